Context: an optimization exercise on an open-source flow, tuned for a short achievable clock period and few clock cycles per item. The choices shown serve that exercise and are no tape-out recipe.
Where RTL was checked, it was by simulation tests only, not by an equivalence proof against the original.
The runs stand in the order in which they began. Some may have run side by side, so a run need not build on the results above it, and the first need not be the original design.
The series may have gaps, and a smaller design here may also do less where the tests do not look.
The RTL of runs 3 to 10 and 12 to 15 was laid out without a check of its function.

## flow/config.mk

```make
export PLATFORM = sky130hd
export DESIGN_NAME = mm_gcd
export DESIGN_NICKNAME = mm_gcd
export VERILOG_FILES = /design/flow/design.v
export SDC_FILE = /design/flow/constraint.sdc
export NUM_CORES = 4
export LEC_CHECK = 0
export CAP_MARGIN = 20
export CORE_MARGIN = 2
export CORE_UTILIZATION = 40
export SLEW_MARGIN = 20
```

## flow/constraint.sdc

```tcl
create_clock -name core_clock -period 5.0 [get_ports {clock}]
set_input_delay 1.0000 -clock core_clock [delete_from_list [all_inputs] [get_ports {clock}]]
set_output_delay 1.0000 -clock core_clock [all_outputs]
set_load 0.01 [all_outputs]
```

## flow/design.v

```verilog
`timescale 1ns/10ps
module mm_gcd (
    clock,
    reset,
    a,
    b,
    c,
    start,
    finished
);
input clock;
input reset;
input [31:0] a;
input [31:0] b;
output [31:0] c;
reg [31:0] c;
input start;
output finished;
reg finished;
reg [31:0] y;
reg [31:0] x;
always @(posedge clock) begin: MM_GCD_RTL
    if (reset == 0) begin
        y <= 0;
        x <= 0;
        finished <= 1;
        c <= 0;
    end
    else begin
        if (start) begin
            finished <= 1'b0;
            x <= a;
            y <= b;
        end
        else begin
            if ((y == 0)) begin
                finished <= 1'b1;
                c <= x;
            end
            else if ((x > y)) begin
                x <= (x - y);
            end
            else begin
                y <= (y - x);
            end
        end
    end
end
endmodule
```

## flow/run.sh

```bash
#!/bin/bash
# synth_recipe.tcl (not shown) runs the flow's synth.tcl, then flattens the netlist and writes it again
# the make line also repeats each setting of config.mk as NAME=value (left out here)
make -C /OpenROAD-flow-scripts/flow DESIGN_CONFIG=/design/flow/config.mk WORK_HOME=/design/flow/orfs CLKGATE_MAP_FILE= SYNTH_SCRIPT=/design/flow/synth_recipe.tcl finish
```

==> results of run 1 <==
## layer usage
metal | vias up | routed length, µm
met1 | 3524 | 11450
met5 | - | 0
met2 | 226 | 12310
li1 | 3648 | -
met4 | 0 | 1184
met3 | 61 | 1114
## synthesized netlist by cell type, types with 5 or more instances
cell type and n:
a21boi_0 7, a21o_1 26, a21oi_1 127, a221o_1 8, a22oi_2 10, a311oi_1 12, a31oi_1 5, and2_1 5
and3_1 12, buf_2 28, clkbuf_1 26, dfxtp_1 97, ha_1 63, inv_1 81, nand2_1 136, nand3_1 17
nand4_1 19, nor2_1 45, nor2b_1 7, nor3_1 14, nor4_1 10, o211ai_1 12, o21a_1 7, o21ai_0 55
o21ai_1 5, o21ai_2 10, o21bai_1 13, xnor2_1 35, xor2_1 19
## metrics by stage
stage | area, µm² | util
after global placement | 8660 | 0.4629
after global routing | 8972 | 0.4797
after detailed placement | 8661 | 0.4630
after floorplan | 7627 | -
final | 8972 | 0.4797
after CTS | 8956 | 0.4788
## cell usage in the layout (no fill, tap or decap), drive strengths merged, types with 7 or more instances in the layout
master         Yosys  routed
clkdlybuf4s50      0      99
o211ai            13      13
nand4             19      19
a21oi            128     128
o21ai             71      71
dfxtp             97      97
nor2b              7       7
a21o              26      26
nand2            137     137
inv               82      85
a22oi             14      14
ha                63      63
nor3              16      16
nand3             18      18
xnor2             35      35
a21boi             9       9
a221o              8       8
a311oi            12      12
nor4              10      10
o21a               8       8
buf               36       8
o21bai            13      13
nor2              46      46
and3              13      13
xor2              19      19
clkbuf            26      10
## flip-flops by register name (all words and copies together), names as in the netlist
signal / cells
c: 32
x: 32
y: 32
finished: 1
## cell families after synthesis
logic type,count (synthesis),share of synthesized area
xor gates and xnor gates,54,0.06201
and+or+nand+nor,283,0.1719
buffers and inverters,145,0.08136
AOI/OAI and AO/OA,349,0.3163
DFF,97,0.2546
adders and majority gates,65,0.1086
muxes,4,0.005250
## critical path, delay by kind of cell, from the launching register on
kind / cells / cell delay, ns
AND/OR/NAND/NOR: 5 / 1.46
AO/OA/AOI/OAI: 4 / 1.18
adder cells (fa/ha/maj): 1 / 0.45
flip-flops: 1 / 0.40
buffers and inverters: 1 / 0.06
## worst paths after layout
| kind | endpoint | slack [ns] | cells after the start |
|---|---|---|---|
| max | y[29] | 1.31 | 11 |
| min | c[22] | 0.46 | 2 |
| max reg2reg | y[29] | 1.31 | 11 |
| min reg2reg | c[22] | 0.46 | 2 |
## cell type report
type | instances | area, µm²
sequential | 97 | 1942
clock inverter | 6 | 56.30
multi-input combinational | 755 | 5076
fill | 1907 | 9733
tap | 234 | 292.8
inverter | 83 | 311.5
clock buffer | 10 | 239.0
timing repair buffer | 107 | 1055
==> impl_metrics.toml, run 1 <==
[die]
ios = 100
rows = 50
core_um2 = 18710
chipHeight_um = 142.1
floorplan.initialDensity = 0.4078
die_area_um2 = 20190
die_w_um = 142.1

[placed_design]
hpwl_um = 20010
gp_congestion = 0.9593
pre_cts_ws_ns = 1.320
dp_cells = 1275
port_buffers = 99

[logic_synthesis]
synth.net_count = 1129
ys_types = 80
yosysSeqAreaShare = 0.2546
ys_ff_latch = 97
syn-instance-count = 997
synth_ff_type = "dfxtp_1"
yosysWarnings = 1
synth_top_cells_by_area = "dfxtp_1 25%, ha_1 10%, a21oi_1 8.3%"
netlist.area_leader.share = 0.2546
synth_edf_count = 0
async_reset_ff_frac = 0
syn_area_um2 = 7627
syn_area_per_cell_um2 = 7.650
synth_largest_area_cell = "dfxtp_1"

[clock_network]
cts_buffers = 9
cts_tree = "done"
root_buffer = "clkbuf_16"
clk_path_buf_depth = 2
cts_sinks = 97
post_cts_buffers = 0
cts.repair.resized = 0
insertion_delay_ns = 0.36
postCtsHoldBufs = 0
path_clk_slew_ns = 0.07
cts_max_level = 3

[global_routing]
met2_usage = 0.4297
grt-ovfl-total = 0
grtUsageMet1 = 0.3324
antenna_found_initial = 0
grt_first_pass_wirelength_um = 40280
use_met3 = 0.02961
grt_max_degree = 49
grt_usage = 0.2579
busiest_layer = "met2"
grt_pass1_vias = 7247

[worst_hold_path]
hold_path_startpoint = "c[22]"
hold_class = "reg -> reg"

[critical_path]
crit_chain = "inv_1 > ha_1 > and2_1 > nand4_1 > nor3_1 > nand3_1 > o31ai_1 > a21oi_1 > nor3_2 > a21boi_1 > a2111oi_2"
worst_ep_arrival_time_ns = 3.92
cp_max_fo = 8
crit_path_start_kind = "register"
r2r-start = "y[3]"
cp_slowest_cell = "nor3_2"
crit_path_start = "y[3]"
slowest_delay_ns = 0.68
path_class = "reg -> reg"
worstPathRequired_ns = 5.23
cp-end-kind = "register"

[route]
drcViolationCount = 0
drt_wl_total_um = 26060
wire_per_inst_um = 20.17
vias = 7459
vias_per_cell = 5.773
drt-initial-drc-count = 535
drtAntennaViolNets = 0
dr.pass1.iters = 5

[timing]
setup_viol = 0
drv_slew = 0
max_freq_mhz = 270.8
min_period_over_period = 0.7385
finClkSkew_ns = 0.008335
final-hold-violation-count = 0
setup_ws_ns = 1.308
rsz0062_at_grt = "no"
fin_crit_ns = 3.692
worst_pin_slew_ns = 0.8345
relSlewSlack = 0.4407
hold_ws_ns = 0.4553
fin_setup_tns_ns = 0

[run_status]
outcome = "timing/DRC/antenna clean"

[layout]
fin_nets = 1185
antennaDiodeCount = 0
stdcell_count = 1292
drive_gt1_frac = 0.06994
area_delta_synth_final_pct = 17.63

[job]
drv_cap = 0
Testbench counts, summed over its fixed seeds: cycles 348,584, items 2,400.
Power of run 1 is not shown: the default activity estimate is doubtful for this run.
==> run 2, diff against run 1 <==
==> flow/design.v (replaced) <==
`timescale 1ns/10ps
module mm_gcd (
    clock,
    reset,
    a,
    b,
    c,
    start,
    finished
);
input clock;
input reset;
input [31:0] a;
input [31:0] b;
output [31:0] c;
input start;
output finished;
reg [31:0] u;
reg [31:0] v;
reg [4:0] k;
reg fin;
reg fix;
assign finished = fin;
assign c = u << k;
function [4:0] ctz32;
    input [31:0] x;
    integer i;
    begin
        ctz32 = 5'd0;
        for (i = 31; i >= 0; i = i - 1)
            if (x[i]) ctz32 = i;
    end
endfunction
function [3:0] qsel;
    input [2:0] l;
    input [2:0] s;
    reg [3:0] lf, sf;
    integer m;
    begin
        lf = {l, 1'b1};
        sf = {s, 1'b1};
        qsel = 4'd0;
        for (m = 7; m >= 1; m = m - 2) begin
            if (((lf - m * sf) & 4'hf) == 4'd0) qsel = {1'b1, m[2:0]};
            if (((lf + m * sf) & 4'hf) == 4'd0) qsel = {1'b0, m[2:0]};
        end
    end
endfunction
function [31:0] reduce;
    input [31:0] l;
    input [31:0] s;
    reg [3:0] q;
    reg [37:0] se, ns, p, x, y, nx, ny, nl, sum, csa_c, nsum, ncsa_c;
    reg [37:0] r, nr, ar, sh;
    reg [3:0] t;
    integer i;
    begin
        q = qsel(l[3:1], s[3:1]);
        se = {6'd0, s};
        ns = ~se ^ 38'd1;                       
        case (q[2:0])
            3'd3: p = se << 1;
            3'd5: p = se << 2;
            3'd7: p = se << 3;
            default: p = 38'd0;
        endcase
        if (q[3]) begin
            x = (q[2:0] == 3'd7) ? (ns << 3) : ((q[2:0] == 3'd5) ? (ns << 2) :
                ((q[2:0] == 3'd3) ? (ns << 1) : 38'd0));
            y = (q[2:0] == 3'd7) ? se : ns;
            nx = p;
            ny = (q[2:0] == 3'd7) ? ns : se;
        end else begin
            x = p;
            y = (q[2:0] == 3'd7) ? ns : se;
            nx = (q[2:0] == 3'd7) ? (ns << 3) : ((q[2:0] == 3'd5) ? (ns << 2) :
                 ((q[2:0] == 3'd3) ? (ns << 1) : 38'd0));
            ny = (q[2:0] == 3'd7) ? se : ns;
        end
        nl = ~{6'd0, l} ^ 38'd1;                
        sum = {6'd0, l} ^ x ^ y;
        csa_c = (({6'd0, l} & x) | ({6'd0, l} & y) | (x & y)) << 1;
        r = sum + csa_c;
        nsum = nl ^ nx ^ ny;
        ncsa_c = ((nl & nx) | (nl & ny) | (nx & ny)) << 1;
        nr = nsum + ncsa_c;
        ar = r[37] ? nr : r;
        t = 4'd7;
        for (i = 10; i >= 4; i = i - 1)
            if (r[i]) t = i - 4;
        sh = (ar >> 4) >> t;
        reduce = sh[31:0];
    end
endfunction
wire [4:0] za = ctz32(a);
wire [4:0] zb = ctz32(b);
wire [31:0] ao = a >> za;
wire [31:0] bo = b >> zb;
wire a_zero = (a == 32'd0);
wire b_zero = (b == 32'd0);
wire a_pow2 = ((a & (a - 32'd1)) == 32'd0);
wire b_pow2 = ((b & (b - 32'd1)) == 32'd0);
wire gt = (u > v);
wire eq = (u == v);
wire [31:0] wu = reduce(u, v);
wire [31:0] wv = reduce(v, u);
wire [31:0] w = gt ? wu : wv;
wire w_one = gt ? (wu == 32'd1) : (wv == 32'd1);
wire [31:0] uf = u >> ctz32(u);
always @(posedge clock) begin
    if (reset == 0) begin
        fin <= 1'b1;
        fix <= 1'b0;
    end
    else if (start) begin
        fix <= 1'b0;
        if (a_zero || b_zero) begin
            fin <= 1'b1;
            u <= a | b;
            k <= 5'd0;
        end
        else begin
            k <= (za < zb) ? za : zb;
            u <= (a_pow2 || b_pow2) ? 32'd1 : ao;
            v <= bo;
            fin <= a_pow2 || b_pow2 || (a == b);
        end
    end
    else if (!fin) begin
        if (fix) begin
            fix <= 1'b0;
            if (u == 32'd0) begin
                u <= v;
                fin <= 1'b1;
            end
            else begin
                u <= uf;
                fin <= (uf == 32'd1);
            end
        end
        else if (eq) begin
            fin <= 1'b1;
        end
        else begin
            u <= w;
            v <= gt ? v : u;
            fin <= w_one;
            fix <= ~w[0];
        end
    end
end
endmodule
==> run 2 against run 1 <==
The layout now fails its checks (negative setup slack). Clock skew grew 0.010 ns. Final area grew to 5.7 times the previous value. Sequential cell count shrank 26. Final cell count increased to 5.7 times the previous value. Register-to-register slack lost 4.4 ns. Via count increased to 6.0 times the previous value. Worst hold slack gained 0.42 ns. Non-clock buffer count rose by 1601.
==> impl_metrics.toml, run 2 <==
[placed_design]
port_buffers = 99
gp_congestion = 1.038
pre_cts_ws_ns = -3.766
placed_area_um2 = 47970
hpwl_um = 154100
dp_cells = 7318

[die]
rows = 107
core_um2 = 85280
chipHeight_um = 297.3
floorplan.initialDensity = 0.4036
ios = 100
die_area_um2 = 88410
die_w_um = 297.3

[clock_network]
insertion_delay_ns = 0.39
cts_sinks = 71
root_buffer = "clkbuf_16"
clk_path_buf_depth = 2
cts_tree = "done"
cts_max_level = 3
cts_buffers = 9
path_clk_slew_ns = 0.07

[logic_synthesis]
synth_top_cells_by_area = "ha_1 11%, mux2i_1 8.5%, fa_1 7.7%"
yosysWarnings = 1
synth_edf_count = 69
synth_largest_area_cell = "ha_1"
syn-instance-count = 4850
synthTopCellsByCount = "517 x nor2_1, 453 x nand2_1, 368 x a21oi_1, 361 x o21ai_0, 322 x inv_1"
async_reset_ff_frac = 0
syn_area_um2 = 34420
syn_area_per_cell_um2 = 7.096
synth.net_count = 5355
yosysMostFrequentCell = "nor2_1"
netlist.area_leader.share = 0.1109
ys_types = 110
ys_ff_latch = 71
synth_ff_type = "edfxtp_1"
yosysSeqAreaShare = 0.06136

[route]
vias_per_cell = 6.085
dr.pass1.iters = 6
drt-initial-drc-count = 4156
vias = 45090
drt_wl_total_um = 184200
wire_per_inst_um = 24.86
drtAntennaViolNets = 0
drcViolationCount = 0

[timing]
final-hold-violation-count = 0
rsz0062_at_grt = "yes"
fin_crit_ns = 8.104
finClkSkew_ns = 0.01878
min_period_over_period = 1.621
worst_pin_slew_ns = 1.127
relSlewSlack = 0.2480
setup_viol = 34
max_freq_mhz = 123.4
setup_ws_ns = -3.104
drv_slew = 0

[critical_path]
reg2reg_slack_ns = -3.10
worstPathRequired_ns = 5.33
cp_max_fo = 19
cp-end-kind = "register"
cp_slowest_cell = "fa_1"
r2r-start = "u[2]"
slowest_delay_ns = 0.55
crit_path_start_kind = "register"
r2r-end = "fin"
path_class = "reg -> reg"
reg2regPathDepth = 35
endpoint = "fin"
worst_ep_arrival_time_ns = 8.44
crit_path_start = "u[2]"

[global_routing]
grt_max_degree = 37
grt-ovfl-total = 0
antenna_found_initial = 4
grt_usage = 0.4008
grt_first_pass_wirelength_um = 272800
grt_pass1_vias = 43940

[layout]
area_delta_synth_final_pct = 49.65
stdcell_count = 7409
fin_nets = 6761
final_cell_area_um2 = 51510
layout_commonest_cell = "buf_4"
final_cell_mix = "1526 x buf_4, 501 x nor2_1, 447 x nand2_1"
top_regs = "u x32, v x32, k x5"
drive_gt1_frac = 0.3388

[run_status]
check.faults = "negative setup slack"
outcome = "finished with violations"

[worst_hold_path]
hold_class = "reg -> reg"

[job]
drv_cap = 0
==> run 2: cell type report <==
cell class	count	area, µm²
diodes	4	10.01
clock buffers	10	229.0
clock inverters	6	115.1
fillers	8017	33770
inverters	330	1256
multi-input cells	4136	32480
flip-flops and latches	71	2112
well taps	1144	1431
repair buffers	1708	13870
==> run 2: what timing repair did <==
item / 4_1_cts / 5_1_grt
gates cloned: 2 / 0
gates resized for setup: 268 / 253
hold buffers: 0 / 0
buffers inserted: 52 / 18
endpoints found under the setup margin: 34 / 53
pin swaps: 79 / 80
==> run 2: cells by family (layout without fill, tap and decap cells) <==
family                     Yosys count  count (layout)  share of synthesized area
AOI/OAI and AO/OA                 1593            1594                     0.3084
xor gates and xnor gates           220             220                    0.05598
adders and majority gates          442             442                     0.1894
buffers and inverters              644            2054                    0.07438
DFF                                 71              71                    0.06136
muxes                              343             343                     0.1059
other                                0               4                          0
and+or+nand+nor                   1537            1537                     0.2046
==> run 2: worst min path at each step <==
stage,startpoint,to,slack [ns],depth (start not counted)
after global placement,fin,fix,0.81,2
after detailed placement,fin,fix,0.84,2
after CTS,fin,fix,0.85,2
after global routing,fin,fix,0.87,2
after floorplan,fin,fix,0.58,2
final,fin,fix,0.87,2
==> run 2: critical path: cells and delay by family, from the launching register on <==
| family | cells | cell delay [ns] |
|---|---|---|
| compound gates | 10 | 2.29 |
| fa+ha+maj | 5 | 1.96 |
| simple gates | 9 | 1.55 |
| buf+inv | 8 | 1.20 |
| xor+xnor | 3 | 0.57 |
| flops | 1 | 0.44 |
==> run 2: metrics by stage <==
step,TNS (ns),util,hold WS (ns)
after global placement,-109.65,0.5625,0.8117
after floorplan,-100.93,-,0.5761
after detailed placement,-112.51,0.5625,0.8351
after global routing,-102.55,0.6038,0.8730
final,-94.70,0.6040,0.8727
after CTS,-91.15,0.5876,0.8475
==> run 2: layer usage <==
metal | vias to the layer above | routed length, µm | global-route usage
li1 | 20780 | - | -
met1 | 21640 | 74100 | 0.5020
met2 | 2153 | 80860 | 0.6431
met3 | 507 | 16040 | 0.07333
met4 | 8 | 13050 | 0.2351
met5 | - | 119 | 0
Testbench counts for the RTL of run 2, summed over its fixed seeds: cycles 20,152, items 2,400.
Power of run 2 is left out: the tool's default activity adds up to more than one toggle a clock period on the data nets, which glitch-free logic cannot reach.
==> run 3, diff against run 2 <==
==> flow/design.v (replaced) <==
`timescale 1ns/10ps
module mm_gcd (
    clock,
    reset,
    a,
    b,
    c,
    start,
    finished
);
input clock;
input reset;
input [31:0] a;
input [31:0] b;
output [31:0] c;
input start;
output finished;
reg [31:0] u;
reg [31:0] v;
reg [4:0] k;
reg fin;
reg fix;
reg [4:0] qu;      
reg [4:0] qv;      
assign finished = fin;
assign c = u << k;
function [4:0] ctz32;
    input [31:0] x;
    integer i;
    begin
        ctz32 = 5'd0;
        for (i = 31; i >= 0; i = i - 1)
            if (x[i]) ctz32 = i;
    end
endfunction
function [4:0] qtab;
    input [2:0] l;
    input [2:0] s;
    begin
        case ({l, s})
            6'o00: qtab = 5'b00011;
            6'o01: qtab = 5'b01000;
            6'o02: qtab = 5'b10000;
            6'o03: qtab = 5'b00110;
            6'o04: qtab = 5'b00101;
            6'o05: qtab = 5'b10011;
            6'o06: qtab = 5'b01011;
            6'o07: qtab = 5'b00000;
            6'o10: qtab = 5'b10011;
            6'o11: qtab = 5'b00011;
            6'o12: qtab = 5'b00110;
            6'o13: qtab = 5'b01011;
            6'o14: qtab = 5'b01000;
            6'o15: qtab = 5'b00101;
            6'o16: qtab = 5'b00000;
            6'o17: qtab = 5'b10000;
            6'o20: qtab = 5'b01011;
            6'o21: qtab = 5'b00110;
            6'o22: qtab = 5'b00011;
            6'o23: qtab = 5'b10011;
            6'o24: qtab = 5'b10000;
            6'o25: qtab = 5'b00000;
            6'o26: qtab = 5'b00101;
            6'o27: qtab = 5'b01000;
            6'o30: qtab = 5'b00110;
            6'o31: qtab = 5'b10000;
            6'o32: qtab = 5'b01000;
            6'o33: qtab = 5'b00011;
            6'o34: qtab = 5'b00000;
            6'o35: qtab = 5'b01011;
            6'o36: qtab = 5'b10011;
            6'o37: qtab = 5'b00101;
            6'o40: qtab = 5'b00101;
            6'o41: qtab = 5'b10011;
            6'o42: qtab = 5'b01011;
            6'o43: qtab = 5'b00000;
            6'o44: qtab = 5'b00011;
            6'o45: qtab = 5'b01000;
            6'o46: qtab = 5'b10000;
            6'o47: qtab = 5'b00110;
            6'o50: qtab = 5'b01000;
            6'o51: qtab = 5'b00101;
            6'o52: qtab = 5'b00000;
            6'o53: qtab = 5'b10000;
            6'o54: qtab = 5'b10011;
            6'o55: qtab = 5'b00011;
            6'o56: qtab = 5'b00110;
            6'o57: qtab = 5'b01011;
            6'o60: qtab = 5'b10000;
            6'o61: qtab = 5'b00000;
            6'o62: qtab = 5'b00101;
            6'o63: qtab = 5'b01000;
            6'o64: qtab = 5'b01011;
            6'o65: qtab = 5'b00110;
            6'o66: qtab = 5'b00011;
            6'o67: qtab = 5'b10011;
            6'o70: qtab = 5'b00000;
            6'o71: qtab = 5'b01011;
            6'o72: qtab = 5'b10011;
            6'o73: qtab = 5'b00101;
            6'o74: qtab = 5'b00110;
            6'o75: qtab = 5'b10000;
            6'o76: qtab = 5'b01000;
            6'o77: qtab = 5'b00011;
        endcase
    end
endfunction
function [4:0] qneg;
    input [4:0] q;
    input n;
    begin
        qneg = {q[4:2], q[1] ^ n, q[0] ^ n};
    end
endfunction
function [71:0] reduce_sums;
    input [31:0] l;
    input [31:0] s;
    input [4:0] q;
    reg [35:0] se, sp, sn, nl, le, x, y, nx, ny, r, nr;
    begin
        le = {4'd0, l};
        se = {4'd0, s};
        nl = ~le ^ 36'd1;                   
        sn = ~se ^ 36'd1;                   
        sp = q[1] ? sn : se;                
        x = ({36{q[4]}} & (sp << 1)) | ({36{q[3]}} & (sp << 2)) | ({36{q[2]}} & (sp << 3));
        sp = q[1] ? se : sn;
        nx = ({36{q[4]}} & (sp << 1)) | ({36{q[3]}} & (sp << 2)) | ({36{q[2]}} & (sp << 3));
        y = q[0] ? sn : se;
        ny = q[0] ? se : sn;
        r = (le ^ x ^ y) + (((le & x) | (le & y) | (x & y)) << 1);
        nr = (nl ^ nx ^ ny) + (((nl & nx) | (nl & ny) | (nx & ny)) << 1);
        reduce_sums = {r, nr};
    end
endfunction
wire [4:0] za = ctz32(a);
wire [4:0] zb = ctz32(b);
wire [31:0] ao = a >> za;
wire [31:0] bo = b >> zb;
wire a_zero = (a == 32'd0);
wire b_zero = (b == 32'd0);
wire a_pow2 = ((a & (a - 32'd1)) == 32'd0);
wire b_pow2 = ((b & (b - 32'd1)) == 32'd0);
wire gt = (u > v);
wire eq = (u == v);
wire [35:0] ru, nru, rv, nrv;
assign {ru, nru} = reduce_sums(u, v, qu);
assign {rv, nrv} = reduce_sums(v, u, qv);
function [2:0] tz;
    input [6:0] x;
    begin
        casez (x)
            7'b??????1: tz = 3'd0;
            7'b?????10: tz = 3'd1;
            7'b????100: tz = 3'd2;
            7'b???1000: tz = 3'd3;
            7'b??10000: tz = 3'd4;
            7'b?100000: tz = 3'd5;
            7'b1000000: tz = 3'd6;
            default:    tz = 3'd7;
        endcase
    end
endfunction
function is_one_pow2;    
    input [35:0] x;
    begin
        is_one_pow2 = (x[35:12] == 24'd0) && (x[3:0] == 4'd0) &&
                      (x[11:4] != 8'd0) && ((x[11:4] & (x[11:4] - 8'd1)) == 8'd0);
    end
endfunction
wire [2:0] tu = tz(ru[10:4]);
wire [2:0] tv = tz(rv[10:4]);
wire [35:0] au = ru[35] ? nru : ru;
wire [35:0] av = rv[35] ? nrv : rv;
wire [31:0] wu = au[35:4] >> tu;
wire [31:0] wv = av[35:4] >> tv;
wire ou = is_one_pow2(ru) || is_one_pow2(nru);
wire ov = is_one_pow2(rv) || is_one_pow2(nrv);
wire eu = (ru[11:4] == 8'd0);            
wire ev = (rv[11:4] == 8'd0);
wire [14:0] ru_sh = ru[18:4] >> tu;
wire [14:0] rv_sh = rv[18:4] >> tv;
wire [4:0] qu_gt = qneg(qtab(ru_sh[3:1], v[3:1]), ru[35]);
wire [4:0] qv_gt = qneg(qtab(v[3:1], ru_sh[3:1]), ru[35]);
wire [4:0] qu_le = qneg(qtab(rv_sh[3:1], u[3:1]), rv[35]);
wire [4:0] qv_le = qneg(qtab(u[3:1], rv_sh[3:1]), rv[35]);
wire [31:0] uf = u >> ctz32(u);
always @(posedge clock) begin
    if (reset == 0) begin
        fin <= 1'b1;
        fix <= 1'b0;
    end
    else if (start) begin
        fix <= 1'b0;
        if (a_zero || b_zero) begin
            fin <= 1'b1;
            u <= a | b;
            k <= 5'd0;
        end
        else begin
            k <= (za < zb) ? za : zb;
            u <= (a_pow2 || b_pow2) ? 32'd1 : ao;
            v <= bo;
            fin <= a_pow2 || b_pow2 || (a == b);
            qu <= qtab(ao[3:1], bo[3:1]);
            qv <= qtab(bo[3:1], ao[3:1]);
        end
    end
    else if (!fin) begin
        if (fix) begin
            fix <= 1'b0;
            if (u == 32'd0) begin
                u <= v;
                fin <= 1'b1;
            end
            else begin
                u <= uf;
                fin <= (uf == 32'd1);
                qu <= qtab(uf[3:1], v[3:1]);
                qv <= qtab(v[3:1], uf[3:1]);
            end
        end
        else if (eq) begin
            fin <= 1'b1;
        end
        else if (gt) begin
            u <= wu;
            fin <= ou;
            fix <= eu;
            qu <= qu_gt;
            qv <= qv_gt;
        end
        else begin
            u <= wv;
            v <= u;
            fin <= ov;
            fix <= ev;
            qu <= qu_le;
            qv <= qv_le;
        end
    end
end
endmodule
==> run 3 against run 2 <==
The layout still fails its checks (negative setup slack). Via count shrank 2.8%. Area after synthesis is 0.67% higher. Non-clock buffer count increased by 30. Worst setup slack better by 1.8 ns. Synthesized cell count shrank 5.4%. Critical path depth is 8 lower. Sequential cell count rose by 10. Clock-buffer cell count is 1 lower. Clock skew shrank 0.0068 ns. First-iteration DRC count grew 23%. Core utilization is 0.71 points higher. Fmax increased by 28%. Critical endpoint is now qv[0].
==> impl_metrics.toml, run 3 <==
[run_status]
outcome = "finished with violations"
check.faults = "negative setup slack"

[global_routing]
antenna_found_initial = 6
grt_first_pass_wirelength_um = 268000
grt_max_degree = 59
grt_usage = 0.3960
grt-ovfl-total = 0
grt_pass1_vias = 42100

[job]
drv_cap = 0

[critical_path]
cp_max_fo = 4
worst_ep_arrival_time_ns = 6.41
path_class = "reg -> reg"
cp-end-kind = "register"
worstPathRequired_ns = 5.09
crit_path_start_kind = "register"

[logic_synthesis]
yosysSeqAreaShare = 0.06962
ys_ff_latch = 81
yosysMostFrequentCell = "inv_1"
syn-instance-count = 4586
netlist.area_leader.share = 0.09793
syn_area_um2 = 34650
synthTopCellsByCount = "394 x inv_1, 345 x nand2_1, 339 x mux2i_1, 329 x nor2_1, 294 x a21oi_1"
synth_top_cells_by_area = "mux2i_1 9.8%, ha_1 9.0%, fa_1 7.4%"
syn_area_per_cell_um2 = 7.555
synth_ff_type = "edfxtp_1"
yosysWarnings = 1
synth_edf_count = 79
synth_largest_area_cell = "mux2i_1"
synth.net_count = 5030
ys_types = 99
async_reset_ff_frac = 0

[timing]
fin_crit_ns = 6.315
drv_slew = 0
relSlewSlack = 0.2105
final-hold-violation-count = 0
setup_viol = 43
rsz0062_at_grt = "yes"
min_period_over_period = 1.263
setup_ws_ns = -1.315
finClkSkew_ns = 0.01200
max_freq_mhz = 158.4
worst_pin_slew_ns = 1.182

[worst_hold_path]
hold_class = "reg -> reg"

[layout]
utilization = 0.6111
top_regs = "u x32, v x32"
final_cell_area_um2 = 52280
final_cell_mix = "1518 x buf_4, 387 x inv_1, 336 x nand2_1"
area_delta_synth_final_pct = 50.88
fin_nets = 6452
drive_gt1_frac = 0.3607
layout_commonest_cell = "buf_4"

[placed_design]
placed_area_um2 = 48040
port_buffers = 99
pre_cts_ws_ns = -1.531
hpwl_um = 151400
gp_congestion = 1.082

[clock_network]
path_clk_slew_ns = 0.07
root_buffer = "clkbuf_16"
cts_max_level = 3
cts_tree = "done"
insertion_delay_ns = 0.40
cts_buffers = 9
clk_path_buf_depth = 2
cts_sinks = 81
postCtsHoldBufs = 0

[route]
drt-initial-drc-count = 5110
dr.pass1.iters = 10
vias = 43820
wire_per_inst_um = 25.70
drcViolationCount = 0
drtAntennaViolNets = 0
vias_per_cell = 6.120
drt_wl_total_um = 184100

[die]
die_area_um2 = 88990
rows = 107
core_um2 = 85550
chipHeight_um = 298.3
floorplan.initialDensity = 0.4050
ios = 100
die_w_um = 298.3
[run 3: metrics by stage]
| step | TNS [ns] | hold slack (ns) | std cells |
|---|---|---|---|
| global placement | -40.62 | 0.7001 | 7021 |
| detailed placement | -41.87 | 0.6816 | 7021 |
| finish | -43.05 | 0.7389 | 7161 |
| floorplan | -10.80 | 0.5848 | 4586 |
| CTS | -33.82 | 0.7038 | 7124 |
| global route | -49.34 | 0.7689 | 7158 |
[run 3: what timing repair did]
action	4_1_cts	5_1_grt
pin swaps	146	140
setup buffers	112	45
resized for setup	407	183
cloned	9	0
setup endpoints to repair	44	44
[run 3: kinds of logic after synthesis]
logic type | after synthesis | share of synthesized area
adder cells (fa/ha/maj) | 382 | 0.1653
AO/OA/AOI/OAI | 1386 | 0.2794
XOR/XNOR | 399 | 0.1009
multiplexers | 454 | 0.1490
AND/OR/NAND/NOR | 1148 | 0.1553
buffers and inverters | 736 | 0.08049
flip-flops | 81 | 0.06962
[run 3: final cells by class]
type	instances	area [µm²]
diodes	4	10.01
clock buffers	9	225.2
clock inverters	7	45.04
fillers	7765	33270
inverters	408	1540
multi-input cells	3770	32330
flip-flops and latches	81	2412
well taps	1144	1431
repair buffers	1738	14290
[run 3: metal layers]
metal / up-vias / track usage / wire, µm
met5: - / 0 / 56
met4: 8 / 0.2131 / 11890
met3: 511 / 0.07263 / 17370
met2: 2335 / 0.6161 / 80180
met1: 21090 / 0.5195 / 74570
li1: 19880 / - / -
[run 3: worst max-delay path: stages (launching register included)]
cell	delay, ns
edfxtp_1	0.41
buf_4	0.16
buf_6	0.11
xor2_2	0.15
a222oi_1	0.30
inv_1	0.11
fa_1	0.45
ha_1	0.33
nor2b_1	0.15
o31a_1	0.30
buf_6	0.13
buf_4	0.13
o21a_1	0.21
o21a_1	0.21
mux2i_1	0.14
and2_4	0.17
nor2_1	0.12
a211oi_2	0.06
o31ai_2	0.34
clkbuf_16	0.23
clkinvlp_4	0.15
ha_4	0.21
mux2_2	0.28
mux4_2	0.51
xnor2_2	0.19
nor3_2	0.08
a31oi_4	0.24
a31oi_1	0.13
[run 3: final timing paths]
path,cells after the start,start,slack (ns),end
max,27,qv[1],-1.31,qv[0]
min,2,fin,0.74,fix
max reg2reg,27,qv[1],-1.31,qv[0]
min reg2reg,2,fin,0.74,fix
Power of run 3 is left out for the same reason.
==> run 4, diff against run 3 <==
==> flow/design.v (replaced) <==
`timescale 1ns/10ps
module mm_gcd (
    clock,
    reset,
    a,
    b,
    c,
    start,
    finished
);
input clock;
input reset;
input [31:0] a;
input [31:0] b;
output [31:0] c;
input start;
output finished;
reg [32:0] u;      
reg [32:0] v;      
reg [4:0] k;
reg fin;
reg fix;
reg [4:0] qu;      
reg [4:0] qv;      
wire [31:0] mag = u[32] ? {~u[31:1], 1'b1} : u[31:0];
assign finished = fin;
assign c = mag << k;
function [4:0] ctz32;
    input [31:0] x;
    integer i;
    begin
        ctz32 = 5'd0;
        for (i = 31; i >= 0; i = i - 1)
            if (x[i]) ctz32 = i;
    end
endfunction
function [5:0] ctz33;
    input [32:0] x;
    integer i;
    begin
        ctz33 = 6'd0;
        for (i = 32; i >= 0; i = i - 1)
            if (x[i]) ctz33 = i;
    end
endfunction
function [4:0] qtab;
    input [2:0] l;
    input [2:0] s;
    begin
        case ({l, s})
            6'o00: qtab = 5'b00011;
            6'o01: qtab = 5'b01000;
            6'o02: qtab = 5'b10000;
            6'o03: qtab = 5'b00110;
            6'o04: qtab = 5'b00101;
            6'o05: qtab = 5'b10011;
            6'o06: qtab = 5'b01011;
            6'o07: qtab = 5'b00000;
            6'o10: qtab = 5'b10011;
            6'o11: qtab = 5'b00011;
            6'o12: qtab = 5'b00110;
            6'o13: qtab = 5'b01011;
            6'o14: qtab = 5'b01000;
            6'o15: qtab = 5'b00101;
            6'o16: qtab = 5'b00000;
            6'o17: qtab = 5'b10000;
            6'o20: qtab = 5'b01011;
            6'o21: qtab = 5'b00110;
            6'o22: qtab = 5'b00011;
            6'o23: qtab = 5'b10011;
            6'o24: qtab = 5'b10000;
            6'o25: qtab = 5'b00000;
            6'o26: qtab = 5'b00101;
            6'o27: qtab = 5'b01000;
            6'o30: qtab = 5'b00110;
            6'o31: qtab = 5'b10000;
            6'o32: qtab = 5'b01000;
            6'o33: qtab = 5'b00011;
            6'o34: qtab = 5'b00000;
            6'o35: qtab = 5'b01011;
            6'o36: qtab = 5'b10011;
            6'o37: qtab = 5'b00101;
            6'o40: qtab = 5'b00101;
            6'o41: qtab = 5'b10011;
            6'o42: qtab = 5'b01011;
            6'o43: qtab = 5'b00000;
            6'o44: qtab = 5'b00011;
            6'o45: qtab = 5'b01000;
            6'o46: qtab = 5'b10000;
            6'o47: qtab = 5'b00110;
            6'o50: qtab = 5'b01000;
            6'o51: qtab = 5'b00101;
            6'o52: qtab = 5'b00000;
            6'o53: qtab = 5'b10000;
            6'o54: qtab = 5'b10011;
            6'o55: qtab = 5'b00011;
            6'o56: qtab = 5'b00110;
            6'o57: qtab = 5'b01011;
            6'o60: qtab = 5'b10000;
            6'o61: qtab = 5'b00000;
            6'o62: qtab = 5'b00101;
            6'o63: qtab = 5'b01000;
            6'o64: qtab = 5'b01011;
            6'o65: qtab = 5'b00110;
            6'o66: qtab = 5'b00011;
            6'o67: qtab = 5'b10011;
            6'o70: qtab = 5'b00000;
            6'o71: qtab = 5'b01011;
            6'o72: qtab = 5'b10011;
            6'o73: qtab = 5'b00101;
            6'o74: qtab = 5'b00110;
            6'o75: qtab = 5'b10000;
            6'o76: qtab = 5'b01000;
            6'o77: qtab = 5'b00011;
        endcase
    end
endfunction
function [72:0] step;
    input [32:0] l;
    input [32:0] s;
    input [4:0] q;
    reg [35:0] le, se, sn, sp, x, y, ps, cs, p, g, z;
    reg [2:0] t;
    reg [2:0] lo;
    reg c4, more;
    integer i;
    begin
        le = {{3{l[32]}}, l};
        se = {{3{s[32]}}, s};
        sn = ~se ^ 36'd1;                   
        sp = q[1] ? sn : se;
        x = ({36{q[4]}} & (sp << 1)) | ({36{q[3]}} & (sp << 2)) | ({36{q[2]}} & (sp << 3));
        y = q[0] ? sn : se;
        ps = le ^ x ^ y;
        cs = ((le & x) | (le & y) | (x & y)) << 1;
        p = ps ^ cs;
        g = ps & cs;
        z = p ^ ((ps | cs) << 1);
        c4 = (ps[3:0] != 4'd0) || (cs[3:0] != 4'd0);
        more = (z[11:4] == 8'd0);
        t = 3'd7;
        for (i = 10; i >= 4; i = i - 1)
            if (z[i]) t = i - 4;
        lo = 3'd0;
        for (i = 4; i <= 11; i = i + 1) begin
            if (t == i - 4)
                lo = {p[i+3] ^ (g[i+2] | (p[i+2] & g[i+1]) | (p[i+2] & p[i+1] & g[i])),
                      p[i+2] ^ (g[i+1] | (p[i+1] & g[i])),
                      p[i+1] ^ g[i]};
        end
        step = {ps[35:4], cs[35:4], c4, t, more, lo};
    end
endfunction
wire [4:0] za = ctz32(a);
wire [4:0] zb = ctz32(b);
wire [31:0] ao = a >> za;
wire [31:0] bo = b >> zb;
wire a_zero = (a == 32'd0);
wire b_zero = (b == 32'd0);
wire a_pow2 = ((a & (a - 32'd1)) == 32'd0);
wire b_pow2 = ((b & (b - 32'd1)) == 32'd0);
wire [33:0] sum_uv = {u[32], u} + {v[32], v};
wire [33:0] dif_uv = {u[32], u} - {v[32], v};
wire gt = (sum_uv[33] == dif_uv[33]);           
wire eq = (u == v) || (u[32:1] == ~v[32:1]);   
wire [31:0] psu, csu, psv, csv;
wire c4u, c4v, mu, mv;
wire [2:0] tu, tv, lu, lv;
assign {psu, csu, c4u, tu, mu, lu} = step(u, v, qu);
assign {psv, csv, c4v, tv, mv, lv} = step(v, u, qv);
wire [32:0] sumu = ({psu, 1'b1} + {csu, c4u});    
wire [32:0] sumv = ({psv, 1'b1} + {csv, c4v});
wire [31:0] ru = sumu[32:1];                      
wire [31:0] rv = sumv[32:1];
wire [32:0] wu = {{8{ru[31]}}, ru} >> tu;          
wire [32:0] wv = {{8{rv[31]}}, rv} >> tv;
function is_unit;
    input [31:0] r;
    input [2:0] t;
    reg [31:0] above;
    begin
        above = ~(32'd1 << t) & ~((32'd1 << t) - 32'd1);
        is_unit = ((r & above) == 32'd0) || ((~r & above) == 32'd0);
    end
endfunction
wire ou = is_unit(ru, tu);
wire ov = is_unit(rv, tv);
wire [5:0] zu = ctz33(u);
wire [32:0] uf = $signed(u) >>> zu;
always @(posedge clock) begin
    if (reset == 0) begin
        fin <= 1'b1;
        fix <= 1'b0;
    end
    else if (start) begin
        fix <= 1'b0;
        if (a_zero || b_zero) begin
            fin <= 1'b1;
            u <= {1'b0, a | b};
            k <= 5'd0;
        end
        else begin
            k <= (za < zb) ? za : zb;
            u <= (a_pow2 || b_pow2) ? 33'd1 : {1'b0, ao};
            v <= {1'b0, bo};
            fin <= a_pow2 || b_pow2 || (a == b);
            qu <= qtab(ao[3:1], bo[3:1]);
            qv <= qtab(bo[3:1], ao[3:1]);
        end
    end
    else if (!fin) begin
        if (fix) begin
            fix <= 1'b0;
            if (u == 33'd0) begin
                u <= v;
                fin <= 1'b1;
            end
            else begin
                u <= uf;
                fin <= (uf == 33'd1) || (uf == {33{1'b1}});
                qu <= qtab(uf[3:1], v[3:1]);
                qv <= qtab(v[3:1], uf[3:1]);
            end
        end
        else if (eq) begin
            fin <= 1'b1;
        end
        else if (gt) begin
            u <= wu;
            fin <= ou && !mu;
            fix <= mu;
            qu <= qtab(lu, v[3:1]);
            qv <= qtab(v[3:1], lu);
        end
        else begin
            u <= wv;
            v <= u;
            fin <= ov && !mv;
            fix <= mv;
            qu <= qtab(lv, u[3:1]);
            qv <= qtab(u[3:1], lv);
        end
    end
end
endmodule
==> run 4 against run 3 <==
The layout still fails its checks (negative setup slack). Core utilization decreased by 1.8 points. Critical path depth fell by 5. Die area fell by 8.7%. Non-clock buffer count decreased by 202. Largest cell class unchanged. Clock-buffer cell count grew 1. Global-route usage decreased by 1.5 points. Worst hold slack improved by 0.21 ns. Sequential share of layout area up 0.69 points. Via count shrank 8.2%.
==> impl_metrics.toml, run 4 <==
[route]
drcViolationCount = 0
vias = 40250
vias_per_cell = 6.199
dr.pass1.iters = 7
drtAntennaViolNets = 0
wire_per_inst_um = 25.04
drt-initial-drc-count = 4586
drt_wl_total_um = 162600

[logic_synthesis]
syn-instance-count = 4252
synth_edf_count = 81
synth_largest_area_cell = "ha_1"
async_reset_ff_frac = 0
synth_top_cells_by_area = "ha_1 9.3%, mux2i_1 9.1%, edfxtp_1 7.7%"
syn_area_per_cell_um2 = 7.429
synthTopCellsByCount = "346 x nor2_1, 338 x nand2_1, 321 x a21oi_1, 288 x mux2i_1, 249 x clkbuf_1"
synth_ff_type = "edfxtp_1"
yosysSeqAreaShare = 0.07827
ys_types = 115
synth.net_count = 4640
ys_ff_latch = 83
netlist.area_leader.share = 0.09308
yosysMostFrequentCell = "nor2_1"
yosysWarnings = 1
syn_area_um2 = 31590

[critical_path]
worstPathRequired_ns = 5.31
reg2regPathDepth = 22
reg2reg_slack_ns = -0.63
r2r-start = "qv[4]"
cp_max_fo = 8
crit_path_start = "qv[4]"
endpoint = "fin"
r2r-end = "fin"
cp-end-kind = "register"
crit_path_start_kind = "register"
path_class = "reg -> reg"
worst_ep_arrival_time_ns = 5.94

[timing]
fin_crit_ns = 5.629
fin_setup_tns_ns = -17.23
drv_slew = 0
rsz0062_at_grt = "yes"
final-hold-violation-count = 0
min_period_over_period = 1.126
setup_viol = 73
relSlewSlack = 0.3381
finClkSkew_ns = 0.01633
setup_ws_ns = -0.6293
max_freq_mhz = 177.6
worst_pin_slew_ns = 0.9929

[layout]
fillCellCount = 7289
fin_nets = 5824
stdcell_count = 6493
final_cell_mix = "1352 x buf_4, 342 x nor2_1, 334 x nand2_1"
area_delta_synth_final_pct = 47.65
drive_gt1_frac = 0.3670
final_cell_area_um2 = 46640
layout_commonest_cell = "buf_4"
top_regs = "u x33, v x33"

[clock_network]
postCtsHoldBufs = 0
insertion_delay_ns = 0.38
cts_buffers = 9
cts_tree = "done"
cts_sinks = 83
cts_max_level = 3
clk_path_buf_depth = 2
path_clk_slew_ns = 0.08
root_buffer = "clkbuf_16"

[placed_design]
port_buffers = 99
gp_congestion = 1.086
hpwl_um = 133700
pre_cts_ws_ns = -1.003
dp_cells = 6400
placed_area_um2 = 43610

[die]
core_um2 = 78610
die_w_um = 285.0
chipHeight_um = 285.0
die_area_um2 = 81240
floorplan.initialDensity = 0.4018
rows = 103
ios = 100

[global_routing]
grt_pass1_vias = 37760
grt_first_pass_wirelength_um = 237400
grt_max_degree = 62
grt_usage = 0.3808
antenna_found_initial = 4
grt-ovfl-total = 0

[worst_hold_path]
whs_path_depth = 2
hold_class = "reg -> reg"

[run_status]
outcome = "finished with violations"
check.faults = "negative setup slack"

[job]
drv_cap = 0
## run 4: cell types whose count changed after synthesis, moves of 38 or more
cell,delta
a222oi_1,-108
fa_1,-42
xor2_1,-91
inv_1,-169
buf_2,+41
mux2_2,-38
a21o_1,-54
mux2i_1,-51
## run 4: critical path, cell delays in order (launching register included)
cell,delay (ns)
edfxtp_1,0.46
buf_4,0.22
a222oi_1,0.35
inv_1,0.10
fa_1,0.53
nor2b_4,0.06
and4b_2,0.30
fa_2,0.36
and3b_2,0.28
nor4_4,0.06
o32a_1,0.34
buf_6,0.14
a221oi_4,0.24
buf_4,0.16
xnor2_2,0.06
or3b_4,0.38
or4_4,0.51
nor4_4,0.16
nand4b_1,0.14
o32ai_2,0.31
buf_4,0.20
o21ai_4,0.07
a21oi_2,0.11
## run 4: cell families (layout without fill, tap and decap cells)
group / Yosys count / after routing / synth area share
buf+inv: 606 / 1795 / 0.07585
fa+ha+maj: 325 / 325 / 0.1488
simple gates: 1181 / 1181 / 0.1792
xor+xnor: 285 / 285 / 0.07926
compound gates: 1419 / 1419 / 0.3110
mux: 353 / 353 / 0.1276
other cells: 0 / 2 / 0
flops: 83 / 83 / 0.07827
## run 4: worst min path at each step
| stage | to | start | slack (ns) |
|---|---|---|---|
| 2_1_floorplan | fin | fin | 0.73 |
| 3_3_place_gp | u[5] | fix | 0.90 |
| 3_5_place_dp | u[5] | fix | 0.90 |
| 4_1_cts | u[7] | fix | 0.93 |
| 5_1_grt | u[5] | fix | 0.93 |
| 6_report | u[5] | fix | 0.95 |
## run 4: repair_timing
| action | CTS | global route |
|---|---|---|
| gates cloned | 1 | 0 |
| pin swaps | 109 | 123 |
| setup endpoints to repair | 77 | 80 |
| hold endpoints to repair | 0 | 0 |
| gates resized for setup | 256 | 244 |
| buffers inserted | 49 | 40 |
## run 4: metal layers
metal	part of all wire	wire length, µm	GRT usage
met5	0.00035	57	0.005814
met4	0.073	11900	0.2281
met3	0.088	14340	0.06584
met2	0.44	71370	0.6009
met1	0.40	64930	0.4863
## run 4: final cells by class
type | instances | area (µm²) | share of cell area
Antenna cell | 2 | 5.005 | 0.0001073
Clock buffer | 10 | 229.0 | 0.004909
Clock inverter | 6 | 50.05 | 0.001073
Inverter | 243 | 933.4 | 0.02001
Multi-Input combinational cell | 3563 | 29210 | 0.6262
Sequential cell | 83 | 2472 | 0.05301
Tap cell | 1050 | 1314 | 0.02817
Timing Repair Buffer | 1536 | 12430 | 0.2665
## run 4: stage by stage
| stage | hold WS (ns) | utilization |
|---|---|---|
| CTS | 0.9332 | 0.5756 |
| global route | 0.9300 | 0.5933 |
| floorplan | 0.7260 | - |
| detailed placement | 0.9050 | 0.5547 |
| finish | 0.9491 | 0.5933 |
| global placement | 0.8985 | 0.5547 |
Power of run 4 is left out for the same reason.
==> run 5, diff against run 4 <==
--- a/flow/config.mk
+++ b/flow/config.mk
@@ -8,4 +8,6 @@
 export CAP_MARGIN = 20
 export CORE_MARGIN = 2
 export CORE_UTILIZATION = 40
+export SETUP_SLACK_MARGIN = 0.3
 export SLEW_MARGIN = 20
+export TNS_END_PERCENT = 100
==> run 5 against run 4 <==
The layout still fails its checks (negative setup slack). Fmax decreased by 2.1%. Sequential share of layout area barely moved. Core utilization about the same. Clock skew down 0.0032 ns. Synthesized cell count unchanged. First-iteration DRC count fell by 1.9%. Die area did not move. Clock-buffer cell count shrank 1. Critical path depth is 1 lower. Critical endpoint unchanged. Largest cell class unchanged. Highest routed layer is now met4.
==> impl_metrics.toml, run 5 <==
[placed_design]
port_buffers = 99
dp_cells = 6353
gp_congestion = 1.107
hpwl_um = 130800

[die]
ios = 100
floorplan.initialDensity = 0.4018
die_area_um2 = 81240
chipHeight_um = 285.0
die_w_um = 285.0
core_um2 = 78610
rows = 103

[critical_path]
worstPathRequired_ns = 5.31
worst_ep_arrival_time_ns = 6.06
cp-end-kind = "register"
crit_family = "simple AND/OR/NAND/NOR gates"
cp_max_fo = 3
path_class = "reg -> reg"
cp_slowest_cell = "fa_1"
crit_top_cell = "buf_4"
crit_chain = "xor2_2 > a222oi_1 > inv_1 > fa_1 > nor2b_4 > and4b_2 > fa_2 > and3b_2 > nor4_2 > buf_4 > o32a_1 > a221oi_4 > xnor2_1 > or3b_2 > or4_4 > nor4_4 > nand4b_1 > o32ai_2 > buf_4 > o21ai_1 > a21oi_1"
path_depth = 21
crit_buf_inv = 3
crit_path_start_kind = "register"
r2r-start = "u[1]"
reg2regPathDepth = 21
crit_path_start = "u[1]"
slowest_delay_ns = 0.55

[timing]
drv_slew = 0
max_freq_mhz = 174.0
finClkSkew_ns = 0.01312
rsz0062_at_grt = "yes"
final-hold-violation-count = 0
setup_ws_ns = -0.7485
setup_viol = 42
min_period_over_period = 1.150
relSlewSlack = 0.2555
worst_pin_slew_ns = 1.108
fin_crit_ns = 5.748

[clock_network]
insertion_delay_ns = 0.39
cts_tree = "done"
cts_sinks = 83
root_buffer = "clkbuf_16"
cts_buffers = 9
postCtsHoldBufs = 0
path_clk_slew_ns = 0.08
clk_path_buf_depth = 2
cts_max_level = 3

[global_routing]
grt_first_pass_wirelength_um = 235900
grt_pass1_vias = 37850
antenna_found_initial = 3
grt-ovfl-total = 0
grt_max_degree = 62
grt_usage = 0.3764

[job]
drv_cap = 0

[logic_synthesis]
yosysMostFrequentCell = "nor2_1"
yosysWarnings = 1
async_reset_ff_frac = 0
yosysSeqAreaShare = 0.07827
synth.net_count = 4640
ys_types = 115
syn_area_per_cell_um2 = 7.429
syn_area_um2 = 31590
ys_ff_latch = 83
synth_edf_count = 81
synth_top_cells_by_area = "ha_1 9.3%, mux2i_1 9.1%, edfxtp_1 7.7%"
synthTopCellsByCount = "346 x nor2_1, 338 x nand2_1, 321 x a21oi_1, 288 x mux2i_1, 249 x clkbuf_1"
syn-instance-count = 4252
synth_largest_area_cell = "ha_1"
netlist.area_leader.share = 0.09308
synth_ff_type = "edfxtp_1"

[layout]
stdcell_count = 6479
top_regs = "u x33, v x33"
drive_gt1_frac = 0.3676
final_cell_mix = "1334 x buf_4, 331 x nor2_1, 327 x nand2_1"
layout_commonest_cell = "buf_4"
area_delta_synth_final_pct = 47.73
fin_nets = 5810

[route]
vias_per_cell = 6.192
wire_per_inst_um = 24.76
dr.pass1.iters = 8
vias = 40120
drt-initial-drc-count = 4500
drt_wl_total_um = 160400
drtAntennaViolNets = 0
drcViolationCount = 0

[worst_hold_path]
hold_class = "reg -> reg"
hold_path_startpoint = "fix"
whs_path_depth = 3

[run_status]
outcome = "finished with violations"
check.faults = "negative setup slack"
## run 5: cells by family after synthesis
kind of cell / count (synthesis) / synth area share
buffers and inverters: 606 / 0.07585
AND/OR/NAND/NOR: 1181 / 0.1792
XOR/XNOR: 285 / 0.07926
AO/OA/AOI/OAI: 1419 / 0.3110
multiplexers: 353 / 0.1276
flip-flops: 83 / 0.07827
adder cells (fa/ha/maj): 325 / 0.1488
## run 5: worst paths after layout
path / end / slack, ns
worst max-delay path: fin / -0.75
worst min-delay path: u[5] / 0.93
worst max register to register: fin / -0.75
worst min register to register: u[5] / 0.93
## run 5: worst reg2reg max path: cells and delay by family (launching register included)
family	cells	cell delay [ns]
adders and majority gates	2	0.92
AOI/OAI and AO/OA	6	1.54
DFF	1	0.53
buffers and inverters	3	0.40
xor gates and xnor gates	2	0.39
and+or+nand+nor	8	1.92
## run 5: per-stage QoR
step | hold slack [ns] | cell area (µm²) | utilization | setup TNS, ns | setup slack, ns
final | 0.9298 | 46670 | 0.5936 | -18.26 | -0.7485
after global routing | 0.9448 | 46660 | 0.5936 | -24.67 | -0.9012
after CTS | 0.9001 | 45410 | 0.5776 | -13.20 | -0.6112
after detailed placement | 0.8923 | 43250 | 0.5501 | -25.55 | -0.8902
after global placement | 0.8999 | 43250 | 0.5501 | -24.62 | -0.8652
after floorplan | 0.7260 | 32540 | - | -6.504 | -0.5378
## run 5: final cells by class
type / instances / area [µm²]
Clock inverter: 7 / 83.83
Clock buffer: 9 / 225.2
Fill cell: 7102 / 31950
Inverter: 243 / 928.4
Antenna cell: 2 / 5.005
Multi-Input combinational cell: 3563 / 29290
Tap cell: 1050 / 1314
Sequential cell: 83 / 2472
Timing Repair Buffer: 1522 / 12350
## run 5: what timing repair did
item | CTS | global route
cloned | 2 | 2
resized for setup | 299 | 197
pin swaps | 108 | 81
buffers inserted | 60 | 44
endpoints found under the hold margin | 0 | 0
endpoints found under the setup margin | 82 | 82
## run 5: per-layer routing
layer  global-route usage  vias to the layer above  wire [µm]
met4               0.2212                        0      11740
met2               0.5956                     2251      70130
met5                    0                        -          0
met3              0.06560                      470      15090
li1                     -                    18310          -
met1               0.4809                    19090      63490
Power of run 5 is left out for the same reason.
==> run 6, diff against run 5 <==
--- a/flow/config.mk
+++ b/flow/config.mk
@@ -7,7 +7,9 @@
 export LEC_CHECK = 0
 export CAP_MARGIN = 20
 export CORE_MARGIN = 2
-export CORE_UTILIZATION = 40
+export CORE_UTILIZATION = 25
+export GPL_TIMING_DRIVEN = 1
+export PLACE_DENSITY = 0.5
 export SETUP_SLACK_MARGIN = 0.3
 export SLEW_MARGIN = 20
 export TNS_END_PERCENT = 100
==> run 6 against run 5 <==
The layout still fails its checks (negative setup slack). Global-route usage is 13 points lower. Critical endpoint unchanged. First-iteration DRC count up 4.0%. Largest cell class unchanged. Wire length increased by 3.6%. Worst hold slack better by 0.035 ns.
==> impl_metrics.toml, run 6 <==
[layout]
final_cell_mix = "1348 x buf_4, 335 x nor2_1, 329 x nand2_1"
fin_nets = 5814
layout_commonest_cell = "buf_4"
top_regs = "u x33, v x33"
area_delta_synth_final_pct = 49.07
fillCellCount = 13090
drive_gt1_frac = 0.3590

[clock_network]
clk_path_buf_depth = 2
cts_tree = "done"
cts_buffers = 9
cts_max_level = 3
insertion_delay_ns = 0.38
postCtsHoldBufs = 0
root_buffer = "clkbuf_16"
path_clk_slew_ns = 0.07
cts_sinks = 83

[route]
wire_per_inst_um = 23.47
vias_per_cell = 5.632
drt_wl_total_um = 166200
dr.pass1.iters = 10
drcViolationCount = 0
drt-initial-drc-count = 4680
drtAntennaViolNets = 0
vias = 39890

[die]
die_w_um = 359.5
rows = 130
ios = 100
die_area_um2 = 129200
chipHeight_um = 359.5
core_um2 = 125600
floorplan.initialDensity = 0.2516

[global_routing]
grt_first_pass_wirelength_um = 242300
grt_usage = 0.2434
grt_pass1_vias = 37600
grt_max_degree = 52
antenna_found_initial = 3
grt-ovfl-total = 0

[timing]
rsz0062_at_grt = "yes"
fin_crit_ns = 5.772
worst_pin_slew_ns = 1.052
setup_ws_ns = -0.7723
finClkSkew_ns = 0.01352
drv_slew = 0
relSlewSlack = 0.2989
fin_setup_tns_ns = -20.71
min_period_over_period = 1.154
final-hold-violation-count = 0
setup_viol = 43
max_freq_mhz = 173.2

[critical_path]
crit_path_start_kind = "register"
worst_ep_arrival_time_ns = 6.09
worstPathRequired_ns = 5.32
cp-end-kind = "register"
cp_max_fo = 5
reg2reg_slack_ns = -0.77
path_class = "reg -> reg"

[logic_synthesis]
synth_top_cells_by_area = "ha_1 9.3%, mux2i_1 9.1%, edfxtp_1 7.7%"
netlist.area_leader.share = 0.09308
async_reset_ff_frac = 0
synth_ff_type = "edfxtp_1"
synth_edf_count = 81
synthTopCellsByCount = "346 x nor2_1, 338 x nand2_1, 321 x a21oi_1, 288 x mux2i_1, 249 x clkbuf_1"
ys_types = 115
syn-instance-count = 4252
yosysWarnings = 1
ys_ff_latch = 83
syn_area_um2 = 31590
yosysSeqAreaShare = 0.07827
synth.net_count = 4640
yosysMostFrequentCell = "nor2_1"
syn_area_per_cell_um2 = 7.429
synth_largest_area_cell = "ha_1"

[placed_design]
hpwl_um = 137500
gp_congestion = 1.045
port_buffers = 99
pre_cts_ws_ns = -0.9986

[run_status]
outcome = "finished with violations"
check.faults = "negative setup slack"

[worst_hold_path]
hold_class = "reg -> reg"

[job]
drv_cap = 0
==> run 6: cell counts after synthesis <==
No cell type changed its count.
==> run 6: layer usage <==
layer | global-route usage | vias up | routed length (µm)
met4 | 0.09244 | 4 | 7242
li1 | - | 18310 | -
met5 | 0 | - | 23
met2 | 0.3901 | 1894 | 74000
met1 | 0.3228 | 19340 | 70240
met3 | 0.04549 | 340 | 14740
==> run 6: final cells by class <==
class | count | area [µm²] | share of cell area
multi-input cells | 3563 | 29050 | 0.6169
well taps | 1650 | 2064 | 0.04384
repair buffers | 1526 | 12300 | 0.2613
clock inverters | 5 | 40.04 | 0.0008502
flip-flops and latches | 83 | 2472 | 0.05250
clock buffers | 11 | 232.7 | 0.004942
diodes | 1 | 2.502 | 0.00005314
inverters | 243 | 923.4 | 0.01961
==> run 6: path summary, 6_finish.rpt <==
kind              startpoint    end  cells after the start
hold reg to reg        v[32]  u[32]                      3
hold / removal         v[32]  u[32]                      3
setup reg to reg       qv[1]    fin                     22
setup / recovery       qv[1]    fin                     22
==> run 6: what timing repair did <==
item,CTS,global route
gates resized for setup,196,249
cloned,2,1
buffers inserted,34,42
setup endpoints to repair,72,91
pin swaps,53,83
==> run 6: worst max-delay path, cell delays in order (launching register included) <==
cell,delay (ns)
edfxtp_1,0.50
buf_6,0.19
xor2_2,0.15
a222oi_1,0.36
inv_1,0.10
fa_2,0.54
nor2b_2,0.04
and4b_2,0.28
fa_2,0.36
and3b_2,0.26
nor4_2,0.04
buf_4,0.15
o32a_1,0.38
a221oi_4,0.35
xnor2_1,0.14
or3b_2,0.45
or4_1,0.46
nor4_4,0.18
nand4b_1,0.16
o32ai_2,0.29
buf_4,0.16
o21ai_1,0.05
a21oi_1,0.11
==> run 6: logic make-up (layout without fill, tap and decap cells) <==
group / after synthesis / in the layout / synth area share
DFF: 83 / 83 / 0.07827
AOI/OAI and AO/OA: 1419 / 1419 / 0.3110
other: 0 / 1 / 0
adders and majority gates: 325 / 325 / 0.1488
buffers and inverters: 606 / 1785 / 0.07585
muxes: 353 / 353 / 0.1276
and+or+nand+nor: 1181 / 1181 / 0.1792
xor gates and xnor gates: 285 / 285 / 0.07926
==> run 6: per-stage QoR <==
step	cell area (µm²)	std cells	utilization	hold WS [ns]
detailed placement	44250	6985	0.3524	0.9473
global route	47090	7081	0.3750	0.9938
finish	47090	7082	0.3750	0.9651
CTS	45580	7037	0.3630	0.9492
global placement	44250	6985	0.3524	0.9212
floorplan	32540	4252	-	0.7260
Power of run 6 is left out for the same reason.
==> run 7, diff against run 6 <==
==> flow/design.v (replaced) <==
`timescale 1ns/10ps
module mm_gcd (
    clock,
    reset,
    a,
    b,
    c,
    start,
    finished
);
input clock;
input reset;
input [31:0] a;
input [31:0] b;
output [31:0] c;
input start;
output finished;
reg [32:0] u;      
reg [32:0] v;      
reg [4:0] k;
reg fin;
reg fix;
reg [7:0] qu;      
reg [7:0] qv;      
wire [31:0] mag = u[32] ? {~u[31:1], 1'b1} : u[31:0];
assign finished = fin;
assign c = mag << k;
function [4:0] ctz32;
    input [31:0] x;
    integer i;
    begin
        ctz32 = 5'd0;
        for (i = 31; i >= 0; i = i - 1)
            if (x[i]) ctz32 = i;
    end
endfunction
function [5:0] ctz33;
    input [32:0] x;
    integer i;
    begin
        ctz33 = 6'd0;
        for (i = 32; i >= 0; i = i - 1)
            if (x[i]) ctz33 = i;
    end
endfunction
function [31:0] ks32;
    input [31:0] x;
    input [31:0] y;
    input ci;
    reg [31:0] p, g, pp, g2, p2;
    integer i, d;
    begin
        p = x ^ y;
        g = x & y;
        g[0] = g[0] | (p[0] & ci);
        pp = p;
        for (d = 1; d < 32; d = d * 2) begin
            g2 = g;
            p2 = pp;
            for (i = d; i < 32; i = i + 1) begin
                g2[i] = g[i] | (pp[i] & g[i-d]);
                p2[i] = pp[i] & pp[i-d];
            end
            g = g2;
            pp = p2;
        end
        ks32 = p ^ {g[30:0], ci};
    end
endfunction
function [7:0] qtab;
    input [2:0] l;
    input [2:0] s;
    begin
        case ({l, s})
            6'o00: qtab = 8'b00000001;
            6'o01: qtab = 8'b00100010;
            6'o02: qtab = 8'b10000010;
            6'o03: qtab = 8'b00000110;
            6'o04: qtab = 8'b00001001;
            6'o05: qtab = 8'b01000001;
            6'o06: qtab = 8'b00010001;
            6'o07: qtab = 8'b00000010;
            6'o10: qtab = 8'b01000001;
            6'o11: qtab = 8'b00000001;
            6'o12: qtab = 8'b00000110;
            6'o13: qtab = 8'b00010001;
            6'o14: qtab = 8'b00100010;
            6'o15: qtab = 8'b00001001;
            6'o16: qtab = 8'b00000010;
            6'o17: qtab = 8'b10000010;
            6'o20: qtab = 8'b00010001;
            6'o21: qtab = 8'b00000110;
            6'o22: qtab = 8'b00000001;
            6'o23: qtab = 8'b01000001;
            6'o24: qtab = 8'b10000010;
            6'o25: qtab = 8'b00000010;
            6'o26: qtab = 8'b00001001;
            6'o27: qtab = 8'b00100010;
            6'o30: qtab = 8'b00000110;
            6'o31: qtab = 8'b10000010;
            6'o32: qtab = 8'b00100010;
            6'o33: qtab = 8'b00000001;
            6'o34: qtab = 8'b00000010;
            6'o35: qtab = 8'b00010001;
            6'o36: qtab = 8'b01000001;
            6'o37: qtab = 8'b00001001;
            6'o40: qtab = 8'b00001001;
            6'o41: qtab = 8'b01000001;
            6'o42: qtab = 8'b00010001;
            6'o43: qtab = 8'b00000010;
            6'o44: qtab = 8'b00000001;
            6'o45: qtab = 8'b00100010;
            6'o46: qtab = 8'b10000010;
            6'o47: qtab = 8'b00000110;
            6'o50: qtab = 8'b00100010;
            6'o51: qtab = 8'b00001001;
            6'o52: qtab = 8'b00000010;
            6'o53: qtab = 8'b10000010;
            6'o54: qtab = 8'b01000001;
            6'o55: qtab = 8'b00000001;
            6'o56: qtab = 8'b00000110;
            6'o57: qtab = 8'b00010001;
            6'o60: qtab = 8'b10000010;
            6'o61: qtab = 8'b00000010;
            6'o62: qtab = 8'b00001001;
            6'o63: qtab = 8'b00100010;
            6'o64: qtab = 8'b00010001;
            6'o65: qtab = 8'b00000110;
            6'o66: qtab = 8'b00000001;
            6'o67: qtab = 8'b01000001;
            6'o70: qtab = 8'b00000010;
            6'o71: qtab = 8'b00010001;
            6'o72: qtab = 8'b01000001;
            6'o73: qtab = 8'b00001001;
            6'o74: qtab = 8'b00000110;
            6'o75: qtab = 8'b10000010;
            6'o76: qtab = 8'b00100010;
            6'o77: qtab = 8'b00000001;
        endcase
    end
endfunction
function [76:0] step;
    input [32:0] l;
    input [32:0] s;
    input [7:0] q;
    reg [35:0] le, se, sn, x, y, ps, cs, p, g, z;
    reg [7:0] sel;
    reg [2:0] lo;
    reg c4, more, none;
    integer i, j;
    begin
        le = {{3{l[32]}}, l};
        se = {{3{s[32]}}, s};
        sn = ~se ^ 36'd1;                   
        x = ({36{q[7]}} & (se << 1)) | ({36{q[6]}} & (sn << 1)) |
            ({36{q[5]}} & (se << 2)) | ({36{q[4]}} & (sn << 2)) |
            ({36{q[3]}} & (se << 3)) | ({36{q[2]}} & (sn << 3));
        y = ({36{q[1]}} & se) | ({36{q[0]}} & sn);
        ps = le ^ x ^ y;
        cs = ((le & x) | (le & y) | (x & y)) << 1;
        p = ps ^ cs;
        g = ps & cs;
        z = p ^ ((ps | cs) << 1);
        c4 = (ps[3:0] != 4'd0) || (cs[3:0] != 4'd0);
        more = (z[11:4] == 8'd0);
        none = 1'b1;
        for (j = 0; j < 7; j = j + 1) begin
            sel[j] = z[4+j] & none;
            none = none & ~z[4+j];
        end
        sel[7] = none;
        lo = 3'd0;
        for (j = 0; j < 8; j = j + 1) begin
            i = 4 + j;
            lo = lo | ({3{sel[j]}} &
                 {p[i+3] ^ (g[i+2] | (p[i+2] & g[i+1]) | (p[i+2] & p[i+1] & g[i])),
                  p[i+2] ^ (g[i+1] | (p[i+1] & g[i])),
                  p[i+1] ^ g[i]});
        end
        step = {ps[35:4], cs[35:4], c4, sel, more, lo};
    end
endfunction
function is_unit;
    input [31:0] r;
    input [7:0] sel;
    integer j;
    begin
        is_unit = 1'b0;
        for (j = 0; j < 8; j = j + 1)
            is_unit = is_unit | (sel[j] & ((r >> (j + 1)) == 32'd0 ||
                                           (~r >> (j + 1)) == 32'd0));
    end
endfunction
wire [4:0] za = ctz32(a);
wire [4:0] zb = ctz32(b);
wire [31:0] ao = a >> za;
wire [31:0] bo = b >> zb;
wire a_zero = (a == 32'd0);
wire b_zero = (b == 32'd0);
wire a_pow2 = ((a & (a - 32'd1)) == 32'd0);
wire b_pow2 = ((b & (b - 32'd1)) == 32'd0);
wire [33:0] sum_uv = {u[32], u} + {v[32], v};
wire [33:0] dif_uv = {u[32], u} - {v[32], v};
wire gt = (sum_uv[33] == dif_uv[33]);           
wire eq = (u == v) || (u[32:1] == ~v[32:1]);   
wire [31:0] psu, csu, psv, csv;
wire c4u, c4v, mu, mv;
wire [7:0] su, sv;
wire [2:0] lu, lv;
assign {psu, csu, c4u, su, mu, lu} = step(u, v, qu);
assign {psv, csv, c4v, sv, mv, lv} = step(v, u, qv);
wire [31:0] ru = ks32(psu, csu, c4u);             
wire [31:0] rv = ks32(psv, csv, c4v);
wire [39:0] rux = {{8{ru[31]}}, ru};
wire [39:0] rvx = {{8{rv[31]}}, rv};
wire [7:0] gsu = {8{gt}} & su;
wire [7:0] gsv = {8{~gt}} & sv;
reg [32:0] w;
integer wi, wj;
always @* begin
    w = 33'd0;
    for (wj = 0; wj < 8; wj = wj + 1)
        for (wi = 0; wi < 33; wi = wi + 1)
            w[wi] = w[wi] | (gsu[wj] & rux[wi+wj]) | (gsv[wj] & rvx[wi+wj]);
end
wire ou = is_unit(ru, su) && !mu;
wire ov = is_unit(rv, sv) && !mv;
wire [5:0] zu = ctz33(u);
wire [32:0] uf = $signed(u) >>> zu;
always @(posedge clock) begin
    if (reset == 0) begin
        fin <= 1'b1;
        fix <= 1'b0;
    end
    else if (start) begin
        fix <= 1'b0;
        if (a_zero || b_zero) begin
            fin <= 1'b1;
            u <= {1'b0, a | b};
            k <= 5'd0;
        end
        else begin
            k <= (za < zb) ? za : zb;
            u <= (a_pow2 || b_pow2) ? 33'd1 : {1'b0, ao};
            v <= {1'b0, bo};
            fin <= a_pow2 || b_pow2 || (a == b);
            qu <= qtab(ao[3:1], bo[3:1]);
            qv <= qtab(bo[3:1], ao[3:1]);
        end
    end
    else if (!fin) begin
        if (fix) begin
            fix <= 1'b0;
            if (u == 33'd0) begin
                u <= v;
                fin <= 1'b1;
            end
            else begin
                u <= uf;
                fin <= (uf == 33'd1) || (uf == {33{1'b1}});
                qu <= qtab(uf[3:1], v[3:1]);
                qv <= qtab(v[3:1], uf[3:1]);
            end
        end
        else if (eq) begin
            fin <= 1'b1;
        end
        else begin
            u <= w;
            if (!gt)
                v <= u;
            fin <= gt ? ou : ov;
            fix <= gt ? mu : mv;
            qu <= gt ? qtab(lu, v[3:1]) : qtab(lv, u[3:1]);
            qv <= gt ? qtab(v[3:1], lu) : qtab(u[3:1], lv);
        end
    end
end
endmodule
==> flow/config.mk (replaced) <==
export PLATFORM = sky130hd
export DESIGN_NAME = mm_gcd
export DESIGN_NICKNAME = mm_gcd
export VERILOG_FILES = /design/flow/design.v
export SDC_FILE = /design/flow/constraint.sdc
export NUM_CORES = 4
export LEC_CHECK = 0
export CAP_MARGIN = 20
export CORE_MARGIN = 2
export CORE_UTILIZATION = 40
export SLEW_MARGIN = 20
==> run 7 against run 6 <==
Still fails the layout checks on negative setup slack. Critical path depth increased by 1. Clock-buffer cell count decreased by 2. Final area increased by 0.56%. Synthesized cell count increased by 1.2%. Wire length increased by 16%. Die area decreased by 37%. Area after synthesis increased by 0.20%. Clock skew increased by 0.0025 ns. Worst hold slack got worse by 0.13 ns. Final cell count decreased by 7.7%. Highest routed layer unchanged.
==> impl_metrics.toml, run 7 <==
[run_status]
outcome = "finished with violations"
check.faults = "negative setup slack"

[clock_network]
clk_path_buf_depth = 2
cts_sinks = 89
path_clk_slew_ns = 0.08
root_buffer = "clkbuf_16"
postCtsHoldBufs = 0
cts_max_level = 3
cts_tree = "done"
insertion_delay_ns = 0.39
cts_buffers = 9

[placed_design]
port_buffers = 99
pre_cts_ws_ns = -1.763
hpwl_um = 156000
gp_congestion = 1.103

[logic_synthesis]
async_reset_ff_frac = 0
yosysSeqAreaShare = 0.08380
yosysWarnings = 1
syn_area_um2 = 31650
synth_top_cells_by_area = "mux2i_1 11%, edfxtp_1 8.3%, ha_1 7.2%"
ys_ff_latch = 89
synth_largest_area_cell = "mux2i_1"
synthTopCellsByCount = "345 x nor2_1, 335 x mux2i_1, 310 x clkbuf_1, 291 x a21oi_1, 289 x nand2_1"
ys_types = 117
synth_edf_count = 87
netlist.area_leader.share = 0.1059
yosysMostFrequentCell = "nor2_1"
synth.net_count = 4637
syn_area_per_cell_um2 = 7.359
syn-instance-count = 4301
synth_ff_type = "edfxtp_1"

[layout]
top_regs = "u x33, v x33"
area_delta_synth_final_pct = 49.60
layout_commonest_cell = "buf_4"
drive_gt1_frac = 0.3730
final_cell_mix = "1349 x buf_4, 327 x mux2i_1, 325 x nor2_1"
fin_nets = 5813

[critical_path]
r2r-end = "fin"
cp-end-kind = "register"
worstPathRequired_ns = 5.24
cp_slowest_cell = "fa_1"
reg2reg_slack_ns = -0.93
reg2regPathDepth = 23
slowest_delay_ns = 0.53
worst_ep_arrival_time_ns = 6.17
path_class = "reg -> reg"
crit_path_start_kind = "register"
cp_max_fo = 5
r2r-start = "u[1]"
crit_chain = "buf_6 > mux2_2 > fa_1 > nor4bb_4 > fa_2 > fa_2 > and3b_2 > or4_4 > a41oi_4 > o21ai_4 > a21o_1 > buf_6 > a221oi_4 > xor2_1 > buf_4 > nand4_1 > nor4_1 > buf_4 > buf_6 > o21bai_1 > a221o_1 > a222oi_1 > a31oi_1"
crit_top_cell = "buf_6"

[route]
drt_wl_total_um = 192600
wire_per_inst_um = 29.48
vias_per_cell = 6.577
drt-initial-drc-count = 6432
dr.pass1.iters = 9
drtAntennaViolNets = 0
vias = 42970
drcViolationCount = 0

[global_routing]
grt-ovfl-total = 0
grt_usage = 0.4526
grt_first_pass_wirelength_um = 275500
grt_max_degree = 43
antenna_found_initial = 4
grt_pass1_vias = 40210

[timing]
setup_ws_ns = -0.9289
drv_slew = 0
worst_pin_slew_ns = 1.282
max_freq_mhz = 168.7
min_period_over_period = 1.186
final-hold-violation-count = 0
rsz0062_at_grt = "yes"
setup_viol = 48
finClkSkew_ns = 0.01605
fin_crit_ns = 5.929
relSlewSlack = 0.1431

[die]
die_w_um = 285.3
rows = 103
core_um2 = 78610
chipHeight_um = 285.3
die_area_um2 = 81400
floorplan.initialDensity = 0.4026
ios = 100

[worst_hold_path]
hold_class = "reg -> reg"
whs_path_depth = 3
whs_endpoint = "fix"
hold_path_startpoint = "fix"

[job]
drv_cap = 0
-- run 7: changes by cell type in the layout (fill, tap and decap cells not counted), moves of 21 or more --
cell	delta
nand3_1	+109
xor2_1	-88
mux2i_1	+58
ha_1	-50
mux2_2	+48
nand2_1	-47
nor3_1	+43
buf_6	+37
inv_1	-34
o21ai_0	+27
o221a_2	-27
a21o_1	-21
-- run 7: worst max path at each step --
stage	startpoint	end	slack (ns)	depth (start not counted)
2_1_floorplan	u[3]	fin	-0.73	23
3_3_place_gp	u[1]	u[21]	-2.07	20
3_5_place_dp	u[1]	u[21]	-1.76	20
4_1_cts	u[1]	u[13]	-0.85	21
5_1_grt	u[1]	fin	-1.07	23
6_report	u[1]	fin	-0.93	23
-- run 7: cell type report --
cell class | instances | area, µm²
Inverter | 194 | 728.2
Tap cell | 1050 | 1314
Fill cell | 7306 | 31260
Clock inverter | 7 | 123.9
Clock buffer | 9 | 225.2
Multi-Input combinational cell | 3608 | 29340
Sequential cell | 89 | 2653
Timing Repair Buffer | 1575 | 12970
Antenna cell | 2 | 5.005
-- run 7: worst max-delay path: cells and delay by family, from the launching register on --
kind	cells	cell delay (ns)
DFF	1	0.51
buffers and inverters	5	0.75
adders and majority gates	3	1.05
xor gates and xnor gates	1	0.11
and+or+nand+nor	5	1.17
muxes	1	0.34
AOI/OAI and AO/OA	8	1.83
-- run 7: timing repair --
item / in CTS / in global routing
cloned: 1 / 0
resized for setup: 394 / 203
pin swaps: 159 / 143
buffers inserted: 89 / 40
endpoints found under the setup margin: 49 / 51
-- run 7: per-layer routing --
metal | wire (µm) | track usage
met1 | 79120 | 0.6249
met2 | 77250 | 0.6392
met5 | 229 | 0
met3 | 25540 | 0.1418
met4 | 10460 | 0.2035
-- run 7: logic make-up after synthesis --
group,synth area share
AOI/OAI and AO/OA,0.3050
xor gates and xnor gates,0.04886
adders and majority gates,0.1288
buffers and inverters,0.07578
DFF,0.08380
muxes,0.1515
and+or+nand+nor,0.2063
-- run 7: through the flow --
step                      hold WS, ns  setup TNS [ns]  cell area (µm²)    util  instances
after detailed placement       0.7932          -30.44            43200  0.5495       6401
after floorplan                0.6370          -4.718            31980       -       4301
final                          0.8320          -21.79            47350  0.6024       6534
after CTS                      0.8110          -17.59            46140  0.5869       6501
after global placement         0.7895          -31.92            43200  0.5495       6401
after global routing           0.8289          -28.80            47350  0.6023       6532
Power of run 7 is left out for the same reason.
==> run 8, diff against run 7 <==
--- a/flow/design.v
+++ b/flow/design.v
@@ -139,7 +139,29 @@
         endcase
     end
 endfunction
-function [76:0] step;
+function sum_is;
+    input [35:0] ps;
+    input [35:0] cs;
+    input [35:0] kc;
+    reg [35:0] need;
+    begin
+        need = ((ps & cs) | ((ps | cs) & ~kc)) << 1;
+        sum_is = ((ps ^ cs ^ kc) == need);
+    end
+endfunction
+function is_unit;
+    input [35:0] ps;
+    input [35:0] cs;
+    input [7:0] sel;
+    integer j;
+    begin
+        is_unit = 1'b0;
+        for (j = 0; j < 8; j = j + 1)
+            is_unit = is_unit | (sel[j] & (sum_is(ps, cs, 36'd1 << (j + 4)) ||
+                                           sum_is(ps, cs, -(36'd1 << (j + 4)))));
+    end
+endfunction
+function [77:0] step;
     input [32:0] l;
     input [32:0] s;
     input [7:0] q;
@@ -177,18 +199,7 @@
                   p[i+2] ^ (g[i+1] | (p[i+1] & g[i])),
                   p[i+1] ^ g[i]});
         end
-        step = {ps[35:4], cs[35:4], c4, sel, more, lo};
-    end
-endfunction
-function is_unit;
-    input [31:0] r;
-    input [7:0] sel;
-    integer j;
-    begin
-        is_unit = 1'b0;
-        for (j = 0; j < 8; j = j + 1)
-            is_unit = is_unit | (sel[j] & ((r >> (j + 1)) == 32'd0 ||
-                                           (~r >> (j + 1)) == 32'd0));
+        step = {ps[35:4], cs[35:4], c4, sel, more, lo, is_unit(ps, cs, sel)};
     end
 endfunction
 wire [4:0] za = ctz32(a);
@@ -204,11 +215,11 @@
 wire gt = (sum_uv[33] == dif_uv[33]);           
 wire eq = (u == v) || (u[32:1] == ~v[32:1]);   
 wire [31:0] psu, csu, psv, csv;
-wire c4u, c4v, mu, mv;
+wire c4u, c4v, mu, mv, unu, unv;
 wire [7:0] su, sv;
 wire [2:0] lu, lv;
-assign {psu, csu, c4u, su, mu, lu} = step(u, v, qu);
-assign {psv, csv, c4v, sv, mv, lv} = step(v, u, qv);
+assign {psu, csu, c4u, su, mu, lu, unu} = step(u, v, qu);
+assign {psv, csv, c4v, sv, mv, lv, unv} = step(v, u, qv);
 wire [31:0] ru = ks32(psu, csu, c4u);             
 wire [31:0] rv = ks32(psv, csv, c4v);
 wire [39:0] rux = {{8{ru[31]}}, ru};
@@ -223,8 +234,8 @@
         for (wi = 0; wi < 33; wi = wi + 1)
             w[wi] = w[wi] | (gsu[wj] & rux[wi+wj]) | (gsv[wj] & rvx[wi+wj]);
 end
-wire ou = is_unit(ru, su) && !mu;
-wire ov = is_unit(rv, sv) && !mv;
+wire ou = unu && !mu;
+wire ov = unv && !mv;
 wire [5:0] zu = ctz33(u);
 wire [32:0] uf = $signed(u) >>> zu;
 always @(posedge clock) begin
==> run 8 against run 7 <==
The layout still fails its checks (negative setup slack). Non-clock buffer count grew 36. Area after synthesis increased by 1.4%. Global-route usage is 1.0 points lower. Sequential cell count unchanged. First-iteration DRC count fell by 11%. Highest routed layer unchanged.
==> impl_metrics.toml, run 8 <==
[logic_synthesis]
ys_types = 113
synthTopCellsByCount = "357 x mux2i_1, 335 x nand2_1, 319 x nor2_1, 293 x inv_1, 275 x clkbuf_1"
synth_largest_area_cell = "mux2i_1"
yosysWarnings = 1
syn_area_per_cell_um2 = 7.493
yosysSeqAreaShare = 0.08267
ys_ff_latch = 89
syn-instance-count = 4282
synth.net_count = 4716
syn_area_um2 = 32080
synth_ff_type = "edfxtp_1"
synth_edf_count = 87
synth_top_cells_by_area = "mux2i_1 11%, ha_1 9.2%, fa_1 8.2%"
async_reset_ff_frac = 0
netlist.area_leader.share = 0.1114
yosysMostFrequentCell = "mux2i_1"

[global_routing]
met2_usage = 0.6353
use_met3 = 0.1244
busiest_layer = "met2"
grt_first_pass_wirelength_um = 269600
grtUsageMet1 = 0.6061
grt_usage = 0.4421
antenna_found_initial = 3
grt-ovfl-total = 0
grt_pass1_vias = 39620
grt_max_degree = 58

[route]
drt_wl_total_um = 188000
vias = 41820
vias_per_cell = 6.345
drcViolationCount = 0
drt-initial-drc-count = 5743
wire_per_inst_um = 28.53
dr.pass1.iters = 6
drtAntennaViolNets = 0

[clock_network]
cts_buffers = 9
clk_path_buf_depth = 2
path_clk_slew_ns = 0.08
cts_tree = "done"
postCtsHoldBufs = 0
cts_max_level = 3
root_buffer = "clkbuf_16"
cts_sinks = 89
insertion_delay_ns = 0.40

[critical_path]
worstPathRequired_ns = 5.15
crit_path_start_kind = "register"
r2r-start = "u[1]"
r2r-end = "u[24]"
reg2reg_slack_ns = -0.69
reg2regPathDepth = 21
cp-end-kind = "register"
path_class = "reg -> reg"
cp_max_fo = 4
crit_path_start = "u[1]"
worst_ep_arrival_time_ns = 5.84

[timing]
rsz0062_at_grt = "yes"
drv_slew = 0
fin_crit_ns = 5.689
max_freq_mhz = 175.8
min_period_over_period = 1.138
worst_pin_slew_ns = 1.171
setup_viol = 49
finClkSkew_ns = 0.01005
relSlewSlack = 0.2161
final-hold-violation-count = 0
setup_ws_ns = -0.6890

[job]
drv_cap = 0

[placed_design]
port_buffers = 99
hpwl_um = 154700
placed_area_um2 = 44600
pre_cts_ws_ns = -1.062
gp_congestion = 1.054

[die]
die_w_um = 287.2
rows = 103
chipHeight_um = 287.2
core_um2 = 79260
floorplan.initialDensity = 0.4048
ios = 100
die_area_um2 = 82490

[layout]
final_cell_mix = "1398 x buf_4, 352 x mux2i_1, 322 x nand2_1"
area_delta_synth_final_pct = 47.88
final_cell_area_um2 = 47450
layout_commonest_cell = "buf_4"
top_regs = "u x33, v x33"
utilization = 0.5986
fillCellCount = 7445
drive_gt1_frac = 0.3514
fin_nets = 5969

[worst_hold_path]
hold_path_startpoint = "fin"
whs_endpoint = "fix"
whs_path_depth = 2
hold_class = "reg -> reg"

[run_status]
check.faults = "negative setup slack"
outcome = "finished with violations"
==> run 8: cell types whose count changed in the layout (fill, tap and decap cells not counted), sizes merged, moves of 22 or more <==
cell,before,now
a21oi,296,273
a22oi,54,31
and3,25,54
buf,1475,1512
fa,88,132
ha,181,235
inv,191,301
mux2,72,47
mux2i,335,357
nand2,290,336
nand3,206,143
nor2,347,324
xor2,54,110
==> run 8: critical path: stages (launching register included) <==
cell      delay [ns]
edfxtp_1        0.51
mux2_4          0.35
fa_2            0.37
or4_4           0.56
nor4_4          0.16
buf_4           0.18
fa_2            0.22
fa_2            0.20
and3b_2         0.21
o211ai_1        0.20
a21oi_1         0.11
o211a_1         0.23
o31a_1          0.26
o21a_1          0.22
o41ai_4         0.25
buf_4           0.18
o22a_1          0.15
nand2_2         0.07
a22o_1          0.21
nor4_4          0.31
a41oi_2         0.18
a211o_1         0.31
==> run 8: logic make-up (layout without fill, tap and decap cells) <==
| family | after synthesis | in the layout | share of synthesized area |
|---|---|---|---|
| fa+ha+maj | 371 | 371 | 0.1753 |
| compound gates | 1240 | 1240 | 0.2633 |
| mux | 429 | 429 | 0.1454 |
| simple gates | 1262 | 1263 | 0.1903 |
| flops | 89 | 89 | 0.08267 |
| other cells | 0 | 1 | 0 |
| xor+xnor | 217 | 217 | 0.05982 |
| buf+inv | 674 | 1931 | 0.08318 |
==> run 8: what timing repair did <==
item                                    CTS  global route
endpoints found under the hold margin     0             0
gates resized for setup                 198           196
pin swaps                               125           108
buffers inserted                         45            49
endpoints found under the setup margin   50            50
gates cloned                              1             1
==> run 8: layout make-up <==
cell class	count	area [µm²]	share of cell area
diodes	1	2.502	0.00005274
clock buffers	10	229.0	0.004826
clock inverters	6	73.82	0.001556
inverters	304	1146	0.02416
multi-input cells	3520	28780	0.6065
flip-flops and latches	89	2653	0.05591
well taps	1050	1314	0.02769
repair buffers	1611	13250	0.2793
==> run 8: worst max path at each step <==
stage / to / depth (start not counted)
after floorplan: u[29] / 22
after global placement: u[24] / 22
after detailed placement: u[24] / 22
after CTS: u[24] / 21
after global routing: u[29] / 20
final: u[24] / 21
==> run 8: through the flow <==
step / hold WS, ns / setup TNS, ns / instances
after CTS: 0.5960 / -19.64 / 6547
after detailed placement: 0.5846 / -31.44 / 6488
after floorplan: 0.5832 / -13.54 / 4282
after global routing: 0.6607 / -28.72 / 6591
after global placement: 0.5776 / -30.34 / 6488
final: 0.6094 / -19.75 / 6591
==> run 8: metal layers <==
layer / wire length, µm / share of wire / vias to the layer above
met1: 77990 / 0.41 / 20170
met3: 23350 / 0.12 / 554
met4: 11130 / 0.059 / 2
met2: 75560 / 0.40 / 2708
met5: 13 / 0.000069 / -
li1: - / - / 18390
Power of run 8 is left out for the same reason.
==> run 9, diff against run 8 <==
==> flow/design.v (replaced) <==
`timescale 1ns/10ps
module mm_gcd (
    clock,
    reset,
    a,
    b,
    c,
    start,
    finished
);
input clock;
input reset;
input [31:0] a;
input [31:0] b;
output [31:0] c;
input start;
output finished;
reg [32:0] u;      
reg [32:0] v;      
reg [4:0] k;
reg fin;
reg fix;
reg [4:0] qu;      
reg [4:0] qv;      
wire [31:0] mag = u[32] ? {~u[31:1], 1'b1} : u[31:0];
assign finished = fin;
assign c = mag << k;
function [4:0] ctz32;
    input [31:0] x;
    integer i;
    begin
        ctz32 = 5'd0;
        for (i = 31; i >= 0; i = i - 1)
            if (x[i]) ctz32 = i;
    end
endfunction
function [5:0] ctz33;
    input [32:0] x;
    integer i;
    begin
        ctz33 = 6'd0;
        for (i = 32; i >= 0; i = i - 1)
            if (x[i]) ctz33 = i;
    end
endfunction
function [4:0] qtab;
    input [2:0] l;
    input [2:0] s;
    begin
        case ({l, s})
            6'o00: qtab = 5'b00011;
            6'o01: qtab = 5'b01000;
            6'o02: qtab = 5'b10000;
            6'o03: qtab = 5'b00110;
            6'o04: qtab = 5'b00101;
            6'o05: qtab = 5'b10011;
            6'o06: qtab = 5'b01011;
            6'o07: qtab = 5'b00000;
            6'o10: qtab = 5'b10011;
            6'o11: qtab = 5'b00011;
            6'o12: qtab = 5'b00110;
            6'o13: qtab = 5'b01011;
            6'o14: qtab = 5'b01000;
            6'o15: qtab = 5'b00101;
            6'o16: qtab = 5'b00000;
            6'o17: qtab = 5'b10000;
            6'o20: qtab = 5'b01011;
            6'o21: qtab = 5'b00110;
            6'o22: qtab = 5'b00011;
            6'o23: qtab = 5'b10011;
            6'o24: qtab = 5'b10000;
            6'o25: qtab = 5'b00000;
            6'o26: qtab = 5'b00101;
            6'o27: qtab = 5'b01000;
            6'o30: qtab = 5'b00110;
            6'o31: qtab = 5'b10000;
            6'o32: qtab = 5'b01000;
            6'o33: qtab = 5'b00011;
            6'o34: qtab = 5'b00000;
            6'o35: qtab = 5'b01011;
            6'o36: qtab = 5'b10011;
            6'o37: qtab = 5'b00101;
            6'o40: qtab = 5'b00101;
            6'o41: qtab = 5'b10011;
            6'o42: qtab = 5'b01011;
            6'o43: qtab = 5'b00000;
            6'o44: qtab = 5'b00011;
            6'o45: qtab = 5'b01000;
            6'o46: qtab = 5'b10000;
            6'o47: qtab = 5'b00110;
            6'o50: qtab = 5'b01000;
            6'o51: qtab = 5'b00101;
            6'o52: qtab = 5'b00000;
            6'o53: qtab = 5'b10000;
            6'o54: qtab = 5'b10011;
            6'o55: qtab = 5'b00011;
            6'o56: qtab = 5'b00110;
            6'o57: qtab = 5'b01011;
            6'o60: qtab = 5'b10000;
            6'o61: qtab = 5'b00000;
            6'o62: qtab = 5'b00101;
            6'o63: qtab = 5'b01000;
            6'o64: qtab = 5'b01011;
            6'o65: qtab = 5'b00110;
            6'o66: qtab = 5'b00011;
            6'o67: qtab = 5'b10011;
            6'o70: qtab = 5'b00000;
            6'o71: qtab = 5'b01011;
            6'o72: qtab = 5'b10011;
            6'o73: qtab = 5'b00101;
            6'o74: qtab = 5'b00110;
            6'o75: qtab = 5'b10000;
            6'o76: qtab = 5'b01000;
            6'o77: qtab = 5'b00011;
        endcase
    end
endfunction
function [72:0] step;
    input [32:0] l;
    input [32:0] s;
    input [4:0] q;
    reg [35:0] le, se, sn, sp, x, y, ps, cs, p, g, z;
    reg [2:0] t;
    reg [2:0] lo;
    reg c4, more;
    integer i;
    begin
        le = {{3{l[32]}}, l};
        se = {{3{s[32]}}, s};
        sn = ~se ^ 36'd1;                   
        sp = q[1] ? sn : se;
        x = ({36{q[4]}} & (sp << 1)) | ({36{q[3]}} & (sp << 2)) | ({36{q[2]}} & (sp << 3));
        y = q[0] ? sn : se;
        ps = le ^ x ^ y;
        cs = ((le & x) | (le & y) | (x & y)) << 1;
        p = ps ^ cs;
        g = ps & cs;
        z = p ^ ((ps | cs) << 1);
        c4 = (ps[3:0] != 4'd0) || (cs[3:0] != 4'd0);
        more = (z[11:4] == 8'd0);
        t = 3'd7;
        for (i = 10; i >= 4; i = i - 1)
            if (z[i]) t = i - 4;
        lo = 3'd0;
        for (i = 4; i <= 11; i = i + 1) begin
            if (t == i - 4)
                lo = {p[i+3] ^ (g[i+2] | (p[i+2] & g[i+1]) | (p[i+2] & p[i+1] & g[i])),
                      p[i+2] ^ (g[i+1] | (p[i+1] & g[i])),
                      p[i+1] ^ g[i]};
        end
        step = {ps[35:4], cs[35:4], c4, t, more, lo};
    end
endfunction
wire [4:0] za = ctz32(a);
wire [4:0] zb = ctz32(b);
wire [31:0] ao = a >> za;
wire [31:0] bo = b >> zb;
wire a_zero = (a == 32'd0);
wire b_zero = (b == 32'd0);
wire a_pow2 = ((a & (a - 32'd1)) == 32'd0);
wire b_pow2 = ((b & (b - 32'd1)) == 32'd0);
wire [33:0] sum_uv = {u[32], u} + {v[32], v};
wire [33:0] dif_uv = {u[32], u} - {v[32], v};
wire gt = (sum_uv[33] == dif_uv[33]);           
wire eq = (u == v) || (u[32:1] == ~v[32:1]);   
wire [31:0] psu, csu, psv, csv;
wire c4u, c4v, mu, mv;
wire [2:0] tu, tv, lu, lv;
assign {psu, csu, c4u, tu, mu, lu} = step(u, v, qu);
assign {psv, csv, c4v, tv, mv, lv} = step(v, u, qv);
wire [31:0] ru, rv;                               
mm_gcd_add32 add_u (.x(psu), .y(csu), .ci(c4u), .s(ru));
mm_gcd_add32 add_v (.x(psv), .y(csv), .ci(c4v), .s(rv));
wire [32:0] wu = {{8{ru[31]}}, ru} >> tu;          
wire [32:0] wv = {{8{rv[31]}}, rv} >> tv;
function is_unit;
    input [31:0] r;
    input [2:0] t;
    reg [31:0] above;
    begin
        above = ~(32'd1 << t) & ~((32'd1 << t) - 32'd1);
        is_unit = ((r & above) == 32'd0) || ((~r & above) == 32'd0);
    end
endfunction
wire ou = is_unit(ru, tu);
wire ov = is_unit(rv, tv);
wire [5:0] zu = ctz33(u);
wire [32:0] uf = $signed(u) >>> zu;
always @(posedge clock) begin
    if (reset == 0) begin
        fin <= 1'b1;
        fix <= 1'b0;
    end
    else if (start) begin
        fix <= 1'b0;
        if (a_zero || b_zero) begin
            fin <= 1'b1;
            u <= {1'b0, a | b};
            k <= 5'd0;
        end
        else begin
            k <= (za < zb) ? za : zb;
            u <= (a_pow2 || b_pow2) ? 33'd1 : {1'b0, ao};
            v <= {1'b0, bo};
            fin <= a_pow2 || b_pow2 || (a == b);
            qu <= qtab(ao[3:1], bo[3:1]);
            qv <= qtab(bo[3:1], ao[3:1]);
        end
    end
    else if (!fin) begin
        if (fix) begin
            fix <= 1'b0;
            if (u == 33'd0) begin
                u <= v;
                fin <= 1'b1;
            end
            else begin
                u <= uf;
                fin <= (uf == 33'd1) || (uf == {33{1'b1}});
                qu <= qtab(uf[3:1], v[3:1]);
                qv <= qtab(v[3:1], uf[3:1]);
            end
        end
        else if (eq) begin
            fin <= 1'b1;
        end
        else if (gt) begin
            u <= wu;
            fin <= ou && !mu;
            fix <= mu;
            qu <= qtab(lu, v[3:1]);
            qv <= qtab(v[3:1], lu);
        end
        else begin
            u <= wv;
            v <= u;
            fin <= ov && !mv;
            fix <= mv;
            qu <= qtab(lv, u[3:1]);
            qv <= qtab(u[3:1], lv);
        end
    end
end
endmodule
module mm_gcd_add32 (
    x,
    y,
    ci,
    s
);
input [31:0] x;
input [31:0] y;
input ci;
output [31:0] s;
reg [31:0] p, g, pp, g2, p2;
integer i, d;
always @* begin
    p = x ^ y;
    g = x & y;
    g[0] = g[0] | (p[0] & ci);
    pp = p;
    for (d = 1; d < 32; d = d * 2) begin
        g2 = g;
        p2 = pp;
        for (i = d; i < 32; i = i + 1) begin
            g2[i] = g[i] | (pp[i] & g[i-d]);
            p2[i] = pp[i] & pp[i-d];
        end
        g = g2;
        pp = p2;
    end
end
assign s = p ^ {g[30:0], ci};
endmodule
--- a/flow/config.mk
+++ b/flow/config.mk
@@ -9,3 +9,5 @@
 export CORE_MARGIN = 2
 export CORE_UTILIZATION = 40
 export SLEW_MARGIN = 20
+export SYNTH_HIERARCHICAL = 1
+export SYNTH_MINIMUM_KEEP_SIZE = 10
==> run 9 against run 8 <==
The layout still fails its checks (negative setup slack). Worst setup slack worse by 0.31 ns. Synthesized cell count grew 1.2%. Via count down 3.2%. Critical path depth grew 3. Final area fell by 0.59%. Clock-buffer cell count decreased by 1. Fmax fell by 5.2%. Worst hold slack better by 0.12 ns. Clock skew increased by 0.0019 ns. First-iteration DRC count fell by 15%. Global-route usage shrank 7.6 points. Critical path type unchanged. Highest routed layer unchanged.
==> impl_metrics.toml, run 9 <==
[run_status]
outcome = "finished with violations"
check.faults = "negative setup slack"

[critical_path]
crit_path_start_kind = "register"
cp-end-kind = "register"
worstPathRequired_ns = 5.32
path_class = "reg -> reg"
cp_max_fo = 3
worst_ep_arrival_time_ns = 6.32

[timing]
rsz0062_at_grt = "yes"
finClkSkew_ns = 0.01193
min_period_over_period = 1.200
worst_pin_slew_ns = 1.066
setup_viol = 42
fin_crit_ns = 6.002
drv_slew = 0
setup_ws_ns = -1.002
final-hold-violation-count = 0
max_freq_mhz = 166.6
relSlewSlack = 0.2831

[die]
die_w_um = 290.3
die_area_um2 = 84250
ios = 100
rows = 104
core_um2 = 80810
chipHeight_um = 290.3
floorplan.initialDensity = 0.4056

[clock_network]
insertion_delay_ns = 0.39
cts_sinks = 83
cts_buffers = 9
cts_max_level = 3
cts_tree = "done"
path_clk_slew_ns = 0.08
root_buffer = "clkbuf_16"
postCtsHoldBufs = 0
clk_path_buf_depth = 2

[placed_design]
port_buffers = 99
pre_cts_ws_ns = -1.166
hpwl_um = 133200
gp_congestion = 1.110

[logic_synthesis]
synth_top_cells_by_area = "mux2i_1 10%, ha_1 9.7%, edfxtp_1 7.4%"
syn_area_um2 = 32780
yosysWarnings = 8
async_reset_ff_frac = 0
synth_largest_area_cell = "mux2i_1"
syn-instance-count = 4333
synth_ff_type = "edfxtp_1"
synth_edf_count = 81
syn_area_per_cell_um2 = 7.565
netlist.area_leader.share = 0.1035
yosysMostFrequentCell = "nand2_1"
ys_types = 125
ys_ff_latch = 83
yosysSeqAreaShare = 0.07543
synthTopCellsByCount = "429 x nand2_1, 339 x mux2i_1, 314 x a21oi_1, 314 x nor2_1, 253 x ha_1"
synth.net_count = 4741

[route]
drcViolationCount = 0
drt-initial-drc-count = 4885
drt_wl_total_um = 161700
wire_per_inst_um = 24.70
dr.pass1.iters = 9
vias_per_cell = 6.184
drtAntennaViolNets = 0
vias = 40490

[layout]
final_cell_mix = "1316 x buf_4, 404 x nand2_1, 308 x nor2_1"
top_regs = "u x33, v x33"
area_delta_synth_final_pct = 43.89
layout_commonest_cell = "buf_4"
fin_nets = 5887
drive_gt1_frac = 0.3437

[global_routing]
use_met3 = 0.07808
grtUsageMet1 = 0.4671
busiest_layer = "met2"
grt_usage = 0.3663
grt-ovfl-total = 0
grt_pass1_vias = 38520
antenna_found_initial = 8
grt_max_degree = 45
met2_usage = 0.5681
grt_first_pass_wirelength_um = 238900

[job]
drv_cap = 0

[worst_hold_path]
hold_class = "reg -> reg"
-- run 9: cell count changes in the layout (fill, tap and decap cells not counted), sizes merged, moves of 30 or more --
| cell | before | now |
|---|---|---|
| a21oi | 273 | 322 |
| buf | 1512 | 1405 |
| a22o | 10 | 40 |
| a31oi | 90 | 44 |
| nand3 | 143 | 78 |
| mux4 | 25 | 55 |
| o22ai | 112 | 61 |
| a221o | 4 | 42 |
| inv | 301 | 263 |
| fa | 132 | 88 |
| xor2 | 110 | 172 |
| and3 | 54 | 9 |
| nand2 | 336 | 430 |
-- run 9: final timing paths --
kind                            startpoint   to  slack (ns)  depth (start not counted)
worst max-delay path                 qu[1]  fin       -1.00                         24
worst min-delay path                   fin  fix        0.73                          2
worst max register to register       qu[1]  fin       -1.00                         24
worst min register to register         fin  fix        0.73                          2
-- run 9: metrics by stage --
stage	util	TNS, ns	cell area, µm²	hold slack [ns]	std cells
floorplan	-	-2.838	33210	0.5808	4333
global placement	0.5477	-26.46	44260	0.6732	6468
detailed placement	0.5477	-28.22	44260	0.6616	6468
CTS	0.5677	-14.25	45870	0.6752	6514
global route	0.5836	-26.08	47160	0.7427	6545
finish	0.5837	-20.97	47160	0.7281	6548
-- run 9: per-layer routing --
metal,vias up,wire (µm)
met5,-,68
met4,6,11940
met3,549,16330
met2,2241,69620
met1,19220,63780
li1,18480,-
-- run 9: layout make-up --
| cell class | instances | area (µm²) |
|---|---|---|
| flip-flops and latches | 83 | 2472 |
| clock inverters | 7 | 76.32 |
| inverters | 265 | 1002 |
| repair buffers | 1504 | 12190 |
| fillers | 7448 | 33640 |
| clock buffers | 9 | 225.2 |
| multi-input cells | 3616 | 29860 |
| diodes | 4 | 10.01 |
| well taps | 1060 | 1326 |
-- run 9: repair_timing --
item | 4_1_cts | 5_1_grt
pin swaps | 80 | 93
setup buffers | 35 | 36
endpoints found under the setup margin | 76 | 77
gates resized for setup | 241 | 192
cloned | 2 | 0
-- run 9: kinds of logic after synthesis --
group / Yosys count / synth area share
fa+ha+maj: 344 / 0.1512
flops: 83 / 0.07543
mux: 429 / 0.1541
buf+inv: 634 / 0.07883
simple gates: 1225 / 0.1770
xor+xnor: 283 / 0.07608
compound gates: 1335 / 0.2873
-- run 9: worst max-delay path, cell delays in order (launching register included) --
cell and delay [ns]:
edfxtp_1 0.46, xor2_1 0.20, a222oi_1 0.34, inv_1 0.14, fa_1 0.46, nor2b_2 0.16, nand4_1 0.19, fa_2 0.48
fa_2 0.40, a21o_4 0.23, nand4_4 0.14, a21oi_4 0.08, a2111o_1 0.42, a21o_1 0.20, o311ai_4 0.10, nand4_1 0.13
or4_4 0.45, a2111oi_4 0.26, nand2_1 0.12, and3b_1 0.20, nor4_2 0.23, buf_4 0.19, a41o_4 0.13, o32ai_1 0.09
a31oi_1 0.15
-- run 9: modules after synthesis (local to each module, per instance) --
module,times used,cells
mm_gcd,1,3791
mm_gcd_add32,2,271
Power of run 9 is left out for the same reason.
==> run 10, diff against run 9 <==
==> flow/design.v (replaced) <==
`timescale 1ns/10ps
module mm_gcd (
    clock,
    reset,
    a,
    b,
    c,
    start,
    finished
);
input clock;
input reset;
input [31:0] a;
input [31:0] b;
output [31:0] c;
input start;
output finished;
reg [32:0] u;      
reg [32:0] v;      
reg [4:0] k;
reg fin;
reg fix;
wire [31:0] mag = u[32] ? {~u[31:1], 1'b1} : u[31:0];
assign finished = fin;
assign c = mag << k;
function [4:0] ctz32;
    input [31:0] x;
    integer i;
    begin
        ctz32 = 5'd0;
        for (i = 31; i >= 0; i = i - 1)
            if (x[i]) ctz32 = i;
    end
endfunction
function [5:0] ctz33;
    input [32:0] x;
    integer i;
    begin
        ctz33 = 6'd0;
        for (i = 32; i >= 0; i = i - 1)
            if (x[i]) ctz33 = i;
    end
endfunction
function [42:0] step;
    input [32:0] l;
    input [32:0] s;
    reg [34:0] le, y, z, r, need;
    reg [2:0] t;
    reg more, unit;
    integer i;
    begin
        le = {{2{l[32]}}, l};
        y = {{2{s[32]}}, s};
        if (l[1] == s[1])
            y = ~y ^ 35'd1;                 
        z = le ^ y ^ ((le | y) << 1);
        more = (z[9:2] == 8'd0);
        t = 3'd7;
        for (i = 8; i >= 2; i = i - 1)
            if (z[i]) t = i - 2;
        unit = 1'b0;
        for (i = 2; i < 10; i = i + 1) begin
            need = ((le & y) | ((le | y) & ~(35'd1 << i))) << 1;
            if (t == i - 2 && (le ^ y ^ (35'd1 << i)) == need) unit = 1'b1;
            need = ((le & y) | ((le | y) & ~(-(35'd1 << i)))) << 1;
            if (t == i - 2 && (le ^ y ^ (-(35'd1 << i))) == need) unit = 1'b1;
        end
        r = le + y;
        step = {r[34:2], t, more, unit};
    end
endfunction
wire [4:0] za = ctz32(a);
wire [4:0] zb = ctz32(b);
wire [31:0] ao = a >> za;
wire [31:0] bo = b >> zb;
wire a_zero = (a == 32'd0);
wire b_zero = (b == 32'd0);
wire a_pow2 = ((a & (a - 32'd1)) == 32'd0);
wire b_pow2 = ((b & (b - 32'd1)) == 32'd0);
wire [33:0] sum_uv = {u[32], u} + {v[32], v};
wire [33:0] dif_uv = {u[32], u} - {v[32], v};
wire gt = (sum_uv[33] == dif_uv[33]);           
wire eq = (u == v) || (u[32:1] == ~v[32:1]);   
wire [32:0] ru, rv;
wire [2:0] tu, tv;
wire mu, mv, nu, nv;
assign {ru, tu, mu, nu} = step(u, v);
assign {rv, tv, mv, nv} = step(v, u);
wire [32:0] wu = $signed(ru) >>> tu;
wire [32:0] wv = $signed(rv) >>> tv;
wire ou = nu && !mu;
wire ov = nv && !mv;
wire [5:0] zu = ctz33(u);
wire [32:0] uf = $signed(u) >>> zu;
always @(posedge clock) begin
    if (reset == 0) begin
        fin <= 1'b1;
        fix <= 1'b0;
    end
    else if (start) begin
        fix <= 1'b0;
        if (a_zero || b_zero) begin
            fin <= 1'b1;
            u <= {1'b0, a | b};
            k <= 5'd0;
        end
        else begin
            k <= (za < zb) ? za : zb;
            u <= (a_pow2 || b_pow2) ? 33'd1 : {1'b0, ao};
            v <= {1'b0, bo};
            fin <= a_pow2 || b_pow2 || (a == b);
        end
    end
    else if (!fin) begin
        if (fix) begin
            fix <= 1'b0;
            if (u == 33'd0) begin
                u <= v;
                fin <= 1'b1;
            end
            else begin
                u <= uf;
                fin <= (uf == 33'd1) || (uf == {33{1'b1}});
            end
        end
        else if (eq) begin
            fin <= 1'b1;
        end
        else if (gt) begin
            u <= wu;
            fin <= ou && !mu;
            fix <= mu;
        end
        else begin
            u <= wv;
            v <= u;
            fin <= ov && !mv;
            fix <= mv;
        end
    end
end
endmodule
--- a/flow/config.mk
+++ b/flow/config.mk
@@ -8,6 +8,6 @@
 export CAP_MARGIN = 20
 export CORE_MARGIN = 2
 export CORE_UTILIZATION = 40
+export SETUP_SLACK_MARGIN = 0.3
 export SLEW_MARGIN = 20
-export SYNTH_HIERARCHICAL = 1
-export SYNTH_MINIMUM_KEEP_SIZE = 10
+export TNS_END_PERCENT = 100
==> run 10 against run 9 <==
Critical path depth down 12. Final area down 34%. Core utilization down 8.9 points. Sequential cell count down 10. Non-clock buffer count down 993. Wire length down 21%. Sequential share of layout area up 1.7 points. Critical endpoint unchanged. Now clean on timing, DRC and antenna. Critical path type unchanged. Fmax up 23%. Worst setup slack better by 1.1 ns. Register-to-register slack better by 1.1 ns.
==> impl_metrics.toml, run 10 <==
[route]
dr.pass1.iters = 9
vias_per_cell = 6.499
vias = 29550
drt_wl_total_um = 128200
drtAntennaViolNets = 0
drt-initial-drc-count = 4174
drcViolationCount = 0
wire_per_inst_um = 28.19

[timing]
rsz0062_at_grt = "yes"
drv_slew = 0
setup_ws_ns = 0.1291
min_period_over_period = 0.9742
relSlewSlack = 0.2950
max_freq_mhz = 205.3
worst_pin_slew_ns = 1.057
final-hold-violation-count = 0
fin_crit_ns = 4.871
finClkSkew_ns = 0.009990
setup_viol = 0

[logic_synthesis]
synthTopCellsByCount = "297 x inv_1, 267 x nor2_1, 249 x nand2_1, 247 x mux2i_1, 239 x a21oi_1"
synth_top_cells_by_area = "ha_1 12%, mux2i_1 9.7%, edfxtp_1 8.4%"
netlist.area_leader.share = 0.1152
syn_area_per_cell_um2 = 7.439
synth.net_count = 3777
syn-instance-count = 3416
synth_edf_count = 71
yosysSeqAreaShare = 0.08548
syn_area_um2 = 25410
ys_types = 120
yosysWarnings = 1
yosysMostFrequentCell = "inv_1"
async_reset_ff_frac = 0
ys_ff_latch = 73
synth_ff_type = "edfxtp_1"
synth_largest_area_cell = "ha_1"

[clock_network]
cts_buffers = 9
cts_max_level = 3
insertion_delay_ns = 0.36
root_buffer = "clkbuf_16"
clk_path_buf_depth = 2
cts_tree = "done"
path_clk_slew_ns = 0.06
cts_sinks = 73

[layout]
drive_gt1_frac = 0.1951
layout_commonest_cell = "buf_4"
area_delta_synth_final_pct = 22.53
antennaDiodeCount = 0
fin_nets = 4057
final_cell_mix = "387 x buf_4, 294 x inv_1, 263 x nor2_1"
top_regs = "u x33, v x33, k x5"

[die]
die_w_um = 256.0
rows = 92
chipHeight_um = 256.0
ios = 100
die_area_um2 = 65560
floorplan.initialDensity = 0.4036
core_um2 = 62970

[critical_path]
path_class = "reg -> reg"
cp-end-kind = "register"
crit_path_start_kind = "register"
cp_max_fo = 8
reg2regPathDepth = 12
worstPathRequired_ns = 5.28
worst_ep_arrival_time_ns = 5.15

[global_routing]
grt_pass1_vias = 27580
grt_usage = 0.3730
grt_first_pass_wirelength_um = 184300
grt-ovfl-total = 0
antenna_found_initial = 2
grt_max_degree = 45

[placed_design]
port_buffers = 99
gp_congestion = 1.091
hpwl_um = 104100
pre_cts_ws_ns = -0.03545

[run_status]
outcome = "timing/DRC/antenna clean"

[job]
drv_cap = 0

[worst_hold_path]
hold_class = "reg -> reg"
whs_path_depth = 2
## run 10: worst max-delay path, stage by stage, from the launching register on
cell and delay, ns:
edfxtp_1 0.81, nor2b_1 0.26, o21a_1 0.19, a211o_1 0.30, nand3_1 0.37, o211ai_1 0.69, o32ai_1 0.25, a221oi_2 0.46
nand4_1 0.28, o31a_1 0.40, nor4b_2 0.28, nand4_1 0.26, a31oi_1 0.24
## run 10: logic make-up after synthesis
kind of cell / after synthesis / synth area share
buf+inv: 544 / 0.08622
flops: 73 / 0.08548
simple gates: 956 / 0.1834
xor+xnor: 227 / 0.07824
compound gates: 1015 / 0.2701
fa+ha+maj: 296 / 0.1633
mux: 305 / 0.1333
## run 10: layout make-up
cell class              instances  area [µm²]
clock buffers                   9       225.2
clock inverters                 7       92.59
fillers                      6302       31830
inverters                     302        1134
multi-input cells            2799       22060
flip-flops and latches         73        2172
well taps                     846        1059
repair buffers                511        4389
## run 10: repair_timing
action                                  in CTS  in global routing
resized for setup                           25                172
cloned                                       2                  2
hold buffers                                 0                  0
setup buffers                                4                 34
endpoints found under the setup margin      15                 36
pin swaps                                    4                 48
## run 10: final timing paths
kind	start	end	slack, ns
worst max-delay path	u[9]	fin	0.13
worst min-delay path	fin	fix	0.68
worst max register to register	u[9]	fin	0.13
worst min register to register	fin	fix	0.68
## run 10: layer usage
| metal | vias up | share of wire | global-route usage |
|---|---|---|---|
| met5 | - | 0 | 0 |
| met4 | 0 | 0.099 | 0.2934 |
| met2 | 1880 | 0.43 | 0.5810 |
| li1 | 13100 | - | - |
| met1 | 14020 | 0.38 | 0.4586 |
| met3 | 552 | 0.093 | 0.06001 |
## run 10: stage by stage
| step | TNS, ns | instance area (µm²) | utilization | hold slack, ns | std cells |
|---|---|---|---|---|---|
| floorplan | 0 | 25420 | - | 0.5969 | 3416 |
| global placement | 0 | 29410 | 0.4671 | 0.6565 | 4489 |
| detailed placement | -0.03545 | 29410 | 0.4671 | 0.6467 | 4489 |
| CTS | 0 | 29960 | 0.4758 | 0.6597 | 4511 |
| global route | 0 | 31140 | 0.4945 | 0.6980 | 4547 |
| finish | 0 | 31140 | 0.4945 | 0.6804 | 4547 |
Power of run 10 is left out for the same reason.
==> run 11, diff against run 10 <==
--- a/flow/design.v
+++ b/flow/design.v
@@ -86,12 +86,15 @@
 wire mu, mv, nu, nv;
 assign {ru, tu, mu, nu} = step(u, v);
 assign {rv, tv, mv, nv} = step(v, u);
-wire [32:0] wu = $signed(ru) >>> tu;
-wire [32:0] wv = $signed(rv) >>> tv;
+wire [39:0] wux = {{7{ru[32]}}, ru} >> tu;      
+wire [32:0] wu = wux[32:0];
+wire [39:0] wvx = {{7{rv[32]}}, rv} >> tv;
+wire [32:0] wv = wvx[32:0];
 wire ou = nu && !mu;
 wire ov = nv && !mv;
 wire [5:0] zu = ctz33(u);
-wire [32:0] uf = $signed(u) >>> zu;
+wire [65:0] ufx = {{33{u[32]}}, u} >> zu;
+wire [32:0] uf = ufx[32:0];                    
 always @(posedge clock) begin
     if (reset == 0) begin
         fin <= 1'b1;
==> run 11 against run 10 <==
Still clean. Area after synthesis grew 0.50%. Fmax rose by 1.0%. Die area increased by 0.49%. Non-clock buffer count up 158. Sequential share of layout area shrank 0.32 points. Global-route usage increased by 3.8 points. Synthesized cell count is 2.1% higher. Largest cell class unchanged.
==> impl_metrics.toml, run 11 <==
[run_status]
outcome = "timing/DRC/antenna clean"

[logic_synthesis]
synthTopCellsByCount = "304 x a21oi_1, 301 x inv_1, 270 x nand2_1, 266 x nor2_1, 234 x ha_1"
synth_ff_type = "edfxtp_1"
synth-xor-area-share = 0.07751
synth_largest_area_cell = "ha_1"
ys_ff_latch = 73
async_reset_ff_frac = 0
yosys.area_share.adder = 0.1636
syn-instance-count = 3487
yosysSeqAreaShare = 0.08506
yosysMostFrequentCell = "a21oi_1"
synth_edf_count = 71
yosysWarnings = 1
netlist.area_leader.share = 0.1146
synth_top_family_by_area = "compound AO/OA/AOI/OAI gates"
synth_mux_area_frac = 0.1193
ys_types = 115
synth.net_count = 3848
synthSimpleGateAreaFrac = 0.1943
synth_top_cells_by_area = "ha_1 11%, edfxtp_1 8.3%, mux2i_1 7.9%"
syn_area_um2 = 25540
synth-compound-area-share = 0.2741
syn_area_per_cell_um2 = 7.323

[critical_path]
cp-end-kind = "register"
crit_buf_inv = 4
worst_ep_arrival_time_ns = 5.14
worstPathRequired_ns = 5.31
crit_path_start_kind = "register"
cp_max_fo = 7
crit_chain = "ha_4 > buf_12 > buf_12 > buf_4 > xor2_1 > ha_1 > inv_1 > fa_1 > nor4_1 > nand4_1 > or4b_4 > or3_1 > or3_1 > o31ai_1 > nand2_1 > a31oi_2 > o21ba_4 > a41o_1 > o21ai_0 > a21oi_1"
cp_slowest_cell = "or4b_4"
slowest_delay_ns = 0.60
crit_family = "simple AND/OR/NAND/NOR gates"
path_class = "reg -> reg"

[global_routing]
use_met3 = 0.07216
grt_pass1_vias = 29060
antenna_found_initial = 6
busiest_layer = "met2"
grt_usage = 0.4109
grt-ovfl-total = 0
grt_max_degree = 53
grtUsageMet1 = 0.4940
grt_first_pass_wirelength_um = 200300
met2_usage = 0.6654

[route]
wire_per_inst_um = 29.42
vias = 30640
drtAntennaViolNets = 0
drt_wl_total_um = 140500
drt-initial-drc-count = 3698
drcViolationCount = 0
dr.pass1.iters = 6
vias_per_cell = 6.417

[timing]
max_freq_mhz = 207.4
relSlewSlack = 0.3011
worst_pin_slew_ns = 1.048
final-hold-violation-count = 0
setup_viol = 0
finClkSkew_ns = 0.01713
rsz0062_at_grt = "yes"
fin_crit_ns = 4.822
drv_slew = 0
min_period_over_period = 0.9645

[die]
rows = 92
die_w_um = 256.7
core_um2 = 63080
floorplan.initialDensity = 0.4048
chipHeight_um = 256.7
die_area_um2 = 65880
ios = 100

[layout]
area_delta_synth_final_pct = 27.80
final_cell_area_um2 = 32640
top_regs = "u x33, v x33, k x5"
layout_commonest_cell = "buf_4"
drive_gt1_frac = 0.2239
final_cell_mix = "528 x buf_4, 299 x inv_1, 287 x a21oi_1"
fin_nets = 4281

[placed_design]
gp_congestion = 1.109
port_buffers = 99
hpwl_um = 115100
placed_area_um2 = 31020

[clock_network]
cts_tree = "done"
root_buffer = "clkbuf_16"
clk_path_buf_depth = 2
postCtsHoldBufs = 0
cts_sinks = 73
cts_max_level = 3
insertion_delay_ns = 0.39
path_clk_slew_ns = 0.07
cts_buffers = 9

[job]
drv_cap = 0

[worst_hold_path]
hold_class = "reg -> reg"
## run 11: path summary, 6_finish.rpt
check / start / to / slack (ns) / cells past startpoint
setup / recovery: u[1] / fin / 0.18 / 20
hold / removal: fin / fix / 0.59 / 2
setup reg to reg: u[1] / fin / 0.18 / 20
hold reg to reg: fin / fix / 0.59 / 2
## run 11: final cells by class
cell class                      instances  area, µm²
Timing Repair Buffer                  669       5804
Clock inverter                          7      123.9
Inverter                              308       1156
Tap cell                              846       1059
Fill cell                            6420      30440
Antenna cell                            4      10.01
Multi-Input combinational cell       2859      22090
Sequential cell                        73       2172
Clock buffer                            9      225.2
## run 11: tightest hold or removal path, delay by kind of cell, from the launching register on
kind / cells / cell delay [ns]
AO/OA/AOI/OAI: 1 / 0.06
flip-flops: 1 / 0.39
AND/OR/NAND/NOR: 1 / 0.10
## run 11: routing by layer
layer | part of all wire | vias up
met3 | 0.091 | 501
met5 | 0.000093 | -
met4 | 0.086 | 2
met1 | 0.37 | 14700
li1 | - | 13650
met2 | 0.45 | 1794
## run 11: stage by stage
stage / instances / hold slack [ns] / worst slack, ns / setup TNS [ns] / util
final: 4775 / 0.5906 / 0.1776 / 0 / 0.5174
after global routing: 4771 / 0.6368 / -0.0008997 / -0.0008997 / 0.5172
after CTS: 4739 / 0.5819 / 0.1989 / 0 / 0.5018
after detailed placement: 4711 / 0.5721 / -0.1031 / -0.1840 / 0.4917
after global placement: 4711 / 0.5664 / -0.04848 / -0.07402 / 0.4917
after floorplan: 3487 / 0.5190 / 0.2910 / 0 / -
## run 11: what timing repair did
item	CTS	global route
endpoints found under the setup margin	26	66
resized for setup	30	148
buffers inserted	11	29
pin swaps	5	28
cloned	1	3
## run 11: logic make-up after synthesis
logic type,count (synthesis)
xor+xnor,226
compound gates,1054
buf+inv,556
flops,73
fa+ha+maj,299
mux,266
simple gates,1013
Testbench counts for the RTL of run 11, summed over its fixed seeds: cycles 28,447, items 2,400.
Power of run 11 is left out for the same reason.
==> run 12, diff against run 11 <==
--- a/flow/design.v
+++ b/flow/design.v
@@ -17,6 +17,7 @@
 output finished;
 reg [32:0] u;      
 reg [32:0] v;      
+reg [35:0] m;      
 reg [4:0] k;
 reg fin;
 reg fix;
@@ -41,32 +42,136 @@
             if (x[i]) ctz33 = i;
     end
 endfunction
-function [42:0] step;
-    input [32:0] l;
+function [4:0] qtab;
+    input [2:0] l;
+    input [2:0] s;
+    begin
+        case ({l, s})
+            6'o00: qtab = 5'b11000;
+            6'o01: qtab = 5'b00010;
+            6'o02: qtab = 5'b00100;
+            6'o03: qtab = 5'b10001;
+            6'o04: qtab = 5'b00001;
+            6'o05: qtab = 5'b10100;
+            6'o06: qtab = 5'b10010;
+            6'o07: qtab = 5'b01000;
+            6'o10: qtab = 5'b10100;
+            6'o11: qtab = 5'b11000;
+            6'o12: qtab = 5'b10001;
+            6'o13: qtab = 5'b10010;
+            6'o14: qtab = 5'b00010;
+            6'o15: qtab = 5'b00001;
+            6'o16: qtab = 5'b01000;
+            6'o17: qtab = 5'b00100;
+            6'o20: qtab = 5'b10010;
+            6'o21: qtab = 5'b10001;
+            6'o22: qtab = 5'b11000;
+            6'o23: qtab = 5'b10100;
+            6'o24: qtab = 5'b00100;
+            6'o25: qtab = 5'b01000;
+            6'o26: qtab = 5'b00001;
+            6'o27: qtab = 5'b00010;
+            6'o30: qtab = 5'b10001;
+            6'o31: qtab = 5'b00100;
+            6'o32: qtab = 5'b00010;
+            6'o33: qtab = 5'b11000;
+            6'o34: qtab = 5'b01000;
+            6'o35: qtab = 5'b10010;
+            6'o36: qtab = 5'b10100;
+            6'o37: qtab = 5'b00001;
+            6'o40: qtab = 5'b00001;
+            6'o41: qtab = 5'b10100;
+            6'o42: qtab = 5'b10010;
+            6'o43: qtab = 5'b01000;
+            6'o44: qtab = 5'b11000;
+            6'o45: qtab = 5'b00010;
+            6'o46: qtab = 5'b00100;
+            6'o47: qtab = 5'b10001;
+            6'o50: qtab = 5'b00010;
+            6'o51: qtab = 5'b00001;
+            6'o52: qtab = 5'b01000;
+            6'o53: qtab = 5'b00100;
+            6'o54: qtab = 5'b10100;
+            6'o55: qtab = 5'b11000;
+            6'o56: qtab = 5'b10001;
+            6'o57: qtab = 5'b10010;
+            6'o60: qtab = 5'b00100;
+            6'o61: qtab = 5'b01000;
+            6'o62: qtab = 5'b00001;
+            6'o63: qtab = 5'b00010;
+            6'o64: qtab = 5'b10010;
+            6'o65: qtab = 5'b10001;
+            6'o66: qtab = 5'b11000;
+            6'o67: qtab = 5'b10100;
+            6'o70: qtab = 5'b01000;
+            6'o71: qtab = 5'b10010;
+            6'o72: qtab = 5'b10100;
+            6'o73: qtab = 5'b00001;
+            6'o74: qtab = 5'b10001;
+            6'o75: qtab = 5'b00100;
+            6'o76: qtab = 5'b00010;
+            6'o77: qtab = 5'b11000;
+        endcase
+    end
+endfunction
+function [35:0] pm;
     input [32:0] s;
-    reg [34:0] le, y, z, r, need;
-    reg [2:0] t;
+    input l1;
+    reg [35:0] se;
+    begin
+        se = {{3{s[32]}}, s};
+        pm = (l1 == s[1]) ? (~se ^ 36'd1) : se;
+    end
+endfunction
+function [46:0] step;
+    input [35:0] x;
+    input [35:0] y;
+    reg [35:0] p, g, z, r, need;
+    reg [2:0] t, lo;
     reg more, unit;
     integer i;
     begin
-        le = {{2{l[32]}}, l};
-        y = {{2{s[32]}}, s};
-        if (l[1] == s[1])
-            y = ~y ^ 35'd1;                 
-        z = le ^ y ^ ((le | y) << 1);
+        p = x ^ y;
+        g = x & y;
+        z = p ^ ((x | y) << 1);
         more = (z[9:2] == 8'd0);
         t = 3'd7;
         for (i = 8; i >= 2; i = i - 1)
             if (z[i]) t = i - 2;
         unit = 1'b0;
+        lo = 3'd0;
         for (i = 2; i < 10; i = i + 1) begin
-            need = ((le & y) | ((le | y) & ~(35'd1 << i))) << 1;
-            if (t == i - 2 && (le ^ y ^ (35'd1 << i)) == need) unit = 1'b1;
-            need = ((le & y) | ((le | y) & ~(-(35'd1 << i)))) << 1;
-            if (t == i - 2 && (le ^ y ^ (-(35'd1 << i))) == need) unit = 1'b1;
-        end
-        r = le + y;
-        step = {r[34:2], t, more, unit};
+            need = ((x & y) | ((x | y) & ~(36'd1 << i))) << 1;
+            if (t == i - 2 && (p ^ (36'd1 << i)) == need) unit = 1'b1;
+            need = ((x & y) | ((x | y) & ~(-(36'd1 << i)))) << 1;
+            if (t == i - 2 && (p ^ (-(36'd1 << i))) == need) unit = 1'b1;
+            if (t == i - 2)
+                lo = {p[i+3] ^ (g[i+2] | (p[i+2] & g[i+1]) | (p[i+2] & p[i+1] & g[i])),
+                      p[i+2] ^ (g[i+1] | (p[i+1] & g[i])),
+                      p[i+1] ^ g[i]};
+        end
+        r = x + y;
+        step = {r[35:2], t, more, unit, lo};
+    end
+endfunction
+function [287:0] mults;
+    input [32:0] s;
+    reg [35:0] se, sn;
+    begin
+        se = {{3{s[32]}}, s};
+        sn = ~se ^ 36'd1;                   
+        mults = {se, se + (se << 1), se + (se << 2), (se << 3) + sn,
+                 sn, sn + (sn << 1), sn + (sn << 2), (sn << 3) + se};
+    end
+endfunction
+function [35:0] pick;
+    input [287:0] ms;
+    input [4:0] q;
+    begin
+        pick = ({36{~q[4] & q[3]}} & ms[287:252]) | ({36{~q[4] & q[2]}} & ms[251:216]) |
+               ({36{~q[4] & q[1]}} & ms[215:180]) | ({36{~q[4] & q[0]}} & ms[179:144]) |
+               ({36{q[4] & q[3]}} & ms[143:108]) | ({36{q[4] & q[2]}} & ms[107:72]) |
+               ({36{q[4] & q[1]}} & ms[71:36]) | ({36{q[4] & q[0]}} & ms[35:0]);
     end
 endfunction
 wire [4:0] za = ctz32(a);
@@ -81,17 +186,17 @@
 wire [33:0] dif_uv = {u[32], u} - {v[32], v};
 wire gt = (sum_uv[33] == dif_uv[33]);           
 wire eq = (u == v) || (u[32:1] == ~v[32:1]);   
-wire [32:0] ru, rv;
-wire [2:0] tu, tv;
+wire [33:0] ru, rv;
+wire [2:0] tu, tv, lu, lv;
 wire mu, mv, nu, nv;
-assign {ru, tu, mu, nu} = step(u, v);
-assign {rv, tv, mv, nv} = step(v, u);
-wire [39:0] wux = {{7{ru[32]}}, ru} >> tu;      
+assign {ru, tu, mu, nu, lu} = step({{3{u[32]}}, u}, m);
+assign {rv, tv, mv, nv, lv} = step({{3{v[32]}}, v}, pm(u, v[1]));
+wire [40:0] wux = {{7{ru[33]}}, ru} >> tu;      
 wire [32:0] wu = wux[32:0];
-wire [39:0] wvx = {{7{rv[32]}}, rv} >> tv;
+wire [40:0] wvx = {{7{rv[33]}}, rv} >> tv;
 wire [32:0] wv = wvx[32:0];
-wire ou = nu && !mu;
-wire ov = nv && !mv;
+wire [287:0] mults_u = mults(u);
+wire [287:0] mults_v = mults(v);
 wire [5:0] zu = ctz33(u);
 wire [65:0] ufx = {{33{u[32]}}, u} >> zu;
 wire [32:0] uf = ufx[32:0];                    
@@ -111,6 +216,7 @@
             k <= (za < zb) ? za : zb;
             u <= (a_pow2 || b_pow2) ? 33'd1 : {1'b0, ao};
             v <= {1'b0, bo};
+            m <= pm({1'b0, bo}, ao[1]);
             fin <= a_pow2 || b_pow2 || (a == b);
         end
     end
@@ -123,6 +229,7 @@
             end
             else begin
                 u <= uf;
+                m <= pm(v, uf[1]);
                 fin <= (uf == 33'd1) || (uf == {33{1'b1}});
             end
         end
@@ -131,14 +238,16 @@
         end
         else if (gt) begin
             u <= wu;
-            fin <= ou && !mu;
+            fin <= nu && !mu;
             fix <= mu;
+            m <= pick(mults_v, qtab(lu, v[3:1]));
         end
         else begin
             u <= wv;
             v <= u;
-            fin <= ov && !mv;
+            fin <= nv && !mv;
             fix <= mv;
+            m <= pick(mults_u, qtab(lv, u[3:1]));
         end
     end
 end
--- a/flow/config.mk
+++ b/flow/config.mk
@@ -8,6 +8,4 @@
 export CAP_MARGIN = 20
 export CORE_MARGIN = 2
 export CORE_UTILIZATION = 40
-export SETUP_SLACK_MARGIN = 0.3
 export SLEW_MARGIN = 20
-export TNS_END_PERCENT = 100
==> run 12 against run 11 <==
Now fails the layout checks on negative setup slack. Wire length up 110%. Area after synthesis grew 95%. Fmax decreased by 11%. Sequential cell count increased by 36. Synthesized cell count up 96%. Clock skew grew 0.011 ns. Critical path depth up 6. Die area is 93% higher. Sequential share of layout area decreased by 1.9 points. First-iteration DRC count increased by 110%. Critical endpoint is now m[17].
==> impl_metrics.toml, run 12 <==
[logic_synthesis]
async_reset_ff_frac = 0
yosysSeqAreaShare = 0.06538
synth_ff_type = "edfxtp_1"
synth_largest_area_cell = "ha_1"
yosysMostFrequentCell = "ha_1"
synth_top_cells_by_area = "ha_1 16%, mux2i_1 6.8%, xnor2_1 6.6%"
syn_area_per_cell_um2 = 7.274
ys_ff_latch = 109
syn-instance-count = 6840
synthTopCellsByCount = "625 x ha_1, 613 x a21oi_1, 548 x nand2_1, 521 x nor2_1, 431 x o21ai_0"
synth.net_count = 7606
netlist.area_leader.share = 0.1572
synth_edf_count = 107
yosysWarnings = 1
ys_types = 106
syn_area_um2 = 49750

[critical_path]
path_class = "reg -> reg"
cp_slowest_cell = "edfxtp_1"
worstPathRequired_ns = 5.17
crit_top_cell = "buf_12"
slowest_delay_ns = 0.43
crit_family = "buffers and inverters"
cp-end-kind = "register"
path_depth = 26
reg2regPathDepth = 26
cp_max_fo = 9
crit_buf_inv = 10
crit_path_start_kind = "register"
worst_ep_arrival_time_ns = 5.61

[layout]
largest_register_ffs = 36
top_register = "m"
top_regs = "m x36, u x33, v x33"
final_cell_mix = "1568 x buf_4, 604 x ha_1, 588 x a21oi_1"
fin_nets = 8939
stdcell_count = 9831
drive_gt1_frac = 0.2704
area_delta_synth_final_pct = 36.28
layout_commonest_cell = "buf_4"

[global_routing]
grt_usage = 0.4502
grt_max_degree = 55
grt-ovfl-total = 0
grt_pass1_vias = 59900
antenna_found_initial = 17
grt_first_pass_wirelength_um = 421700

[clock_network]
clk_path_buf_depth = 2
postCtsHoldBufs = 0
root_buffer = "clkbuf_16"
insertion_delay_ns = 0.44
path_clk_slew_ns = 0.10
cts_tree = "done"
cts_buffers = 9
cts_max_level = 3
cts_sinks = 109

[run_status]
check.faults = "negative setup slack"
outcome = "finished with violations"

[die]
die_area_um2 = 127200
ios = 100
core_um2 = 123600
floorplan.initialDensity = 0.4024
rows = 129
die_w_um = 356.7
chipHeight_um = 356.7

[timing]
final-hold-violation-count = 0
finClkSkew_ns = 0.02798
setup_ws_ns = -0.4341
setup_viol = 36
max_freq_mhz = 184.0
min_period_over_period = 1.087
worst_pin_slew_ns = 1.075
fin_crit_ns = 5.434
drv_slew = 0
rsz0062_at_grt = "yes"
fin_setup_tns_ns = -9.861
relSlewSlack = 0.2832

[placed_design]
gp_congestion = 1.115
hpwl_um = 245600
port_buffers = 99
dp_cells = 9685

[worst_hold_path]
whs_path_depth = 2
hold_class = "reg -> reg"

[route]
drt-initial-drc-count = 7692
drcViolationCount = 0
drt_wl_total_um = 300800
wire_per_inst_um = 30.60
drtAntennaViolNets = 0
dr.pass1.iters = 7
vias = 63470
vias_per_cell = 6.456

[job]
drv_cap = 0
[run 12: cell type report]
| cell class | instances | area (µm²) |
|---|---|---|
| Inverter | 343 | 1295 |
| Clock inverter | 7 | 93.84 |
| Antenna cell | 16 | 40.04 |
| Clock buffer | 9 | 225.2 |
| Tap cell | 1637 | 2048 |
| Multi-Input combinational cell | 5915 | 45750 |
| Fill cell | 11980 | 55830 |
| Timing Repair Buffer | 1795 | 15100 |
| Sequential cell | 109 | 3253 |
[run 12: path summary, 6_finish.rpt]
| kind | from | end | slack [ns] |
|---|---|---|---|
| worst max-delay path | v[1] | m[17] | -0.43 |
| worst min-delay path | fin | fix | 0.65 |
| worst max register to register | v[1] | m[17] | -0.43 |
| worst min register to register | fin | fix | 0.65 |
[run 12: timing repair]
| action | in CTS | in global routing |
|---|---|---|
| setup buffers | 32 | 78 |
| resized for setup | 157 | 339 |
| pin swaps | 58 | 145 |
| setup endpoints to repair | 54 | 62 |
| gates cloned | 4 | 7 |
[run 12: kinds of logic (layout without fill, tap and decap cells)]
family	after synthesis	in the layout	synth area share
compound gates	2387	2387	0.3174
xor+xnor	570	570	0.1022
fa+ha+maj	707	707	0.1886
buf+inv	816	2154	0.06566
flops	109	109	0.06538
mux	405	405	0.08769
other cells	0	16	0
simple gates	1846	1846	0.1732
[run 12: through the flow]
stage / setup slack [ns] / hold WS [ns] / util / cell area, µm²
after CTS: -0.2893 / 0.6509 / 0.5282 / 65300
after floorplan: -0.8606 / 0.5760 / - / 50020
after detailed placement: -0.7277 / 0.6329 / 0.5161 / 63810
after global routing: -0.5473 / 0.6798 / 0.5481 / 67770
final: -0.4341 / 0.6538 / 0.5484 / 67810
after global placement: -0.6833 / 0.6306 / 0.5161 / 63810
[run 12: metal layers]
metal,share of wire,vias to the layer above,routed length (µm),GRT usage
met3,0.12,858,34740,0.1212
met1,0.40,30590,120500,0.5880
met5,0.00021,-,62,0
met4,0.071,10,21330,0.2661
li1,-,28040,-,-
met2,0.41,3968,124200,0.6607
[run 12: worst min-delay path, cell delays in order (launching register included)]
cell,delay (ns)
dfxtp_1,0.39
a21oi_1,0.17
nor2_1,0.05
Power of run 12 is left out for the same reason.
==> run 13, diff against run 12 <==
--- a/flow/design.v
+++ b/flow/design.v
@@ -123,35 +123,44 @@
         pm = (l1 == s[1]) ? (~se ^ 36'd1) : se;
     end
 endfunction
-function [46:0] step;
+function [48:0] step;
     input [35:0] x;
     input [35:0] y;
+    input [2:0] o;
     reg [35:0] p, g, z, r, need;
+    reg [7:0] sel;
     reg [2:0] t, lo;
-    reg more, unit;
+    reg [4:0] q;
+    reg more, unit, none, eqp, eqn;
     integer i;
     begin
         p = x ^ y;
         g = x & y;
         z = p ^ ((x | y) << 1);
         more = (z[9:2] == 8'd0);
-        t = 3'd7;
-        for (i = 8; i >= 2; i = i - 1)
-            if (z[i]) t = i - 2;
+        none = 1'b1;
+        for (i = 0; i < 7; i = i + 1) begin
+            sel[i] = z[i+2] & none;
+            none = none & ~z[i+2];
+        end
+        sel[7] = none;
+        t = {sel[4] | sel[5] | sel[6] | sel[7], sel[2] | sel[3] | sel[6] | sel[7],
+             sel[1] | sel[3] | sel[5] | sel[7]};
         unit = 1'b0;
-        lo = 3'd0;
+        q = 5'd0;
         for (i = 2; i < 10; i = i + 1) begin
             need = ((x & y) | ((x | y) & ~(36'd1 << i))) << 1;
-            if (t == i - 2 && (p ^ (36'd1 << i)) == need) unit = 1'b1;
+            eqp = ((p ^ (36'd1 << i)) == need);
             need = ((x & y) | ((x | y) & ~(-(36'd1 << i)))) << 1;
-            if (t == i - 2 && (p ^ (-(36'd1 << i))) == need) unit = 1'b1;
-            if (t == i - 2)
-                lo = {p[i+3] ^ (g[i+2] | (p[i+2] & g[i+1]) | (p[i+2] & p[i+1] & g[i])),
-                      p[i+2] ^ (g[i+1] | (p[i+1] & g[i])),
-                      p[i+1] ^ g[i]};
+            eqn = ((p ^ (-(36'd1 << i))) == need);
+            unit = unit | (sel[i-2] & (eqp | eqn));
+            lo = {p[i+3] ^ (g[i+2] | (p[i+2] & g[i+1]) | (p[i+2] & p[i+1] & g[i])),
+                  p[i+2] ^ (g[i+1] | (p[i+1] & g[i])),
+                  p[i+1] ^ g[i]};
+            q = q | ({5{sel[i-2]}} & qtab(lo, o));
         end
         r = x + y;
-        step = {r[35:2], t, more, unit, lo};
+        step = {r[35:2], t, more, unit, q};
     end
 endfunction
 function [287:0] mults;
@@ -187,16 +196,17 @@
 wire gt = (sum_uv[33] == dif_uv[33]);           
 wire eq = (u == v) || (u[32:1] == ~v[32:1]);   
 wire [33:0] ru, rv;
-wire [2:0] tu, tv, lu, lv;
+wire [2:0] tu, tv;
+wire [4:0] qnu, qnv;
 wire mu, mv, nu, nv;
-assign {ru, tu, mu, nu, lu} = step({{3{u[32]}}, u}, m);
-assign {rv, tv, mv, nv, lv} = step({{3{v[32]}}, v}, pm(u, v[1]));
+assign {ru, tu, mu, nu, qnu} = step({{3{u[32]}}, u}, m, v[3:1]);
+assign {rv, tv, mv, nv, qnv} = step({{3{v[32]}}, v}, pm(u, v[1]), u[3:1]);
 wire [40:0] wux = {{7{ru[33]}}, ru} >> tu;      
 wire [32:0] wu = wux[32:0];
 wire [40:0] wvx = {{7{rv[33]}}, rv} >> tv;
 wire [32:0] wv = wvx[32:0];
-wire [287:0] mults_u = mults(u);
-wire [287:0] mults_v = mults(v);
+wire [35:0] m_gt = pick(mults(v), qnu);
+wire [35:0] m_le = pick(mults(u), qnv);
 wire [5:0] zu = ctz33(u);
 wire [65:0] ufx = {{33{u[32]}}, u} >> zu;
 wire [32:0] uf = ufx[32:0];                    
@@ -240,14 +250,14 @@
             u <= wu;
             fin <= nu && !mu;
             fix <= mu;
-            m <= pick(mults_v, qtab(lu, v[3:1]));
+            m <= m_gt;
         end
         else begin
             u <= wv;
             v <= u;
             fin <= nv && !mv;
             fix <= mv;
-            m <= pick(mults_u, qtab(lv, u[3:1]));
+            m <= m_le;
         end
     end
 end
--- a/flow/config.mk
+++ b/flow/config.mk
@@ -8,4 +8,6 @@
 export CAP_MARGIN = 20
 export CORE_MARGIN = 2
 export CORE_UTILIZATION = 40
+export SETUP_SLACK_MARGIN = 0.3
 export SLEW_MARGIN = 20
+export TNS_END_PERCENT = 100
==> run 13 against run 12 <==
The layout still fails its checks (negative setup slack). First-iteration DRC count is 7.9% lower. Sequential share of layout area about the same. Critical path depth shrank 2. Worst setup slack gained 0.066 ns. Die area grew 3.6%. Clock skew down 0.0030 ns. Worst hold slack improved by 0.036 ns. Area after synthesis rose by 3.6%. Sequential cell count unchanged. Non-clock buffer count decreased by 207. Via count down 0.35%.
==> impl_metrics.toml, run 13 <==
[layout]
fillCellCount = 12430
final_cell_mix = "1370 x buf_4, 667 x a21oi_1, 608 x ha_1"
top_register = "m"
largest_register_ffs = 36
final_cell_area_um2 = 67600
multi_input_area_um2 = 47120
area_delta_synth_final_pct = 31.12
layout_commonest_cell = "buf_4"
stdcell_count = 9824
fin_nets = 8916
utilization = 0.5294
drive_gt1_frac = 0.2503
top_regs = "m x36, u x33, v x33"
regArea_um2 = 3253

[timing]
final-hold-violation-count = 0
finClkSkew_ns = 0.02500
min_period_over_period = 1.074
rsz0062_at_grt = "yes"
setup_viol = 40
fin_crit_ns = 5.368
worst_pin_slew_ns = 1.176
setup_ws_ns = -0.3683
relSlewSlack = 0.2160
hold_ws_ns = 0.6898
max_freq_mhz = 186.3
drv_slew = 0

[critical_path]
crit_chain = "clkinvlp_4 > ha_4 > buf_12 > xor2_2 > ha_2 > inv_2 > fa_2 > xnor2_4 > buf_6 > mux2i_2 > xnor2_1 > mux2i_1 > o2111ai_2 > buf_4 > or2_4 > buf_12 > buf_8 > nor2_1 > a21oi_1 > xnor2_1 > a2111oi_2 > o21ai_1 > a32oi_1 > o21ai_1"
r2r-start = "v[1]"
worstPathRequired_ns = 5.16
path_class = "reg -> reg"
slowest_delay_ns = 0.41
worst_ep_arrival_time_ns = 5.53
cp_slowest_cell = "edfxtp_1"
cp-end-kind = "register"
cp_max_fo = 7
crit_path_start_kind = "register"
crit_buf_inv = 7
reg2reg_slack_ns = -0.37
reg2regPathDepth = 24
r2r-end = "m[10]"
crit_family = "compound AO/OA/AOI/OAI gates"

[route]
drcViolationCount = 0
wire_per_inst_um = 28.38
drt_wl_total_um = 278800
drt-initial-drc-count = 7081
dr.pass1.iters = 8
vias_per_cell = 6.438
vias = 63250
drtAntennaViolNets = 0

[logic_synthesis]
async_reset_ff_frac = 0
synthTopCellsByCount = "703 x a21oi_1, 625 x ha_1, 598 x nand2_1, 591 x nor2_1, 490 x o21ai_0"
ys_types = 107
syn_area_per_cell_um2 = 7.282
syn-instance-count = 7080
yosysWarnings = 1
netlist.area_leader.share = 0.1517
yosysSeqAreaShare = 0.06310
syn_area_um2 = 51550
yosysMostFrequentCell = "a21oi_1"
synth_edf_count = 107
synth_top_cells_by_area = "ha_1 15%, mux2i_1 7.0%, a21oi_1 6.8%"
synth_ff_type = "edfxtp_1"
ys_ff_latch = 109
synth_largest_area_cell = "ha_1"
synth.net_count = 7846

[die]
floorplan.initialDensity = 0.4038
ios = 100
die_area_um2 = 131800
chipHeight_um = 363.0
die_w_um = 363.0
rows = 131
core_um2 = 127700

[global_routing]
grt_max_degree = 96
grt_usage = 0.4036
grt_first_pass_wirelength_um = 399000
antenna_found_initial = 10
grt_pass1_vias = 60030
grt-ovfl-total = 0

[placed_design]
port_buffers = 99
gp_congestion = 1.104
placed_area_um2 = 64310
hpwl_um = 226100
dp_cells = 9718

[clock_network]
path_clk_slew_ns = 0.10
cts_sinks = 109
cts_max_level = 3
cts_tree = "done"
insertion_delay_ns = 0.43
root_buffer = "clkbuf_16"
clk_path_buf_depth = 2
cts_buffers = 9
postCtsHoldBufs = 0

[run_status]
check.faults = "negative setup slack"
outcome = "finished with violations"

[worst_hold_path]
whs_endpoint = "fix"
hold_class = "reg -> reg"
whs_path_depth = 2
hold_path_startpoint = "fin"

[job]
drv_cap = 0
## run 13: cell count changes in the layout (fill, tap and decap cells not counted), sizes merged, moves of 31 or more
cell    delta
o21ai     +50
mux4      +62
nor2      +68
a21oi     +86
buf      -203
nand3     -31
a211oi    -45
nand2     +50
## run 13: worst max-delay path by stage
stage / depth (start not counted) / slack, ns / start / end
after CTS: 25 / -0.27 / v[1] / m[19]
after global placement: 18 / -0.58 / a[8] / u[15]
after global routing: 23 / -0.51 / v[1] / m[10]
after floorplan: 20 / -0.50 / v[1] / m[7]
after detailed placement: 20 / -0.55 / v[1] / m[7]
final: 24 / -0.37 / v[1] / m[10]
## run 13: worst reg2reg max path: stages (launching register included)
cell and delay (ns):
edfxtp_1 0.41, clkinvlp_4 0.13, ha_4 0.33, buf_12 0.15
xor2_2 0.16, ha_2 0.20, inv_2 0.04, fa_2 0.40
xnor2_4 0.22, buf_6 0.13, mux2i_2 0.23, xnor2_1 0.17
mux2i_1 0.28, o2111ai_2 0.23, buf_4 0.20, or2_4 0.32
buf_12 0.17, buf_8 0.14, nor2_1 0.11, a21oi_1 0.06
xnor2_1 0.16, a2111oi_2 0.34, o21ai_1 0.24, a32oi_1 0.24
o21ai_1 0.09
## run 13: what timing repair did
action	in CTS	in global routing
endpoints found under the setup margin	70	83
resized for setup	221	222
gates cloned	5	3
setup buffers	46	28
pin swaps	107	109
## run 13: per-stage QoR
step | TNS (ns) | setup WS, ns
floorplan | -16.03 | -0.4969
global placement | -18.20 | -0.5817
detailed placement | -19.86 | -0.5504
CTS | -5.306 | -0.2724
global route | -13.51 | -0.5114
finish | -7.761 | -0.3683
## run 13: layout make-up
class,count,area share
Antenna cell,7,0.0002591
Clock buffer,9,0.003332
Clock inverter,7,0.001944
Inverter,353,0.01982
Multi-Input combinational cell,6089,0.6971
Sequential cell,109,0.04813
Tap cell,1662,0.03076
Timing Repair Buffer,1588,0.1986
## run 13: cells by family (layout without fill, tap and decap cells)
family | after synthesis | in the layout | share of synthesized area
other | 0 | 7 | 0
AND/OR/NAND/NOR | 1951 | 1951 | 0.1754
buffers and inverters | 882 | 1957 | 0.06708
multiplexers | 495 | 495 | 0.1173
AO/OA/AOI/OAI | 2396 | 2396 | 0.2999
adder cells (fa/ha/maj) | 701 | 701 | 0.1808
XOR/XNOR | 546 | 546 | 0.09637
flip-flops | 109 | 109 | 0.06310
## run 13: per-layer routing
layer / track usage / vias to the layer above / routed length [µm]
met5: 0 / - / 35
met4: 0.2317 / 6 / 19290
met3: 0.08306 / 744 / 27710
met2: 0.6225 / 3427 / 120000
met1: 0.5214 / 30730 / 111800
li1: - / 28340 / -
Power of run 13 is left out for the same reason.
==> run 14, diff against run 13 <==
--- a/flow/design.v
+++ b/flow/design.v
@@ -123,14 +123,14 @@
         pm = (l1 == s[1]) ? (~se ^ 36'd1) : se;
     end
 endfunction
-function [48:0] step;
+function [91:0] step;
     input [35:0] x;
     input [35:0] y;
     input [2:0] o;
     reg [35:0] p, g, z, r, need;
     reg [7:0] sel;
     reg [2:0] t, lo;
-    reg [4:0] q;
+    reg [39:0] q;
     reg more, unit, none, eqp, eqn;
     integer i;
     begin
@@ -147,7 +147,6 @@
         t = {sel[4] | sel[5] | sel[6] | sel[7], sel[2] | sel[3] | sel[6] | sel[7],
              sel[1] | sel[3] | sel[5] | sel[7]};
         unit = 1'b0;
-        q = 5'd0;
         for (i = 2; i < 10; i = i + 1) begin
             need = ((x & y) | ((x | y) & ~(36'd1 << i))) << 1;
             eqp = ((p ^ (36'd1 << i)) == need);
@@ -157,30 +156,38 @@
             lo = {p[i+3] ^ (g[i+2] | (p[i+2] & g[i+1]) | (p[i+2] & p[i+1] & g[i])),
                   p[i+2] ^ (g[i+1] | (p[i+1] & g[i])),
                   p[i+1] ^ g[i]};
-            q = q | ({5{sel[i-2]}} & qtab(lo, o));
+            q[5*(i-2) +: 5] = qtab(lo, o);
         end
         r = x + y;
-        step = {r[35:2], t, more, unit, q};
-    end
-endfunction
-function [287:0] mults;
+        step = {r[35:2], t, more, unit, sel, q};
+    end
+endfunction
+function [143:0] mults;
     input [32:0] s;
-    reg [35:0] se, sn;
+    reg [35:0] se;
     begin
         se = {{3{s[32]}}, s};
-        sn = ~se ^ 36'd1;                   
-        mults = {se, se + (se << 1), se + (se << 2), (se << 3) + sn,
-                 sn, sn + (sn << 1), sn + (sn << 2), (sn << 3) + se};
+        mults = {se, se + (se << 1), se + (se << 2), (se << 3) - se};
     end
 endfunction
 function [35:0] pick;
-    input [287:0] ms;
+    input [143:0] ms;
     input [4:0] q;
     begin
-        pick = ({36{~q[4] & q[3]}} & ms[287:252]) | ({36{~q[4] & q[2]}} & ms[251:216]) |
-               ({36{~q[4] & q[1]}} & ms[215:180]) | ({36{~q[4] & q[0]}} & ms[179:144]) |
-               ({36{q[4] & q[3]}} & ms[143:108]) | ({36{q[4] & q[2]}} & ms[107:72]) |
-               ({36{q[4] & q[1]}} & ms[71:36]) | ({36{q[4] & q[0]}} & ms[35:0]);
+        pick = (({36{q[3]}} & ms[143:108]) | ({36{q[2]}} & ms[107:72]) |
+                ({36{q[1]}} & ms[71:36]) | ({36{q[0]}} & ms[35:0])) ^
+               ({36{q[4]}} & ~36'd1);
+    end
+endfunction
+function [35:0] next_m;
+    input [143:0] ms;
+    input [7:0] sel;
+    input [39:0] q;
+    integer i;
+    begin
+        next_m = 36'd0;
+        for (i = 0; i < 8; i = i + 1)
+            next_m = next_m | ({36{sel[i]}} & pick(ms, q[5*i +: 5]));
     end
 endfunction
 wire [4:0] za = ctz32(a);
@@ -197,16 +204,17 @@
 wire eq = (u == v) || (u[32:1] == ~v[32:1]);   
 wire [33:0] ru, rv;
 wire [2:0] tu, tv;
-wire [4:0] qnu, qnv;
+wire [7:0] su, sv;
+wire [39:0] qnu, qnv;
 wire mu, mv, nu, nv;
-assign {ru, tu, mu, nu, qnu} = step({{3{u[32]}}, u}, m, v[3:1]);
-assign {rv, tv, mv, nv, qnv} = step({{3{v[32]}}, v}, pm(u, v[1]), u[3:1]);
+assign {ru, tu, mu, nu, su, qnu} = step({{3{u[32]}}, u}, m, v[3:1]);
+assign {rv, tv, mv, nv, sv, qnv} = step({{3{v[32]}}, v}, pm(u, v[1]), u[3:1]);
 wire [40:0] wux = {{7{ru[33]}}, ru} >> tu;      
 wire [32:0] wu = wux[32:0];
 wire [40:0] wvx = {{7{rv[33]}}, rv} >> tv;
 wire [32:0] wv = wvx[32:0];
-wire [35:0] m_gt = pick(mults(v), qnu);
-wire [35:0] m_le = pick(mults(u), qnv);
+wire [35:0] m_gt = next_m(mults(v), su, qnu);
+wire [35:0] m_le = next_m(mults(u), sv, qnv);
 wire [5:0] zu = ctz33(u);
 wire [65:0] ufx = {{33{u[32]}}, u} >> zu;
 wire [32:0] uf = ufx[32:0];                    
--- a/flow/config.mk
+++ b/flow/config.mk
@@ -7,7 +7,7 @@
 export LEC_CHECK = 0
 export CAP_MARGIN = 20
 export CORE_MARGIN = 2
-export CORE_UTILIZATION = 40
+export CORE_UTILIZATION = 55
 export SETUP_SLACK_MARGIN = 0.3
 export SLEW_MARGIN = 20
 export TNS_END_PERCENT = 100
==> run 14 against run 13 <==
The flow now stops in 5_1_grt. Area after synthesis is 16% higher. Synthesized cell count is 18% higher.
==> impl_metrics.toml, run 14 <==
[logic_synthesis]
syn_area_per_cell_um2 = 7.192
synth_largest_area_cell = "ha_1"
yosysWarnings = 1
ys_ff_latch = 109
yosysSeqAreaShare = 0.05434
async_reset_ff_frac = 0
synthTopCellsByCount = "736 x nand2_1, 653 x a21oi_1, 587 x nor2_1, 561 x o21ai_0, 558 x clkbuf_1"
netlist.area_leader.share = 0.09468
syn-instance-count = 8323
synth_ff_type = "edfxtp_1"
ys_types = 101
synth_top_cells_by_area = "ha_1 9.5%, mux2i_1 7.5%, xnor2_1 6.9%"
synth_edf_count = 107
yosysMostFrequentCell = "nand2_1"
syn_area_um2 = 59860
synth.net_count = 8909

[clock_network]
cts_buffers = 9
cts_sinks = 109
root_buffer = "clkbuf_16"
cts_max_level = 3
clk_path_buf_depth = 2

[placed_design]
gp_congestion = 1.311
dp_cells = 10840
placed_area_um2 = 75600
hpwl_um = 293700
port_buffers = 99

[global_routing]
grt_pass1_vias = 88680
grt_usage = 0.7406
grt_first_pass_wirelength_um = 629800
grt_max_degree = 56
grt-ovfl-total = 441

[run_status]
error_line = "[ERROR GRT-0116] Global routing finished with congestion. Check the congestion regions in the DRC Viewer."
outcome = "did not finish"
failed_stage = "5_1_grt"

[die]
ios = 100
chipHeight_um = 333.9
floorplan.initialDensity = 0.5522
rows = 121
die_w_um = 333.9
[run 14: cell families after synthesis]
kind of cell,Yosys count,synth area share
buf+inv,1010,0.06475
compound gates,3082,0.3535
simple gates,2191,0.1703
xor+xnor,769,0.1132
mux,639,0.1265
flops,109,0.05434
fa+ha+maj,523,0.1174
[run 14: stage by stage]
| stage | TNS (ns) | worst slack [ns] | hold slack (ns) |
|---|---|---|---|
| floorplan | -0.09646 | -0.09646 | 0.5999 |
| global placement | -11.77 | -1.136 | 0.6872 |
| detailed placement | -15.78 | -0.7832 | 0.7004 |
| CTS | -0.3939 | -0.1289 | 0.7343 |
[run 14: worst max-delay path by stage]
stage	slack, ns	to	cells past startpoint
floorplan	-0.1	m[2]	19
global placement	-1.14	m[33]	21
detailed placement	-0.78	m[29]	18
CTS	-0.13	fin	23
[run 14: metal layers]
layer / GRT overflow / GRT usage
met5: 7 / 0.3356
met4: 202 / 0.6405
met3: 31 / 0.5968
met2: 182 / 0.8827
met1: 19 / 0.7852
[run 14: what timing repair did]
item	CTS
gates resized for setup	409
endpoints found under the setup margin	101
hold buffers	0
buffers inserted	105
gates cloned	4
pin swaps	164
==> run 15, diff against run 14 <==
--- a/flow/design.v
+++ b/flow/design.v
@@ -21,6 +21,7 @@
 reg [4:0] k;
 reg fin;
 reg fix;
+reg bneg;          
 wire [31:0] mag = u[32] ? {~u[31:1], 1'b1} : u[31:0];
 assign finished = fin;
 assign c = mag << k;
@@ -123,7 +124,7 @@
         pm = (l1 == s[1]) ? (~se ^ 36'd1) : se;
     end
 endfunction
-function [91:0] step;
+function [92:0] step;
     input [35:0] x;
     input [35:0] y;
     input [2:0] o;
@@ -131,7 +132,7 @@
     reg [7:0] sel;
     reg [2:0] t, lo;
     reg [39:0] q;
-    reg more, unit, none, eqp, eqn;
+    reg more, unit, none, eqp, eqn, w1;
     integer i;
     begin
         p = x ^ y;
@@ -147,6 +148,7 @@
         t = {sel[4] | sel[5] | sel[6] | sel[7], sel[2] | sel[3] | sel[6] | sel[7],
              sel[1] | sel[3] | sel[5] | sel[7]};
         unit = 1'b0;
+        w1 = 1'b0;
         for (i = 2; i < 10; i = i + 1) begin
             need = ((x & y) | ((x | y) & ~(36'd1 << i))) << 1;
             eqp = ((p ^ (36'd1 << i)) == need);
@@ -157,9 +159,10 @@
                   p[i+2] ^ (g[i+1] | (p[i+1] & g[i])),
                   p[i+1] ^ g[i]};
             q[5*(i-2) +: 5] = qtab(lo, o);
+            w1 = w1 | (sel[i-2] & lo[0]);
         end
         r = x + y;
-        step = {r[35:2], t, more, unit, sel, q};
+        step = {r[35:2], t, more, unit, sel, q, w1};
     end
 endfunction
 function [143:0] mults;
@@ -206,9 +209,11 @@
 wire [2:0] tu, tv;
 wire [7:0] su, sv;
 wire [39:0] qnu, qnv;
+wire w1u, w1v;
 wire mu, mv, nu, nv;
-assign {ru, tu, mu, nu, su, qnu} = step({{3{u[32]}}, u}, m, v[3:1]);
-assign {rv, tv, mv, nv, sv, qnv} = step({{3{v[32]}}, v}, pm(u, v[1]), u[3:1]);
+wire [35:0] ue = {{3{u[32]}}, u};
+assign {ru, tu, mu, nu, su, qnu, w1u} = step(ue, m, v[3:1]);
+assign {rv, tv, mv, nv, sv, qnv, w1v} = step({{3{v[32]}}, v}, ue ^ {{35{bneg}}, 1'b0}, u[3:1]);
 wire [40:0] wux = {{7{ru[33]}}, ru} >> tu;      
 wire [32:0] wu = wux[32:0];
 wire [40:0] wvx = {{7{rv[33]}}, rv} >> tv;
@@ -235,6 +240,7 @@
             u <= (a_pow2 || b_pow2) ? 33'd1 : {1'b0, ao};
             v <= {1'b0, bo};
             m <= pm({1'b0, bo}, ao[1]);
+            bneg <= (ao[1] == bo[1]);
             fin <= a_pow2 || b_pow2 || (a == b);
         end
     end
@@ -248,6 +254,7 @@
             else begin
                 u <= uf;
                 m <= pm(v, uf[1]);
+                bneg <= (uf[1] == v[1]);
                 fin <= (uf == 33'd1) || (uf == {33{1'b1}});
             end
         end
@@ -259,6 +266,7 @@
             fin <= nu && !mu;
             fix <= mu;
             m <= m_gt;
+            bneg <= (w1u == v[1]);
         end
         else begin
             u <= wv;
@@ -266,6 +274,7 @@
             fin <= nv && !mv;
             fix <= mv;
             m <= m_le;
+            bneg <= (w1v == u[1]);
         end
     end
 end
--- a/flow/config.mk
+++ b/flow/config.mk
@@ -7,7 +7,7 @@
 export LEC_CHECK = 0
 export CAP_MARGIN = 20
 export CORE_MARGIN = 2
-export CORE_UTILIZATION = 55
+export CORE_UTILIZATION = 40
 export SETUP_SLACK_MARGIN = 0.3
 export SLEW_MARGIN = 20
 export TNS_END_PERCENT = 100
==> run 15 against run 14 <==
Now fails the layout checks on negative setup slack. Synthesized cell count shrank 2.9%. Area after synthesis shrank 0.75%.
==> impl_metrics.toml, run 15 <==
[clock_network]
path_clk_slew_ns = 0.10
root_buffer = "clkbuf_16"
clk_path_buf_depth = 2
insertion_delay_ns = 0.43
cts_max_level = 3
cts_tree = "done"
cts_sinks = 110
cts_buffers = 9

[global_routing]
grt_pass1_vias = 79420
grt_max_degree = 61
antenna_found_initial = 41
grt_usage = 0.5494
grt-ovfl-total = 0
grt_first_pass_wirelength_um = 601300

[timing]
setup_ws_ns = -0.2353
fin_crit_ns = 5.235
min_period_over_period = 1.047
worst_pin_slew_ns = 1.342
drv_slew = 0
setup_viol = 16
rsz0062_at_grt = "yes"
relSlewSlack = 0.09886
final-hold-violation-count = 0
max_freq_mhz = 191.0
finClkSkew_ns = 0.02860

[placed_design]
gp_congestion = 1.149
pre_cts_ws_ns = -0.9399
port_buffers = 99
hpwl_um = 341600

[die]
rows = 141
die_area_um2 = 151600
floorplan.initialDensity = 0.4023
die_w_um = 389.4
chipHeight_um = 389.4
core_um2 = 147700
ios = 100

[job]
drv_cap = 0

[route]
drt_wl_total_um = 444200
drt-initial-drc-count = 17680
wire_per_inst_um = 37.90
vias = 85980
drtAntennaViolNets = 0
drcViolationCount = 0
vias_per_cell = 7.336
dr.pass1.iters = 22

[worst_hold_path]
whs_path_depth = 2
hold_path_startpoint = "fin"
hold_class = "reg -> reg"
whs_endpoint = "fin"

[logic_synthesis]
ys_types = 120
synthTopCellsByCount = "723 x nand2_1, 573 x o21ai_0, 563 x mux2i_1, 531 x a21oi_1, 500 x nor2_1"
yosysMostFrequentCell = "nand2_1"
ys_ff_latch = 110
synth_edf_count = 108
yosysWarnings = 1
synth_top_cells_by_area = "ha_1 9.5%, mux2i_1 9.5%, xnor2_1 7.3%"
syn-instance-count = 8085
async_reset_ff_frac = 0
netlist.area_leader.share = 0.09540
synth_ff_type = "edfxtp_1"
yosysSeqAreaShare = 0.05526
syn_area_um2 = 59410
synth.net_count = 8671
syn_area_per_cell_um2 = 7.348
synth_largest_area_cell = "ha_1"

[run_status]
check.faults = "negative setup slack"
outcome = "finished with violations"

[critical_path]
r2r-start = "bneg"
r2r-end = "m[30]"
worstPathRequired_ns = 5.17
path_class = "reg -> reg"
reg2reg_slack_ns = -0.24
cp-end-kind = "register"
reg2regPathDepth = 23
cp_max_fo = 6
worst_ep_arrival_time_ns = 5.40
crit_path_start_kind = "register"

[layout]
largest_register_ffs = 36
layout_commonest_cell = "buf_4"
top_register = "m"
fin_nets = 10340
top_regs = "m x36, u x33, v x33"
utilization = 0.5713
final_cell_mix = "1937 x buf_4, 714 x nand2_1, 504 x a21oi_1"
regArea_um2 = 3283
area_delta_synth_final_pct = 41.99
fillCellCount = 13730
multi_input_area_um2 = 56730
drive_gt1_frac = 0.3185
## run 15: cell count changes after synthesis, moves of 30 or more
cell,change
buf_2,+72
clkbuf_1,-82
a22o_1,+33
a222oi_1,-41
o221ai_1,-82
nor2_1,-87
a21oi_1,-122
a31oi_1,-33
mux2i_1,+112
nand3_1,-30
mux2_2,-36
## run 15: how the worst max path moves through the flow
| stage | start | to | slack, ns | cells after the start |
|---|---|---|---|---|
| 6_report | bneg | m[30] | -0.24 | 23 |
| 5_1_grt | bneg | m[7] | -0.21 | 21 |
| 4_1_cts | u[3] | u[23] | 0.03 | 18 |
| 3_5_place_dp | u[5] | m[30] | -0.94 | 18 |
| 3_3_place_gp | u[5] | m[30] | -0.86 | 18 |
| 2_1_floorplan | u[32] | fin | 0.17 | 19 |
## run 15: metal layers
metal,vias to the layer above,global-route usage,share of wire
li1,34500,-,-
met1,40850,0.6544,0.35
met2,8088,0.7436,0.38
met3,2508,0.2788,0.17
met4,40,0.4092,0.099
met5,-,0.02010,0.0021
## run 15: cells by family after synthesis
kind of cell	Yosys count	share of synthesized area
flops	110	0.05526
fa+ha+maj	526	0.1188
xor+xnor	783	0.1168
compound gates	2939	0.3408
buf+inv	980	0.06541
simple gates	2028	0.1622
mux	719	0.1407
## run 15: layout make-up
type	instances	area share
Clock inverter	5	0.0008900
Timing Repair Buffer	2325	0.2409
Clock buffer	11	0.002759
Antenna cell	28	0.0008306
Tap cell	1930	0.02863
Multi-Input combinational cell	6995	0.6725
Inverter	317	0.01461
Sequential cell	110	0.03892
## run 15: metrics by stage
stage / cell area (µm²) / hold WS, ns / instances / TNS, ns
floorplan: 59640 / 0.6602 / 8085 / 0
global placement: 77460 / 0.7259 / 11420 / -11.48
detailed placement: 77470 / 0.7244 / 11420 / -12.24
CTS: 80400 / 0.7503 / 11550 / 0
global route: 84300 / 0.8242 / 11700 / -1.517
finish: 84350 / 0.7639 / 11720 / -1.086
## run 15: repair_timing
action                     4_1_cts  5_1_grt
setup buffers                  106      142
pin swaps                       80      155
hold buffers                     0        0
cloned                           1        5
setup endpoints to repair       79      126
resized for setup              364      566
## run 15: critical path, cell delays in order, from the launching register on
cell and delay (ns):
edfxtp_1 0.47, buf_12 0.20, xor2_2 0.17, buf_4 0.13, inv_1 0.05, buf_4 0.14
fa_2 0.49, xnor2_4 0.24, buf_6 0.14, buf_4 0.11, xor2_1 0.19, nand2_1 0.12
xnor2_1 0.18, xnor2_2 0.33, buf_4 0.18, nor2_1 0.11, buf_4 0.28, buf_4 0.18
o2bb2ai_1 0.13, nor3_1 0.25, a21oi_1 0.17, o31ai_4 0.50, buf_6 0.19, o21ai_2 0.05
Power of run 15 is left out for the same reason.
==> run 16, diff against run 15 <==
==> flow/design.v (replaced) <==
`timescale 1ns/10ps
module mm_gcd (
    clock,
    reset,
    a,
    b,
    c,
    start,
    finished
);
input clock;
input reset;
input [31:0] a;
input [31:0] b;
output [31:0] c;
input start;
output finished;
reg [32:0] u;      
reg [32:0] v;      
reg [4:0] k;
reg fin;
reg fix;
reg bneg;          
wire [31:0] mag = u[32] ? {~u[31:1], 1'b1} : u[31:0];
assign finished = fin;
assign c = mag << k;
function [4:0] ctz32;
    input [31:0] x;
    integer i;
    begin
        ctz32 = 5'd0;
        for (i = 31; i >= 0; i = i - 1)
            if (x[i]) ctz32 = i;
    end
endfunction
function [5:0] ctz33;
    input [32:0] x;
    integer i;
    begin
        ctz33 = 6'd0;
        for (i = 32; i >= 0; i = i - 1)
            if (x[i]) ctz33 = i;
    end
endfunction
function [43:0] step;
    input [32:0] l;
    input [32:0] s;
    input neg;
    reg [34:0] le, y, p, g, z, r, need;
    reg [7:0] sel;
    reg [2:0] t;
    reg more, unit, none, w1;
    integer i;
    begin
        le = {{2{l[32]}}, l};
        y = {{2{s[32]}}, s} ^ {{34{neg}}, 1'b0};    
        p = le ^ y;
        g = le & y;
        z = p ^ ((le | y) << 1);
        more = (z[9:2] == 8'd0);
        none = 1'b1;
        for (i = 0; i < 7; i = i + 1) begin
            sel[i] = z[i+2] & none;
            none = none & ~z[i+2];
        end
        sel[7] = none;
        t = {sel[4] | sel[5] | sel[6] | sel[7], sel[2] | sel[3] | sel[6] | sel[7],
             sel[1] | sel[3] | sel[5] | sel[7]};
        unit = 1'b0;
        w1 = 1'b0;
        for (i = 2; i < 10; i = i + 1) begin
            need = ((le & y) | ((le | y) & ~(35'd1 << i))) << 1;
            unit = unit | (sel[i-2] & ((p ^ (35'd1 << i)) == need));
            need = ((le & y) | ((le | y) & ~(-(35'd1 << i)))) << 1;
            unit = unit | (sel[i-2] & ((p ^ (-(35'd1 << i))) == need));
            w1 = w1 | (sel[i-2] & (p[i+1] ^ g[i]));
        end
        r = le + y;
        step = {r[34:2], t, more, unit, w1};
    end
endfunction
wire [4:0] za = ctz32(a);
wire [4:0] zb = ctz32(b);
wire [31:0] ao = a >> za;
wire [31:0] bo = b >> zb;
wire a_zero = (a == 32'd0);
wire b_zero = (b == 32'd0);
wire a_pow2 = ((a & (a - 32'd1)) == 32'd0);
wire b_pow2 = ((b & (b - 32'd1)) == 32'd0);
wire [33:0] sum_uv = {u[32], u} + {v[32], v};
wire [33:0] dif_uv = {u[32], u} - {v[32], v};
wire gt = (sum_uv[33] == dif_uv[33]);           
wire eq = (u == v) || (u[32:1] == ~v[32:1]);   
wire [32:0] ru, rv;
wire [2:0] tu, tv;
wire mu, mv, nu, nv, w1u, w1v;
assign {ru, tu, mu, nu, w1u} = step(u, v, bneg);
assign {rv, tv, mv, nv, w1v} = step(v, u, bneg);
wire [39:0] wux = {{7{ru[32]}}, ru} >> tu;      
wire [32:0] wu = wux[32:0];
wire [39:0] wvx = {{7{rv[32]}}, rv} >> tv;
wire [32:0] wv = wvx[32:0];
wire ou = nu && !mu;
wire ov = nv && !mv;
wire [5:0] zu = ctz33(u);
wire [65:0] ufx = {{33{u[32]}}, u} >> zu;
wire [32:0] uf = ufx[32:0];                    
always @(posedge clock) begin
    if (reset == 0) begin
        fin <= 1'b1;
        fix <= 1'b0;
    end
    else if (start) begin
        fix <= 1'b0;
        if (a_zero || b_zero) begin
            fin <= 1'b1;
            u <= {1'b0, a | b};
            k <= 5'd0;
        end
        else begin
            k <= (za < zb) ? za : zb;
            u <= (a_pow2 || b_pow2) ? 33'd1 : {1'b0, ao};
            v <= {1'b0, bo};
            fin <= a_pow2 || b_pow2 || (a == b);
            bneg <= (ao[1] == bo[1]);
        end
    end
    else if (!fin) begin
        if (fix) begin
            fix <= 1'b0;
            if (u == 33'd0) begin
                u <= v;
                fin <= 1'b1;
            end
            else begin
                u <= uf;
                fin <= (uf == 33'd1) || (uf == {33{1'b1}});
                bneg <= (uf[1] == v[1]);
            end
        end
        else if (eq) begin
            fin <= 1'b1;
        end
        else if (gt) begin
            u <= wu;
            fin <= ou && !mu;
            fix <= mu;
            bneg <= (w1u == v[1]);
        end
        else begin
            u <= wv;
            v <= u;
            fin <= ov && !mv;
            fix <= mv;
            bneg <= (w1v == u[1]);
        end
    end
end
endmodule
==> run 16 against run 15 <==
The run now finishes clean. Worst hold slack got worse by 0.0030 ns. Critical path depth is 6 lower. Global-route usage down 18 points. Final cell count down 62%. Critical path type unchanged. Critical endpoint is now u[23]. Largest cell class unchanged.
==> impl_metrics.toml, run 16 <==
[logic_synthesis]
syn_area_um2 = 24590
syn-instance-count = 3353
synth.net_count = 3714
netlist.area_leader.share = 0.1191
syn_area_per_cell_um2 = 7.334
yosysSeqAreaShare = 0.08955
synth_largest_area_cell = "ha_1"
synth_edf_count = 72
ys_ff_latch = 74
async_reset_ff_frac = 0
synth_top_cells_by_area = "ha_1 12%, mux2i_1 9.4%, edfxtp_1 8.8%"
synth_ff_type = "edfxtp_1"
yosysWarnings = 1
yosysMostFrequentCell = "nor2_1"
ys_types = 109
synthTopCellsByCount = "312 x nor2_1, 301 x inv_1, 287 x nand2_1, 255 x a21oi_1, 234 x ha_1"

[run_status]
outcome = "timing/DRC/antenna clean"

[critical_path]
cp_slowest_cell = "edfxtp_1"
crit_buf_inv = 6
r2r-end = "u[23]"
crit_top_cell = "buf_4"
crit_chain = "inv_1 > ha_1 > xnor2_1 > nor2_1 > nand2_1 > buf_4 > nor3_1 > buf_4 > nor3_4 > buf_4 > mux2i_1 > buf_4 > buf_4 > nand2_1 > a31o_2 > a21oi_1 > o221ai_1"
reg2regPathDepth = 17
slowest_delay_ns = 0.70
worst_ep_arrival_time_ns = 4.75
cp-end-kind = "register"
path_class = "reg -> reg"
cp_max_fo = 15
r2r-start = "u[2]"
crit_family = "buffers and inverters"
reg2reg_slack_ns = 0.33
crit_path_start_kind = "register"
worstPathRequired_ns = 5.08

[worst_hold_path]
hold_path_startpoint = "fin"
whs_path_depth = 2
whs_endpoint = "fix"
hold_class = "reg -> reg"

[timing]
fin_crit_ns = 4.671
hold_ws_ns = 0.7609
rsz0062_at_grt = "yes"
min_period_over_period = 0.9341
worst_pin_slew_ns = 0.9363
finClkSkew_ns = 0.01232
final-hold-violation-count = 0
max_freq_mhz = 214.1
drv_slew = 0
setup_viol = 0
relSlewSlack = 0.3758

[placed_design]
hpwl_um = 100200
gp_congestion = 1.103
port_buffers = 99

[layout]
antennaDiodeCount = 0
top_regs = "u x33, v x33, k x5"
layout_commonest_cell = "buf_4"
drive_gt1_frac = 0.1913
fin_nets = 4068
area_delta_synth_final_pct = 23.64
fillCellCount = 6044
final_cell_mix = "441 x buf_4, 306 x nor2_1, 301 x inv_1"

[global_routing]
grt_first_pass_wirelength_um = 175200
grt_usage = 0.3697
grt-ovfl-total = 0
antenna_found_initial = 3
grt_max_degree = 53
grt_pass1_vias = 26580

[clock_network]
cts_tree = "done"
clk_path_buf_depth = 2
cts_max_level = 3
cts_sinks = 74
root_buffer = "clkbuf_16"
cts_buffers = 9
insertion_delay_ns = 0.37
path_clk_slew_ns = 0.07
postCtsHoldBufs = 0

[route]
drcViolationCount = 0
wire_per_inst_um = 27.04
drt-initial-drc-count = 3345
vias_per_cell = 6.317
drtAntennaViolNets = 0
drt_wl_total_um = 121500
vias = 28390
dr.pass1.iters = 6

[die]
chipHeight_um = 251.9
ios = 100
rows = 90
floorplan.initialDensity = 0.4059
die_area_um2 = 63480
die_w_um = 251.9
core_um2 = 60580

[job]
drv_cap = 0
==> run 16: changes by cell type after synthesis, moves of 108 or more <==
cell,delta
o22ai_1,-182
a222oi_1,-168
o21ai_0,-397
ha_1,-219
nor2_1,-188
mux2i_1,-333
clkbuf_1,-343
nand2_1,-436
a221oi_1,-212
a22oi_1,-108
xor2_1,-142
a21oi_1,-276
xnor2_1,-401
==> run 16: final cells by class <==
| cell class | instances | area, µm² | share of cell area |
|---|---|---|---|
| well taps | 782 | 978.4 | 0.03218 |
| repair buffers | 563 | 4725 | 0.1554 |
| clock buffers | 11 | 232.7 | 0.007654 |
| multi-input cells | 2753 | 21060 | 0.6928 |
| clock inverters | 5 | 55.05 | 0.001811 |
| flip-flops and latches | 74 | 2202 | 0.07242 |
| inverters | 306 | 1149 | 0.03778 |
==> run 16: metal layers <==
layer / GRT usage / up-vias / wire [µm]
met4: 0.2081 / 4 / 8426
li1: - / 12870 / -
met5: 0 / - / 23
met2: 0.5990 / 1579 / 54220
met1: 0.4705 / 13560 / 48450
met3: 0.05396 / 374 / 10420
==> run 16: tightest hold or removal path, cell delays in order (launching register included) <==
cell and delay, ns:
dfxtp_1 0.41, a32oi_1 0.25, nor2_1 0.06
==> run 16: cells by family after synthesis <==
kind of cell	Yosys count	synth area share
and+or+nand+nor	990	0.1918
DFF	74	0.08955
adders and majority gates	297	0.1691
buffers and inverters	527	0.08604
AOI/OAI and AO/OA	966	0.2598
xor gates and xnor gates	229	0.08156
muxes	270	0.1221
==> run 16: repair_timing <==
item                       4_1_cts  5_1_grt
setup buffers                   18       42
cloned                           1        2
pin swaps                        4       27
setup endpoints to repair       22       36
gates resized for setup         18      137
==> run 16: worst max path at each step <==
stage | startpoint | end | slack, ns | cells past startpoint
after global routing | bneg | fin | 0.24 | 18
after floorplan | u[32] | fin | 0.33 | 21
after CTS | bneg | u[28] | 0.24 | 21
after global placement | a[30] | bneg | -0.04 | 16
after detailed placement | a[30] | bneg | -0.07 | 16
final | u[2] | u[23] | 0.33 | 17
==> run 16: stage by stage <==
step                      TNS [ns]  utilization  instances  setup WS [ns]  area [µm²]
after floorplan                  0            -       3353         0.3313       24590
after global placement    -0.04074       0.4762       4414       -0.03809       28850
after detailed placement   -0.1192       0.4762       4414       -0.06813       28850
after CTS                        0       0.4850       4449         0.2447       29380
after global routing             0       0.5019       4494         0.2360       30410
final                            0       0.5019       4494         0.3295       30410
Testbench counts for the RTL of run 16, summed over its fixed seeds: cycles 28,447, items 2,400.
Power of run 16 is left out for the same reason.
==> run 17, diff against run 16 <==
--- a/flow/config.mk
+++ b/flow/config.mk
@@ -7,7 +7,7 @@
 export LEC_CHECK = 0
 export CAP_MARGIN = 20
 export CORE_MARGIN = 2
-export CORE_UTILIZATION = 40
-export SETUP_SLACK_MARGIN = 0.3
+export CORE_UTILIZATION = 35
+export SETUP_SLACK_MARGIN = 0.6
 export SLEW_MARGIN = 20
 export TNS_END_PERCENT = 100
==> run 17 against run 16 <==
Clock skew up 0.0039 ns. Non-clock buffer count rose by 199. Via count is 4.6% higher. Critical path type unchanged. Critical endpoint is now u[28]. Highest routed layer unchanged.
==> impl_metrics.toml, run 17 <==
[logic_synthesis]
ys_ff_latch = 74
synth_largest_area_cell = "ha_1"
synth_ff_type = "edfxtp_1"
yosysSeqAreaShare = 0.08955
syn_area_per_cell_um2 = 7.334
syn_area_um2 = 24590
netlist.area_leader.share = 0.1191
synth_top_cells_by_area = "ha_1 12%, mux2i_1 9.4%, edfxtp_1 8.8%"
synthTopCellsByCount = "312 x nor2_1, 301 x inv_1, 287 x nand2_1, 255 x a21oi_1, 234 x ha_1"
synth_edf_count = 72
synth.net_count = 3714
async_reset_ff_frac = 0
yosysMostFrequentCell = "nor2_1"
yosysWarnings = 1
ys_types = 109
syn-instance-count = 3353

[route]
vias = 29690
drtAntennaViolNets = 0
dr.pass1.iters = 8
drt_wl_total_um = 131000
wire_per_inst_um = 26.98
vias_per_cell = 6.116
drt-initial-drc-count = 3118
drcViolationCount = 0

[timing]
final-hold-violation-count = 0
relSlewSlack = 0.4344
min_period_over_period = 0.9013
finClkSkew_ns = 0.01623
setup_viol = 0
worst_pin_slew_ns = 0.8472
rsz0062_at_grt = "yes"
drv_slew = 0
hold_ws_ns = 0.6957
fin_crit_ns = 4.507
max_freq_mhz = 221.9
setup_ws_ns = 0.4934

[clock_network]
postCtsHoldBufs = 0
cts_max_level = 3
cts_sinks = 74
cts_buffers = 9
insertion_delay_ns = 0.38
clk_path_buf_depth = 2
cts_tree = "done"
root_buffer = "clkbuf_16"
path_clk_slew_ns = 0.06

[die]
ios = 100
chipHeight_um = 269.1
die_w_um = 269.1
core_um2 = 69790
floorplan.initialDensity = 0.3524
die_area_um2 = 72400
rows = 97

[worst_hold_path]
hold_class = "reg -> reg"

[critical_path]
worst_ep_arrival_time_ns = 4.72
cp_max_fo = 8
crit_family = "compound AO/OA/AOI/OAI gates"
crit_buf_inv = 6
worstPathRequired_ns = 5.22
path_class = "reg -> reg"
crit_chain = "buf_6 > buf_12 > xor2_2 > ha_2 > inv_2 > fa_2 > a21boi_2 > o21ai_2 > a31oi_4 > a2111oi_4 > nor2_4 > a211oi_2 > o211ai_1 > nand2_1 > xor2_2 > mux2i_2 > buf_4 > buf_6 > a2111oi_4 > buf_4 > nor3_4 > o211ai_1"
slowest_delay_ns = 0.43
cp_slowest_cell = "edfxtp_1"
crit_path_start_kind = "register"
cp-end-kind = "register"

[global_routing]
grt_first_pass_wirelength_um = 185500
grt_max_degree = 54
grt_usage = 0.3488
grt-ovfl-total = 0
grt_pass1_vias = 27950
antenna_found_initial = 3

[layout]
regArea_um2 = 2202
fillCellCount = 6916
fin_nets = 4268
multi_input_area_um2 = 22510
final_cell_mix = "604 x buf_4, 298 x nor2_1, 286 x inv_1"
layout_commonest_cell = "buf_4"
drive_gt1_frac = 0.2876
area_delta_synth_final_pct = 37.91
top_regs = "u x33, v x33, k x5"
final_cell_area_um2 = 33910

[job]
drv_cap = 0

[placed_design]
port_buffers = 99
placed_area_um2 = 29840
hpwl_um = 105000
pre_cts_ws_ns = -0.1737
gp_congestion = 1.068

[run_status]
outcome = "timing/DRC/antenna clean"
## run 17: cell counts after synthesis
No cell type changed its count.
## run 17: kinds of logic after synthesis
family                   Yosys count  share of synthesized area
AND/OR/NAND/NOR                  990                     0.1918
AO/OA/AOI/OAI                    966                     0.2598
buffers and inverters            527                    0.08604
adder cells (fa/ha/maj)          297                     0.1691
multiplexers                     270                     0.1221
XOR/XNOR                         229                    0.08156
flip-flops                        74                    0.08955
## run 17: stage by stage
step,utilization,instances,TNS (ns)
finish,0.4860,4855,0
global route,0.4859,4853,0
detailed placement,0.4277,4670,-0.4724
CTS,0.4590,4781,0
global placement,0.4277,4670,-0.2345
floorplan,-,3353,0
## run 17: area by class of cell
cell class,count,share of cell area
inverters,306,0.03398
repair buffers,762,0.1937
clock buffers,10,0.006752
well taps,940,0.03468
diodes,3,0.0002214
multi-input cells,2754,0.6638
flip-flops and latches,74,0.06493
clock inverters,6,0.001882
## run 17: routing by layer
layer	track usage	share of wire
met1	0.4320	0.39
met4	0.2366	0.084
met5	0	0.000076
met3	0.04968	0.085
met2	0.5619	0.44
## run 17: worst reg2reg max path: cells and delay by family (launching register included)
kind	cells	cell delay (ns)
flip-flops	1	0.43
AND/OR/NAND/NOR	3	0.32
adder cells (fa/ha/maj)	2	0.56
XOR/XNOR	2	0.39
AO/OA/AOI/OAI	8	1.74
multiplexers	1	0.12
buffers and inverters	6	0.80
## run 17: timing repair
| action | in CTS | in global routing |
|---|---|---|
| buffers inserted | 90 | 69 |
| gates cloned | 5 | 2 |
| gates resized for setup | 241 | 280 |
| setup endpoints to repair | 77 | 95 |
| pin swaps | 61 | 109 |
## run 17: path summary, 6_finish.rpt
check | start | to | slack, ns | depth (start not counted)
setup reg to reg | bneg | u[28] | 0.49 | 22
hold reg to reg | fin | fix | 0.70 | 2
hold / removal | fin | fix | 0.70 | 2
setup / recovery | bneg | u[28] | 0.49 | 22
Power of run 17 is left out for the same reason.
==> run 18, diff against run 17 <==
--- a/flow/config.mk
+++ b/flow/config.mk
@@ -7,7 +7,7 @@
 export LEC_CHECK = 0
 export CAP_MARGIN = 20
 export CORE_MARGIN = 2
-export CORE_UTILIZATION = 35
-export SETUP_SLACK_MARGIN = 0.6
+export CORE_UTILIZATION = 30
+export SETUP_SLACK_MARGIN = 1.0
 export SLEW_MARGIN = 20
 export TNS_END_PERCENT = 100
==> run 18 against run 17 <==
Still clean on timing, DRC and antenna. Final area grew 7.1%. Worst setup slack lost 0.038 ns. Global-route usage shrank 5.3 points. Register-to-register slack lost 0.04 ns. Critical endpoint is now u[25]. Clock skew shrank 0.0067 ns.
==> impl_metrics.toml, run 18 <==
[run_status]
outcome = "timing/DRC/antenna clean"

[logic_synthesis]
ys_ff_latch = 74
yosys.area_share.adder = 0.1691
yosysSeqAreaShare = 0.08955
synth_mux_area_frac = 0.1221
syn-instance-count = 3353
ys_types = 109
synth_largest_area_cell = "ha_1"
synthTopCellsByCount = "312 x nor2_1, 301 x inv_1, 287 x nand2_1, 255 x a21oi_1, 234 x ha_1"
synth_top_cells_by_area = "ha_1 12%, mux2i_1 9.4%, edfxtp_1 8.8%"
syn_area_per_cell_um2 = 7.334
synth_top_family_by_area = "compound AO/OA/AOI/OAI gates"
synth.net_count = 3714
netlist.area_leader.share = 0.1191
synth_ff_type = "edfxtp_1"
yosysMostFrequentCell = "nor2_1"
synth_edf_count = 72
syn_area_um2 = 24590
yosysWarnings = 1
synthSimpleGateAreaFrac = 0.1918
async_reset_ff_frac = 0
synth-xor-area-share = 0.08156
synth-compound-area-share = 0.2598

[timing]
hold_ws_ns = 0.7536
relSlewSlack = 0.2500
drv_slew = 0
max_freq_mhz = 220.1
finClkSkew_ns = 0.009548
fin_crit_ns = 4.544
worst_pin_slew_ns = 1.121
setup_viol = 0
final-hold-violation-count = 0
rsz0062_at_grt = "yes"
min_period_over_period = 0.9088

[critical_path]
worst_ep_arrival_time_ns = 4.66
endpoint = "u[25]"
r2r-end = "u[25]"
crit_path_start = "bneg"
worstPathRequired_ns = 5.12
reg2reg_slack_ns = 0.46
cp_max_fo = 12
cp-end-kind = "register"
crit_path_start_kind = "register"
r2r-start = "bneg"
reg2regPathDepth = 20
path_class = "reg -> reg"

[clock_network]
cts_buffers = 9
postCtsHoldBufs = 0
cts_tree = "done"
path_clk_slew_ns = 0.07
cts_sinks = 74
root_buffer = "clkbuf_16"
insertion_delay_ns = 0.38
cts_max_level = 3
clk_path_buf_depth = 2

[route]
drt-initial-drc-count = 3386
drcViolationCount = 0
dr.pass1.iters = 6
vias_per_cell = 5.998
drt_wl_total_um = 136000
drtAntennaViolNets = 0
vias = 30330
wire_per_inst_um = 26.89

[global_routing]
grt_max_degree = 57
grt_pass1_vias = 27810
grt-ovfl-total = 0
grt_usage = 0.2954
antenna_found_initial = 1
grt_first_pass_wirelength_um = 187100

[die]
die_area_um2 = 84280
die_w_um = 290.3
ios = 100
core_um2 = 80810
chipHeight_um = 290.3
rows = 104
floorplan.initialDensity = 0.3043

[placed_design]
port_buffers = 99
hpwl_um = 106700
gp_congestion = 1.064

[worst_hold_path]
hold_class = "reg -> reg"
hold_path_startpoint = "fix"
whs_path_depth = 2

[job]
drv_cap = 0

[layout]
multi_input_area_um2 = 23440
drive_gt1_frac = 0.3412
fin_nets = 4351
final_cell_mix = "624 x buf_4, 287 x nor2_1, 275 x nand2_1"
layout_commonest_cell = "buf_4"
top_regs = "u x33, v x33, k x5"
regArea_um2 = 2202
area_delta_synth_final_pct = 47.65
fillCellCount = 7824
==> run 18: changes by cell type in the layout (fill, tap and decap cells not counted), sizes merged, moves of 6 or more <==
cell / previous run / this run
dlygate4sd2: 16 / 2
clkbuf: 11 / 24
buf: 662 / 736
inv: 304 / 298
clkinvlp: 2 / 8
dlymetal6s2s: 10 / 59
clkdlybuf4s50: 72 / 33
==> run 18: layer usage <==
layer,vias up,share of wire,GRT usage
met5,-,0,0
met4,0,0.079,0.1860
met3,458,0.098,0.04795
met2,1923,0.43,0.4558
met1,14520,0.39,0.3838
li1,13430,-,-
==> run 18: cell families (layout without fill, tap and decap cells) <==
logic type | count (synthesis) | in the layout
AO/OA/AOI/OAI | 966 | 966
multiplexers | 270 | 270
adder cells (fa/ha/maj) | 297 | 297
buffers and inverters | 527 | 1169
AND/OR/NAND/NOR | 990 | 990
flip-flops | 74 | 74
other | 0 | 1
XOR/XNOR | 229 | 229
==> run 18: cell type report <==
| cell class | count | share of cell area |
|---|---|---|
| clock inverters | 6 | 0.001826 |
| well taps | 1060 | 0.03653 |
| multi-input cells | 2752 | 0.6455 |
| flip-flops and latches | 74 | 0.06065 |
| repair buffers | 847 | 0.2166 |
| inverters | 306 | 0.03246 |
| clock buffers | 10 | 0.006306 |
| diodes | 1 | 0.00006892 |
==> run 18: what timing repair did <==
item                                    4_1_cts  5_1_grt
endpoints found under the setup margin      120      164
buffers inserted                             66      159
gates resized for setup                     135      665
gates cloned                                  3       14
pin swaps                                    41      190
==> run 18: critical path, cell delays in order, from the launching register on <==
cell and delay [ns]:
edfxtp_1 0.41, buf_12 0.16, buf_12 0.15, buf_12 0.17
xor2_1 0.25, inv_1 0.13, ha_2 0.41, nand4_1 0.21
a41o_1 0.27, o221ai_1 0.19, nor2_2 0.10, buf_6 0.14
a21oi_4 0.18, a31oi_4 0.11, xnor2_2 0.20, mux2i_1 0.15
buf_4 0.18, nor2_2 0.05, nor3_2 0.16, a221oi_1 0.09
or4b_4 0.53
==> run 18: stage by stage <==
step           utilization  cell area (µm²)  cells  setup TNS (ns)  worst slack [ns]
3_5_place_dp        0.3743            30250   4797         -0.4209           -0.1659
2_1_floorplan            -            24760   3353               0            0.9146
3_3_place_gp        0.3743            30250   4797         -0.2804           -0.1659
5_1_grt             0.4493            36310   5056               0            0.3552
6_report            0.4493            36310   5056               0            0.4558
4_1_cts             0.3935            31800   4882               0            0.3773
==> run 18: worst min-delay path by stage <==
stage                to
global placement    fix
finish              fix
global route        fix
detailed placement  fix
CTS                 fix
floorplan           fix
Power of run 18 is left out for the same reason.
==> run 19, diff against run 18 <==
--- a/flow/design.v
+++ b/flow/design.v
@@ -46,14 +46,16 @@
     input [32:0] l;
     input [32:0] s;
     input neg;
-    reg [34:0] le, y, p, g, z, r, need;
+    reg [34:0] le, se, sn, y, p, g, z, r, need;
     reg [7:0] sel;
     reg [2:0] t;
     reg more, unit, none, w1;
     integer i;
     begin
         le = {{2{l[32]}}, l};
-        y = {{2{s[32]}}, s} ^ {{34{neg}}, 1'b0};    
+        se = {{2{s[32]}}, s};
+        sn = ~se ^ 35'd1;                           
+        y = neg ? sn : se;
         p = le ^ y;
         g = le & y;
         z = p ^ ((le | y) << 1);
@@ -73,6 +75,10 @@
             unit = unit | (sel[i-2] & ((p ^ (35'd1 << i)) == need));
             need = ((le & y) | ((le | y) & ~(-(35'd1 << i)))) << 1;
             unit = unit | (sel[i-2] & ((p ^ (-(35'd1 << i))) == need));
+            need = ((le & y) | ((le | y) & ~(se << i))) << 1;
+            unit = unit | (sel[i-2] & ((p ^ (se << i)) == need));
+            need = ((le & y) | ((le | y) & ~(sn << i))) << 1;
+            unit = unit | (sel[i-2] & ((p ^ (sn << i)) == need));
             w1 = w1 | (sel[i-2] & (p[i+1] ^ g[i]));
         end
         r = le + y;
--- a/flow/config.mk
+++ b/flow/config.mk
@@ -7,7 +7,7 @@
 export LEC_CHECK = 0
 export CAP_MARGIN = 20
 export CORE_MARGIN = 2
-export CORE_UTILIZATION = 30
-export SETUP_SLACK_MARGIN = 1.0
+export CORE_UTILIZATION = 35
+export SETUP_SLACK_MARGIN = 0.6
 export SLEW_MARGIN = 20
 export TNS_END_PERCENT = 100
==> run 19 against run 18 <==
Still clean on timing, DRC and antenna. Register-to-register slack lost 0.17 ns. Synthesized cell count grew 65%. Clock-buffer cell count is the same. Core utilization grew 0.60 points. Critical path depth shrank 2. Global-route usage grew 11 points.
==> impl_metrics.toml, run 19 <==
[timing]
final-hold-violation-count = 0
setup_viol = 0
worst_pin_slew_ns = 1.013
max_freq_mhz = 212.3
fin_setup_tns_ns = 0
fin_crit_ns = 4.710
min_period_over_period = 0.9419
rsz0062_at_grt = "yes"
drv_slew = 0
relSlewSlack = 0.3245
finClkSkew_ns = 0.01185

[logic_synthesis]
yosysMostFrequentCell = "fa_1"
synth.net_count = 6737
synth_top_cells_by_area = "fa_1 35%, xnor2_1 10%, xor2_1 8.7%"
ys_ff_latch = 74
ys_types = 101
syn_area_um2 = 52020
netlist.area_leader.share = 0.3533
async_reset_ff_frac = 0
synth_edf_count = 72
yosysWarnings = 1
syn_area_per_cell_um2 = 9.428
yosysSeqAreaShare = 0.04233
synth_ff_type = "edfxtp_1"
synthTopCellsByCount = "918 x fa_1, 611 x xnor2_1, 516 x xor2_1, 319 x nand2_1, 305 x a21oi_1"
syn-instance-count = 5518
synth_largest_area_cell = "fa_1"

[die]
die_w_um = 389.5
die_area_um2 = 151700
chipHeight_um = 389.5
rows = 141
floorplan.initialDensity = 0.3523
ios = 100
core_um2 = 147700

[placed_design]
port_buffers = 99
gp_congestion = 1.090
hpwl_um = 248100

[layout]
top_regs = "u x33, v x33, k x5"
drive_gt1_frac = 0.2509
final_cell_mix = "962 x buf_4, 907 x fa_1, 585 x xnor2_1"
fillCellCount = 14270
area_delta_synth_final_pct = 29.24
layout_commonest_cell = "buf_4"
fin_nets = 7741

[route]
met2WireLength_um = 133700
wire_per_inst_um = 37.01
wl_met1_um = 116800
drtAntennaViolNets = 0
drcViolationCount = 0
drt_wl_total_um = 313000
vias = 52810
drt-initial-drc-count = 6867
highest_layer = "met5"
vias_per_cell = 6.245
wl_met3_um = 34100
dr.pass1.iters = 8

[global_routing]
grt_max_degree = 55
grt_usage = 0.4047
grt-ovfl-total = 0
grt_pass1_vias = 53640
antenna_found_initial = 9
grt_first_pass_wirelength_um = 428600

[critical_path]
worstPathRequired_ns = 5.28
reg2reg_slack_ns = 0.29
worst_ep_arrival_time_ns = 4.99
crit_path_start_kind = "register"
path_class = "reg -> reg"
cp_max_fo = 12
cp-end-kind = "register"

[clock_network]
cts_buffers = 9
insertion_delay_ns = 0.36
postCtsHoldBufs = 0
cts_sinks = 74
path_clk_slew_ns = 0.05
clk_path_buf_depth = 2
cts_max_level = 3
root_buffer = "clkbuf_16"
cts_tree = "done"

[run_status]
outcome = "timing/DRC/antenna clean"

[worst_hold_path]
hold_class = "reg -> reg"

[job]
drv_cap = 0
==> run 19: cells by family (layout without fill, tap and decap cells) <==
family / Yosys count / in the layout / share of synthesized area
other: 0 / 2 / 0
buffers and inverters: 522 / 1529 / 0.03899
AOI/OAI and AO/OA: 1040 / 1040 / 0.1283
muxes: 279 / 279 / 0.06155
DFF: 74 / 74 / 0.04233
adders and majority gates: 1156 / 1156 / 0.4103
and+or+nand+nor: 1320 / 1320 / 0.1288
xor gates and xnor gates: 1127 / 1127 / 0.1897
==> run 19: per-layer routing <==
layer | track usage | vias up
li1 | - | 21150
met3 | 0.1039 | 1115
met4 | 0.2831 | 12
met1 | 0.5053 | 26760
met5 | 0 | -
met2 | 0.6105 | 3771
==> run 19: layout make-up <==
cell class | count | area (µm²) | area share
multi-input combinational | 4922 | 49880 | 0.7419
timing repair buffer | 1224 | 11250 | 0.1673
tap | 1930 | 2415 | 0.03592
sequential | 74 | 2202 | 0.03275
inverter | 291 | 1209 | 0.01798
clock buffer | 10 | 229.0 | 0.003406
clock inverter | 4 | 45.04 | 0.0006700
antenna | 2 | 5.005 | 0.00007444
==> run 19: repair_timing <==
action,4_1_cts,5_1_grt
resized for setup,217,252
setup buffers,86,62
cloned,2,2
pin swaps,32,51
setup endpoints to repair,95,99
==> run 19: per-stage QoR <==
step           worst slack [ns]  instance area (µm²)  instances  hold WS, ns  utilization
2_1_floorplan            0.4059                52620       5518       0.6245            -
6_report                 0.2903                67230       8457       0.6646       0.4553
5_1_grt                  0.2853                67230       8455       0.7037       0.4553
4_1_cts                  0.5199                65550       8391       0.6515       0.4439
3_3_place_gp           -0.04585                63380       8288       0.6212       0.4292
3_5_place_dp          -0.008494                63400       8289       0.6377       0.4293
==> run 19: path summary, 6_finish.rpt <==
kind               to  cells past startpoint  start
hold / removal    fix                      2    fin
setup / recovery  fin                     18   bneg
setup reg to reg  fin                     18   bneg
hold reg to reg   fix                      2    fin
==> run 19: worst max-delay path: stages (launching register included) <==
cell,delay [ns]
edfxtp_1,0.41
buf_12,0.18
buf_16,0.17
xor2_1,0.20
inv_2,0.20
buf_6,0.28
fa_1,0.52
xor2_2,0.25
nor4_4,0.33
nand4_1,0.19
nor4_2,0.33
buf_4,0.17
o211ai_1,0.23
a31oi_2,0.40
o41ai_4,0.12
nand4_1,0.20
a31oi_1,0.13
o2bb2ai_1,0.13
a31oi_1,0.14
Testbench counts for the RTL of run 19, summed over its fixed seeds: cycles 27,934, items 2,400.
Power of run 19 is left out for the same reason.
==> run 20, diff against run 19 <==
--- a/flow/config.mk
+++ b/flow/config.mk
@@ -8,6 +8,7 @@
 export CAP_MARGIN = 20
 export CORE_MARGIN = 2
 export CORE_UTILIZATION = 35
+export GPL_TIMING_DRIVEN = 1
 export SETUP_SLACK_MARGIN = 0.6
 export SLEW_MARGIN = 20
 export TNS_END_PERCENT = 100
==> run 20 against run 19 <==
Critical path depth stayed put. First-iteration DRC count stayed put. Critical path type unchanged. Non-clock buffer count stayed put.
==> impl_metrics.toml, run 20 <==
[run_status]
outcome = "timing/DRC/antenna clean"

[logic_synthesis]
synth_top_cells_by_area = "fa_1 35%, xnor2_1 10%, xor2_1 8.7%"
synth_largest_area_cell = "fa_1"
netlist.area_leader.share = 0.3533
synth.net_count = 6737
synth_ff_type = "edfxtp_1"
syn_area_um2 = 52020
synthTopCellsByCount = "918 x fa_1, 611 x xnor2_1, 516 x xor2_1, 319 x nand2_1, 305 x a21oi_1"
yosysWarnings = 1
yosysMostFrequentCell = "fa_1"
yosysSeqAreaShare = 0.04233
syn_area_per_cell_um2 = 9.428
synth_edf_count = 72
ys_types = 101
syn-instance-count = 5518
async_reset_ff_frac = 0
ys_ff_latch = 74

[critical_path]
cp_max_fo = 12
cp_slowest_cell = "fa_1"
reg2reg_slack_ns = 0.29
crit_chain = "buf_12 > buf_16 > xor2_1 > inv_2 > buf_6 > fa_1 > xor2_2 > nor4_4 > nand4_1 > nor4_2 > buf_4 > o211ai_1 > a31oi_2 > o41ai_4 > nand4_1 > a31oi_1 > o2bb2ai_1 > a31oi_1"
worstPathRequired_ns = 5.28
path_class = "reg -> reg"
crit_family = "compound AO/OA/AOI/OAI gates"
crit_buf_inv = 5
worst_ep_arrival_time_ns = 4.99
slowest_delay_ns = 0.52
crit_path_start_kind = "register"
cp-end-kind = "register"

[route]
wire_per_inst_um = 37.01
drcViolationCount = 0
drtAntennaViolNets = 0
dr.pass1.iters = 8
drt_wl_total_um = 313000
drt-initial-drc-count = 6867
vias = 52810
vias_per_cell = 6.245

[timing]
fin_crit_ns = 4.710
setup_viol = 0
relSlewSlack = 0.3245
worst_pin_slew_ns = 1.013
max_freq_mhz = 212.3
drv_slew = 0
finClkSkew_ns = 0.01185
hold_ws_ns = 0.6646
final-hold-violation-count = 0
min_period_over_period = 0.9419
rsz0062_at_grt = "yes"

[layout]
top_regs = "u x33, v x33, k x5"
multi_input_area_um2 = 49880
final_cell_mix = "962 x buf_4, 907 x fa_1, 585 x xnor2_1"
area_delta_synth_final_pct = 29.24
drive_gt1_frac = 0.2509
fillCellCount = 14270
fin_nets = 7741
layout_commonest_cell = "buf_4"
regArea_um2 = 2202
final_cell_area_um2 = 67230

[placed_design]
hpwl_um = 248100
placed_area_um2 = 63400
gp_congestion = 1.090
port_buffers = 99

[clock_network]
path_clk_slew_ns = 0.05
postCtsHoldBufs = 0
root_buffer = "clkbuf_16"
insertion_delay_ns = 0.36
clk_path_buf_depth = 2
cts_max_level = 3
cts_sinks = 74
cts_buffers = 9
cts_tree = "done"

[global_routing]
grt-ovfl-total = 0
grt_usage = 0.4047
grt_pass1_vias = 53640
grt_max_degree = 55
grt_first_pass_wirelength_um = 428600
antenna_found_initial = 9

[job]
drv_cap = 0

[die]
ios = 100
chipHeight_um = 389.5
rows = 141
die_area_um2 = 151700
core_um2 = 147700
floorplan.initialDensity = 0.3523
die_w_um = 389.5

[worst_hold_path]
hold_class = "reg -> reg"
## run 20: cell counts after synthesis
Identical to the previous run, type by type.
## run 20: area by class of cell
type | count | area share
antenna | 2 | 0.00007444
timing repair buffer | 1224 | 0.1673
clock buffer | 10 | 0.003406
inverter | 291 | 0.01798
tap | 1930 | 0.03592
clock inverter | 4 | 0.0006700
sequential | 74 | 0.03275
multi-input combinational | 4922 | 0.7419
## run 20: worst paths after layout
kind | from | end | cells after the start
max reg2reg | bneg | fin | 18
min | fin | fix | 2
min reg2reg | fin | fix | 2
max | bneg | fin | 18
## run 20: cell families (layout without fill, tap and decap cells)
kind of cell | Yosys count | after routing | synth area share
XOR/XNOR | 1127 | 1127 | 0.1897
other | 0 | 2 | 0
flip-flops | 74 | 74 | 0.04233
buffers and inverters | 522 | 1529 | 0.03899
adder cells (fa/ha/maj) | 1156 | 1156 | 0.4103
multiplexers | 279 | 279 | 0.06155
AO/OA/AOI/OAI | 1040 | 1040 | 0.1283
AND/OR/NAND/NOR | 1320 | 1320 | 0.1288
## run 20: worst reg2reg max path, delay by kind of cell, from the launching register on
| kind | cells | cell delay, ns |
|---|---|---|
| xor gates and xnor gates | 2 | 0.48 |
| buffers and inverters | 5 | 1.00 |
| and+or+nand+nor | 4 | 1.05 |
| AOI/OAI and AO/OA | 6 | 1.16 |
| DFF | 1 | 0.41 |
| adders and majority gates | 1 | 0.54 |
## run 20: what timing repair did
item                                    in CTS  in global routing
pin swaps                                   32                 51
gates resized for setup                    217                252
cloned                                       2                  2
buffers inserted                            86                 62
endpoints found under the setup margin      95                 99
endpoints found under the hold margin        0                  0
## run 20: per-layer routing
layer | up-vias | part of all wire | wire length [µm] | GRT usage
li1 | 21150 | - | - | -
met1 | 26760 | 0.37 | 116800 | 0.5053
met2 | 3771 | 0.43 | 133700 | 0.6105
met3 | 1115 | 0.11 | 34100 | 0.1039
met4 | 12 | 0.091 | 28390 | 0.2831
met5 | - | 0.00030 | 93 | 0
## run 20: metrics by stage
step                      worst slack [ns]    util  setup TNS (ns)  cells
final                               0.2903  0.4553               0   8457
after global routing                0.2853  0.4553               0   8455
after CTS                           0.5199  0.4439               0   8391
after detailed placement         -0.008494  0.4293       -0.008494   8289
after global placement            -0.04585  0.4292        -0.07808   8288
after floorplan                     0.4059       -               0   5518
Power of run 20 is left out for the same reason.
==> run 21, diff against run 20 <==
--- a/flow/design.v
+++ b/flow/design.v
@@ -46,16 +46,14 @@
     input [32:0] l;
     input [32:0] s;
     input neg;
-    reg [34:0] le, se, sn, y, p, g, z, r, need;
+    reg [34:0] le, y, p, g, z, r, need;
     reg [7:0] sel;
     reg [2:0] t;
     reg more, unit, none, w1;
     integer i;
     begin
         le = {{2{l[32]}}, l};
-        se = {{2{s[32]}}, s};
-        sn = ~se ^ 35'd1;                           
-        y = neg ? sn : se;
+        y = {{2{s[32]}}, s} ^ {{34{neg}}, 1'b0};    
         p = le ^ y;
         g = le & y;
         z = p ^ ((le | y) << 1);
@@ -75,10 +73,6 @@
             unit = unit | (sel[i-2] & ((p ^ (35'd1 << i)) == need));
             need = ((le & y) | ((le | y) & ~(-(35'd1 << i)))) << 1;
             unit = unit | (sel[i-2] & ((p ^ (-(35'd1 << i))) == need));
-            need = ((le & y) | ((le | y) & ~(se << i))) << 1;
-            unit = unit | (sel[i-2] & ((p ^ (se << i)) == need));
-            need = ((le & y) | ((le | y) & ~(sn << i))) << 1;
-            unit = unit | (sel[i-2] & ((p ^ (sn << i)) == need));
             w1 = w1 | (sel[i-2] & (p[i+1] ^ g[i]));
         end
         r = le + y;
==> flow/config.mk (replaced) <==
export PLATFORM = sky130hd
export DESIGN_NAME = mm_gcd
export DESIGN_NICKNAME = mm_gcd
export VERILOG_FILES = /design/flow/design.v
export SDC_FILE = /design/flow/constraint.sdc
export NUM_CORES = 4
export LEC_CHECK = 0
export ABC_AREA = 0
export CAP_MARGIN = 30
export CORE_MARGIN = 2
export CORE_UTILIZATION = 40
export SETUP_SLACK_MARGIN = 0.8
export SLEW_MARGIN = 30
export TNS_END_PERCENT = 100
==> run 21 against run 20 <==
Sequential cell count stayed put. Still clean. Fmax rose by 4.3%. Final cell count fell by 44%. Clock skew shrank 0.0017 ns. Clock-buffer cell count unchanged. Core utilization rose by 12 points. Die area is 58% lower. Wire length down 58%.
==> impl_metrics.toml, run 21 <==
[die]
floorplan.initialDensity = 0.4059
chipHeight_um = 251.9
die_area_um2 = 63480
core_um2 = 60580
ios = 100
die_w_um = 251.9
rows = 90

[layout]
final_cell_mix = "599 x buf_4, 283 x inv_1, 283 x nor2_1"
utilization = 0.5751
layout_commonest_cell = "buf_4"
top_regs = "u x33, v x33, k x5"
fin_nets = 4281
drive_gt1_frac = 0.3284
area_delta_synth_final_pct = 41.69

[job]
drv_cap = 0

[timing]
fin_setup_tns_ns = 0
max_freq_mhz = 221.4
setup_viol = 0
min_period_over_period = 0.9032
final-hold-violation-count = 0
rsz0062_at_grt = "yes"
relSlewSlack = 0.5275
finClkSkew_ns = 0.01011
fin_crit_ns = 4.516
worst_pin_slew_ns = 0.7087
drv_slew = 0

[logic_synthesis]
synth_largest_area_cell = "ha_1"
synth_top_family_by_area = "compound AO/OA/AOI/OAI gates"
synth_mux_area_frac = 0.1221
ys_types = 109
ys_ff_latch = 74
syn_area_um2 = 24590
synthTopCellsByCount = "312 x nor2_1, 301 x inv_1, 287 x nand2_1, 255 x a21oi_1, 234 x ha_1"
synth_edf_count = 72
yosysSeqAreaShare = 0.08955
synthSimpleGateAreaFrac = 0.1918
synth_top_cells_by_area = "ha_1 12%, mux2i_1 9.4%, edfxtp_1 8.8%"
synth-compound-area-share = 0.2598
async_reset_ff_frac = 0
synth.net_count = 3714
synth-xor-area-share = 0.08156
yosysMostFrequentCell = "nor2_1"
syn-instance-count = 3353
synth_ff_type = "edfxtp_1"
syn_area_per_cell_um2 = 7.334
yosys.area_share.adder = 0.1691
netlist.area_leader.share = 0.1191
yosysWarnings = 1

[clock_network]
path_clk_slew_ns = 0.06
insertion_delay_ns = 0.37
cts_sinks = 74
cts_max_level = 3
postCtsHoldBufs = 0
cts_tree = "done"
cts_buffers = 9
clk_path_buf_depth = 2
root_buffer = "clkbuf_16"

[placed_design]
gp_congestion = 1.085
hpwl_um = 103300
port_buffers = 99

[worst_hold_path]
whs_path_depth = 2
hold_class = "reg -> reg"

[critical_path]
cp_max_fo = 11
cp-end-kind = "register"
path_class = "reg -> reg"
crit_path_start_kind = "register"
worst_ep_arrival_time_ns = 4.80
worstPathRequired_ns = 5.28
reg2regPathDepth = 17

[route]
drt_wl_total_um = 131700
wl_met1_um = 48890
drt-initial-drc-count = 3596
drcViolationCount = 0
wire_per_inst_um = 27.96
drtAntennaViolNets = 0
wl_met3_um = 12570
met2WireLength_um = 58220
highest_layer = "met4"
vias_per_cell = 6.412
vias = 30190
dr.pass1.iters = 9

[run_status]
outcome = "timing/DRC/antenna clean"

[global_routing]
grt_max_degree = 55
grt_first_pass_wirelength_um = 185900
grt_pass1_vias = 28420
antenna_found_initial = 3
grt-ovfl-total = 0
grt_usage = 0.3937
run 21: worst paths after layout:
| path | endpoint | from | slack [ns] |
|---|---|---|---|
| setup / recovery | fin | bneg | 0.48 |
| hold / removal | fix | fin | 0.72 |
| setup reg to reg | fin | bneg | 0.48 |
| hold reg to reg | fix | fin | 0.72 |
run 21: per-layer routing:
| layer | track usage | vias to the layer above |
|---|---|---|
| li1 | - | 13280 |
| met1 | 0.4823 | 14390 |
| met5 | 0 | - |
| met2 | 0.6341 | 1980 |
| met3 | 0.05860 | 546 |
| met4 | 0.2788 | 0 |
run 21: what timing repair did:
| action | in CTS | in global routing |
|---|---|---|
| setup endpoints to repair | 99 | 107 |
| resized for setup | 371 | 409 |
| pin swaps | 93 | 153 |
| gates cloned | 8 | 2 |
| setup buffers | 117 | 89 |
run 21: layout make-up:
cell class / count / area (µm²)
Fill cell: 5605 / 25740
Inverter: 306 / 1156
Tap cell: 782 / 978.4
Multi-Input combinational cell: 2754 / 23410
Timing Repair Buffer: 775 / 6795
Sequential cell: 74 / 2202
Antenna cell: 2 / 5.005
Clock inverter: 6 / 67.56
Clock buffer: 10 / 229.0
run 21: logic make-up (layout without fill, tap and decap cells):
| family | after synthesis | in the layout |
|---|---|---|
| buffers and inverters | 527 | 1097 |
| xor gates and xnor gates | 229 | 229 |
| adders and majority gates | 297 | 297 |
| and+or+nand+nor | 990 | 990 |
| muxes | 270 | 270 |
| AOI/OAI and AO/OA | 966 | 968 |
| DFF | 74 | 74 |
| other | 0 | 2 |
run 21: per-stage QoR:
stage | worst slack (ns) | cell area [µm²] | hold slack (ns) | cells
finish | 0.4841 | 34840 | 0.7248 | 4709
global route | 0.3976 | 34840 | 0.7544 | 4707
CTS | 0.6515 | 32260 | 0.6975 | 4616
detailed placement | 0.03491 | 29380 | 0.6831 | 4475
global placement | 0.006283 | 29360 | 0.6932 | 4474
floorplan | 0.7705 | 24640 | 0.5660 | 3353
run 21: worst max-delay path, stage by stage (launching register included):
cell      delay, ns
edfxtp_1       0.42
buf_6          0.15
buf_12         0.17
buf_8          0.17
xor2_2         0.23
inv_1          0.10
ha_1           0.44
xor2_1         0.30
nand4_1        0.19
nor4_1         0.42
nand3_1        0.33
nor4_2         0.31
a31oi_1        0.14
o221ai_1       0.24
a21oi_1        0.16
nor4_1         0.31
nor4_1         0.11
a221oi_2       0.23
Testbench counts for the RTL of run 21, summed over its fixed seeds: cycles 28,447, items 2,400.
Power of run 21 is left out for the same reason.
==> run 22, diff against run 21 <==
==> flow/config.mk (replaced) <==
export PLATFORM = sky130hd
export DESIGN_NAME = mm_gcd
export DESIGN_NICKNAME = mm_gcd
export VERILOG_FILES = /design/flow/design.v
export SDC_FILE = /design/flow/constraint.sdc
export NUM_CORES = 4
export LEC_CHECK = 0
export CAP_MARGIN = 20
export CORE_MARGIN = 2
export CORE_UTILIZATION = 35
export PLACE_DENSITY = 0.75
export SETUP_SLACK_MARGIN = 0.6
export SLEW_MARGIN = 20
export TNS_END_PERCENT = 100
==> run 22 against run 21 <==
Wire length fell by 6.1%. Clock skew rose by 0.0048 ns. Synthesized cell count did not move. Clock-buffer cell count fell by 1. Final area fell by 5.2%. Fmax fell by 1.6%. Worst hold slack improved by 0.032 ns. Final cell count rose by 0.66%. Core utilization fell by 10 points. Via count fell by 0.60%. Critical path depth rose by 2.
==> impl_metrics.toml, run 22 <==
[clock_network]
cts_tree = "done"
postCtsHoldBufs = 0
insertion_delay_ns = 0.38
cts_max_level = 3
path_clk_slew_ns = 0.07
cts_sinks = 74
cts_buffers = 9
clk_path_buf_depth = 2
root_buffer = "clkbuf_16"

[die]
rows = 97
core_um2 = 69790
floorplan.initialDensity = 0.3524
die_w_um = 269.1
ios = 100
chipHeight_um = 269.1
die_area_um2 = 72400

[logic_synthesis]
yosysWarnings = 1
ys_types = 109
synth_top_cells_by_area = "ha_1 12%, mux2i_1 9.4%, edfxtp_1 8.8%"
yosysSeqAreaShare = 0.08955
synth_mux_area_frac = 0.1221
ys_ff_latch = 74
synth.net_count = 3714
synth-compound-area-share = 0.2598
netlist.area_leader.share = 0.1191
synth_largest_area_cell = "ha_1"
synth_ff_type = "edfxtp_1"
synthTopCellsByCount = "312 x nor2_1, 301 x inv_1, 287 x nand2_1, 255 x a21oi_1, 234 x ha_1"
yosysMostFrequentCell = "nor2_1"
yosys.area_share.adder = 0.1691
synth_edf_count = 72
synth-xor-area-share = 0.08156
syn_area_per_cell_um2 = 7.334
synth_top_family_by_area = "compound AO/OA/AOI/OAI gates"
syn-instance-count = 3353
synthSimpleGateAreaFrac = 0.1918
syn_area_um2 = 24590
async_reset_ff_frac = 0

[layout]
final_cell_mix = "503 x buf_4, 292 x inv_1, 291 x nor2_1"
stdcell_count = 4740
antennaDiodeCount = 0
layout_commonest_cell = "buf_4"
fin_nets = 4156
top_regs = "u x33, v x33, k x5"
area_delta_synth_final_pct = 34.28
drive_gt1_frac = 0.2655

[critical_path]
crit_chain = "nor4_4 > o31ai_2 > a41o_4 > buf_6 > buf_12 > a21oi_4 > buf_6 > mux2i_1 > buf_4 > buf_4 > mux2i_1 > a22oi_1 > o211ai_1 > buf_4 > nand4_1 > nor4b_2 > and4b_1 > nand4_1 > a221oi_2"
cp-end-kind = "register"
worstPathRequired_ns = 5.29
reg2regPathDepth = 19
cp_slowest_cell = "edfxtp_1"
cp_max_fo = 7
path_class = "reg -> reg"
crit_top_cell = "buf_4"
crit_path_start_kind = "register"
worst_ep_arrival_time_ns = 4.87
r2r-start = "u[22]"
slowest_delay_ns = 0.56
reg2reg_slack_ns = 0.41
r2r-end = "fin"

[timing]
finClkSkew_ns = 0.01491
relSlewSlack = 0.2965
worst_pin_slew_ns = 1.051
min_period_over_period = 0.9176
drv_slew = 0
setup_viol = 0
setup_ws_ns = 0.4121
fin_crit_ns = 4.588
hold_ws_ns = 0.7571
fin_setup_tns_ns = 0
max_freq_mhz = 218.0
rsz0062_at_grt = "yes"
final-hold-violation-count = 0

[global_routing]
grt_first_pass_wirelength_um = 173600
grt-ovfl-total = 0
antenna_found_initial = 1
grt_max_degree = 50
grt_usage = 0.3201
grt_pass1_vias = 27160

[worst_hold_path]
whs_path_depth = 2
hold_path_startpoint = "fin"
hold_class = "reg -> reg"
whs_endpoint = "fix"

[placed_design]
pre_cts_ws_ns = 0.05739
port_buffers = 99
gp_congestion = 1.156
dp_cells = 4585
hpwl_um = 96670

[route]
drtAntennaViolNets = 0
wire_per_inst_um = 26.10
dr.pass1.iters = 6
vias_per_cell = 6.332
vias = 30010
drt-initial-drc-count = 4599
drcViolationCount = 0
drt_wl_total_um = 123700

[run_status]
outcome = "timing/DRC/antenna clean"

[job]
drv_cap = 0
[run 22: cell families after synthesis]
family,after synthesis
xor gates and xnor gates,229
buffers and inverters,527
muxes,270
adders and majority gates,297
AOI/OAI and AO/OA,966
DFF,74
and+or+nand+nor,990
[run 22: worst max-delay path by stage]
stage / start / end / depth (start not counted)
after floorplan: u[32] / fin / 21
after global placement: bneg / u[20] / 20
after detailed placement: bneg / u[20] / 20
after CTS: bneg / u[20] / 22
after global routing: bneg / u[25] / 19
final: u[22] / fin / 19
[run 22: area by class of cell]
type,count,area [µm²]
Sequential cell,74,2202
Clock inverter,7,83.83
Timing Repair Buffer,650,5642
Multi-Input combinational cell,2754,22540
Tap cell,940,1176
Clock buffer,9,225.2
Fill cell,6661,36770
Inverter,306,1152
[run 22: stage by stage]
stage	utilization	instance area, µm²
after floorplan	-	24600
after global placement	0.4176	29140
after detailed placement	0.4176	29140
after CTS	0.4326	30190
after global routing	0.4732	33020
final	0.4732	33020
[run 22: what timing repair did]
item,CTS,global route
setup buffers,37,94
cloned,1,7
setup endpoints to repair,46,75
gates resized for setup,103,397
pin swaps,31,131
[run 22: critical path, delay by kind of cell, from the launching register on]
family          cells  cell delay, ns
mux                 2            0.23
compound gates      6            1.47
buf+inv             6            0.91
flops               1            0.56
simple gates        5            1.34
[run 22: routing by layer]
layer  track usage  routed length (µm)  up-vias
met2        0.4877               51540     2268
met3       0.07461               15580      576
li1              -                   -    13040
met4        0.1946               10340        0
met5             0                   0        -
met1        0.4094               46240    14130
Power of run 22 is left out for the same reason.

-- what the ideal ports hide --
How much do the figures lean on ideal ports? The routed layouts below were timed once more, with nothing changed but the port constraints.
Step 1 (the two cells are an assumption about what drives the block):
set clk [get_ports {clock}]
set_driving_cell -lib_cell sky130_fd_sc_hd__clkbuf_16 $clk
set_driving_cell -lib_cell sky130_fd_sc_hd__buf_2 [delete_from_list [all_inputs] $clk]
Step 2 times the ports against the registers' clock, not the clock port: input delays grow and output delays shrink by t, the midpoint of the rising clock arrivals with the driver on.
Three values: ideal, step 1, step 2; two values: the first two.
run	shift t [ns]	setup slack, ns	worst setup path at the end	pins driven straight from the clock port
run 1	0.396	1.308 / 1.308 / 1.308	register to register	1
run 2	0.447	-3.104 / -3.104 / -3.104	register to register	1
run 3	0.442	-1.315 / -1.315 / -1.315	register to register	1
run 4	0.441	-0.629 / -0.629 / -0.633	input to register	1
run 5	0.443	-0.748 / -0.748 / -0.748	register to register	1
run 6	0.427	-0.772 / -0.772 / -0.772	register to register	1
run 7	0.444	-0.929 / -0.929 / -0.929	register to register	1
run 8	0.456	-0.689 / -0.689 / -0.689	register to register	1
run 9	0.430	-1.002 / -1.002 / -1.014	input to register	1
run 10	0.406	0.129 / 0.129 / 0.033	input to register	1
run 11	0.441	0.178 / 0.178 / -0.006	input to register	1
run 12	0.481	-0.434 / -0.434 / -0.561	input to register	1
run 13	0.479	-0.368 / -0.368 / -0.462	input to register	1
run 15	0.493	-0.235 / -0.235 / -0.372	input to register	1
run 16	0.417	0.329 / 0.329 / 0.097	input to register	1
run 17	0.431	0.493 / 0.493 / 0.159	input to register	1
run 18	0.431	0.456 / 0.456 / 0.419	input to register	1
run 19	0.412	0.290 / 0.290 / 0.233	input to register	1
run 20	0.412	0.290 / 0.290 / 0.233	input to register	1
run 21	0.418	0.484 / 0.484 / 0.386	input to register	1
run 22	0.422	0.412 / 0.412 / 0.222	input to register	1
With both steps, setup timing fails in run 11, where it was met with ideal ports. For run 17, which loses most, drivers alone change the setup slack by 0.000 ns; drivers and shift together by -0.334 ns.
